Context: an optimization exercise on an open-source flow, tuned for small area, a short achievable clock period and few clock cycles. The choices shown serve that exercise and are no tape-out recipe. Only simulation tests tie the RTL to the original design; equivalence was not proved. Runs are listed by start time; runs that overlapped did not see each other's results, and the first one shown may already differ from the original design. Not every run is shown, and edits may drop behaviour that the tests do not exercise. Power figures rest on the tool's default switching activity, not on a simulated workload.

## flow/run.sh

```bash
#!/bin/bash
# synth_recipe.tcl (not shown) runs the flow's synth.tcl, then flattens the netlist and writes it again
# the make line also repeats each setting of config.mk as NAME=value (left out here)
make -C /OpenROAD-flow-scripts/flow DESIGN_CONFIG=/design/flow/config.mk WORK_HOME=/design/flow/orfs CLKGATE_MAP_FILE= SYNTH_SCRIPT=/design/flow/synth_recipe.tcl finish
```

## flow/design.v

```verilog
module Stallctrl(
    input wire rst,
    input wire if_stall,
    input wire id_stall,
    input wire mem_stall,
    output reg [5:0] stall_out
);
    always @ (*) begin
        if (rst == 1)
            stall_out <= 6'b000000;
        else if (mem_stall == 1)
            stall_out <= 6'b011111;
        else if (id_stall == 1)
            stall_out <= 6'b000111;
        else if (if_stall == 1)
            stall_out <= 6'b000011;
        else
            stall_out <= 6'b000000;
    end
endmodule
module Pc_Reg(
    input wire clk,
    input wire rst,
    input wire [5:0] stall,
    input wire branch_enable,
    input wire [31:0] branch_addr,
    output reg [31:0] pc
);
always @(posedge clk) begin
    if(rst)
        pc <= 0;
    else if(branch_enable)
        pc <= branch_addr;
    else if(stall[0] == 0)
        pc <= pc + 4;
end
endmodule
module Register(
    input wire clk,
    input wire rst,
    input wire write_enable,
    input wire [4:0] write_addr,
    input wire [31:0] write_data,
    input wire reg1_read_enable,   
    input wire [4:0] reg1_addr,
    output reg [31:0] reg1_data,
    input wire reg2_read_enable,   
    input wire [4:0] reg2_addr,
    output reg [31:0] reg2_data
);
reg[31:0] real_register[31:0];
integer i;
always @(posedge clk) begin
    if(rst == 1) begin
        for(i = 0; i<= 31; i = i + 1)
            real_register[i] <= 0;
    end
    else begin
        if(write_enable == 1 && rst == 0 && write_addr != 32'h0) 
            real_register[write_addr] <= write_data;
    end
end
always @(*) begin
    if(reg1_read_enable == 1 && rst == 0) begin
        if(reg1_addr == 5'h0)
            reg1_data = 32'h0;
        else
            reg1_data = real_register[reg1_addr];
    end
    else
        reg1_data = 32'h0;
end
always @(*) begin
    if(reg2_read_enable == 1 && rst == 0) begin
        if(reg2_addr == 5'h0)
            reg2_data = 32'h0;
        else
            reg2_data = real_register[reg2_addr];
    end
    else
        reg2_data = 32'h0;
end
endmodule
module IF(
    input wire rst,
    input wire [31:0] pc_in,
    input wire [31:0] mem_ctrl_inst_in,
    input wire mem_ctrl_busy_if_in,
    input wire mem_ctrl_busy_mem_in,
    input wire mem_ctrl_inst_done_in,
    input wire branch_enable,
    output reg mem_ctrl_enable_out,
    output reg [31:0] mem_ctrl_addr_out,
    output reg stall_from_if,
    output reg [31:0] pc_out,
    output reg [31:0] inst_out
);
always @(*) begin
    if(rst == 1) begin
        stall_from_if <= 0;
        pc_out <= 0;
        inst_out <= 0;
        mem_ctrl_enable_out <= 0;
        mem_ctrl_addr_out <= 0;
    end
    else if(branch_enable) begin
        stall_from_if <= 0;
        pc_out <= 0;
        inst_out <= 0;
        mem_ctrl_enable_out <= 0;
        mem_ctrl_addr_out <= 0;
    end
    else if(mem_ctrl_inst_done_in) begin
        stall_from_if <= 0;
        pc_out <= pc_in;
        inst_out <= mem_ctrl_inst_in;
        mem_ctrl_enable_out <= 0;
        mem_ctrl_addr_out <= 0;
    end
    else if(mem_ctrl_busy_mem_in) begin
        stall_from_if <= 0;
        pc_out <= 0;
        inst_out <= 0;
        mem_ctrl_enable_out <= 0;
        mem_ctrl_addr_out <= 0;
    end
    else if(mem_ctrl_busy_if_in == 1 && mem_ctrl_busy_mem_in == 0) begin
        stall_from_if <= 1;
        pc_out <= pc_in;
        inst_out <= 0;
        mem_ctrl_enable_out <= 1;
        mem_ctrl_addr_out <= pc_in;
    end
    else begin
        stall_from_if <= 1;
        pc_out <= pc_in;
        inst_out <= 0;
        mem_ctrl_enable_out <= 1;
        mem_ctrl_addr_out <= pc_in;
    end
end
endmodule
module IFID(
    input wire clk, 
    input wire rst,
    input wire [5:0] stall,
    input wire [31:0] if_pc,
    input wire [31:0] if_inst,
    output reg [31:0] id_pc,
    output reg [31:0] id_inst,
    input wire branch_enable
);
always @(posedge clk) begin
    if (rst == 1) begin
        id_pc <= 0;
        id_inst <= 0;
    end
    else if(stall[1] == 1 && stall[2] == 0) begin
        id_pc <= 0;
        id_inst <= 0;
    end  
    else if(branch_enable) begin
        id_pc <= 0;
        id_inst <= 0;
    end
    else if(stall[1] == 0) begin
        id_pc <= if_pc;
        id_inst <= if_inst;
    end
end
endmodule
module ID(
    input wire rst,
    input wire [31:0] pc_in,
    input wire [31:0] inst,
    input wire [31:0] reg1_data,
    input wire [31:0] reg2_data,
    output reg [31:0] pc_out,
    output reg [4:0] reg1_addr,
    output reg reg1_read_enable,
    output reg [4:0] reg2_addr,
    output reg reg2_read_enable,
    output reg [31:0] rs1_num,
    output reg [31:0] rs2_num,
    output reg [31:0] imm,
    output reg [4:0] rd,
    output reg rd_enable,
    output reg [5:0] aluop,
    output reg [2:0] alusel
    );
    wire[6:0] opcode = inst[6:0];
    wire[2:0] func3 = inst[14:12];
    wire[4:0] rs1 = inst[19:15];
    wire[4:0] rs2 = inst[24:20];
    wire[6:0] func7 = inst[31:25];
always @ (*) begin
    if (rst == 1) begin
        reg1_addr = 0;
        reg2_addr = 0;
    end
    else begin
        reg1_addr = inst[19:15];
        reg2_addr = inst[24:20];
    end
end
always @(*) begin
    imm = 0;
    rd_enable = 0;
    reg1_read_enable = 0;
    reg2_read_enable = 0;
    rd = 0; 
    aluop = 0;
    alusel = 0;
    case(opcode)
        7'b0110111: begin
            rd_enable = 1;
            rd = inst[11:7];
            imm = {inst[31:12], 12'h0};
            aluop = 6'd1;
        end
        7'b0010111: begin
            rd_enable = 1;
            rd = inst[11:7];
            imm = {inst[31:12], 12'h0};
            aluop = 6'd2;
        end
        7'b1101111: begin
            rd_enable = 1;
            rd = inst[11:7];
            imm = {{12{inst[31]}}, inst[19:12], inst[20], inst[30:25], inst[24:21], 1'b0};
            aluop = 6'd3;
        end
        7'b1100111: begin
            rd_enable = 1;
            rd = inst[11:7];
            reg1_read_enable = 1;
            imm = {{21{inst[31]}}, inst[30:20]};
            aluop = 6'd4;
        end
        7'b1100011: begin
            reg1_read_enable = 1;
            reg2_read_enable = 1;
            imm = {{20{inst[31]}}, inst[7], inst[30:25], inst[11:8], 1'b0};
            case(func3)
                3'b000: begin
                    aluop = 6'd5;
                end
                3'b001: begin
                    aluop = 6'd6;
                end
                3'b100: begin
                    aluop = 6'd7;
                end
                3'b101: begin
                    aluop = 6'd8;
                end
                3'b110: begin
                    aluop = 6'd9;
                end
                3'b111: begin
                    aluop = 6'd10;
                end
            endcase
        end
        7'b0000011: begin
            rd_enable = 1;
            rd = inst[11:7];
            reg1_read_enable = 1;
            imm = {{21{inst[31]}}, inst[30:20]};
            case(func3)
                3'b000: begin
                    aluop = 6'd11;
                end
                3'b001: begin
                    aluop = 6'd12;
                end
                3'b010: begin
                    aluop = 6'd13;
                end
                3'b100: begin
                    aluop = 6'd14;
                end
                3'b101: begin
                    aluop = 6'd15;
                end
            endcase
        end
        7'b0100011: begin
            reg1_read_enable = 1;
            reg2_read_enable = 1;
            imm = {{21{inst[31]}}, inst[30:25], inst[11:8], inst[7]};
            case(func3)
                3'b000: begin
                    aluop = 6'd16;
                end
                3'b001: begin
                    aluop = 6'd17;
                end
                3'b010: begin
                    aluop = 6'd18;
                end
            endcase
        end
        7'b0010011: begin
            rd_enable = 1;
            rd = inst[11:7];
            reg1_read_enable = 1;
            imm = {{21{inst[31]}}, inst[30:20]};
            case(func3)
                3'b000: begin
                    aluop = 6'd19;
                end
                3'b010: begin
                    aluop = 6'd20;
                end
                3'b011: begin
                    aluop = 6'd21;
                end
                3'b100: begin
                    aluop = 6'd22;
                end
                3'b110: begin
                    aluop = 6'd23;
                end
                3'b111: begin
                    aluop = 6'd24;
                end
                3'b001: begin
                    aluop = 6'd25;
                end
                3'b101: begin
                    imm = {27'b0, inst[24:20]};
                    if(func7 == 7'b0000000)
                        aluop = 6'd26;
                    else
                        aluop = 6'd27;
                end
            endcase
        end
        7'b0110011: begin
            rd_enable = 1;
            rd = inst[11:7];
            reg1_read_enable = 1;
            reg2_read_enable = 1;
            if(func3 == 3'b000 && func7 == 7'b0000000) begin
                aluop = 6'd28;
            end
            else if(func3 == 3'b000 && func7 == 7'b0100000) begin
                aluop = 6'd29;
            end
            else if(func3 == 3'b001 && func7 == 7'b0000000) begin
                aluop = 6'd30;
            end
            else if(func3 == 3'b010 && func7 == 7'b0000000) begin
                aluop = 6'd31;
            end
            else if(func3 == 3'b011 && func7 == 7'b0000000) begin
                aluop = 6'd32;
            end
            else if(func3 == 3'b100 && func7 == 7'b0000000) begin
                aluop = 6'd33;
            end
            else if(func3 == 3'b101 && func7 == 7'b0000000) begin
                aluop = 6'd34;
            end
            else if(func3 == 3'b101 && func7 == 7'b0100000) begin
                aluop = 6'd35;
            end
            else if(func3 == 3'b110 && func7 == 7'b0000000) begin
                aluop = 6'd36;
            end
            else if(func3 == 3'b111 && func7 == 7'b0000000) begin
                aluop = 6'd37;
            end
        end
    endcase
end
always @ (*) begin
    if (rst == 1) begin
        rs1_num = 0;
    end
    else if (reg1_read_enable == 0) begin
        rs1_num = 0;
    end
    else begin
        rs1_num = reg1_data;
    end
end
always @ (*) begin
    if (rst == 1) begin
        rs2_num = 0;
    end
    else if (reg2_read_enable == 0) begin
        rs2_num = 0;
    end
    else begin
        rs2_num = reg2_data;
    end
end
always @(*) begin
    pc_out = pc_in;
end
endmodule
module IDEX(
    input wire clk,
    input wire rst,
    input wire [5:0] stall,
    input wire [31:0] id_rs1,
    input wire [31:0] id_rs2,
    input wire [31:0] id_imm,
    input wire [4:0] id_rd_addr,
    input wire id_rd_enable,
    input wire [5:0] id_aluop,
    input wire [2:0] id_alusel,
    input wire [31:0] id_pc,
    input wire branch_enable,
    output reg [31:0] ex_rs1,
    output reg [31:0] ex_rs2,
    output reg [31:0] ex_imm,
    output reg [4:0] ex_rd_addr,
    output reg ex_rd_enable,
    output reg [5:0] ex_aluop,
    output reg [2:0] ex_alusel,
    output reg [31:0] ex_pc
    );
always @ (posedge clk) begin
    if (rst == 1) begin
        ex_aluop <= 0;
        ex_alusel <= 0;
        ex_rs1 <= 0;
        ex_rs2 <= 0;
        ex_rd_addr <= 0;
        ex_imm <= 0;
        ex_rd_enable <= 0;
        ex_pc <= 0;
    end
    else if(stall[2] == 1 && stall[3] == 0) begin
        ex_aluop <= 0;
        ex_alusel <= 0;
        ex_rs1 <= 0;
        ex_rs2 <= 0;
        ex_rd_addr <= 0;
        ex_imm <= 0;
        ex_rd_enable <= 0;
        ex_pc <= 0;
    end
    else if(branch_enable) begin
        ex_aluop <= 0;
        ex_alusel <= 0;
        ex_rs1 <= 0;
        ex_rs2 <= 0;
        ex_rd_addr <= 0;
        ex_imm <= 0;
        ex_rd_enable <= 0;
        ex_pc <= 0;
    end
    else if(stall[2] == 0) begin
        ex_rs1 <= id_rs1;
        ex_rs2 <= id_rs2;
        ex_imm <= id_imm;
        ex_rd_addr <= id_rd_addr;
        ex_rd_enable <= id_rd_enable;
        ex_aluop <= id_aluop;
        ex_alusel <= id_alusel;
        ex_pc <= id_pc;
    end
end
endmodule
module EX(
    input wire rst,
    input wire [31:0] rs1,
    input wire [31:0] rs2,
    input wire [31:0] imm,
    input wire [4:0] rd_addr_in,
    input wire rd_enable_in,
    input wire [5:0] aluop,
    input wire [2:0] alusel,
    input wire [31:0] pc_in,
    output reg pc_change,
    output reg [31:0] new_pc_num,
    output reg [31:0] rd_num_out,
    output reg [4:0] rd_addr_out,
    output reg rd_enable_out,
    output reg [31:0] val_store_num,
    output reg [31:0] val_store_and_load_addr,
    output reg val_store_enable,
    output reg val_load_enable
    );
    reg [31:0] temp_out;
    always @(*) begin
        if (rst == 1) begin
            pc_change = 0;
            new_pc_num = 0;
            temp_out = 0;
            rd_num_out = 0;
            rd_addr_out = 0;
            rd_enable_out = 0;
            val_store_num = 0;
            val_store_and_load_addr = 0;
            val_store_enable = 0;
            val_load_enable = 0;
        end
        else begin
            pc_change = 0;
            new_pc_num = 0;
            temp_out = 0;
            rd_num_out = 0;
            rd_addr_out = rd_addr_in;
            rd_enable_out = rd_enable_in;
            val_store_num = 0;
            val_store_and_load_addr = 0;
            val_store_enable = 0;
            val_load_enable = 0;
            case (aluop)
                6'd1: begin
                    rd_num_out = imm;
                end
                6'd2: begin
                    rd_num_out = pc_in + imm;
                end
                6'd3: begin
                    rd_num_out = pc_in + 4;
                    pc_change = 1;
                    new_pc_num = pc_in + imm;
                end
                6'd4: begin
                    rd_num_out = pc_in + 4;
                    pc_change = 1;
                    new_pc_num = (rs1 + imm) & 32'hFFFFFFFE;
                end
                6'd5: begin
                    if(rs1 == rs2) begin
                        pc_change = 1;
                        new_pc_num = pc_in + imm;
                    end
                    else begin
                        pc_change = 0;
                    end
                end
                6'd6: begin
                    if(rs1 != rs2) begin
                        pc_change = 1;
                        new_pc_num = pc_in + imm;
                    end
                    else begin
                        pc_change = 0;
                    end
                end
                6'd7: begin
                    if($signed(rs1) < $signed(rs2)) begin
                        pc_change = 1;
                        new_pc_num = pc_in + imm;
                    end
                    else begin
                        pc_change = 0;
                    end
                end
                6'd8: begin
                    if($signed(rs1) >= $signed(rs2)) begin
                        pc_change = 1;
                        new_pc_num = pc_in + imm;
                    end
                    else begin
                        pc_change = 0;
                    end
                end
                6'd9: begin
                    if(rs1 < rs2) begin
                        pc_change = 1;
                        new_pc_num = pc_in + imm;
                    end
                    else begin
                        pc_change = 0;
                    end
                end
                6'd10: begin
                    if(rs1 >= rs2) begin
                        pc_change = 1;
                        new_pc_num = pc_in + imm;
                    end
                    else begin
                        pc_change = 0;
                    end
                end
                6'd11: begin
                    val_load_enable = 1;
                    val_store_and_load_addr = rs1 + imm;
                end
                6'd12: begin
                    val_load_enable = 1;
                    val_store_and_load_addr = rs1 + imm;
                end
                6'd13: begin
                    val_load_enable = 1;
                    val_store_and_load_addr = rs1 + imm;
                end
                6'd14: begin
                    val_load_enable = 1;
                    val_store_and_load_addr = rs1 + imm;
                end
                6'd15: begin
                    val_load_enable = 1;
                    val_store_and_load_addr = rs1 + imm;
                end
                6'd16: begin
                    val_store_enable = 1;
                    val_store_num = rs2;
                    val_store_and_load_addr = rs1 + imm;
                end
                6'd17: begin
                    val_store_enable = 1;
                    val_store_num = rs2;
                    val_store_and_load_addr = rs1 + imm;
                end
                6'd18: begin
                    val_store_enable = 1;
                    val_store_num = rs2;
                    val_store_and_load_addr = rs1 + imm;
                end
                6'd19: begin
                    rd_num_out = rs1 + imm;
                end
                6'd20: begin
                    rd_num_out = $signed(rs1) < $signed(imm);
                end
                6'd21: begin
                    rd_num_out = rs1 < imm;
                end
                6'd22: begin
                    rd_num_out = rs1 ^ imm;
                end
                6'd23: begin
                    rd_num_out = rs1 | imm;
                end
                6'd24: begin
                    rd_num_out = rs1 & imm;
                end
                6'd25: begin
                    rd_num_out = rs1 << imm[4:0];
                end
                6'd26: begin
                    rd_num_out = rs1 >> imm[4:0];
                end
                6'd27: begin
                    rd_num_out = $signed(rs1) >>> imm[4:0];
                end
                6'd28: begin
                    rd_num_out = rs1 + rs2;
                end
                6'd29: begin
                    rd_num_out = rs1 - rs2;
                end
                6'd30: begin
                    rd_num_out = rs1 << rs2[4:0];
                end
                6'd31: begin
                    rd_num_out = $signed(rs1) < $signed(rs2);
                end
                6'd32: begin
                    rd_num_out = rs1 < rs2;
                end
                6'd33: begin
                    rd_num_out = rs1 ^ rs2;
                end
                6'd34: begin
                    rd_num_out = rs1 >> rs2[4:0];
                end
                6'd35: begin
                    rd_num_out = $signed(rs1) >>> rs2[4:0];
                end
                6'd36 : begin
                    rd_num_out = rs1 | rs2;
                end
                6'd37: begin
                    rd_num_out = rs1 & rs2;
                end
                default: 
                    rd_num_out = 0;
            endcase
        end
    end
endmodule
module EXMEM(
    input wire clk,
    input wire rst,
    input wire [5:0] stall,
    input wire ex_rd_enable,
    input wire [31:0] ex_rd_num,
    input wire [4:0] ex_rd_addr,
    input wire [5:0] ex_aluop,
    input wire [31:0] ex_val_store_num,
    input wire [31:0] ex_val_store_and_load_addr,
    input wire ex_val_store_enable,
    input wire ex_val_load_enable,
    output reg mem_rd_enable,
    output reg [31:0] mem_rd_num,
    output reg [4:0] mem_rd_addr,
    output reg [5:0] mem_aluop,
    output reg [31:0] mem_val_store_num,
    output reg [31:0] mem_val_store_and_load_addr,
    output reg mem_val_store_enable,
    output reg mem_val_load_enable
);
always @(posedge clk) begin
    if(rst == 1) begin
        mem_rd_enable <= 0;
        mem_rd_num <= 0;
        mem_rd_addr <= 0;
        mem_aluop <= 0;
        mem_val_store_num <= 0;
        mem_val_store_and_load_addr <= 0;
        mem_val_store_enable <= 0;
        mem_val_load_enable <= 0;
    end
    else if(stall[3] == 1 && stall[4] == 0) begin
        mem_rd_enable <= 0;
        mem_rd_num <= 0;
        mem_rd_addr <= 0;
        mem_aluop <= 0;
        mem_val_store_num <= 0;
        mem_val_store_and_load_addr <= 0;
        mem_val_store_enable <= 0;
        mem_val_load_enable <= 0;
    end
    else if(stall[3] == 0) begin
        mem_rd_enable <= ex_rd_enable;
        mem_rd_num <= ex_rd_num;
        mem_rd_addr <= ex_rd_addr;
        mem_aluop <= ex_aluop;
        mem_val_store_num <= ex_val_store_num;
        mem_val_store_and_load_addr <= ex_val_store_and_load_addr;
        mem_val_store_enable <= ex_val_store_enable;
        mem_val_load_enable <= ex_val_load_enable;
    end
end
endmodule
module MEM(
    input wire rst,
    input wire rd_enable_in,
    input wire [4:0] rd_addr_in,
    input wire [31:0] rd_num_in,
    input wire [5:0] aluop,
    input wire [31:0] val_store_num,
    input wire [31:0] val_store_and_load_addr,
    input wire val_store_enable,
    input wire val_load_enable,
    input wire mem_ctrl_enable_in,
    input wire mem_ctrl_if_busy_in,
    input wire mem_ctrl_mem_busy_in,
    input wire [31:0] mem_ctrl_addr_in,
    input wire [31:0] mem_ctrl_data_in,
    output reg mem_ctrl_enable_out,
    output reg mem_ctrl_rw_status_out,
    output reg [31:0] mem_ctrl_addr_out,
    output reg [31:0] mem_ctrl_data_out,
    output reg [2:0] mem_ctrl_data_len_out,
    output reg stall_from_mem,
    output reg rd_enable_out,
    output reg [31:0] rd_data_out,
    output reg [4:0] rd_addr_out
);
always @(*) begin
    mem_ctrl_data_len_out <= 0;
    if(rst == 1) begin
        mem_ctrl_enable_out <= 0;
        mem_ctrl_rw_status_out <= 0;
        mem_ctrl_addr_out <= 0;
        mem_ctrl_data_out <= 0;
        mem_ctrl_data_len_out <= 0;
        stall_from_mem <= 0;
        rd_enable_out <= 0;
        rd_data_out <= 0;
        rd_addr_out <= 0;
    end
    else if(mem_ctrl_enable_in) begin
        mem_ctrl_enable_out <= 0;
        mem_ctrl_rw_status_out <= 0;
        mem_ctrl_addr_out <= 0;
        mem_ctrl_data_out <= 0;
        stall_from_mem <= 0;
        rd_enable_out <= 1;
        rd_addr_out <= rd_addr_in;
        if (aluop == 6'd11)
            rd_data_out <= {{24{mem_ctrl_data_in[7]}}, mem_ctrl_data_in[7:0]};
        else if (aluop == 6'd14)
            rd_data_out <= mem_ctrl_data_in[7:0];
        else if (aluop == 6'd12)
            rd_data_out <= {{16{mem_ctrl_data_in[15]}}, mem_ctrl_data_in[15:0]};
        else if (aluop == 6'd15)
            rd_data_out <= mem_ctrl_data_in[15:0];
        else if (aluop == 6'd13)
            rd_data_out <= mem_ctrl_data_in;
        else
            rd_data_out <= 0;
    end
    else if(val_load_enable) begin
        if(mem_ctrl_if_busy_in) begin
            mem_ctrl_enable_out <= 0;
            mem_ctrl_rw_status_out <= 0;
            mem_ctrl_addr_out <= 0;
            mem_ctrl_data_out <= 0;
            stall_from_mem <= 1;
            rd_enable_out <= 0;
            rd_data_out <= 0;
            rd_addr_out <= 0;
        end
        else begin
            mem_ctrl_enable_out <= 1;
            mem_ctrl_rw_status_out <= 0;
            mem_ctrl_addr_out <= val_store_and_load_addr;
            mem_ctrl_data_out <= 0;
            stall_from_mem <= 1;
            rd_enable_out <= 0;
            rd_data_out <= 0;
            rd_addr_out <= 0;
        end
    end
    else if(val_store_enable) begin
        if(mem_ctrl_if_busy_in) begin
            mem_ctrl_enable_out <= 0;
            mem_ctrl_rw_status_out <= 0;
            mem_ctrl_addr_out <= 0;
            mem_ctrl_data_out <= 0;
            stall_from_mem <= 1;
            rd_enable_out <= 0;
            rd_data_out <= 0;
            rd_addr_out <= 0;
        end
        else begin
            mem_ctrl_enable_out <= 1;
            mem_ctrl_rw_status_out <= 1;
            mem_ctrl_addr_out <= val_store_and_load_addr;
            stall_from_mem <= 1;
            rd_enable_out <= 0;
            rd_data_out <= 0;
            rd_addr_out <= 0;
            if (aluop == 6'd16)
                mem_ctrl_data_out <= val_store_num[7:0];
            else if (aluop == 6'd17)
                mem_ctrl_data_out <= val_store_num[15:0];
            else if (aluop == 6'd18)
                mem_ctrl_data_out <= val_store_num;
            else
                mem_ctrl_data_out <= 0;
            if (aluop == 6'd16)
                mem_ctrl_data_len_out <= 1;
            else if (aluop == 6'd17)
                mem_ctrl_data_len_out <= 2;
            else if (aluop == 6'd18)
                mem_ctrl_data_len_out <= 4;
            else
                mem_ctrl_data_len_out <= 0;
        end
    end
    else begin
        mem_ctrl_enable_out <= 0;
        mem_ctrl_rw_status_out <= 0;
        mem_ctrl_addr_out <= 0;
        mem_ctrl_data_out <= 0;
        stall_from_mem <= 0;
        rd_enable_out <= rd_enable_in;
        rd_data_out <= rd_num_in;
        rd_addr_out <= rd_addr_in;
    end
end
endmodule
module MEMWB(
    input wire clk,
    input wire rst,
    input wire [5:0] stall,
    input wire mem_rd_enable,
    input wire[31:0] mem_rd_num,
    input wire[4:0] mem_rd_addr,
    output reg wb_rd_enable,
    output reg [31:0] wb_rd_num,
    output reg [4:0] wb_rd_addr
);
always @(posedge clk) begin
    if (rst == 1) begin
        wb_rd_enable <= 0;
        wb_rd_addr <= 0;
        wb_rd_num <= 0;
    end
    else if(stall[4] == 1 && stall[5] == 0) begin
        wb_rd_enable <= 0;
        wb_rd_addr <= 0;
        wb_rd_num <= 0;
    end
    else if(stall[4] == 0) begin
        wb_rd_enable <= mem_rd_enable;
        wb_rd_addr <= mem_rd_addr;
        wb_rd_num <= mem_rd_num;
    end  
end
endmodule
module MEMCTRL(
    input wire clk,
    input wire rst,
    input wire if_enable_in,
    input wire [31:0] if_addr_in,
    input wire mem_enable_in,
    input wire mem_rw_status_in,
    input wire [31:0] mem_addr_in,
    input wire [31:0] mem_data_in,
    input wire [2:0] mem_data_len_in,
    input wire [7:0] ram_data_in,
    output reg ram_rw_status_out,
    output wire [31:0] ram_addr_out,
    output reg [7:0] ram_data_out,
    output reg if_busy_out,
    output reg if_enable_out,
    output reg [31:0] if_inst_out,
    output reg mem_busy_out,
    output reg mem_enable_out,
    output reg [31:0] mem_data_out
);
wire [7:0] store_data [3:0];
assign store_data[0] = mem_data_in[7:0];
assign store_data[1] = mem_data_in[15:8];
assign store_data[2] = mem_data_in[23:16];
assign store_data[3] = mem_data_in[31:24];
reg[7:0] load_data[2:0];
reg[2:0] cnt;
assign ram_addr_out = if_enable_in ? (if_addr_in + cnt) : (mem_rw_status_in ? (cnt == 0? 0 : mem_addr_in + cnt - 1) :mem_addr_in + cnt);
always @(posedge clk) begin
    if (rst == 1) begin
        cnt <= 0;
        load_data[0] <= 8'b00000000;
        load_data[1] <= 8'b00000000;
        load_data[2] <= 8'b00000000;
        ram_rw_status_out <= 0;
        ram_data_out <= 0;
        mem_enable_out <= 0;
        mem_data_out <= 0;
        if_busy_out <= 0;
        if_enable_out <= 0;
        if_inst_out <= 0;
        mem_busy_out <= 0;
        mem_enable_out <= 0;
        mem_data_out <= 0;
    end
    else begin
        if(mem_enable_in == 1) begin
            ram_rw_status_out <= 0;
            ram_data_out <= 0;
            if_busy_out <= 0;
            if_enable_out <= 0;
            if_inst_out <= 0;
            mem_busy_out <= 1;
            mem_enable_out <= 0;
            mem_data_out <= 0;
            if(mem_rw_status_in == 0) begin
                if(cnt == 0) begin
                    cnt <= cnt + 1;
                end
                if(cnt < 4) begin
                    load_data[cnt-1] <= ram_data_in;
                    cnt <= cnt + 1;
                end
                else if(cnt == 4) begin
                    cnt <= 0;
                    mem_enable_out <= 1;
                    mem_data_out <= {ram_data_in, load_data[2], load_data[1], load_data[0]};
                    mem_busy_out <= 0;
                    if_busy_out <= 0;
                end
            end
            else if(mem_rw_status_in == 1) begin
                ram_rw_status_out <= 1;
                if(cnt < mem_data_len_in) begin
                    ram_data_out <= store_data[cnt];
                    cnt <= cnt + 1;
                end
                else if(cnt == mem_data_len_in) begin
                    cnt <= 0;
                    mem_enable_out <= 1;
                    mem_busy_out <= 0;
                    if_busy_out <= 0;
                    ram_rw_status_out <= 0;
                end
            end   
        end
        else if(if_enable_in == 1) begin
            ram_rw_status_out <= 0;
            if_busy_out <= 1;
            if_enable_out <= 0;
            if_inst_out <= 0;
            mem_busy_out <= 0;
            mem_enable_out <= 0;
            mem_data_out <= 0;
            if(cnt == 0) begin
                cnt <= cnt + 1;
            end
            if(cnt < 4) begin
                load_data[cnt-1] <= ram_data_in;
                cnt <= cnt + 1;
            end
            else if(cnt == 4) begin
                cnt <= 0;
                if_enable_out <= 1;
                if_inst_out <= {ram_data_in, load_data[2], load_data[1], load_data[0]};
                if_busy_out <= 0;
                mem_busy_out <= 0;
            end
        end
        else begin
            cnt <= 0;
            if_enable_out <= 0;
            mem_enable_out <= 0;
        end
    end
end
endmodule
module cpu(
    input  wire                 clk_in,			 
    input  wire                 rst_in,			 
	input  wire					rdy_in,			 
    input  wire [ 7:0]          mem_din,		 
    output wire [ 7:0]          mem_dout,		 
    output wire [31:0]          mem_a,			 
    output wire                 mem_wr,			 
	input  wire                 io_buffer_full,  
	output wire [31:0]			dbgreg_dout		 
);
wire rst = rst_in | (~rdy_in);
wire if_stall;
wire id_stall;
wire mem_stall;
assign id_stall = 1'b0;
wire [5:0] main_stall;
Stallctrl stallctrl(
    .rst(rst_in),
    .if_stall(if_stall),
    .id_stall(id_stall),
    .mem_stall(mem_stall),
    .stall_out(main_stall)
);
wire ex_out_branch_enable;
wire [31:0] ex_out_branch_addr;
wire [31:0] pc;
Pc_Reg pc_reg(
    .clk(clk_in),
    .rst(rst),
    .pc(pc),
    .stall(main_stall),
    .branch_enable(ex_out_branch_enable),
    .branch_addr(ex_out_branch_addr)
);
wire wb_rd_enable;
wire [31:0] wb_rd_num;
wire [4:0] wb_rd_addr;
wire reg1_read_enable;   
wire [4:0] reg1_addr;
wire [31:0] reg1_data;
wire reg2_read_enable;   
wire [4:0] reg2_addr;
wire [31:0] reg2_data;
Register register(
    .clk(clk_in),
    .rst(rst),
    .write_enable(wb_rd_enable),
    .write_addr(wb_rd_addr),
    .write_data(wb_rd_num),
    .reg1_read_enable(reg1_read_enable),   
    .reg1_addr(reg1_addr),
    .reg1_data(reg1_data),
    .reg2_read_enable(reg2_read_enable),   
    .reg2_addr(reg2_addr),
    .reg2_data(reg2_data)
);
wire [31:0] if_to_ifid_pc;
wire [31:0] if_inst;
wire if_to_mem_ctrl_enable;
wire [31:0] if_to_mem_ctrl_addr;
wire mem_ctrl_to_if_busy;
wire mem_ctrl_to_if_enable;
wire [31:0] mem_ctrl_to_if_inst;
wire mem_ctrl_to_mem_busy;
wire mem_ctrl_to_mem_enable;
IF ifif(
    .rst(rst),
    .pc_in(pc),
    .mem_ctrl_inst_in(mem_ctrl_to_if_inst),
    .mem_ctrl_busy_if_in(mem_ctrl_to_if_busy),
    .mem_ctrl_busy_mem_in(mem_ctrl_to_mem_busy),
    .mem_ctrl_inst_done_in(mem_ctrl_to_if_enable),
    .branch_enable(ex_out_branch_enable),
    .mem_ctrl_enable_out(if_to_mem_ctrl_enable),
    .mem_ctrl_addr_out(if_to_mem_ctrl_addr),
    .stall_from_if(if_stall),
    .pc_out(if_to_ifid_pc),
    .inst_out(if_inst)
);
wire [31:0] ifid_to_id_pc;
wire [31:0] id_inst;
IFID ifid(
    .clk(clk_in),
    .rst(rst),
    .stall(main_stall),
    .if_pc(if_to_ifid_pc),
    .if_inst(if_inst),
    .id_pc(ifid_to_id_pc),
    .id_inst(id_inst),
    .branch_enable(ex_out_branch_enable)
);
wire [31:0] id_rs1;
wire [31:0] id_rs2;
wire [31:0] id_imm;
wire [4:0] id_rd_addr;
wire id_rd_enable;
wire [5:0] id_aluop;
wire [2:0] id_alusel;
wire [31:0] id_to_idex_pc;
ID id(
    .rst(rst),
    .pc_in(ifid_to_id_pc),
    .pc_out(id_to_idex_pc),
    .inst(id_inst),
    .reg1_read_enable(reg1_read_enable),   
    .reg1_addr(reg1_addr),
    .reg1_data(reg1_data),
    .reg2_read_enable(reg2_read_enable),   
    .reg2_addr(reg2_addr),
    .reg2_data(reg2_data),
    .rs1_num(id_rs1),
    .rs2_num(id_rs2),
    .imm(id_imm),
    .rd(id_rd_addr),
    .rd_enable(id_rd_enable),
    .aluop(id_aluop),
    .alusel(id_alusel)
);
wire [31:0] ex_rs1;
wire [31:0] ex_rs2;
wire [31:0] ex_imm;
wire [4:0] idex_to_ex_rd_addr;
wire [31:0] idex_to_ex_pc;
wire idex_to_ex_rd_enable;
wire [5:0] ex_aluop;
wire [2:0] ex_alusel;
IDEX idex(
    .clk(clk_in),
    .rst(rst),
    .stall(main_stall),
    .id_rs1(id_rs1),
    .id_rs2(id_rs2),
    .id_imm(id_imm),
    .id_rd_addr(id_rd_addr),
    .id_rd_enable(id_rd_enable),
    .id_aluop(id_aluop),
    .id_alusel(id_alusel),
    .id_pc(id_to_idex_pc),
    .ex_rs1(ex_rs1),
    .ex_rs2(ex_rs2),
    .ex_imm(ex_imm),
    .ex_rd_addr(idex_to_ex_rd_addr),
    .ex_rd_enable(idex_to_ex_rd_enable),
    .ex_aluop(ex_aluop),
    .ex_alusel(ex_alusel),
    .ex_pc(idex_to_ex_pc),
    .branch_enable(ex_out_branch_enable)
); 
wire [31:0] ex_rd_num;
wire [4:0] ex_rd_addr;
wire ex_rd_enable;
wire [31:0] ex_val_store_num;
wire [31:0] ex_val_store_and_load_addr;
wire ex_val_store_enable;
wire ex_val_load_enable;
EX ex(
    .rst(rst),
    .rs1(ex_rs1),
    .rs2(ex_rs2),
    .imm(ex_imm),
    .rd_addr_in(idex_to_ex_rd_addr),
    .rd_enable_in(idex_to_ex_rd_enable),
    .aluop(ex_aluop),
    .alusel(ex_alusel),
    .pc_in(idex_to_ex_pc),
    .pc_change(ex_out_branch_enable),
    .new_pc_num(ex_out_branch_addr),
    .rd_num_out(ex_rd_num),
    .rd_addr_out(ex_rd_addr),
    .rd_enable_out(ex_rd_enable),
    .val_store_num(ex_val_store_num),
    .val_store_and_load_addr(ex_val_store_and_load_addr),
    .val_store_enable(ex_val_store_enable),
    .val_load_enable(ex_val_load_enable)
);
wire exmem_to_mem_rd_enable;
wire [31:0] exmem_to_mem_rd_num;
wire [4:0] exmem_to_mem_rd_addr;
wire [5:0] mem_aluop;
wire [31:0] mem_val_store_num;
wire [31:0] mem_val_store_and_load_addr;
wire mem_val_store_enable;
wire mem_val_load_enable;
EXMEM exmem(
    .clk(clk_in),
    .rst(rst),
    .stall(main_stall),
    .ex_rd_enable(ex_rd_enable),
    .ex_rd_num(ex_rd_num),
    .ex_rd_addr(ex_rd_addr),
    .ex_aluop(ex_aluop),
    .ex_val_store_num(ex_val_store_num),
    .ex_val_store_and_load_addr(ex_val_store_and_load_addr),
    .ex_val_store_enable(ex_val_store_enable),
    .ex_val_load_enable(ex_val_load_enable),
    .mem_rd_enable(exmem_to_mem_rd_enable),
    .mem_rd_num(exmem_to_mem_rd_num),
    .mem_rd_addr(exmem_to_mem_rd_addr),
    .mem_aluop(mem_aluop),
    .mem_val_store_num(mem_val_store_num),
    .mem_val_store_and_load_addr(mem_val_store_and_load_addr),
    .mem_val_store_enable(mem_val_store_enable),
    .mem_val_load_enable(mem_val_load_enable)
);
wire mem_rd_enable;
wire [31:0] mem_rd_num;
wire [4:0] mem_rd_addr;
wire [31:0] mem_ctrl_to_mem_addr;
assign mem_ctrl_to_mem_addr = 32'h0;
wire [31:0] mem_ctrl_to_mem_data;
wire mem_to_mem_ctrl_enable;
wire mem_to_mem_ctrl_rw_status;
wire [31:0] mem_to_mem_ctrl_addr;
wire [31:0] mem_to_mem_ctrl_data;
wire [2:0] mem_to_mem_ctrl_data_len;
MEM mem(
    .rst(rst),
    .rd_enable_in(exmem_to_mem_rd_enable),
    .rd_addr_in(exmem_to_mem_rd_addr),
    .rd_num_in(exmem_to_mem_rd_num),
    .aluop(mem_aluop),
    .val_store_num(mem_val_store_num),
    .val_store_and_load_addr(mem_val_store_and_load_addr),
    .val_store_enable(mem_val_store_enable),
    .val_load_enable(mem_val_load_enable),
    .mem_ctrl_enable_in(mem_ctrl_to_mem_enable),
    .mem_ctrl_if_busy_in(mem_ctrl_to_if_busy),
    .mem_ctrl_mem_busy_in(mem_ctrl_to_mem_busy),
    .mem_ctrl_addr_in(mem_ctrl_to_mem_addr),
    .mem_ctrl_data_in(mem_ctrl_to_mem_data),
    .mem_ctrl_enable_out(mem_to_mem_ctrl_enable),
    .mem_ctrl_rw_status_out(mem_to_mem_ctrl_rw_status),
    .mem_ctrl_addr_out(mem_to_mem_ctrl_addr),
    .mem_ctrl_data_out(mem_to_mem_ctrl_data),
    .mem_ctrl_data_len_out(mem_to_mem_ctrl_data_len),
    .stall_from_mem(mem_stall),
    .rd_enable_out(mem_rd_enable),
    .rd_data_out(mem_rd_num),
    .rd_addr_out(mem_rd_addr)
);
MEMCTRL memctrl(
    .clk(clk_in),
    .rst(rst),
    .if_enable_in(if_to_mem_ctrl_enable),
    .if_addr_in(if_to_mem_ctrl_addr),
    .mem_enable_in(mem_to_mem_ctrl_enable),
    .mem_rw_status_in(mem_to_mem_ctrl_rw_status),
    .mem_addr_in(mem_to_mem_ctrl_addr),
    .mem_data_in(mem_to_mem_ctrl_data),
    .mem_data_len_in(mem_to_mem_ctrl_data_len),
    .ram_data_in(mem_din),
    .ram_rw_status_out(mem_wr),
    .ram_addr_out(mem_a),
    .ram_data_out(mem_dout),
    .if_busy_out(mem_ctrl_to_if_busy),
    .if_enable_out(mem_ctrl_to_if_enable),
    .if_inst_out(mem_ctrl_to_if_inst),
    .mem_busy_out(mem_ctrl_to_mem_busy),
    .mem_enable_out(mem_ctrl_to_mem_enable),
    .mem_data_out(mem_ctrl_to_mem_data)
);
MEMWB memwb(
    .clk(clk_in),
    .rst(rst),
    .stall(main_stall),
    .mem_rd_enable(mem_rd_enable),
    .mem_rd_num(mem_rd_num),
    .mem_rd_addr(mem_rd_addr),
    .wb_rd_enable(wb_rd_enable),
    .wb_rd_num(wb_rd_num),
    .wb_rd_addr(wb_rd_addr)
);
assign dbgreg_dout = 32'h0;
endmodule
```

## flow/config.mk

```make
export PLATFORM = sky130hd
export DESIGN_NAME = cpu
export DESIGN_NICKNAME = cpu
export VERILOG_FILES = /design/flow/design.v
export SDC_FILE = /design/flow/constraint.sdc
export NUM_CORES = 8
export LEC_CHECK = 0
export CAP_MARGIN = 20
export CORE_MARGIN = 2
export CORE_UTILIZATION = 40
export SLEW_MARGIN = 20
```

## flow/constraint.sdc

```tcl
create_clock -name core_clock -period 12.0 [get_ports {clk_in}]
set_input_delay 2.4000 -clock core_clock [delete_from_list [all_inputs] [get_ports {clk_in}]]
set_output_delay 2.4000 -clock core_clock [all_outputs]
set_load 0.01 [all_outputs]
```

==> results of run 1 <==
## cells in the mapped netlist (all sizes together) (14+ instances only)
library cell and count:
o21ai 386, and2 1040, a22oi 71, a222oi 27
nor2b 233, nor3 137, a32oi 62, a311oi 226
clkbuf 817, nand3 341, a221o 35, and3 102
nor2 505, o211ai 46, a211oi 295, xnor2 152
o21bai 35, o31ai 24, o221ai 30, a31oi 62
o22ai 99, mux2i 550, a22o 64, o311ai 75
or2 18, edfxtp 1048, buf 189, inv 149
a21oi 663, nand4 39, nand2b 44, dfxtp 464
mux2 25, o2111ai 14, a221oi 79, a21o 63
ha 175, a211o 15, xor2 73, or3 40
nand2 1394, nor4 34, mux4 145, or4 14
a2111oi 14
## logic make-up after synthesis
kind of cell    Yosys count  synth area share [%]
xor+xnor                225                 2.059
other cells               1              0.003919
buf+inv                1157                 4.810
flops                  1512                 42.59
mux                     720                 9.476
compound gates         2493                 17.75
simple gates           4006                 20.88
fa+ha+maj               182                 2.424
## worst min-delay path, delay by kind of cell, from the launching register on
family | cells | cell delay (ns)
flops | 1 | 0.31
simple gates | 1 | 0.05
compound gates | 1 | 0.06
## per-layer routing
metal  vias to the layer above  global-route usage [%]  wire length, um
met5                         -                       0              181
li1                      36849                       -                -
met2                      5740                   54.02           193800
met3                      1404                   8.558            47740
met4                        26                   23.13            34800
met1                     42752                   43.23           162800
## through the flow
step           hold WS, ns  power, mW  cell area [um2]  worst slack (ns)  util [%]
2_1_floorplan       0.4168      6.162            95930             3.413         -
3_3_place_gp        0.4323      6.312            99580             2.101     41.87
3_5_place_dp        0.4448      6.328            99670             2.130     41.90
4_1_cts             0.4338      11.75           105500             1.222     44.35
5_1_grt             0.4499      12.01           105500            0.8046     44.38
6_report            0.4459      11.74           105600            0.9363     44.38
## worst max path at each step
stage | start | to | slack, ns | cells past startpoint
2_1_floorplan | rdy_in | mem_a[24] | 3.41 | 19
3_3_place_gp | rst_in | mem_a[11] | 2.10 | 13
3_5_place_dp | rst_in | mem_a[11] | 2.13 | 13
4_1_cts | idex.ex_rs2[31]$_SDFFE_PP0N_ | mem_a[24] | 1.22 | 20
5_1_grt | idex.ex_rs2[31]$_SDFFE_PP0N_ | mem_a[24] | 0.80 | 20
6_report | idex.ex_rs2[31]$_SDFFE_PP0N_ | mem_a[24] | 0.94 | 20
## where the power goes
part | leakage [nW] | internal, mW | switching [mW]
sequential | 15.3 | 5.73 | 0.0892
combinational | 18.5 | 0.130 | 0.287
clock | 2.82 | 3.10 | 2.41
## layout make-up
cell class | instances | area [um2] | area share [%]
Antenna cell | 7 | 17.52 | 0.01659
Clock buffer | 222 | 4693 | 4.446
Clock inverter | 95 | 1115 | 1.056
Inverter | 151 | 571.8 | 0.5417
Multi-Input combinational cell | 7690 | 51420 | 48.71
Sequential cell | 1512 | 40790 | 38.64
Tap cell | 3167 | 3963 | 3.754
Timing Repair Buffer | 356 | 2994 | 2.836
==> results by group, run 1 <==
Timing
  – Slew Viols, Final: 0
  – Hold Fails Final Rpt: 0
  – Final Skew: 0.09146 ns
  – Final worst-path cycle share: 92.20%
  – Final setup vio count: 0
  – Tmin final: 11.06 ns
  – Slew headroom: 10.52%
  – Measured slew at the worst slew-check pin: 1.321 ns
  – RSZ-0062 raised after global routing: no
  – Fin Setup TNS: 0 ns
  – Fmax: 90.39 MHz

Synthesis
  – Synthesized instance count: 10,296
  – Share of the synthesized area in the top cell type: 32.89%
  – Post-synth EDFFs: 1,048
  – Top_reg_cell synth: edfxtp_1
  – FF+latch count, synth: 1,512
  – Post-Syn Area: 95,700 um2
  – Cell variety after synth: 110
  – Syn Area/Cell: 9.295 um2
  – Warnings, synthesis: 12
  – Most area-consuming cells after synthesis: edfxtp_1, dfxtp_1, and2_1
  – Asr flop ratio synth: 0%
  – Post-synthesis sequential area ratio: 42.59%
  – Area leader, netlist: edfxtp_1

Critical path
  – CP bufs+invs: 3
  – Register-to-Register Path Depth: 15
  – Worst path cell trace: inv_1 -> ha_1 -> and3_1 -> nand4_1 -> nor4_1 -> mux2i_1 -> o311ai_2 -> nor4_4 -> buf_4 -> nand2_1 -> fa_1 -> nor2b_1 -> o2111ai_1 -> nor2_1 -> nand3_1 -> or2_2 -> nand2b_1 -> xor2_1 -> o22ai_1 -> clkdlybuf4s50_1
  – Top delay family on crit path: simple AND/OR/NAND/NOR gates
  – Reg-to-reg endpoint: memctrl.load_data[2][6]$_SDFFCE_PN0P_
  – WP data arrival: 8.66 ns
  – CP max-delay cell: nor4_1
  – Setup crit start kind: flip-flop
  – R2r setup slk: 5.52 ns
  – Worst Setup End Kind: primary output
  – Maximum fanout along the worst path: 56
  – Worst stage delay on the critical path: 0.99 ns
  – R2R Path Start: idex.ex_rs2[31]$_SDFFE_PP0N_
  – WP data required: 9.60 ns
  – Critical path type: reg -> out

Global route
  – Vias in the first global route: 81,536
  – GRT Total Usage: 34.91%
  – Initial antenna violation count: 26
  – First-pass GRT wire length: 614,600 um
  – Largest net degree at the start of global routing: 130
  – Congestion Overflow GR: 0

Clocking
  – CTS resizes: 0
  – TritonCTS clock tree: yes
  – Num CTS Buffers: 174
  – CTS Sinks: 1,512
  – Clock-pin slew on the worst setup and hold paths: 0.06 ns
  – Deepest clock path buffer count: 3
  – Clock root buffer: clkbuf_16
  – Setup bufs post-CTS: 0
  – Clock Latency Late Sink: 0.90 ns
  – # hold bufs at CTS: 0
  – CTS H-tree depth: 4

Die
  – Core area: 237,900 um2
  – Die area: 243,200 um2
  – Io pins: 85
  – Height of the chip: 493.1 um
  – DIE WIDTH: 493.1 um
  – Starting density of the core: 40.23%
  – Row count: 179

Power and ir drop
  – PwrDens: 111.2 nW/um2
  – Leakage: 36.62 nW
  – VDD IR max: 0.0001087 V

Worst hold path
  – Hold Crit Depth: 2
  – Hold Crit Start: ifid.id_pc[5]$_SDFFE_PP0N_
  – Endpoint of the worst hold path: idex.ex_pc[5]$_SDFFE_PP0N_
  – Hold Crit Class: reg -> reg

Placed design
  – Routability Congestion: 1.066
  – Post-detail-place hpwl: 292,300 um
  – Placed Instances: 12,875
  – Port Buffers: 51

Detailed routing
  – WL per Instance: 33.28 um
  – DRT Pass-1 Iters: 19
  – # DRC: 0
  – Initial DRC Count: 12,501
  – Post-Route WL: 439,300 um
  – Post-DR vias/cell: 6.574
  – Routed Antenna Nets: 0
  – Total number of vias: 86,771

Layout
  – Max reg flops: 1,024
  – Commonest non-fill, non-tap cells in the layout: nand2_1, edfxtp_1, and2_1, a21oi_1, mux2i_1
  – # fillers: 22,654
  – Share of cells above drive strength 1: 9.435%
  – Area growth, synth to finish: 10.31%
  – Most common cell after layout, fill and taps aside: nand2_1
  – Layout Nets: 10,078
  – Non-filler cells, final: 13,200
  – Top reg by flops: register.real_register

Job
  – Number of max-cap violations: 0

Outcome
  – Outcome: complete, no violations
Testbench counts, summed over its fixed seeds: cycles 323,444.
==> run 2: changes to the inputs <==
==> flow/design.v (replaced) <==
module cpu(
    input  wire        clk_in,
    input  wire        rst_in,
    input  wire        rdy_in,
    input  wire [ 7:0] mem_din,
    output wire [ 7:0] mem_dout,
    output wire [31:0] mem_a,
    output wire        mem_wr,
    input  wire        io_buffer_full,
    output wire [31:0] dbgreg_dout
);
wire clk = clk_in;
wire rst = rst_in | ~rdy_in;
assign dbgreg_dout = 32'h0;
reg  [1:0] ph;
reg  [1:0] clrc;
wire       clr = rst | (clrc != 2'd0);
always @(posedge clk) begin
    if (rst) begin
        ph   <= 2'd0;
        clrc <= 2'd3;
    end else begin
        ph <= ph + 2'd1;
        if (clrc != 2'd0) clrc <= clrc - 2'd1;
    end
end
wire p0 = (ph == 2'd0);
wire p1 = (ph == 2'd1);
wire p2 = (ph == 2'd2);
wire p3 = (ph == 2'd3);
reg  [31:0] FB;           
reg         fbh;          
reg  [2:0]  fbi;          
reg  [15:0] FA;           
reg         rq_ok;        
reg  [1:0]  rq_b;         
reg         fa_ok;        
reg  [1:0]  fa_b;         
reg         tgtu;         
reg  [31:0] IR;           
reg         XV;           
reg         XF;           
reg  [29:0] XPC;          
reg  [17:0] MA;           
reg         MW;           
reg  [7:0]  MD;           
reg  [1:0]  mcnt;         
reg         mst;          
reg         lreq;         
reg         ldin;         
reg  [7:0]  A, B;         
reg  [7:0]  D1, D2, D3;   
reg  [7:0]  SD;           
reg         cy;           
reg         lcy;          
reg         eqa;          
reg         sflag;        
reg         sgn;          
reg  [4:0]  shreg;        
reg         lsgn;         
reg  [7:0]  Wd;           
reg         Wwe;
reg  [4:0]  Wrd;
assign mem_a    = {14'h0, MA};
assign mem_wr   = MW;
assign mem_dout = MD;
wire [4:0] opc   = IR[6:2];
wire [2:0] f3    = IR[14:12];
wire [4:0] rdi   = IR[11:7];
wire isLUI   = (opc == 5'b01101);
wire isAUIPC = (opc == 5'b00101);
wire isJAL   = (opc == 5'b11011);
wire isJALR  = (opc == 5'b11001);
wire isBR    = (opc == 5'b11000);
wire isLD    = (opc == 5'b00000);
wire isST    = (opc == 5'b01000);
wire isOPI   = (opc == 5'b00100);
wire isOP    = (opc == 5'b01100);
wire isALU   = isOP | isOPI;
wire isSLT   = isALU & (f3[2:1] == 2'b01);
wire isSR    = isALU & (f3 == 3'b101);
wire isSLL   = isALU & (f3 == 3'b001);
wire isSUB   = isOP & (f3 == 3'b000) & IR[30];
wire multi   = isLD | isSLT | isSR;
wire back    = isBR & IR[31];
wire x0 = XV & ~XF;       
wire x1 = XV &  XF;       
wire [31:0] immI = {{20{IR[31]}}, IR[31:20]};
wire [31:0] immS = {{20{IR[31]}}, IR[31:25], IR[11:7]};
wire [31:0] immU = {IR[31:12], 12'h0};
wire [29:0] immJ = {{12{IR[31]}}, IR[19:12], IR[20], IR[30:22]};          
wire [29:0] immB = {{20{IR[31]}}, IR[7], IR[30:25], IR[11:9]};           
wire [31:0] imm  = (isLUI | isAUIPC) ? immU : (isST ? immS : immI);
reg  [7:0]  immb;
always @(*) begin
    case (ph)
        2'd0: immb = imm[7:0];
        2'd1: immb = imm[15:8];
        2'd2: immb = imm[23:16];
        default: immb = imm[31:24];
    endcase
end
wire [29:0] TA = XPC + (isJAL ? immJ : immB);
reg [7:0] pcb;
always @(*) begin
    case (ph)
        2'd0: pcb = {XPC[5:0], 2'b00};
        2'd1: pcb = XPC[13:6];
        2'd2: pcb = XPC[21:14];
        default: pcb = XPC[29:22];
    endcase
end
wire [31:0] wsel;
wire [7:0]  wdat = clr ? 8'h00 : Wd;
wire [255:0] rdf;         
assign rdf[7:0] = 8'h00;
genvar g;
generate
    for (g = 1; g < 32; g = g + 1) begin : RF
        reg [7:0] b0, b1, b2, b3;
        assign wsel[g] = clr | (Wwe & (Wrd == g));
        always @(posedge clk) begin
            b0 <= b1;
            b1 <= b2;
            b2 <= wsel[g] ? wdat : b3;
            b3 <= b0;
        end
        assign rdf[g*8 +: 8] = b1;
    end
endgenerate
assign wsel[0] = 1'b0;
wire       irbusy = x0 & multi;                   
wire       rsel_fb = p3 & ~irbusy;
wire [4:0] rs1i = rsel_fb ? FB[19:15] : IR[19:15];
wire [4:0] rs2i = rsel_fb ? FB[24:20] : IR[24:20];
wire [7:0] rA = rdf[rs1i*8 +: 8];
wire [7:0] rB = rdf[rs2i*8 +: 8];
wire [7:0] Ae = isAUIPC ? pcb : (isLUI ? 8'h00 : A);
wire       useimm = isOPI | isLD | isST | isJALR | isLUI | isAUIPC;
wire [7:0] Be = useimm ? immb : B;
wire       dosub = isSUB | isBR | isSLT;
wire [7:0] Bx = dosub ? ~Be : Be;
wire       cin = p0 ? dosub : cy;
wire [8:0] sum = {1'b0, Ae} + {1'b0, Bx} + {8'h00, cin};
wire       eqn = (p0 ? 1'b1 : eqa) & (A == Be);
wire       ltu = ~sum[8];
wire       lts = (A[7] ^ Be[7]) ? A[7] : ~sum[8];
reg        taken;
always @(*) begin
    case (f3)
        3'b000: taken = eqn;
        3'b001: taken = ~eqn;
        3'b100: taken = lts;
        3'b101: taken = ~lts;
        3'b110: taken = ltu;
        default: taken = ~ltu;
    endcase
end
wire [8:0] lk = {1'b0, pcb} + (p0 ? 9'd4 : {8'h00, lcy});
wire [4:0]  sh = isOPI ? IR[24:20] : ((~XF & p0) ? B[4:0] : shreg);
wire [31:0] Wv = {A, D1, D2, D3};
wire        sr = isSR;
wire [4:0]  rot = sr ? (5'd24 + sh) : (5'd24 - sh);
wire [63:0] Wvv = {Wv, Wv} >> rot;
wire [7:0]  shraw = Wvv[7:0];
wire [5:0]  base8 = {1'b0, ph, 3'b000};
wire [6:0]  tl = {1'b0, base8} - {2'b00, sh};        
wire [6:0]  tr = {1'b0, base8} + {2'b00, sh};        
wire        fillb = IR[30] & sgn;
reg  [7:0]  shout;
integer j;
always @(*) begin
    for (j = 0; j < 8; j = j + 1) begin
        if (sr) shout[j] = ((tr + j) <= 7'd31) ? shraw[j] : fillb;
        else    shout[j] = ($signed(tl) + j >= 0) ? shraw[j] : 1'b0;
    end
end
wire [1:0] lw = f3[1:0];            
wire       ldv = (lw == 2'd2) | (ph == 2'd0) | ((lw == 2'd1) & (ph == 2'd1));
wire [7:0] ldb = ldv ? D1 : {8{lsgn & ~f3[2]}};
reg [7:0] Y;
always @(*) begin
    if (XF & isLD)            Y = ldb;
    else if (XF & isSLT)      Y = {7'h00, sflag & p0};
    else if (isSR | isSLL)    Y = shout;
    else if (isJAL | isJALR)  Y = lk[7:0];
    else if (isALU & (f3 == 3'b100)) Y = A ^ Be;
    else if (isALU & (f3 == 3'b110)) Y = A | Be;
    else if (isALU & (f3 == 3'b111)) Y = A & Be;
    else Y = sum[7:0];
end
wire writer = (x0 & (isLUI | isAUIPC | isJAL | isJALR | (isALU & ~multi))) |
              (x1 & (isLD | isSR | isSLT));
wire [1:0]  a1716 = rA[1:0] + {IR[31], IR[31]} + {1'b0, sum[8]};
wire [17:0] daddr = {a1716, sum[7:0], D1};
wire mstart = x0 & (isLD | isST) & p1;
wire mcont  = (mcnt != 2'd0);
wire mbusy  = mstart | mcont;            
wire brr   = x0 & isBR & p3;
wire red_jal  = x0 & isJAL & p0;
wire red_jalr = x0 & isJALR & p1;
wire red_bt   = brr & taken & ~(fbh & tgtu);       
wire red_bn   = brr & ~taken & tgtu;               
wire flush    = red_jal | red_jalr | red_bt | (red_bn & fbh);
wire [15:0] fa_red = red_jalr ? daddr[17:2] :
                     (red_bn ? (XPC[15:0] + 16'd2) : TA[15:0]);
wire        redir = red_jal | red_jalr | red_bt | red_bn;
wire arr     = fa_ok & ~flush;                     
wire fbh_end = fbh | (arr & (fa_b == 2'd3));       
wire xfer    = p3 & fbh & ~irbusy;                 
wire [15:0] fa_e  = redir ? fa_red : FA;
wire [2:0]  fbi_e = redir ? ((red_bn & ~fbh) ? 3'd4 : 3'd0) : fbi;
wire        want  = (fbi_e != 3'd4) | (p1 & ~irbusy);
wire        fiss  = want & ~mbusy;
wire [1:0]  fidx  = (fbi_e == 3'd4) ? 2'd0 : fbi_e[1:0];
wire        ovr   = x0 & back & ~tgtu & ~p3 & ~redir;
wire        ovr3  = ovr & fiss & (fidx == 2'd3);
always @(posedge clk) begin
    if (rst) begin
        fbh   <= 1'b0;
        fbi   <= 3'd0;
        FA    <= 16'h0;
        rq_ok <= 1'b0;
        fa_ok <= 1'b0;
        tgtu  <= 1'b0;
    end else begin
        if (arr) FB[fa_b*8 +: 8] <= mem_din;
        fa_ok <= rq_ok & ~flush;
        fa_b  <= rq_b;
        rq_ok <= fiss;
        rq_b  <= fidx;
        if (fiss) begin
            if (fidx == 2'd3) begin
                FA  <= ovr3 ? TA[15:0] : fa_e + 16'd1;
                fbi <= 3'd4;
            end else begin
                FA  <= fa_e;
                fbi <= {1'b0, fidx} + 3'd1;
            end
        end else begin
            FA  <= fa_e;
            fbi <= (xfer & (fbi_e == 3'd4) & ~redir) ? 3'd0 : fbi_e;
        end
        if (flush) fbh <= 1'b0;
        else if (xfer) fbh <= 1'b0;
        else fbh <= fbh_end;
        if (xfer | redir) tgtu <= 1'b0;
        else if (ovr3) tgtu <= 1'b1;
    end
end
wire squash = x0 & ((isBR & taken) | isJAL | isJALR);
wire [29:0] jtgt = {sum[7:0], D1, D2, D3[7:2]};
always @(posedge clk) begin
    if (rst) begin
        XV  <= 1'b0;
        XF  <= 1'b0;
        XPC <= 30'h0;
    end else if (p3) begin
        if (irbusy) begin
            XF <= 1'b1;
        end else if (fbh) begin
            IR <= FB;
            XV <= ~squash;
            XF <= 1'b0;
        end else begin
            XV <= 1'b0;
            XF <= 1'b0;
        end
        if (x0) begin
            if (isJAL | (isBR & taken)) XPC <= TA;
            else if (isJALR)            XPC <= jtgt;
            else                        XPC <= XPC + 30'd1;
        end
    end
end
always @(posedge clk) begin
    A  <= rA;
    B  <= rB;
    SD <= B;
    D2 <= D1;
    D3 <= D2;
    if (ldin)                D1 <= mem_din;
    else if (isSR | isSLL)   D1 <= A;
    else                     D1 <= sum[7:0];
    cy  <= sum[8];
    lcy <= lk[8];
    eqa <= eqn;
    if (x0 & p3) begin
        sflag <= isSLT & (f3[0] ? ltu : lts);
        sgn   <= A[7];
    end
    if (x0 & p0) shreg <= B[4:0];
    if (x1 & (ph == {1'b0, lw[0]})) lsgn <= D1[7];
    Wd  <= Y;
    Wrd <= rdi;
end
always @(posedge clk) begin
    if (rst) Wwe <= 1'b0;
    else     Wwe <= writer & (rdi != 5'd0);
end
always @(posedge clk) begin
    if (rst) begin
        MA   <= 18'h0;
        MW   <= 1'b0;
        mcnt <= 2'd0;
        mst  <= 1'b0;
        lreq <= 1'b0;
        ldin <= 1'b0;
    end else begin
        lreq <= 1'b0;
        ldin <= lreq;
        MW   <= 1'b0;
        if (mstart) begin
            MA   <= daddr;
            mcnt <= (lw == 2'd2) ? 2'd3 : {1'b0, lw[0]};
            mst  <= isST;
            MW   <= isST;
            lreq <= isLD;
        end else if (mcont) begin
            MA   <= MA + 18'd1;
            mcnt <= mcnt - 2'd1;
            MW   <= mst;
            lreq <= ~mst;
        end else if (fiss) begin
            MA <= {fa_e, fidx};
        end
    end
end
always @(posedge clk) MD <= SD;
endmodule
==> results by group, run 2 <==
Die
  – Die area: 116,500 um2 (-52%)
  – Height of the chip: 341.3 um (-31%)
  – Starting density of the core: 40.41% (+0.17 points)
  – Core area: 112,700 um2 (-53%)
  – Io pins: 85 (unchanged)
  – DIE WIDTH: 341.3 um (-31%)
  – Row count: 123 (-31%)

Synthesis
  – Top-count cell post-synth: dfxtp_1
  – Syn Area/Cell: 9.716 um2 (+4.5%)
  – Synthesized instance count: 4,685 (-54%)
  – Share of the synthesized area in the top cell type: 50.49% (+18 points)
  – Top cells by count, synth: dfxtp_1, nand2_1, nor2_1, mux2i_1, clkbuf_1
  – Asr flop ratio synth: 0% (unchanged)
  – Top_reg_cell synth: dfxtp_1
  – Post-Syn Area: 45,520 um2 (-52%)
  – Post-synth EDFFs: 72 (-93%)
  – Post-synthesis sequential area ratio: 55.24% (+13 points)
  – Area leader, netlist: dfxtp_1
  – Warnings, synthesis: 1 (-11)
  – Most area-consuming cells after synthesis: dfxtp_1, mux2i_1, nand2_1
  – Cell variety after synth: 95 (-14%)
  – FF+latch count, synth: 1,220 (-19%)

Clocking
  – Clock-pin slew on the worst setup and hold paths: 0.06 ns (about the same)
  – Deepest clock path buffer count: 3 (unchanged)
  – CTS H-tree depth: 3 (-1)
  – TritonCTS clock tree: yes
  – CTS Sinks: 1,220 (-19%)
  – Clock Latency Late Sink: 0.74 ns (-0.16 ns)
  – Num CTS Buffers: 115 (-34%)
  – Setup bufs post-CTS: 0 (unchanged)
  – Clock root buffer: clkbuf_16
  – # hold bufs at CTS: 0 (unchanged)
  – CTS resizes: 0 (unchanged)

Power and ir drop
  – VDD IR max: 0.0001425 V (+31%)
  – Leakage: 19.30 nW (-47%)
  – PwrDens: 158.6 nW/um2 (+43%)
  – Switching Fraction: 22.32% (-1.4 points)
  – Internal power: 6.293 mW (-30%)
  – Sequential Power Share: 50.9% (+1.4 points)
  – Logic pwr share: 3.2% (-0.4 points)
  – Clock Power Share: 45.9% (-1.0 points)
  – Switching power: 1.809 mW (-35%)

Timing
  – Fmax: 114.0 MHz (+26%)
  – Slew Viols, Final: 0 (unchanged)
  – Measured slew at the worst slew-check pin: 1.102 ns (-0.2189 ns)
  – Final setup vio count: 0 (unchanged)
  – Fin Setup TNS: 0 ns (unchanged)
  – RSZ-0062 raised after global routing: no
  – Tmin final: 8.770 ns (-2.294 ns)
  – Final Skew: 0.06985 ns (-0.02162 ns)
  – PnR worst setup slack: 3.230 ns (+2.294 ns)
  – Hold Fails Final Rpt: 0 (unchanged)
  – Final worst-path cycle share: 73.08% (-19 points)
  – Slew headroom: 25.82% (+15 points)

Global route
  – Congestion Overflow GR: 0 (unchanged)
  – Vias in the first global route: 31,738 (-61%)
  – Largest net degree at the start of global routing: 134 (+3.1%)
  – First-pass GRT wire length: 207,100 um (-66%)
  – Initial antenna violation count: 4 (-85%)
  – GRT Total Usage: 23.24% (-12 points)

Layout
  – Final core utilization: 45.35% (+0.97 points)
  – Area growth, synth to finish: 12.25%
  – Share of cells above drive strength 1: 7.433% (-2.0 points)
  – Commonest non-fill, non-tap cells in the layout: dfxtp_1, nand2_1, nor2_1, mux2i_1, nand3_1
  – # fillers: 10,743 (-53%)
  – Area occupied by multi-input gates: 18,810 um2 (-63%)
  – Most common cell after layout, fill and taps aside: dfxtp_1
  – Reg area: 25,150 um2 (-38%)
  – Layout Nets: 4,718 (-53%)
  – ANT cells: 0 (-7)

Critical path
  – Worst Setup End Kind: flip-flop
  – WP data required: 12.58 ns (+2.98 ns)
  – Critical path type: reg -> reg
  – Setup crit start kind: flip-flop
  – Maximum fanout along the worst path: 22 (-61%)
  – WP data arrival: 9.35 ns (+0.69 ns)

Placed design
  – Dpl ws: 3.616 ns (+1.486 ns)
  – Port Buffers: 37 (-27%)
  – Routability Congestion: 0.9629 (-9.7%)
  – Post-detail-place hpwl: 89,140 um (-70%)

Detailed routing
  – Post-DR vias/cell: 5.513 (-16%)
  – Initial DRC Count: 3,242 (-74%)
  – # DRC: 0 (unchanged)
  – Total number of vias: 34,231 (-61%)
  – WL per Instance: 22.26 um (-33%)
  – DRT Pass-1 Iters: 8 (-11)
  – Routed Antenna Nets: 0 (unchanged)
  – Post-Route WL: 138,200 um (-69%)

Outcome
  – Outcome: complete, no violations

Worst hold path
  – Hold Crit Class: reg -> reg

Job
  – Number of max-cap violations: 0 (unchanged)
[run 2: cell types whose count changed after synthesis, moves of 150 or more]
| cell | previous run | this run |
|---|---|---|
| and2_1 | 1038 | 18 |
| mux2i_1 | 548 | 311 |
| nor2b_1 | 233 | 23 |
| a21oi_1 | 661 | 197 |
| nand2_1 | 1391 | 719 |
| a211oi_1 | 293 | 49 |
| nand3_1 | 341 | 191 |
| dfxtp_1 | 464 | 1148 |
| edfxtp_1 | 1048 | 72 |
| clkbuf_1 | 816 | 243 |
| o21ai_0 | 366 | 161 |
[run 2: final timing paths]
path | start | end | slack [ns] | depth (start not counted)
max reg2reg | IR[4]$_DFFE_PP_ | tgtu$_SDFFE_PP0P_ | 3.23 | 24
min | RF[1].b2[7]$_DFF_P_ | RF[1].b1[7]$_DFF_P_ | 0.28 | 0
min reg2reg | RF[1].b2[7]$_DFF_P_ | RF[1].b1[7]$_DFF_P_ | 0.28 | 0
max | IR[4]$_DFFE_PP_ | tgtu$_SDFFE_PP0P_ | 3.23 | 24
[run 2: routing by layer]
| metal | routed length, um | GRT usage [%] |
|---|---|---|
| met1 | 60970 | 31.97 |
| met2 | 62090 | 36.95 |
| met3 | 9302 | 2.956 |
| met4 | 5862 | 9.462 |
| met5 | 0 | 0 |
[run 2: power by group through the flow]
stage | clock, mW | combinational (mW) | sequential (mW)
after CTS | 3.78 | 0.250 | 4.13
after global routing | 3.94 | 0.273 | 4.13
final | 3.72 | 0.255 | 4.13
after floorplan | 0 | 0.181 | 4.20
after global placement | 0 | 0.247 | 4.22
after detailed placement | 0 | 0.248 | 4.22
[run 2: cell type report]
type	instances	share of cell area (%)
Sequential cell	1220	49.22
Multi-Input combinational cell	3066	36.82
Clock buffer	159	6.529
Tap cell	1500	3.673
Timing Repair Buffer	109	1.832
Clock inverter	54	1.178
Inverter	101	0.7420
[run 2: kinds of logic (layout without fill, tap and decap cells)]
kind of cell | count (synthesis) | in the layout | synth area share (%)
DFF | 1220 | 1220 | 55.24
and+or+nand+nor | 1671 | 1671 | 15.97
muxes | 347 | 347 | 8.076
AOI/OAI and AO/OA | 796 | 796 | 11.77
other | 1 | 46 | 0.008238
buffers and inverters | 444 | 423 | 4.123
adders and majority gates | 93 | 93 | 2.639
xor gates and xnor gates | 113 | 113 | 2.174
[run 2: stage by stage]
stage	cells	total power, mW	hold WS (ns)	area (um2)
4_1_cts	6209	8.157	0.2886	51090
3_5_place_dp	5996	4.466	0.3121	47150
2_1_floorplan	4730	4.377	0.3096	45690
5_1_grt	6209	8.342	0.3016	51090
3_3_place_gp	5996	4.465	0.3095	47150
6_report	6209	8.102	0.2782	51090
[run 2: critical path: stages (launching register included)]
cell       delay (ns)
edfxtp_1         0.62
nor4_1           0.98
nand2_1          0.32
mux2_2           0.35
a222oi_1         0.23
o32ai_1          0.14
mux2_2           0.34
xnor2_1          0.16
fa_1             0.45
inv_1            0.08
fa_1             0.20
nor2b_1          0.06
o31a_1           0.28
o22ai_1          0.53
o32a_1           0.42
o21a_1           0.62
o211a_2          0.55
nand2_1          0.17
ha_1             0.24
and2_1           0.15
o21ai_1          0.10
nand3_1          0.71
nor2_1           0.61
nor2_1           0.08
a2111oi_0        0.26
Testbench counts for the RTL of run 2, summed over its fixed seeds: cycles 227,636.
==> run 3: changes to the inputs <==
==> flow/design.v (replaced) <==
module cpu(
    input  wire        clk_in,
    input  wire        rst_in,
    input  wire        rdy_in,
    input  wire [ 7:0] mem_din,
    output wire [ 7:0] mem_dout,
    output wire [31:0] mem_a,
    output wire        mem_wr,
    input  wire        io_buffer_full,
    output wire [31:0] dbgreg_dout
);
wire clk = clk_in;
wire rst_n = rst_in | ~rdy_in;    
reg  rst;
always @(posedge clk) rst <= rst_n;
assign dbgreg_dout = 32'h0;
reg  [1:0] ph;
reg  [2:0] clrc;                  
wire       clr = (clrc != 3'd0);
always @(posedge clk) begin
    if (rst) begin
        ph   <= 2'd0;
        clrc <= 3'd4;
    end else begin
        ph <= ph + 2'd1;
        if (clr) clrc <= clrc - 3'd1;
    end
end
wire p0 = (ph == 2'd0);
wire p1 = (ph == 2'd1);
wire p2 = (ph == 2'd2);
wire p3 = (ph == 2'd3);
reg  [31:0] FB;           
reg         fbh;          
reg  [2:0]  fbi;          
reg  [15:0] FA;           
reg         rq_ok;        
reg  [1:0]  rq_b;         
reg         fa_ok;        
reg  [1:0]  fa_b;         
reg         tgtu;         
reg         rbt;          
reg         rbn;          
reg         rbf;          
reg  [31:0] IR;           
reg         XV;           
reg         XF;           
reg  [29:0] XPC;          
reg dLUI, dAUIPC, dJAL, dJALR, dBR, dLD, dST, dSLT, dSR, dSLL, dSHF;
reg dXOR, dOR, dAND, dUseImm, dSub, dMulti, dBack, dWr1, dWr2, dSRA;
reg dShOP, dBeq, dBltu, dBinv;    
reg [31:1] OH1, OH2;      
reg [4:0] rotr;           
reg [4:0] thr;            
reg  [17:0] MA;           
reg         MW;           
reg  [7:0]  MD;           
reg  [1:0]  mcnt;         
reg         mst;          
reg         lreq;         
reg         ldin;         
reg  [7:0]  A, B;         
reg  [7:0]  IMB;          
reg  [7:0]  PCB;          
reg  [7:0]  D1, D2, D3;   
reg  [7:0]  SD;           
reg         cy;           
reg         lcy;          
reg         eqa;          
reg         sflag;        
reg         sgn;          
reg         lsgn;         
reg  [7:0]  Wd;           
reg         Wwe;
reg  [4:0]  Wrd;
assign mem_a    = {14'h0, MA};
assign mem_wr   = MW;
assign mem_dout = MD;
wire x0 = XV & ~XF;       
wire x1 = XV &  XF;       
wire [2:0] f3  = IR[14:12];
wire [4:0] rdi = IR[11:7];
wire [31:0] wsel;
wire [7:0]  wdat = clr ? 8'h00 : Wd;
wire [255:0] rdf;         
assign rdf[7:0] = 8'h00;
genvar g;
generate
    for (g = 1; g < 32; g = g + 1) begin : RF
        reg [7:0] b0, b1, b2, b3;
        assign wsel[g] = clr | (Wwe & (Wrd == g));
        always @(posedge clk) begin
            b0 <= b1;
            b1 <= b2;
            b2 <= wsel[g] ? wdat : b3;
            b3 <= b0;
        end
        assign rdf[g*8 +: 8] = b1;
    end
endgenerate
assign wsel[0] = 1'b0;
wire       irbusy  = x0 & dMulti;                 
wire       rsel_fb = p3 & ~irbusy;
reg  [7:0] rA, rB;
integer k;
always @(*) begin
    rA = 8'h00;
    rB = 8'h00;
    for (k = 1; k < 32; k = k + 1) begin
        rA = rA | ({8{OH1[k]}} & rdf[k*8 +: 8]);
        rB = rB | ({8{OH2[k]}} & rdf[k*8 +: 8]);
    end
end
wire [4:0] fo = FB[6:2];
wire [2:0] ff3 = FB[14:12];
wire fLUI   = (fo == 5'b01101);
wire fAUIPC = (fo == 5'b00101);
wire fJAL   = (fo == 5'b11011);
wire fJALR  = (fo == 5'b11001);
wire fBR    = (fo == 5'b11000);
wire fLD    = (fo == 5'b00000);
wire fST    = (fo == 5'b01000);
wire fOPI   = (fo == 5'b00100);
wire fOP    = (fo == 5'b01100);
wire fALU   = fOP | fOPI;
wire fSLT   = fALU & (ff3[2:1] == 2'b01);
wire fSR    = fALU & (ff3 == 3'b101);
wire fSLL   = fALU & (ff3 == 3'b001);
wire fShOP  = fOP & (ff3[1:0] == 2'b01);          
wire fMulti = fLD | fSLT | fSR | fShOP;
wire frdnz  = (FB[11:7] != 5'd0);
function [7:0] immbyte;
    input [31:0] ins;
    input [1:0]  p;
    reg   [4:0]  o;
    reg   [31:0] im;
    begin
        o = ins[6:2];
        if (o == 5'b01101 || o == 5'b00101) im = {ins[31:12], 12'h0};
        else if (o == 5'b01000)             im = {{20{ins[31]}}, ins[31:25], ins[11:7]};
        else                                im = {{20{ins[31]}}, ins[31:20]};
        case (p)
            2'd0: immbyte = im[7:0];
            2'd1: immbyte = im[15:8];
            2'd2: immbyte = im[23:16];
            default: immbyte = im[31:24];
        endcase
    end
endfunction
wire [7:0] Ae = dAUIPC ? PCB : (dLUI ? 8'h00 : A);
wire [7:0] Be = dUseImm ? IMB : B;
wire [7:0] Bx = dSub ? ~Be : Be;
wire       cin = p0 ? dSub : cy;
wire [8:0] sum = {1'b0, Ae} + {1'b0, Bx} + {8'h00, cin};
wire       eqb = (A == B);
wire       eqn = (p0 ? 1'b1 : eqa) & eqb;
wire       ltu = ~sum[8];
wire       lts = (A[7] ^ Be[7]) ? A[7] : ~sum[8];
wire       bltu = (A < B) | (eqb & ~cy);
wire       blts = (A[7] ^ B[7]) ? A[7] : bltu;
wire       taken = dBinv ^ (dBeq ? eqn : (dBltu ? bltu : blts));
wire [8:0] lk = {1'b0, PCB} + (p0 ? 9'd4 : {8'h00, lcy});
reg [7:0] wlo, whi;
always @(*) begin
    case (rotr[4:3])
        2'd0: begin wlo = D3; whi = D2; end
        2'd1: begin wlo = D2; whi = D1; end
        2'd2: begin wlo = D1; whi = A;  end
        default: begin wlo = A; whi = D3; end
    endcase
end
wire [15:0] wpair = {whi, wlo} >> rotr[2:0];
wire        fillb = dSRA & sgn;
reg  [7:0]  shout;
integer j;
always @(*) begin
    for (j = 0; j < 8; j = j + 1) begin
        if (dSR) shout[j] = ({ph, j[2:0]} <= thr) ? wpair[j] : fillb;
        else     shout[j] = ({ph, j[2:0]} >= thr) ? wpair[j] : 1'b0;
    end
end
wire [1:0] lw = f3[1:0];            
wire       ldv = (lw == 2'd2) | p0 | ((lw == 2'd1) & p1);
wire [7:0] ldb = ldv ? D1 : {8{lsgn & ~f3[2]}};
reg [7:0] Y;
always @(*) begin
    if (XF & dLD)             Y = ldb;
    else if (XF & dSLT)       Y = {7'h00, sflag & p0};
    else if (dSHF)            Y = shout;
    else if (dJAL | dJALR)    Y = lk[7:0];
    else if (dXOR)            Y = A ^ Be;
    else if (dOR)             Y = A | Be;
    else if (dAND)            Y = A & Be;
    else                      Y = sum[7:0];
end
wire writer = (x0 & dWr1) | (x1 & dWr2);
wire [1:0]  a1716 = rA[1:0] + {IR[31], IR[31]} + {1'b0, sum[8]};
wire [17:0] daddr = {a1716, sum[7:0], D1};
wire [29:0] immJ = {{12{IR[31]}}, IR[19:12], IR[20], IR[30:22]};        
wire [29:0] immB = {{20{IR[31]}}, IR[7], IR[30:25], IR[11:9]};          
wire [29:0] TA   = XPC + (dJAL ? immJ : immB);
wire [29:0] XPC1 = XPC + 30'd1;
wire [29:0] jtgt = {sum[7:0], D1, D2, D3[7:2]};
wire mstart = x0 & (dLD | dST) & p1;
wire mcont  = (mcnt != 2'd0);
wire mbusy  = mstart | mcont | red_jalr;           
wire red_jal  = x0 & dJAL & p0;
wire red_jalr = x0 & dJALR & p1;                   
wire red_b    = (rbt | rbn) & ~red_jal;            
wire redir    = red_jal | red_b;
wire flush    = red_jal | red_jalr | rbt | (rbn & rbf);
wire [15:0] fa_red = red_jal ? TA[15:0] : (rbt ? XPC[15:0] : XPC1[15:0]);
wire arr     = fa_ok & ~flush;                     
wire fbh_end = fbh | (arr & (fa_b == 2'd3));       
wire xfer    = p3 & fbh & ~irbusy;                 
wire [15:0] fa_e  = redir ? fa_red : FA;
wire [2:0]  fbi_e = redir ? ((red_b & rbn & ~rbf) ? 3'd4 : 3'd0) : fbi;
wire        want  = (fbi_e != 3'd4) | (p1 & ~irbusy);
wire        fiss  = want & ~mbusy;
wire [1:0]  fidx  = (fbi_e == 3'd4) ? 2'd0 : fbi_e[1:0];
wire        ovr   = x0 & dBack & ~tgtu & ~p3;
wire        ovr3  = ovr & fiss & (fidx == 2'd3);
always @(posedge clk) begin
    if (rst) begin
        fbh   <= 1'b0;
        fbi   <= 3'd0;
        FA    <= 16'h0;
        rq_ok <= 1'b0;
        fa_ok <= 1'b0;
        tgtu  <= 1'b0;
    end else begin
        fa_ok <= rq_ok & ~flush;
        fa_b  <= rq_b;
        rq_ok <= fiss | red_jalr;
        rq_b  <= red_jalr ? 2'd0 : fidx;
        if (red_jalr) begin
            FA  <= daddr[17:2];
            fbi <= 3'd1;
        end else if (fiss) begin
            if (fidx == 2'd3) begin
                FA  <= ovr3 ? TA[15:0] : FA + 16'd1;
                fbi <= 3'd4;
            end else begin
                FA  <= fa_e;
                fbi <= {1'b0, fidx} + 3'd1;
            end
        end else begin
            FA  <= fa_e;
            fbi <= (xfer & (fbi_e == 3'd4) & ~redir) ? 3'd0 : fbi_e;
        end
        if (flush) fbh <= 1'b0;
        else if (xfer) fbh <= 1'b0;
        else fbh <= fbh_end;
        if (xfer | redir | red_jalr) tgtu <= 1'b0;
        else if (ovr3) tgtu <= 1'b1;
    end
end
always @(posedge clk) if (arr) FB[fa_b*8 +: 8] <= mem_din;
wire brt    = x0 & dBR & taken;
wire squash = brt | (x0 & (dJAL | dJALR));
wire [29:0] xpc_n = (dJAL | (dBR & taken)) ? TA : (dJALR ? jtgt : XPC1);
always @(posedge clk) begin
    if (rst) begin
        XV  <= 1'b0;
        XF  <= 1'b0;
        XPC <= 30'h0;
        rbt <= 1'b0;
        rbn <= 1'b0;
        rbf <= 1'b0;
    end else begin
        rbt <= p3 & brt & ~(fbh & tgtu);
        rbn <= p3 & x0 & dBR & ~taken & tgtu;
        rbf <= fbh;
        if (p3) begin
            if (irbusy) begin
                XF <= 1'b1;
            end else begin
                XV <= fbh & ~squash;
                XF <= 1'b0;
            end
            if (x0) XPC <= xpc_n;
        end
    end
end
always @(posedge clk) begin
    if (p3 & ~irbusy & fbh) begin
        IR      <= FB;
        dLUI    <= fLUI;
        dAUIPC  <= fAUIPC;
        dJAL    <= fJAL;
        dJALR   <= fJALR;
        dBR     <= fBR;
        dLD     <= fLD;
        dST     <= fST;
        dSLT    <= fSLT;
        dSR     <= fSR;
        dSLL    <= fSLL;
        dSHF    <= fSR | fSLL;
        dSRA    <= FB[30];
        dXOR    <= fALU & (ff3 == 3'b100);
        dOR     <= fALU & (ff3 == 3'b110);
        dAND    <= fALU & (ff3 == 3'b111);
        dUseImm <= fOPI | fLD | fST | fJALR | fLUI | fAUIPC;
        dSub    <= (fOP & (ff3 == 3'b000) & FB[30]) | fBR | fSLT;
        dMulti  <= fMulti;
        dBack   <= fBR & FB[31];
        dWr1    <= frdnz & (fLUI | fAUIPC | fJAL | fJALR | (fALU & ~fMulti));
        dWr2    <= frdnz & fMulti;
        dShOP   <= fShOP;
        dBeq    <= (ff3[2:1] == 2'b00);
        dBltu   <= ff3[1];
        dBinv   <= ff3[0];
    end
end
wire [4:0] shs  = (p3 & ~irbusy) ? FB[24:20] : B[4:0];
wire       shsr = (p3 & ~irbusy) ? fSR : dSR;
always @(posedge clk) begin
    if ((p3 & ~irbusy & fbh) | (x0 & p0 & dShOP)) begin
        rotr <= shsr ? (5'd24 + shs) : (5'd24 - shs);
        thr  <= shsr ? (5'd31 - shs) : shs;
    end
end
wire fb24 = (arr & (fa_b == 2'd3)) ? mem_din[0] : FB[24];
reg [4:0] ri1, ri2;
always @(*) begin
    if (p2 & ~irbusy) begin
        ri1 = FB[19:15];
        ri2 = {fb24, FB[23:20]};
    end else if (p3 & xfer) begin
        ri1 = FB[19:15];
        ri2 = FB[24:20];
    end else begin
        ri1 = IR[19:15];
        ri2 = IR[24:20];
    end
end
always @(posedge clk) begin
    for (k = 1; k < 32; k = k + 1) begin
        OH1[k] <= (ri1 == k);
        OH2[k] <= (ri2 == k);
    end
end
always @(posedge clk) begin
    A   <= rA;
    B   <= rB;
    IMB <= rsel_fb ? immbyte(FB, 2'd0) : immbyte(IR, ph + 2'd1);
    PCB <= p3 ? {(x0 ? XPC1[5:0] : XPC[5:0]), 2'b00} :
           p0 ? XPC[13:6] : p1 ? XPC[21:14] : XPC[29:22];
    SD  <= B;
    D2  <= D1;
    D3  <= D2;
    if (ldin)       D1 <= mem_din;
    else if (dSHF)  D1 <= A;
    else            D1 <= sum[7:0];
    cy  <= sum[8];
    lcy <= lk[8];
    eqa <= eqn;
    if (x0 & p3) begin
        sflag <= dSLT & (f3[0] ? ltu : lts);
        sgn   <= A[7];
    end
    if (x1 & (ph == {1'b0, lw[0]})) lsgn <= D1[7];
    Wd  <= Y;
    Wrd <= rdi;
end
always @(posedge clk) begin
    if (rst) Wwe <= 1'b0;
    else     Wwe <= writer;
end
always @(posedge clk) begin
    if (rst) begin
        MA   <= 18'h0;
        MW   <= 1'b0;
        mcnt <= 2'd0;
        mst  <= 1'b0;
        lreq <= 1'b0;
        ldin <= 1'b0;
    end else begin
        lreq <= 1'b0;
        ldin <= lreq;
        MW   <= 1'b0;
        if (mstart) begin
            MA   <= daddr;
            mcnt <= (lw == 2'd2) ? 2'd3 : {1'b0, lw[0]};
            mst  <= dST;
            MW   <= dST & ~rst_n;
            lreq <= dLD;
        end else if (red_jalr) begin
            MA   <= {daddr[17:2], 2'b00};
        end else if (mcont) begin
            MA   <= MA + 18'd1;
            mcnt <= mcnt - 2'd1;
            MW   <= mst & ~rst_n;
            lreq <= ~mst;
        end else if (fiss) begin
            MA <= {fa_e, fidx};
        end
    end
end
always @(posedge clk) MD <= SD;
endmodule
==> results by group, run 3 <==
Global route
  – GRT Total Usage: 25.71% (+2.5 points)
  – Largest net degree at the start of global routing: 140 (+4.5%)
  – Initial antenna violation count: 9 (+5)
  – First-pass GRT wire length: 219,500 um (+6.0%)
  – Vias in the first global route: 30,779 (-3.0%)
  – Congestion Overflow GR: 0 (unchanged)

Synthesis
  – Area leader, netlist: dfxtp_1
  – Cell variety after synth: 87 (-8.4%)
  – Top-count cell post-synth: dfxtp_1
  – Post-synthesis sequential area ratio: 59.89% (+4.7 points)
  – Top cells by count, synth: dfxtp_1, nor2_1, mux2i_1, nand2_1, clkbuf_1
  – Most area-consuming cells after synthesis: dfxtp_1, mux2i_1, edfxtp_1
  – Synthesized instance count: 4,280 (-8.6%)
  – Share of the synthesized area in the top cell type: 53.50% (+3.0 points)
  – Post-synth EDFFs: 98 (+36%)
  – FF+latch count, synth: 1,329 (+8.9%)
  – Syn Area/Cell: 10.76 um2 (+11%)
  – Warnings, synthesis: 1 (unchanged)
  – Asr flop ratio synth: 0% (unchanged)
  – Post-Syn Area: 46,060 um2 (+1.2%)
  – Top_reg_cell synth: dfxtp_1

Timing
  – Slew headroom: 20.04% (-5.8 points)
  – Tmin final: 4.661 ns (-4.108 ns)
  – RSZ-0062 raised after global routing: no
  – Final Skew: 0.03231 ns (-0.03753 ns)
  – Measured slew at the worst slew-check pin: 1.198 ns (+0.09562 ns)
  – Fin Setup TNS: 0 ns (unchanged)
  – Slew Viols, Final: 0 (unchanged)
  – Hold Fails Final Rpt: 0 (unchanged)
  – Hold slack: 0.3080 ns (+0.02980 ns)
  – Fmax: 214.5 MHz (+88%)
  – Final worst-path cycle share: 38.85% (-34 points)
  – PnR worst setup slack: 7.339 ns (+4.108 ns)
  – Final setup vio count: 0 (unchanged)

Power and ir drop
  – VDD IR max: 0.0001375 V (-3.5%)
  – Leakage: 20.27 nW (+5.1%)
  – PwrDens: 169.4 nW/um2 (+6.8%)
  – Total power: 8.827 mW (+9.0%)

Clocking
  – Clock root buffer: clkbuf_16
  – TritonCTS clock tree: yes
  – Num CTS Buffers: 134 (+17%)
  – CTS H-tree depth: 4 (+1)
  – Clock-pin slew on the worst setup and hold paths: 0.06 ns (about the same)
  – Clock Latency Late Sink: 0.76 ns (+0.02 ns)
  – Deepest clock path buffer count: 3 (unchanged)
  – # hold bufs at CTS: 0 (unchanged)
  – Setup bufs post-CTS: 0 (unchanged)
  – CTS resizes: 0 (unchanged)
  – CTS Sinks: 1,329 (+8.9%)

Detailed routing
  – Post-Route WL: 154,400 um (+12%)
  – # DRC: 0 (unchanged)
  – Initial DRC Count: 4,223 (+30%)
  – Post-DR vias/cell: 5.686 (+3.1%)
  – Total number of vias: 33,414 (-2.4%)
  – DRT Pass-1 Iters: 7 (-1)
  – Routed Antenna Nets: 0 (unchanged)
  – WL per Instance: 26.27 um (+18%)

Layout
  – Share of cells above drive strength 1: 7.731% (+0.30 points)
  – Area growth, synth to finish: 13.13%
  – Most common cell after layout, fill and taps aside: dfxtp_1
  – Design Area, Final: 52,110 um2 (+2.0%)
  – Layout Nets: 4,355 (-7.7%)
  – # fillers: 10,523 (-2.0%)
  – Area occupied by multi-input gates: 16,980 um2 (-9.7%)
  – Commonest non-fill, non-tap cells in the layout: dfxtp_1, nor2_1, mux2i_1, nand2_1
  – Reg area: 27,600 um2 (+9.7%)

Critical path
  – WP data arrival: 5.28 ns (-4.07 ns)
  – WP data required: 12.62 ns (+0.04 ns)
  – Worst Setup End Kind: flip-flop
  – Worst path cell trace: inv_1 -> ha_1 -> buf_4 -> mux2i_1 -> fa_1 -> inv_1 -> fa_1 -> a21o_1 -> a21oi_1 -> nor2b_1 -> nor2_1 -> o21bai_1 -> a21oi_1 -> fa_1 -> xnor2_1 -> xnor2_1 -> a21oi_1 -> o21ai_0 -> o21ai_0
  – Maximum fanout along the worst path: 34 (+55%)
  – CP max-delay cell: xnor2_1
  – Top delay family on crit path: compound AO/OA/AOI/OAI gates
  – CP bufs+invs: 3 (+2)
  – Worst stage delay on the critical path: 0.51 ns (-0.47 ns)
  – Critical path type: reg -> reg
  – Setup crit start kind: flip-flop

Worst hold path
  – Hold Crit Class: reg -> reg

Placed design
  – Port Buffers: 37 (unchanged)
  – Post-detail-place hpwl: 108,900 um (+22%)
  – Cell Area, Placed: 47,580 um2 (+0.92%)
  – Routability Congestion: 1.061 (+10%)
  – Dpl ws: 7.440 ns (+3.823 ns)

Outcome
  – Outcome: complete, no violations

Die
  – Height of the chip: 343.3 um (+0.59%)
  – Io pins: 85 (unchanged)
  – Starting density of the core: 40.28% (-0.13 points)
  – DIE WIDTH: 343.3 um (+0.59%)
  – Core area: 114,300 um2 (+1.5%)
  – Row count: 124 (+0.81%)
  – Die area: 117,900 um2 (+1.2%)

Job
  – Number of max-cap violations: 0 (unchanged)
run 3: through the flow:
step / instances / utilization (%)
5_1_grt: 5872 / 45.56
6_report: 5877 / 45.57
2_1_floorplan: 4325 / -
3_5_place_dp: 5629 / 41.61
4_1_cts: 5870 / 45.54
3_3_place_gp: 5629 / 41.61
run 3: cells by family after synthesis:
group                    count (synthesis)  synth area share [%]
adder cells (fa/ha/maj)                 89                 2.483
XOR/XNOR                               116                 2.206
multiplexers                           333                 7.704
buffers and inverters                  393                 3.656
AO/OA/AOI/OAI                          838                 12.40
flip-flops                            1329                 59.89
other                                    1              0.008142
AND/OR/NAND/NOR                       1181                 11.65
run 3: cell type report:
type                    instances  share of cell area, %
flip-flops and latches       1329                  52.96
multi-input cells            2603                  32.59
clock inverters                54                  1.263
well taps                    1512                  3.631
diodes                          6                0.02881
inverters                     101                 0.7276
clock buffers                 187                  7.360
repair buffers                 85                  1.441
run 3: final timing paths:
path | start | to | slack, ns | depth (start not counted)
max | ph[0]$_SDFF_PP0_ | MA[17]$_SDFFE_PP0P_ | 7.34 | 19
min | RF[15].b2[7]$_DFF_P_ | RF[15].b1[7]$_DFF_P_ | 0.31 | 0
max reg2reg | ph[0]$_SDFF_PP0_ | MA[17]$_SDFFE_PP0P_ | 7.34 | 19
min reg2reg | RF[15].b2[7]$_DFF_P_ | RF[15].b1[7]$_DFF_P_ | 0.31 | 0
run 3: metal layers:
layer,share of wire (%),routed length [um],global-route usage [%]
met1,43,66760,35.42
met2,42,64320,37.37
met3,9.7,14920,6.537
met4,5.4,8339,12.70
met5,0.019,30,0.3205
run 3: power breakdown:
group | internal [mW] | switching, mW | total (mW)
sequential | 4.47 | 0.0189 | 4.49
combinational | 0.0344 | 0.0946 | 0.129
clock | 2.43 | 1.78 | 4.21
Testbench counts for the RTL of run 3, summed over its fixed seeds: cycles 227,676.
==> run 4: changes to the inputs <==
--- a/flow/design.v
+++ b/flow/design.v
@@ -27,8 +27,10 @@
     end
 end
-wire p0 = (ph == 2'd0);
-wire p1 = (ph == 2'd1);
-wire p2 = (ph == 2'd2);
-wire p3 = (ph == 2'd3);
+reg  [3:0] P;                     
+always @(posedge clk) P <= rst ? 4'b0001 : {P[2:0], P[3]};
+wire p0 = P[0];
+wire p1 = P[1];
+wire p2 = P[2];
+wire p3 = P[3];
 reg  [31:0] FB;           
 reg         fbh;          
@@ -40,4 +42,5 @@
 reg  [1:0]  fa_b;         
 reg         tgtu;         
+reg         tpend;        
 reg         rbt;          
 reg         rbn;          
@@ -199,5 +202,6 @@
 wire [29:0] immJ = {{12{IR[31]}}, IR[19:12], IR[20], IR[30:22]};        
 wire [29:0] immB = {{20{IR[31]}}, IR[7], IR[30:25], IR[11:9]};          
-wire [29:0] TA   = XPC + (dJAL ? immJ : immB);
+reg  [29:0] TAR;          
+always @(posedge clk) TAR <= XPC + (dJAL ? immJ : immB);
 wire [29:0] XPC1 = XPC + 30'd1;
 wire [29:0] jtgt = {sum[7:0], D1, D2, D3[7:2]};
@@ -205,20 +209,20 @@
 wire mcont  = (mcnt != 2'd0);
 wire mbusy  = mstart | mcont | red_jalr;           
-wire red_jal  = x0 & dJAL & p0;
+wire red_jal  = x0 & dJAL & p1;
 wire red_jalr = x0 & dJALR & p1;                   
-wire red_b    = (rbt | rbn) & ~red_jal;            
+wire red_b    = rbt | rbn;                         
 wire redir    = red_jal | red_b;
 wire flush    = red_jal | red_jalr | rbt | (rbn & rbf);
-wire [15:0] fa_red = red_jal ? TA[15:0] : (rbt ? XPC[15:0] : XPC1[15:0]);
+wire [15:0] fa_red = red_jal ? TAR[15:0] : (rbt ? XPC[15:0] : XPC1[15:0]);
 wire arr     = fa_ok & ~flush;                     
 wire fbh_end = fbh | (arr & (fa_b == 2'd3));       
 wire xfer    = p3 & fbh & ~irbusy;                 
-wire [15:0] fa_e  = redir ? fa_red : FA;
+wire [15:0] fa_e  = redir ? fa_red : (usetgt ? TAR[15:0] : FA);
 wire [2:0]  fbi_e = redir ? ((red_b & rbn & ~rbf) ? 3'd4 : 3'd0) : fbi;
+wire        usetgt = tpend & p1 & ~redir;
 wire        want  = (fbi_e != 3'd4) | (p1 & ~irbusy);
 wire        fiss  = want & ~mbusy;
 wire [1:0]  fidx  = (fbi_e == 3'd4) ? 2'd0 : fbi_e[1:0];
-wire        ovr   = x0 & dBack & ~tgtu & ~p3;
-wire        ovr3  = ovr & fiss & (fidx == 2'd3);
+wire        ovr3  = x0 & dBack & ~tgtu & ~tpend & ~p3 & fiss & (fidx == 2'd3);
 always @(posedge clk) begin
     if (rst) begin
@@ -229,4 +233,5 @@
         fa_ok <= 1'b0;
         tgtu  <= 1'b0;
+        tpend <= 1'b0;
     end else begin
         fa_ok <= rq_ok & ~flush;
@@ -239,5 +244,5 @@
         end else if (fiss) begin
             if (fidx == 2'd3) begin
-                FA  <= ovr3 ? TA[15:0] : FA + 16'd1;
+                FA  <= FA + 16'd1;
                 fbi <= 3'd4;
             end else begin
@@ -253,5 +258,7 @@
         else fbh <= fbh_end;
         if (xfer | redir | red_jalr) tgtu <= 1'b0;
-        else if (ovr3) tgtu <= 1'b1;
+        else if (usetgt & fiss) tgtu <= 1'b1;
+        if (xfer | redir | red_jalr | p3 | (usetgt & fiss) | p1) tpend <= 1'b0;
+        else if (ovr3) tpend <= 1'b1;
     end
 end
@@ -259,5 +266,5 @@
 wire brt    = x0 & dBR & taken;
 wire squash = brt | (x0 & (dJAL | dJALR));
-wire [29:0] xpc_n = (dJAL | (dBR & taken)) ? TA : (dJALR ? jtgt : XPC1);
+wire [29:0] xpc_n = (dJAL | (dBR & taken)) ? TAR : (dJALR ? jtgt : XPC1);
 always @(posedge clk) begin
     if (rst) begin
==> flow/flow/run.sh (new file) <==
#!/bin/bash
# Standard ORFS layout (standard.sh, unchanged synthesis), with two
# placement/repair choices of our own:
#  - ports are buffered with buf_4 instead of the default delay buffer;
#  - repair_timing aims for 8 ns of setup slack at the design's clock, so that
#    the resizer keeps improving paths well beyond the required period.
set -euo pipefail
export SETUP_SLACK_MARGIN=8
export BUFFER_PORTS_ARGS="-buffer_cell sky130_fd_sc_hd__buf_4"
bash standard.sh > run_standard.log 2>&1
==> flow/standard.sh (new file) <==
#!/bin/bash
# synth_recipe.tcl (not shown) runs the flow's synth.tcl, then flattens the netlist and writes it again
# the make line also repeats each setting of config.mk as NAME=value (left out here)
make -C /OpenROAD-flow-scripts/flow DESIGN_CONFIG=/design/flow/config.mk WORK_HOME=/design/flow/orfs CLKGATE_MAP_FILE= SYNTH_SCRIPT=/design/flow/synth_recipe.tcl "${@:-finish}"
removed: flow/run.sh
==> results by group, run 4 <==
Timing
  – Final setup vio count: 0 (unchanged)
  – Slew headroom: 20.11% (+0.064 points)
  – Tmin final: 3.903 ns (-0.7585 ns)
  – RSZ-0062 raised after global routing: yes
  – Final Skew: 0.05040 ns (+0.01809 ns)
  – Measured slew at the worst slew-check pin: 1.190 ns (-0.008222 ns)
  – Final worst-path cycle share: 32.52% (-6.3 points)
  – Fin Setup TNS: 0 ns (unchanged)
  – Slew Viols, Final: 0 (unchanged)
  – Fmax: 256.2 MHz (+19%)
  – Hold Fails Final Rpt: 0 (unchanged)

Synthesis
  – Post-synthesis sequential area ratio: 61.26% (+1.4 points)
  – Asr flop ratio synth: 0% (unchanged)
  – Area leader, netlist: dfxtp_1
  – Simple-gate share of the synthesized area: 10.54% (-1.1 points)
  – Largest family of logic cells by synthesized area: compound AO/OA/AOI/OAI gates
  – Syn Area/Cell: 11.00 um2 (+2.3%)
  – Most area-consuming cells after synthesis: dfxtp_1, mux2i_1, edfxtp_1
  – Top-count cell post-synth: dfxtp_1
  – FF+latch count, synth: 1,364 (+2.6%)
  – Warnings, synthesis: 1 (unchanged)
  – Post-synth EDFFs: 98 (unchanged)
  – Mux cell area share after synthesis: 8.078% (+0.37 points)
  – Top_reg_cell synth: dfxtp_1
  – Share of the synthesized area in the top cell type: 54.89% (+1.4 points)
  – Post-synthesis xor/xnor area fraction: 2.580% (+0.37 points)
  – Post-Synth Adder-Cell Area: 2.450% (-0.033 points)
  – Cell variety after synth: 77 (-11%)
  – Top cells by count, synth: dfxtp_1, nor2_1, mux2i_1, nand2_1, clkbuf_1
  – Post-Syn Area: 46,170 um2 (+0.25%)
  – Synth Area in Compound Gates: 11.49% (-0.91 points)
  – Synthesized instance count: 4,196 (-2.0%)

Die
  – Starting density of the core: 40.38% (+0.10 points)
  – Height of the chip: 343.8 um (+0.12%)
  – Row count: 124 (unchanged)
  – Die area: 118,200 um2 (+0.25%)
  – DIE WIDTH: 343.8 um (+0.12%)
  – Core area: 114,300 um2 (unchanged)
  – Io pins: 85 (unchanged)

Global route
  – Largest net degree at the start of global routing: 74 (-47%)
  – GRT Total Usage: 26.79% (+1.1 points)
  – First-pass GRT wire length: 225,000 um (+2.5%)
  – Congestion Overflow GR: 0 (unchanged)
  – Initial antenna violation count: 6 (-3)
  – Vias in the first global route: 30,163 (-2.0%)

Clocking
  – Clock Latency Late Sink: 0.77 ns (about the same)
  – Num CTS Buffers: 139 (+3.7%)
  – TritonCTS clock tree: yes
  – # hold bufs at CTS: 0 (unchanged)
  – Deepest clock path buffer count: 3 (unchanged)
  – CTS H-tree depth: 4 (unchanged)
  – Clock-pin slew on the worst setup and hold paths: 0.06 ns (about the same)
  – Clock root buffer: clkbuf_16
  – CTS Sinks: 1,364 (+2.6%)

Critical path
  – Worst Setup End Kind: flip-flop
  – Setup crit start kind: flip-flop
  – Maximum fanout along the worst path: 7 (-79%)
  – R2R Path Start: dUseImm$_DFFE_PP_
  – Worst setup path start: dUseImm$_DFFE_PP_
  – WP data arrival: 4.56 ns (-0.72 ns)
  – CP max-delay cell: xnor2_1
  – Top delay family on crit path: XOR/XNOR gates
  – Worst path cell trace: buf_4 -> mux2i_1 -> xnor2_1 -> ha_1 -> nor2b_1 -> o21ai_0 -> a21oi_1 -> nor3_1 -> xnor2_1 -> nand2b_1 -> a221oi_1 -> a211oi_1 -> o31ai_1
  – WP data required: 12.66 ns (+0.04 ns)
  – Worst stage delay on the critical path: 0.93 ns (+0.42 ns)
  – Most used cell, CP: xnor2_1
  – Critical path type: reg -> reg
  – CP bufs+invs: 1 (-2)

Placed design
  – Post-detail-place hpwl: 114,400 um (+5.0%)
  – Routability Congestion: 1.014 (-4.3%)
  – Port Buffers: 37 (unchanged)

Worst hold path
  – Hold Crit Start: RF[30].b2[0]$_DFF_P_
  – Hold Crit Class: reg -> reg

Layout
  – Area growth, synth to finish: 14.06%
  – Final core utilization: 46.06% (+0.49 points)
  – Layout Nets: 4,312 (-0.99%)
  – Commonest non-fill, non-tap cells in the layout: dfxtp_1, nor2_1, mux2i_1, nand2_1, a22oi_1
  – # fillers: 10,478 (-0.43%)
  – Share of cells above drive strength 1: 9.560% (+1.8 points)
  – Most common cell after layout, fill and taps aside: dfxtp_1

Job
  – Number of max-cap violations: 0 (unchanged)

Power and ir drop
  – VDD IR max: 0.0001342 V (-2.4%)
  – Leakage: 20.72 nW (+2.2%)
  – PwrDens: 174.2 nW/um2 (+2.9%)

Detailed routing
  – Post-DR vias/cell: 5.594 (-1.6%)
  – Post-Route WL: 160,400 um (+3.9%)
  – DRT Pass-1 Iters: 7 (unchanged)
  – Total number of vias: 32,648 (-2.3%)
  – WL per Instance: 27.48 um (+4.6%)
  – Routed Antenna Nets: 0 (unchanged)
  – # DRC: 0 (unchanged)
  – Initial DRC Count: 4,024 (-4.7%)

Outcome
  – Outcome: complete, no violations
run 4: layout make-up:
| class | count | area [um2] | area share, % |
|---|---|---|---|
| diodes | 4 | 10.01 | 0.01901 |
| repair buffers | 110 | 829.5 | 1.575 |
| inverters | 103 | 386.6 | 0.7341 |
| multi-input cells | 2494 | 16480 | 31.29 |
| well taps | 1512 | 1892 | 3.592 |
| flip-flops and latches | 1364 | 28300 | 53.74 |
| clock inverters | 47 | 695.7 | 1.321 |
| clock buffers | 202 | 4069 | 7.726 |
run 4: metrics by stage:
| step | hold WS (ns) | instance area [um2] | setup slack, ns | instances | power (mW) |
|---|---|---|---|---|---|
| 3_5_place_dp | 0.3121 | 47740 | 7.264 | 5571 | 4.865 |
| 4_1_cts | 0.2981 | 52580 | 8.013 | 5828 | 9.238 |
| 3_3_place_gp | 0.3096 | 47730 | 7.254 | 5570 | 4.864 |
| 5_1_grt | 0.3053 | 52650 | 7.964 | 5832 | 9.434 |
| 2_1_floorplan | 0.3096 | 46340 | 8.205 | 4241 | 4.806 |
| 6_report | 0.2967 | 52660 | 8.097 | 5836 | 9.176 |
run 4: report_power, final:
group | total (mW) | internal, mW | switching, mW | leakage, nW
registers | 4.62 | 4.59 | 0.0310 | 11.1
logic | 0.146 | 0.0416 | 0.104 | 7.25
clock network | 4.41 | 2.53 | 1.87 | 2.33
run 4: worst paths after layout:
path	endpoint	slack (ns)	cells past startpoint
hold / removal	RF[30].b1[0]$_DFF_P_	0.30	0
hold reg to reg	RF[30].b1[0]$_DFF_P_	0.30	0
setup / recovery	Wd[5]$_DFF_P_	8.10	13
setup reg to reg	Wd[5]$_DFF_P_	8.10	13
run 4: repair_timing:
| action | CTS | global route |
|---|---|---|
| buffers inserted | 8 | 4 |
| gates resized for setup | 4 | 10 |
| endpoints found under the setup margin | 6 | 8 |
| pin swaps | 2 | 8 |
| endpoints found under the hold margin | 0 | 0 |
run 4: metal layers:
layer,global-route usage (%),wire length (um),vias up
met5,0,12,-
met4,11.75,7346,2
met3,6.327,14550,339
met2,37.07,64320,1526
met1,39.37,74140,16099
li1,-,-,14682
run 4: worst reg2reg max path, delay by kind of cell (launching register included):
family / cells / cell delay (ns)
simple gates: 3 / 0.36
flops: 1 / 0.38
fa+ha+maj: 1 / 0.29
xor+xnor: 2 / 1.10
buf+inv: 1 / 0.21
compound gates: 5 / 1.09
mux: 1 / 0.39
run 4: cell families after synthesis:
family / after synthesis
mux: 351
flops: 1364
xor+xnor: 136
simple gates: 1090
compound gates: 783
buf+inv: 383
fa+ha+maj: 88
other cells: 1
Testbench counts for the RTL of run 4, summed over its fixed seeds: cycles 227,676.
==> run 5: changes to the inputs <==
--- a/flow/design.v
+++ b/flow/design.v
@@ -53,5 +53,5 @@
 reg dXOR, dOR, dAND, dUseImm, dSub, dMulti, dBack, dWr1, dWr2, dSRA;
 reg dShOP, dBeq, dBltu, dBinv;    
-reg [31:1] OH1, OH2;      
+reg [4:0] RI1, RI2;
 reg [4:0] rotr;           
 reg [4:0] thr;            
@@ -111,6 +111,6 @@
     rB = 8'h00;
     for (k = 1; k < 32; k = k + 1) begin
-        rA = rA | ({8{OH1[k]}} & rdf[k*8 +: 8]);
-        rB = rB | ({8{OH2[k]}} & rdf[k*8 +: 8]);
+        rA = rA | ({8{RI1 == k}} & rdf[k*8 +: 8]);
+        rB = rB | ({8{RI2 == k}} & rdf[k*8 +: 8]);
     end
 end
@@ -202,6 +202,5 @@
 wire [29:0] immJ = {{12{IR[31]}}, IR[19:12], IR[20], IR[30:22]};        
 wire [29:0] immB = {{20{IR[31]}}, IR[7], IR[30:25], IR[11:9]};          
-reg  [29:0] TAR;          
-always @(posedge clk) TAR <= XPC + (dJAL ? immJ : immB);
+wire [29:0] TAR = XPC + (dJAL ? immJ : immB);    
 wire [29:0] XPC1 = XPC + 30'd1;
 wire [29:0] jtgt = {sum[7:0], D1, D2, D3[7:2]};
@@ -343,8 +342,5 @@
 end
 always @(posedge clk) begin
-    for (k = 1; k < 32; k = k + 1) begin
-        OH1[k] <= (ri1 == k);
-        OH2[k] <= (ri2 == k);
-    end
+    RI1 <= ri1; RI2 <= ri2;
 end
 always @(posedge clk) begin
==> flow/flow/run.sh (replaced) <==
#!/bin/bash
# Standard ORFS layout (standard.sh, unchanged synthesis), with choices
# of our own for how the layout is made:
#  - ports are buffered with buf_4 instead of the default delay buffer;
#  - repair_timing aims for 8.3 ns of setup slack at the design's clock, so that
#    the resizer keeps improving paths well beyond the required period;
#  - clock tree: larger sink clusters, clkbuf_16 only.
set -euo pipefail
export SETUP_SLACK_MARGIN=8.3
export BUFFER_PORTS_ARGS="-buffer_cell sky130_fd_sc_hd__buf_4"
export CTS_CLUSTER_SIZE=30
export CTS_CLUSTER_DIAMETER=80
export CTS_BUF_LIST=sky130_fd_sc_hd__clkbuf_16
bash standard.sh > run_standard.log 2>&1
==> results by group, run 5 <==
Detailed routing
  – Post-Route WL: 153,900 um (-4.0%)
  – DRT Pass-1 Iters: 8 (+1)
  – Total number of vias: 32,182 (-1.4%)
  – Post-DR vias/cell: 5.645 (+0.91%)
  – WL per Instance: 26.99 um (-1.8%)
  – Routed Antenna Nets: 0 (unchanged)
  – # DRC: 0 (unchanged)
  – Initial DRC Count: 3,647 (-9.4%)

Critical path
  – WP data arrival: 1.26 ns (-3.30 ns)
  – CP max-delay cell: dfxtp_4
  – Maximum fanout along the worst path: 6 (-1)
  – Worst path cell trace: buf_4
  – Critical path type: reg -> out
  – Top delay family on crit path: flip-flops
  – Setup crit start kind: flip-flop
  – Worst stage delay on the critical path: 0.41 ns (-0.52 ns)
  – CP bufs+invs: 1 (unchanged)
  – WP data required: 9.60 ns (-3.06 ns)
  – Worst Setup End Kind: primary output

Timing
  – Hold Fails Final Rpt: 0 (unchanged)
  – Slew headroom: 10.91% (-9.2 points)
  – Fmax: 273.3 MHz (+6.7%)
  – Slew Viols, Final: 0 (unchanged)
  – Measured slew at the worst slew-check pin: 1.331 ns (+0.1416 ns)
  – Final Skew: 0.06073 ns (+0.01033 ns)
  – Final setup vio count: 0 (unchanged)
  – PnR worst setup slack: 8.342 ns (+0.2445 ns)
  – RSZ-0062 raised after global routing: yes
  – Tmin final: 3.658 ns (-0.2445 ns)
  – Final worst-path cycle share: 30.49% (-2.0 points)
  – Fin Setup TNS: 0 ns (unchanged)
  – Hold slack: 0.3074 ns (+0.01065 ns)

Power and ir drop
  – PwrDens: 140.8 nW/um2 (-19%)
  – Total power: 6.957 mW (-24%)
  – Leakage: 19.02 nW (-8.2%)
  – VDD IR max: 0.0001286 V (-4.2%)

Global route
  – Vias in the first global route: 29,803 (-1.2%)
  – Initial antenna violation count: 13 (+7)
  – Largest net degree at the start of global routing: 76 (+2.7%)
  – Congestion Overflow GR: 0 (unchanged)
  – First-pass GRT wire length: 218,200 um (-3.0%)
  – GRT Total Usage: 26.01% (-0.79 points)

Placed design
  – Post-detail-place hpwl: 111,500 um (-2.6%)
  – Port Buffers: 37 (unchanged)
  – Routability Congestion: 1.061 (+4.6%)
  – Dpl ws: 7.224 ns (-0.03955 ns)

Clocking
  – Clock Latency Late Sink: 0.73 ns (-0.04 ns)
  – TritonCTS clock tree: yes
  – Clock-pin slew on the worst setup and hold paths: 0.10 ns (+0.04 ns)
  – CTS H-tree depth: 2 (-2)
  – Deepest clock path buffer count: 3 (unchanged)
  – Clock root buffer: clkbuf_16
  – Num CTS Buffers: 59 (-58%)
  – CTS Sinks: 1,282 (-6.0%)

Layout
  – Most common cell after layout, fill and taps aside: dfxtp_1
  – Area occupied by multi-input gates: 17,230 um2 (+4.5%)
  – Layout Nets: 4,276 (-0.83%)
  – # fillers: 10,548 (+0.67%)
  – Area growth, synth to finish: 9.910%
  – Reg area: 26,710 um2 (-5.6%)
  – Share of cells above drive strength 1: 9.586% (+0.026 points)
  – Commonest non-fill, non-tap cells in the layout: dfxtp_1, nor2_1, mux2i_1, nand2_1, buf_4

Synthesis
  – Syn Area/Cell: 10.85 um2 (-1.4%)
  – Asr flop ratio synth: 0% (unchanged)
  – Top-count cell post-synth: dfxtp_1
  – FF+latch count, synth: 1,282 (-6.0%)
  – Synthesized instance count: 4,141 (-1.3%)
  – Post-Syn Area: 44,950 um2 (-2.7%)
  – Area leader, netlist: dfxtp_1
  – Cell variety after synth: 93 (+21%)
  – Share of the synthesized area in the top cell type: 52.73% (-2.2 points)
  – Most area-consuming cells after synthesis: dfxtp_1, mux2i_1, edfxtp_1
  – Top_reg_cell synth: dfxtp_1
  – Top cells by count, synth: dfxtp_1, nor2_1, mux2i_1, nand2_1, o21ai_0
  – Post-synth EDFFs: 98 (unchanged)
  – Warnings, synthesis: 1 (unchanged)
  – Post-synthesis sequential area ratio: 59.28% (-2.0 points)

Die
  – Height of the chip: 339.2 um (-1.3%)
  – Io pins: 85 (unchanged)
  – DIE WIDTH: 339.2 um (-1.3%)
  – Core area: 111,100 um2 (-2.8%)
  – Starting density of the core: 40.45% (+0.066 points)
  – Row count: 122 (-1.6%)
  – Die area: 115,100 um2 (-2.6%)

Outcome
  – Outcome: complete, no violations

Worst hold path
  – Hold Crit Class: reg -> reg

Job
  – Number of max-cap violations: 0 (unchanged)
run 5: cell types whose count changed after synthesis, sizes merged, moves of 28 or more:
cell	previous run	this run
nand2	245	294
nor2	479	507
clkbuf	203	145
dfxtp	1266	1184
nand3	107	72
a22oi	171	111
run 5: worst reg2reg max path: stages (launching register included):
cell     delay (ns)
dfxtp_1        0.52
nand2_1        0.33
nor2_1         0.76
a22oi_1        0.23
nand4_1        0.16
nor2_1         0.08
nand2_1        0.21
inv_1          0.14
fa_2           0.39
xor2_2         0.17
xnor2_2        0.33
o21ai_0        0.14
o21ai_1        0.13
run 5: layout make-up:
cell class,instances,share of cell area [%]
Clock inverter,29,0.8940
Clock buffer,60,3.039
Inverter,105,0.7978
Sequential cell,1282,54.06
Timing Repair Buffer,161,2.520
Multi-Input combinational cell,2567,34.87
Antenna cell,9,0.04559
Tap cell,1488,3.769
run 5: worst paths after layout:
path                        from                   to  slack [ns]  cells past startpoint
min          RF[3].b0[1]$_DFF_P_  RF[3].b3[1]$_DFF_P_        0.31                      0
max           MA[1]$_SDFFE_PP0P_             mem_a[1]        8.34                      1
min reg2reg  RF[3].b0[1]$_DFF_P_  RF[3].b3[1]$_DFF_P_        0.31                      0
max reg2reg       RI1[1]$_DFF_P_  MA[17]$_SDFFE_PP0P_        8.35                     12
run 5: routing by layer:
layer / wire length (um) / global-route usage, % / up-vias
li1: - / - / 14577
met1: 68760 / 37.03 / 15745
met2: 64410 / 38.46 / 1524
met3: 13880 / 5.780 / 328
met4: 6784 / 9.799 / 8
met5: 57 / 0 / -
run 5: stage by stage:
| stage | instance area, um2 | util (%) | instances |
|---|---|---|---|
| after floorplan | 45120 | - | 4186 |
| after CTS | 49010 | 44.10 | 5669 |
| after detailed placement | 46880 | 42.18 | 5572 |
| after global placement | 46850 | 42.16 | 5571 |
| final | 49400 | 44.46 | 5701 |
| after global routing | 49380 | 44.44 | 5692 |
run 5: repair_timing:
| item | 4_1_cts | 5_1_grt |
|---|---|---|
| resized for setup | 42 | 43 |
| pin swaps | 7 | 15 |
| endpoints found under the setup margin | 47 | 33 |
| setup buffers | 8 | 21 |
| hold buffers | 0 | 0 |
run 5: power breakdown:
group	switching, mW	leakage, nW	internal (mW)	total [mW]
clock network	1.45	0.953	1.01	2.46
logic	0.108	7.59	0.0464	0.155
registers	0.0264	10.5	4.31	4.34
total	1.58	19.0	5.37	6.96
run 5: kinds of logic (layout without fill, tap and decap cells):
family          after synthesis  in the layout  share of synthesized area (%)
compound gates              787            787                          12.14
xor+xnor                    127            127                          2.475
fa+ha+maj                    88             88                          2.516
buf+inv                     337            355                          3.388
flops                      1282           1282                          59.28
mux                         358            358                          8.593
other cells                   1             55                       0.008343
simple gates               1161           1161                          11.60
Testbench counts for the RTL of run 5, summed over its fixed seeds: cycles 227,676.
==> run 6: changes to the inputs <==
--- a/flow/design.v
+++ b/flow/design.v
@@ -44,4 +44,10 @@
 reg         tpend;        
 reg         rbt;          
+reg         BV;
+reg  [5:0]  BTAG;
+reg  [15:0] BTGT;
+reg         s_hit;        
+reg         fbp;          
+reg         irp;          
 reg         rbn;          
 reg         rbf;          
@@ -208,5 +214,6 @@
 wire mcont  = (mcnt != 2'd0);
 wire mbusy  = mstart | mcont | red_jalr;           
-wire red_jal  = x0 & dJAL & p1;
+wire tmatch   = (BTGT == TAR[15:0]);
+wire red_jal  = x0 & dJAL & p1 & ~(irp & tmatch);
 wire red_jalr = x0 & dJALR & p1;                   
 wire red_b    = rbt | rbn;                         
@@ -223,5 +230,5 @@
 wire        fiss  = want & ~mbusy;
 wire [1:0]  fidx  = (fbi_e == 3'd4) ? 2'd0 : fbi_e[1:0];
-wire        ovr3  = x0 & dBack & ~tgtu & ~tpend & ~p3 & fiss & (fidx == 2'd3);
+wire        ovr3  = x0 & dBack & ~irp & ~tgtu & ~tpend & ~p3 & fiss & (fidx == 2'd3);
 always @(posedge clk) begin
     if (rst) begin
@@ -233,5 +240,11 @@
         tgtu  <= 1'b0;
         tpend <= 1'b0;
+        s_hit <= 1'b0;
+        fbp   <= 1'b0;
     end else begin
+        if (flush | red_jalr) s_hit <= 1'b0;
+        else if (fiss & (fidx == 2'd0)) s_hit <= BV & (BTAG == fa_e[5:0]);
+        if (flush | red_jalr | xfer | redir | (usetgt & fiss)) fbp <= 1'b0;
+        else if (fiss & (fidx == 2'd3)) fbp <= s_hit;
         fa_ok <= rq_ok & ~flush;
         fa_b  <= rq_b;
@@ -243,5 +256,5 @@
         end else if (fiss) begin
             if (fidx == 2'd3) begin
-                FA  <= FA + 16'd1;
+                FA  <= s_hit ? BTGT : FA + 16'd1;
                 fbi <= 3'd4;
             end else begin
@@ -264,5 +277,7 @@
 always @(posedge clk) if (arr) FB[fa_b*8 +: 8] <= mem_din;
 wire brt    = x0 & dBR & taken;
-wire squash = brt | (x0 & (dJAL | dJALR));
+wire pok    = irp & tmatch & (dJAL | (dBR & taken));       
+wire squash = x0 & (irp ? ~pok : ((dBR & taken) | dJAL | dJALR));
+wire btb_ins   = x0 & p3 & (dJAL | (dBR & taken & dBack)) & ~pok & ~fbp;
 wire [29:0] xpc_n = (dJAL | (dBR & taken)) ? TAR : (dJALR ? jtgt : XPC1);
 always @(posedge clk) begin
@@ -274,7 +289,15 @@
         rbn <= 1'b0;
         rbf <= 1'b0;
+        BV  <= 1'b0;
     end else begin
-        rbt <= p3 & brt & ~(fbh & tgtu);
-        rbn <= p3 & x0 & dBR & ~taken & tgtu;
+        rbt <= p3 & x0 & (irp ? (~pok & ~dJAL & ~dJALR) : (dBR & taken & ~(fbh & tgtu)));
+        rbn <= p3 & x0 & dBR & ~taken & tgtu & ~irp;
+        if (btb_ins) begin
+            BV   <= 1'b1;
+            BTAG <= XPC[5:0];
+            BTGT <= TAR[15:0];
+        end else if (p3 & x0 & irp & ~pok) begin
+            BV   <= 1'b0;
+        end
         rbf <= fbh;
         if (p3) begin
@@ -290,6 +313,8 @@
 end
 always @(posedge clk) begin
+    if (rbn) irp <= 1'b0;                       
     if (p3 & ~irbusy & fbh) begin
         IR      <= FB;
+        irp     <= fbp & ~rbn;
         dLUI    <= fLUI;
         dAUIPC  <= fAUIPC;
@@ -348,5 +373,5 @@
     B   <= rB;
     IMB <= rsel_fb ? immbyte(FB, 2'd0) : immbyte(IR, ph + 2'd1);
-    PCB <= p3 ? {(x0 ? XPC1[5:0] : XPC[5:0]), 2'b00} :
+    PCB <= p3 ? {(x0 ? (irp ? TAR[5:0] : XPC1[5:0]) : XPC[5:0]), 2'b00} :
            p0 ? XPC[13:6] : p1 ? XPC[21:14] : XPC[29:22];
     SD  <= B;
==> results by group, run 6 <==
Die
  – Die area: 117,600 um2 (+2.2%)
  – DIE WIDTH: 342.9 um (+1.1%)
  – Starting density of the core: 40.24% (-0.21 points)
  – Core area: 114,200 um2 (+2.8%)
  – Height of the chip: 342.9 um (+1.1%)
  – Row count: 124 (+1.6%)
  – Io pins: 85 (unchanged)

Detailed routing
  – Max Used Layer: met5
  – # DRC: 0 (unchanged)
  – Post-Route WL: 159,600 um (+3.7%)
  – Routed Antenna Nets: 0 (unchanged)
  – Initial DRC Count: 4,226 (+16%)
  – DRT Pass-1 Iters: 6 (-2)
  – WL per Instance: 27.37 um (+1.4%)
  – Met2 WL: 64,780 um (+0.56%)
  – Total number of vias: 33,582 (+4.4%)
  – WL met3: 15,940 um (+15%)
  – Post-Route M1 WL: 70,690 um (+2.8%)
  – Post-DR vias/cell: 5.761 (+2.1%)

Clocking
  – # hold bufs at CTS: 0 (unchanged)
  – TritonCTS clock tree: yes
  – Num CTS Buffers: 60 (+1.7%)
  – Clock Latency Late Sink: 0.74 ns (about the same)
  – Clock root buffer: clkbuf_16
  – CTS H-tree depth: 2 (unchanged)
  – CTS Sinks: 1,308 (+2.0%)
  – Clock-pin slew on the worst setup and hold paths: 0.11 ns (about the same)
  – Deepest clock path buffer count: 3 (unchanged)

Power and ir drop
  – PwrDens: 139.0 nW/um2 (-1.3%)
  – Leakage: 19.68 nW (+3.5%)
  – VDD IR max: 0.0001183 V (-8.0%)

Timing
  – Fmax: 177.8 MHz (-35%)
  – Tmin final: 5.626 ns (+1.967 ns)
  – Measured slew at the worst slew-check pin: 1.260 ns (-0.07162 ns)
  – Final Skew: 0.08074 ns (+0.02001 ns)
  – Fin Setup TNS: 0 ns (unchanged)
  – Final setup vio count: 0 (unchanged)
  – Hold slack: 0.3049 ns (-0.002537 ns)
  – Slew headroom: 15.55% (+4.6 points)
  – Hold Fails Final Rpt: 0 (unchanged)
  – Final worst-path cycle share: 46.88% (+16 points)
  – Slew Viols, Final: 0 (unchanged)
  – RSZ-0062 raised after global routing: yes

Global route
  – GRT Total Usage: 26.32% (+0.32 points)
  – Congestion Overflow GR: 0 (unchanged)
  – Vias in the first global route: 30,322 (+1.7%)
  – Initial antenna violation count: 5 (-8)
  – First-pass GRT wire length: 223,700 um (+2.5%)
  – Largest net degree at the start of global routing: 82 (+7.9%)

Critical path
  – Setup crit start kind: flip-flop
  – Top delay family on crit path: simple AND/OR/NAND/NOR gates
  – Maximum fanout along the worst path: 8 (+2)
  – CP bufs+invs: 5 (+4)
  – CP max-delay cell: or4b_4
  – WP data arrival: 6.27 ns (+5.01 ns)
  – Critical path type: reg -> reg
  – Worst stage delay on the critical path: 0.56 ns (+0.15 ns)
  – Worst Setup End Kind: flip-flop
  – WP data required: 12.65 ns (+3.05 ns)

Synthesis
  – Post-Syn Area: 45,950 um2 (+2.2%)
  – Area leader, netlist: dfxtp_1
  – Top-count cell post-synth: dfxtp_1
  – Synthesized instance count: 4,228 (+2.1%)
  – Post-synth EDFFs: 121 (+23%)
  – Top cells by count, synth: dfxtp_1, nor2_1, mux2i_1, nand2_1, a21oi_1
  – Asr flop ratio synth: 0% (unchanged)
  – Most area-consuming cells after synthesis: dfxtp_1, edfxtp_1, mux2i_1
  – Syn Area/Cell: 10.87 um2 (+0.12%)
  – Cell variety after synth: 91 (-2.2%)
  – Top_reg_cell synth: dfxtp_1
  – FF+latch count, synth: 1,308 (+2.0%)
  – Warnings, synthesis: 1 (unchanged)
  – Share of the synthesized area in the top cell type: 51.72% (-1.0 points)
  – Post-synthesis sequential area ratio: 59.63% (+0.35 points)

Worst hold path
  – Hold Crit Class: reg -> reg

Placed design
  – Routability Congestion: 1.028 (-3.2%)
  – Port Buffers: 37 (unchanged)
  – Post-detail-place hpwl: 113,200 um (+1.5%)

Layout
  – Commonest non-fill, non-tap cells in the layout: dfxtp_1, nor2_1, mux2i_1, nand2_1, a21oi_1
  – # fillers: 10,703 (+1.5%)
  – Layout Nets: 4,383 (+2.5%)
  – Area occupied by multi-input gates: 17,750 um2 (+3.0%)
  – Final core utilization: 44.74% (+0.29 points)
  – Most common cell after layout, fill and taps aside: dfxtp_1
  – Reg area: 27,460 um2 (+2.8%)
  – Area growth, synth to finish: 11.21%
  – Share of cells above drive strength 1: 11.30% (+1.7 points)

Job
  – Number of max-cap violations: 0 (unchanged)

Outcome
  – Outcome: complete, no violations
==> run 6: cell count changes in the layout (fill, tap and decap cells not counted), sizes merged, moves of 7 or more <==
cell | before | now
a211oi | 37 | 57
a21o | 26 | 12
a21oi | 151 | 189
and2 | 15 | 8
buf | 161 | 188
edfxtp | 98 | 121
mux2i | 306 | 285
nand2 | 294 | 270
nand3 | 72 | 96
o211ai | 19 | 30
o22ai | 11 | 28
or2 | 7 | 14
xnor2 | 87 | 74
xor2 | 40 | 52
==> run 6: cells by family after synthesis <==
| kind of cell | after synthesis | share of synthesized area [%] |
|---|---|---|
| xor+xnor | 131 | 2.672 |
| other cells | 1 | 0.008162 |
| mux | 335 | 7.802 |
| fa+ha+maj | 88 | 2.462 |
| flops | 1308 | 59.63 |
| simple gates | 1155 | 11.32 |
| compound gates | 857 | 12.78 |
| buf+inv | 353 | 3.328 |
==> run 6: path summary, 6_finish.rpt <==
path / start / end / slack, ns / cells past startpoint
max: dJAL$_DFFE_PP_ / tpend$_SDFFE_PP0P_ / 6.37 / 25
min reg2reg: RF[1].b0[7]$_DFF_P_ / RF[1].b3[7]$_DFF_P_ / 0.30 / 0
min: RF[1].b0[7]$_DFF_P_ / RF[1].b3[7]$_DFF_P_ / 0.30 / 0
max reg2reg: dJAL$_DFFE_PP_ / tpend$_SDFFE_PP0P_ / 6.37 / 25
==> run 6: area by class of cell <==
class | count | share of cell area, %
clock buffer | 61 | 2.988
tap | 1512 | 3.703
inverter | 108 | 0.7934
sequential | 1308 | 53.74
multi-input combinational | 2616 | 34.74
timing repair buffer | 189 | 3.049
antenna | 6 | 0.02939
clock inverter | 29 | 0.9599
==> run 6: timing repair <==
action                                  in CTS  in global routing
buffers inserted                            39                 27
pin swaps                                   52                 47
endpoints found under the setup margin     137                133
resized for setup                           97                 63
hold endpoints to repair                     0                  0
gates cloned                                 6                  0
==> run 6: worst register-to-register path, cell delays in order (launching register included) <==
cell and delay [ns]:
edfxtp_1 0.51, buf_6 0.18, mux2_4 0.34, fa_2 0.37, a21o_1 0.18, a32o_2 0.30
buf_4 0.15, nor3b_2 0.15, or4b_4 0.56, xnor2_2 0.18, nand4_2 0.16, nor4_4 0.27
nor2_4 0.12, nor3_4 0.26, nand2_2 0.12, ha_4 0.19, a21boi_4 0.14, nand3_2 0.08
inv_2 0.05, a32oi_2 0.17, inv_2 0.08, a211oi_4 0.19, buf_6 0.17, and2_4 0.24
a31oi_2 0.11, nor4b_1 0.27
==> run 6: power by group <==
part	switching [mW]	total, mW	leakage [nW]	internal [mW]
combinational	0.112	0.159	7.98	0.0471
clock	1.49	2.51	0.977	1.02
sequential	0.0255	4.44	10.7	4.41
total	1.63	7.10	19.7	5.47
==> run 6: metrics by stage <==
step	instance area [um2]	power (mW)	setup slack (ns)	instances
floorplan	46210	4.624	6.334	4273
global placement	47920	4.682	4.967	5661
detailed placement	47920	4.683	4.885	5661
CTS	50650	7.134	6.424	5796
global route	51080	7.309	6.213	5823
finish	51090	7.104	6.374	5829
==> run 6: routing by layer <==
| layer | track usage, % | vias to the layer above |
|---|---|---|
| met5 | 0.6410 | - |
| li1 | - | 14993 |
| met4 | 11.28 | 2 |
| met3 | 6.632 | 372 |
| met1 | 37.88 | 16470 |
| met2 | 37.17 | 1745 |
Testbench counts for the RTL of run 6, summed over its fixed seeds: cycles 213,280.
==> run 7: changes to the inputs <==
--- a/flow/design.v
+++ b/flow/design.v
@@ -56,5 +56,5 @@
 reg         XF;           
 reg  [29:0] XPC;          
-reg dLUI, dAUIPC, dJAL, dJALR, dBR, dLD, dST, dSLT, dSR, dSLL, dSHF;
+reg dLUI, dAUIPC, dJAL, dJALR, dBR, dLD, dST, dSLT, dSR, dSLL, dSHF, dSR1;
 reg dXOR, dOR, dAND, dUseImm, dSub, dMulti, dBack, dWr1, dWr2, dSRA;
 reg dShOP, dBeq, dBltu, dBinv;    
@@ -137,5 +137,6 @@
 wire fSLL   = fALU & (ff3 == 3'b001);
 wire fShOP  = fOP & (ff3[1:0] == 2'b01);          
-wire fMulti = fLD | fSLT | fSR | fShOP;
+wire fSR1   = fSR & fOPI & (FB[24:23] == 2'b00);    
+wire fMulti = fLD | fSLT | (fSR & ~fSR1) | fShOP;
 wire frdnz  = (FB[11:7] != 5'd0);
 function [7:0] immbyte;
@@ -176,9 +177,9 @@
         2'd1: begin wlo = D2; whi = D1; end
         2'd2: begin wlo = D1; whi = A;  end
-        default: begin wlo = A; whi = D3; end
+        default: begin wlo = A; whi = dSR1 ? rA : D3; end
     endcase
 end
 wire [15:0] wpair = {whi, wlo} >> rotr[2:0];
-wire        fillb = dSRA & sgn;
+wire        fillb = dSRA & (dSR1 ? A[7] : sgn);
 reg  [7:0]  shout;
 integer j;
@@ -214,5 +215,6 @@
 wire mcont  = (mcnt != 2'd0);
 wire mbusy  = mstart | mcont | red_jalr;           
-wire tmatch   = (BTGT == TAR[15:0]);
+reg  tmatch;              
+always @(posedge clk) if (p0) tmatch <= (BTGT == TAR[15:0]);
 wire red_jal  = x0 & dJAL & p1 & ~(irp & tmatch);
 wire red_jalr = x0 & dJALR & p1;                   
@@ -272,5 +274,4 @@
         else if (usetgt & fiss) tgtu <= 1'b1;
         if (xfer | redir | red_jalr | p3 | (usetgt & fiss) | p1) tpend <= 1'b0;
-        else if (ovr3) tpend <= 1'b1;
     end
 end
@@ -326,4 +327,5 @@
         dSLT    <= fSLT;
         dSR     <= fSR;
+        dSR1    <= fSR1;
         dSLL    <= fSLL;
         dSHF    <= fSR | fSLL;
==> results by group, run 7 <==
Critical path
  – CP bufs+invs: 0 (-5)
  – Register-to-Register Path Depth: 9 (-64%)
  – Setup crit start kind: flip-flop
  – Worst stage delay on the critical path: 0.89 ns (+0.33 ns)
  – R2R Path Start: RI1[3]$_DFF_P_
  – R2r setup slk: 8.29 ns (+1.92 ns)
  – WP data required: 12.67 ns (+0.02 ns)
  – Worst setup path start: RI1[3]$_DFF_P_
  – Worst path cell trace: nand3_1 -> nor2_1 -> a2111oi_0 -> nand4_1 -> or3_1 -> o21ai_1 -> o2bb2ai_1 -> a2111o_1 -> a31oi_1
  – Top delay family on crit path: simple AND/OR/NAND/NOR gates
  – Worst Setup End Kind: flip-flop
  – WP data arrival: 4.38 ns (-1.89 ns)
  – CP max-delay cell: nor2_1
  – Maximum fanout along the worst path: 18 (+10)
  – Critical path type: reg -> reg
  – Reg-to-reg endpoint: Wd[6]$_DFF_P_

Synthesis
  – Post-Syn Area: 46,620 um2 (+1.5%)
  – Top_reg_cell synth: dfxtp_1
  – Asr flop ratio synth: 0% (unchanged)
  – Top-count cell post-synth: dfxtp_1
  – Share of the synthesized area in the top cell type: 50.80% (-0.92 points)
  – Syn Area/Cell: 10.68 um2 (-1.7%)
  – Post-synthesis sequential area ratio: 58.72% (-0.90 points)
  – Synthesized instance count: 4,366 (+3.3%)
  – Warnings, synthesis: 1 (unchanged)
  – Area leader, netlist: dfxtp_1
  – Top cells by count, synth: dfxtp_1, nor2_1, mux2i_1, nand2_1, o21ai_0
  – Cell variety after synth: 93 (+2.2%)
  – Post-synth EDFFs: 123 (+1.7%)
  – FF+latch count, synth: 1,306 (-0.15%)
  – Most area-consuming cells after synthesis: dfxtp_1, edfxtp_1, mux2i_1

Die
  – Die area: 119,300 um2 (+1.4%)
  – Starting density of the core: 40.23% (about the same)
  – Height of the chip: 345.4 um (+0.72%)
  – Core area: 115,900 um2 (+1.5%)
  – DIE WIDTH: 345.4 um (+0.72%)
  – Io pins: 85 (unchanged)
  – Row count: 125 (+0.81%)

Timing
  – Slew Viols, Final: 0 (unchanged)
  – Final setup vio count: 0 (unchanged)
  – Final worst-path cycle share: 30.91% (-16 points)
  – Final Skew: 0.06486 ns (-0.01588 ns)
  – Slew headroom: 15.05% (-0.50 points)
  – Fmax: 269.6 MHz (+52%)
  – Fin Setup TNS: 0 ns (unchanged)
  – Tmin final: 3.709 ns (-1.917 ns)
  – RSZ-0062 raised after global routing: yes
  – PnR worst setup slack: 8.291 ns (+1.917 ns)
  – Hold Fails Final Rpt: 0 (unchanged)
  – Measured slew at the worst slew-check pin: 1.270 ns (+0.009645 ns)

Power and ir drop
  – Logic pwr share: 2.1% (about the same)
  – Internal power: 5.456 mW (-0.35%)
  – PwrDens: 138.4 nW/um2 (-0.49%)
  – Total power: 7.076 mW (-0.39%)
  – Switching power: 1.620 mW (-0.54%)
  – VDD IR max: 0.0001313 V (+11%)
  – Switching Fraction: 22.90% (-0.034 points)
  – Sequential Power Share: 62.6% (+0.2 points)
  – Leakage: 19.88 nW (+1.0%)
  – Clock Power Share: 35.3% (about the same)

Outcome
  – Outcome: complete, no violations

Placed design
  – Routability Congestion: 1.022 (-0.57%)
  – Port Buffers: 37 (unchanged)
  – Placed Instances: 5,785 (+2.2%)
  – Dpl ws: 7.395 ns (+2.510 ns)
  – Post-detail-place hpwl: 116,600 um (+3.0%)

Worst hold path
  – Hold Crit Class: reg -> reg
  – Hold Crit Start: RF[3].b2[0]$_DFF_P_
  – Endpoint of the worst hold path: RF[3].b1[0]$_DFF_P_
  – Hold Crit Depth: 0 (unchanged)

Detailed routing
  – # DRC: 0 (unchanged)
  – Total number of vias: 33,635 (+0.16%)
  – Post-DR vias/cell: 5.684 (-1.3%)
  – Post-Route WL: 161,500 um (+1.2%)
  – Initial DRC Count: 3,501 (-17%)
  – Routed Antenna Nets: 0 (unchanged)
  – DRT Pass-1 Iters: 7 (+1)
  – WL per Instance: 27.29 um (-0.30%)

Layout
  – Area growth, synth to finish: 9.713%
  – Share of cells above drive strength 1: 9.747% (-1.5 points)
  – Layout Nets: 4,460 (+1.8%)
  – Most common cell after layout, fill and taps aside: dfxtp_1
  – Non-filler cells, final: 5,917 (+1.5%)
  – Commonest non-fill, non-tap cells in the layout: dfxtp_1, nor2_1, mux2i_1, nand2_1, o21ai_0

Clocking
  – CTS Sinks: 1,306 (-0.15%)
  – Clock-pin slew on the worst setup and hold paths: 0.11 ns (about the same)
  – Clock Latency Late Sink: 0.74 ns (about the same)
  – Clock root buffer: clkbuf_16
  – TritonCTS clock tree: yes
  – Num CTS Buffers: 60 (unchanged)
  – CTS H-tree depth: 2 (unchanged)
  – Deepest clock path buffer count: 3 (unchanged)

Global route
  – GRT Total Usage: 26.27% (-0.052 points)
  – Largest net degree at the start of global routing: 80 (-2.4%)
  – Congestion Overflow GR: 0 (unchanged)
  – Vias in the first global route: 30,810 (+1.6%)
  – First-pass GRT wire length: 229,300 um (+2.5%)
  – Initial antenna violation count: 6 (+1)

Job
  – Number of max-cap violations: 0 (unchanged)
-- run 7: cell types whose count changed after synthesis, sizes merged, moves of 25 or more --
| cell | change |
|---|---|
| nand2 | +26 |
| a22oi | -37 |
| mux2i | +38 |
| and3 | +48 |
| nand3 | +25 |
| a21oi | -30 |
| o21ai | +33 |
-- run 7: worst register-to-register path: cells and delay by family (launching register included) --
family,cells,cell delay (ns)
simple gates,4,1.84
compound gates,5,1.24
flops,1,0.58
-- run 7: through the flow --
step                hold WS (ns)  util, %  cell area, um2
detailed placement        0.3121    41.79           48430
global route              0.3176    44.13           51140
CTS                       0.3093    43.78           50740
finish                    0.3043    44.13           51150
global placement          0.3095    41.78           48420
floorplan                 0.3096        -           46790
-- run 7: what timing repair did --
item                                    in CTS  in global routing
buffers inserted                            14                 22
cloned                                       0                  0
pin swaps                                    5                 19
hold buffers                                 0                  0
gates resized for setup                     63                 49
endpoints found under the setup margin      59                 43
-- run 7: cell families (layout without fill, tap and decap cells) --
kind of cell    Yosys count  count (layout)  share of synthesized area (%)
buf+inv                 393             373                          3.749
xor+xnor                133             133                          2.499
other cells               1              48                       0.008044
flops                  1306            1306                          58.72
fa+ha+maj                89              89                          2.453
compound gates          796             796                          11.59
simple gates           1283            1283                          12.76
mux                     365             365                          8.215
-- run 7: worst max path at each step --
stage	to	slack (ns)	cells past startpoint
final	Wd[6]$_DFF_P_	8.29	9
after global routing	MA[17]$_SDFFE_PP0P_	8.10	19
after CTS	MA[17]$_SDFFE_PP0P_	8.22	19
after detailed placement	MA[17]$_SDFFE_PP0P_	7.40	17
after global placement	MA[17]$_SDFFE_PP0P_	7.41	17
after floorplan	MA[16]$_SDFFE_PP0P_	8.33	16
-- run 7: area by class of cell --
type                            count  area [um2]
Timing Repair Buffer              159        1242
Multi-Input combinational cell   2712       18120
Clock inverter                     34       498.0
Inverter                          120       450.4
Clock buffer                       60        1501
Antenna cell                        2       5.005
Fill cell                       10930       64750
Tap cell                         1524        1907
Sequential cell                  1306       27430
-- run 7: power groups by stage --
stage                     sequential (mW)  combinational (mW)  clock (mW)
after detailed placement             4.53               0.139           0
after global placement               4.53               0.139           0
after floorplan                      4.51               0.103           0
after CTS                            4.43               0.141        2.56
final                                4.43               0.147        2.50
after global routing                 4.43               0.158        2.69
-- run 7: per-layer routing --
| metal | wire (um) | global-route usage, % | vias up |
|---|---|---|---|
| met4 | 8868 | 12.22 | 2 |
| met1 | 70950 | 36.83 | 16553 |
| met2 | 70090 | 39.95 | 1450 |
| li1 | - | - | 15273 |
| met5 | 12 | 0 | - |
| met3 | 11560 | 3.803 | 357 |
Testbench counts for the RTL of run 7, summed over its fixed seeds: cycles 209,556.
==> run 8: changes to the inputs <==
--- a/flow/design.v
+++ b/flow/design.v
@@ -41,6 +41,4 @@
 reg         fa_ok;        
 reg  [1:0]  fa_b;         
-reg         tgtu;         
-reg         tpend;        
 reg         rbt;          
 reg         BV;
@@ -50,6 +48,4 @@
 reg         fbp;          
 reg         irp;          
-reg         rbn;          
-reg         rbf;          
 reg  [31:0] IR;           
 reg         XV;           
@@ -219,18 +215,16 @@
 wire red_jal  = x0 & dJAL & p1 & ~(irp & tmatch);
 wire red_jalr = x0 & dJALR & p1;                   
-wire red_b    = rbt | rbn;                         
+wire red_b    = rbt;                               
 wire redir    = red_jal | red_b;
-wire flush    = red_jal | red_jalr | rbt | (rbn & rbf);
-wire [15:0] fa_red = red_jal ? TAR[15:0] : (rbt ? XPC[15:0] : XPC1[15:0]);
+wire flush    = red_jal | red_jalr | rbt;
+wire [15:0] fa_red = red_jal ? TAR[15:0] : XPC[15:0];
 wire arr     = fa_ok & ~flush;                     
 wire fbh_end = fbh | (arr & (fa_b == 2'd3));       
 wire xfer    = p3 & fbh & ~irbusy;                 
-wire [15:0] fa_e  = redir ? fa_red : (usetgt ? TAR[15:0] : FA);
-wire [2:0]  fbi_e = redir ? ((red_b & rbn & ~rbf) ? 3'd4 : 3'd0) : fbi;
-wire        usetgt = tpend & p1 & ~redir;
+wire [15:0] fa_e  = redir ? fa_red : FA;
+wire [2:0]  fbi_e = redir ? 3'd0 : fbi;
 wire        want  = (fbi_e != 3'd4) | (p1 & ~irbusy);
 wire        fiss  = want & ~mbusy;
 wire [1:0]  fidx  = (fbi_e == 3'd4) ? 2'd0 : fbi_e[1:0];
-wire        ovr3  = x0 & dBack & ~irp & ~tgtu & ~tpend & ~p3 & fiss & (fidx == 2'd3);
 always @(posedge clk) begin
     if (rst) begin
@@ -240,6 +234,4 @@
         rq_ok <= 1'b0;
         fa_ok <= 1'b0;
-        tgtu  <= 1'b0;
-        tpend <= 1'b0;
         s_hit <= 1'b0;
         fbp   <= 1'b0;
@@ -247,5 +239,5 @@
         if (flush | red_jalr) s_hit <= 1'b0;
         else if (fiss & (fidx == 2'd0)) s_hit <= BV & (BTAG == fa_e[5:0]);
-        if (flush | red_jalr | xfer | redir | (usetgt & fiss)) fbp <= 1'b0;
+        if (flush | red_jalr | xfer | redir) fbp <= 1'b0;
         else if (fiss & (fidx == 2'd3)) fbp <= s_hit;
         fa_ok <= rq_ok & ~flush;
@@ -271,7 +263,4 @@
         else if (xfer) fbh <= 1'b0;
         else fbh <= fbh_end;
-        if (xfer | redir | red_jalr) tgtu <= 1'b0;
-        else if (usetgt & fiss) tgtu <= 1'b1;
-        if (xfer | redir | red_jalr | p3 | (usetgt & fiss) | p1) tpend <= 1'b0;
     end
 end
@@ -280,4 +269,5 @@
 wire pok    = irp & tmatch & (dJAL | (dBR & taken));       
 wire squash = x0 & (irp ? ~pok : ((dBR & taken) | dJAL | dJALR));
+wire skip1  = dBR & taken & ~irp & ~fbp & fbh & (immB == 30'd2);
 wire btb_ins   = x0 & p3 & (dJAL | (dBR & taken & dBack)) & ~pok & ~fbp;
 wire [29:0] xpc_n = (dJAL | (dBR & taken)) ? TAR : (dJALR ? jtgt : XPC1);
@@ -288,10 +278,7 @@
         XPC <= 30'h0;
         rbt <= 1'b0;
-        rbn <= 1'b0;
-        rbf <= 1'b0;
         BV  <= 1'b0;
     end else begin
-        rbt <= p3 & x0 & (irp ? (~pok & ~dJAL & ~dJALR) : (dBR & taken & ~(fbh & tgtu)));
-        rbn <= p3 & x0 & dBR & ~taken & tgtu & ~irp;
+        rbt <= p3 & x0 & (irp ? (~pok & ~dJAL & ~dJALR) : (dBR & taken & ~skip1));
         if (btb_ins) begin
             BV   <= 1'b1;
@@ -301,5 +288,4 @@
             BV   <= 1'b0;
         end
-        rbf <= fbh;
         if (p3) begin
             if (irbusy) begin
@@ -314,8 +300,7 @@
 end
 always @(posedge clk) begin
-    if (rbn) irp <= 1'b0;                       
     if (p3 & ~irbusy & fbh) begin
         IR      <= FB;
-        irp     <= fbp & ~rbn;
+        irp     <= fbp;
         dLUI    <= fLUI;
         dAUIPC  <= fAUIPC;
--- a/flow/flow/run.sh
+++ b/flow/flow/run.sh
@@ -5,7 +5,9 @@
 #  - repair_timing aims for 8.3 ns of setup slack at the design's clock, so that
 #    the resizer keeps improving paths well beyond the required period;
-#  - clock tree: larger sink clusters, clkbuf_16 only.
+#  - clock tree: larger sink clusters, clkbuf_16 only;
+#  - ABC maps for area (the resizer then fixes the timing).
 set -euo pipefail
 export SETUP_SLACK_MARGIN=8.3
+export ABC_AREA=1
 export BUFFER_PORTS_ARGS="-buffer_cell sky130_fd_sc_hd__buf_4"
 export CTS_CLUSTER_SIZE=30
==> results by group, run 8 <==
Power and ir drop
  – Clock Power Share: 32.6% (-2.7 points)
  – Switching power: 1.727 mW (+6.6%)
  – Leakage: 20.08 nW (+0.99%)
  – Internal power: 5.556 mW (+1.8%)
  – Logic pwr share: 4.0% (+1.9 points)
  – VDD IR max: 0.0001156 V (-12%)
  – PwrDens: 145.9 nW/um2 (+5.4%)
  – Sequential Power Share: 63.4% (+0.8 points)
  – Switching Fraction: 23.72% (+0.82 points)

Critical path
  – WP data required: 12.61 ns (-0.06 ns)
  – Maximum fanout along the worst path: 5 (-13)
  – Setup crit start kind: flip-flop
  – R2R Path Start: B[0]$_DFF_P_
  – WP data arrival: 4.35 ns (-0.03 ns)
  – Reg-to-reg endpoint: MA[17]$_SDFFE_PP0P_
  – Critical path type: reg -> reg
  – Worst Setup End Kind: flip-flop
  – R2r setup slk: 8.27 ns (-0.03 ns)
  – Register-to-Register Path Depth: 20 (+11)

Placed design
  – Routability Congestion: 1.032 (+1.0%)
  – Port Buffers: 37 (unchanged)
  – Post-detail-place hpwl: 112,600 um (-3.4%)

Synthesis
  – Most area-consuming cells after synthesis: dfxtp_1, nand2_1, edfxtp_1
  – Largest family of logic cells by synthesized area: simple AND/OR/NAND/NOR gates
  – Post-synthesis xor/xnor area fraction: 2.041% (-0.46 points)
  – Simple-gate share of the synthesized area: 16.03% (+3.3 points)
  – Mux cell area share after synthesis: 0.1090% (-8.1 points)
  – Asr flop ratio synth: 0% (unchanged)
  – Area leader, netlist: dfxtp_1
  – Post-synth EDFFs: 123 (unchanged)
  – Post-Syn Area: 45,910 um2 (-1.5%)
  – Top_reg_cell synth: dfxtp_1
  – Share of the synthesized area in the top cell type: 51.58% (+0.78 points)
  – Post-Synth Adder-Cell Area: 2.491% (+0.038 points)
  – Synthesized instance count: 5,026 (+15%)
  – Top-count cell post-synth: dfxtp_1
  – Post-synthesis sequential area ratio: 59.63% (+0.91 points)
  – FF+latch count, synth: 1,306 (unchanged)
  – Syn Area/Cell: 9.135 um2 (-14%)
  – Synth Area in Compound Gates: 13.36% (+1.8 points)
  – Warnings, synthesis: 1 (unchanged)
  – Cell variety after synth: 68 (-27%)
  – Top cells by count, synth: dfxtp_1, nand2_1, o21ai_0, inv_1, nor2_1

Timing
  – Fin Setup TNS: 0 ns (unchanged)
  – RSZ-0062 raised after global routing: yes
  – Final worst-path cycle share: 31.12% (+0.21 points)
  – Measured slew at the worst slew-check pin: 1.059 ns (-0.2106 ns)
  – Hold slack: 0.3093 ns (+0.005042 ns)
  – Hold Fails Final Rpt: 0 (unchanged)
  – Final setup vio count: 0 (unchanged)
  – Final Skew: 0.06261 ns (-0.002246 ns)
  – Tmin final: 3.734 ns (+0.02580 ns)
  – Slew Viols, Final: 0 (unchanged)
  – Slew headroom: 29.16% (+14 points)
  – Fmax: 267.8 MHz (-0.69%)

Clocking
  – CTS H-tree depth: 2 (unchanged)
  – CTS Sinks: 1,306 (unchanged)
  – TritonCTS clock tree: yes
  – # hold bufs at CTS: 0 (unchanged)
  – Deepest clock path buffer count: 3 (unchanged)
  – Num CTS Buffers: 57 (-5.0%)
  – Clock root buffer: clkbuf_16
  – Clock-pin slew on the worst setup and hold paths: 0.10 ns (about the same)
  – Clock Latency Late Sink: 0.73 ns (about the same)

Worst hold path
  – Hold Crit Depth: 0 (unchanged)
  – Hold Crit Start: RF[28].b2[4]$_DFF_P_
  – Hold Crit Class: reg -> reg
  – Endpoint of the worst hold path: RF[28].b1[4]$_DFF_P_

Global route
  – Largest net degree at the start of global routing: 58 (-28%)
  – Initial antenna violation count: 4 (-2)
  – Congestion Overflow GR: 0 (unchanged)
  – GRT Total Usage: 25.20% (-1.1 points)
  – Vias in the first global route: 31,961 (+3.7%)
  – First-pass GRT wire length: 218,300 um (-4.8%)

Detailed routing
  – DRT Pass-1 Iters: 6 (-1)
  – Routed Antenna Nets: 0 (unchanged)
  – Initial DRC Count: 4,530 (+29%)
  – Total number of vias: 35,522 (+5.6%)
  – # DRC: 0 (unchanged)
  – Post-Route WL: 152,200 um (-5.8%)
  – WL per Instance: 23.17 um (-15%)
  – Post-DR vias/cell: 5.408 (-4.9%)

Die
  – Io pins: 85 (unchanged)
  – Row count: 124 (-0.80%)
  – Starting density of the core: 40.26% (about the same)
  – Core area: 114,000 um2 (-1.6%)
  – Die area: 117,500 um2 (-1.5%)
  – DIE WIDTH: 342.8 um (-0.75%)
  – Height of the chip: 342.8 um (-0.75%)

Layout
  – Share of cells above drive strength 1: 6.448% (-3.3 points)
  – Area occupied by multi-input gates: 16,010 um2 (-12%)
  – Reg area: 27,400 um2 (about the same)
  – Most common cell after layout, fill and taps aside: dfxtp_1
  – # fillers: 11,227 (+2.7%)
  – Commonest non-fill, non-tap cells in the layout: dfxtp_1, nand2_1, o21ai_0, inv_1, nor2_1
  – Area growth, synth to finish: 8.740%
  – Layout Nets: 5,133 (+15%)

Job
  – Number of max-cap violations: 0 (unchanged)

Outcome
  – Outcome: complete, no violations
## run 8: cell count changes in the layout (fill, tap and decap cells not counted), sizes merged, moves of 35 or more
cell / delta
mux2i: -318
a22oi: -68
a21oi: +45
buf: -47
xnor2: -56
a211oi: -38
nor2: -190
o21ai: +379
nand2b: -35
and3: -73
nand2: +751
a22o: -40
inv: +359
nand3: +120
## run 8: cells by family after synthesis
logic type | count (synthesis)
flip-flops | 1306
XOR/XNOR | 107
multiplexers | 5
other | 1
adder cells (fa/ha/maj) | 89
AO/OA/AOI/OAI | 1062
buffers and inverters | 712
AND/OR/NAND/NOR | 1744
## run 8: routing by layer
metal	global-route usage, %	share of wire, %	up-vias
li1	-	-	16589
met1	37.20	46	16997
met2	36.90	42	1624
met3	4.133	8.3	308
met4	9.147	4.2	4
met5	0	0.017	-
## run 8: critical path: stages, from the launching register on
cell	delay, ns
dfxtp_1	0.59
o21ai_2	0.15
xor2_2	0.20
fa_2	0.34
inv_2	0.10
fa_2	0.22
a21oi_2	0.06
o21bai_1	0.18
a21oi_1	0.10
o21bai_1	0.18
nand2_1	0.09
inv_2	0.08
nor2_4	0.04
nor2_4	0.12
nor2_4	0.06
fa_2	0.37
xnor2_2	0.24
xor2_2	0.10
buf_6	0.14
o211ai_1	0.17
a21oi_1	0.08
## run 8: layout make-up
class                           instances  share of cell area (%)
Sequential cell                      1306                   54.89
Multi-Input combinational cell       3053                   32.07
Tap cell                             1512                   3.789
Inverter                              497                   3.784
Clock buffer                           58                   2.907
Timing Repair Buffer                  113                   1.784
Clock inverter                         25                  0.7293
Timing Repair inverter                  4                 0.04511
Antenna cell                            1                0.005013
## run 8: worst max path at each step
| stage | startpoint | end | slack, ns | depth (start not counted) |
|---|---|---|---|---|
| final | B[0]$_DFF_P_ | MA[17]$_SDFFE_PP0P_ | 8.27 | 20 |
| after global routing | dUseImm$_DFFE_PP_ | MA[17]$_SDFFE_PP0P_ | 8.07 | 21 |
| after CTS | RI1[2]$_DFF_P_ | MA[17]$_SDFFE_PP0P_ | 8.28 | 15 |
| after detailed placement | dJAL$_DFFE_PP_ | MA[5]$_SDFFE_PP0P_ | 7.28 | 13 |
| after global placement | dJAL$_DFFE_PP_ | MA[13]$_SDFFE_PP0P_ | 7.30 | 13 |
| after floorplan | dUseImm$_DFFE_PP_ | MA[17]$_SDFFE_PP0P_ | 8.53 | 21 |
## run 8: power by group through the flow
stage | clock network [mW] | registers, mW | logic [mW]
2_1_floorplan | 0 | 4.67 | 0.178
3_3_place_gp | 0 | 4.71 | 0.273
3_5_place_dp | 0 | 4.72 | 0.276
4_1_cts | 2.42 | 4.62 | 0.281
5_1_grt | 2.57 | 4.63 | 0.315
6_report | 2.37 | 4.62 | 0.290
## run 8: what timing repair did
item                       4_1_cts  5_1_grt
setup endpoints to repair       98       81
pin swaps                        6       21
gates cloned                     1        3
resized for setup               50       40
buffers inserted                14       20
## run 8: metrics by stage
stage	std cells	instance area, um2	utilization (%)	total power, mW	setup WS (ns)
5_1_grt	6568	49920	43.78	7.520	8.072
6_report	6569	49920	43.78	7.283	8.266
3_5_place_dp	6446	47550	41.70	4.995	7.275
2_1_floorplan	5071	46080	-	4.849	8.526
4_1_cts	6544	49610	43.50	7.319	8.278
3_3_place_gp	6444	47530	41.68	4.987	7.304
Testbench counts for the RTL of run 8, summed over its fixed seeds: cycles 208,292.
==> run 9: changes to the inputs <==
--- a/flow/design.v
+++ b/flow/design.v
@@ -144,4 +144,6 @@
         o = ins[6:2];
         if (o == 5'b01101 || o == 5'b00101) im = {ins[31:12], 12'h0};
+        else if (o == 5'b11011)             im = {{12{ins[31]}}, ins[19:12], ins[20], ins[30:21], 1'b0};
+        else if (o == 5'b11000)             im = {{20{ins[31]}}, ins[7], ins[30:25], ins[11:8], 1'b0};
         else if (o == 5'b01000)             im = {{20{ins[31]}}, ins[31:25], ins[11:7]};
         else                                im = {{20{ins[31]}}, ins[31:20]};
@@ -203,7 +205,10 @@
 wire [1:0]  a1716 = rA[1:0] + {IR[31], IR[31]} + {1'b0, sum[8]};
 wire [17:0] daddr = {a1716, sum[7:0], D1};
-wire [29:0] immJ = {{12{IR[31]}}, IR[19:12], IR[20], IR[30:22]};        
-wire [29:0] immB = {{20{IR[31]}}, IR[7], IR[30:25], IR[11:9]};          
-wire [29:0] TAR = XPC + (dJAL ? immJ : immB);    
+reg        pcy;
+wire [8:0] padd = {1'b0, PCB} + {1'b0, IMB} + {8'h00, ~p0 & pcy};
+always @(posedge clk) pcy <= padd[8];
+wire [1:0]  t1716 = XPC[15:14] + (dJAL ? IR[17:16] : {IR[31], IR[31]}) + {1'b0, padd[8]};
+wire [15:0] tgt16 = {t1716, padd[7:0], D1[7:2]};
+wire [29:0] TAR = {padd[7:0], D1, D2, D3[7:2]};
 wire [29:0] XPC1 = XPC + 30'd1;
 wire [29:0] jtgt = {sum[7:0], D1, D2, D3[7:2]};
@@ -211,12 +216,13 @@
 wire mcont  = (mcnt != 2'd0);
 wire mbusy  = mstart | mcont | red_jalr;           
+wire tmatchc = (BTGT == tgt16);
 reg  tmatch;              
-always @(posedge clk) if (p0) tmatch <= (BTGT == TAR[15:0]);
-wire red_jal  = x0 & dJAL & p1 & ~(irp & tmatch);
+always @(posedge clk) if (p1) tmatch <= tmatchc;
+wire red_jal  = x0 & dJAL & p1 & ~(irp & tmatchc);
 wire red_jalr = x0 & dJALR & p1;                   
 wire red_b    = rbt;                               
 wire redir    = red_jal | red_b;
 wire flush    = red_jal | red_jalr | rbt;
-wire [15:0] fa_red = red_jal ? TAR[15:0] : XPC[15:0];
+wire [15:0] fa_red = red_jal ? tgt16 : XPC[15:0];
 wire arr     = fa_ok & ~flush;                     
 wire fbh_end = fbh | (arr & (fa_b == 2'd3));       
@@ -269,5 +275,5 @@
 wire pok    = irp & tmatch & (dJAL | (dBR & taken));       
 wire squash = x0 & (irp ? ~pok : ((dBR & taken) | dJAL | dJALR));
-wire skip1  = dBR & taken & ~irp & ~fbp & fbh & (immB == 30'd2);
+wire skip1  = dBR & taken & ~irp & ~fbp & fbh & (IR[31:25] == 7'd0) & (IR[11:7] == 5'b01000);
 wire btb_ins   = x0 & p3 & (dJAL | (dBR & taken & dBack)) & ~pok & ~fbp;
 wire [29:0] xpc_n = (dJAL | (dBR & taken)) ? TAR : (dJALR ? jtgt : XPC1);
@@ -367,4 +373,5 @@
     if (ldin)       D1 <= mem_din;
     else if (dSHF)  D1 <= A;
+    else if (dBR | dJAL) D1 <= padd[7:0];
     else            D1 <= sum[7:0];
     cy  <= sum[8];
==> results by group, run 9 <==
Outcome
  – Outcome: complete, no violations

Detailed routing
  – DRT Pass-1 Iters: 6 (unchanged)
  – WL per Instance: 23.50 um (+1.4%)
  – # DRC: 0 (unchanged)
  – Total number of vias: 34,190 (-3.7%)
  – Routed Antenna Nets: 0 (unchanged)
  – Post-Route WL: 150,300 um (-1.3%)
  – Post-DR vias/cell: 5.347 (-1.1%)
  – Initial DRC Count: 3,899 (-14%)

Timing
  – RSZ-0062 raised after global routing: yes
  – Slew headroom: 24.01% (-5.2 points)
  – Final worst-path cycle share: 37.37% (+6.2 points)
  – Fmax: 223.0 MHz (-17%)
  – Measured slew at the worst slew-check pin: 1.136 ns (+0.07699 ns)
  – Final Skew: 0.05379 ns (-0.008822 ns)
  – Tmin final: 4.484 ns (+0.7499 ns)
  – Slew Viols, Final: 0 (unchanged)
  – Hold Fails Final Rpt: 0 (unchanged)
  – Final setup vio count: 0 (unchanged)
  – Fin Setup TNS: 0 ns (unchanged)

Critical path
  – Top delay family on crit path: simple AND/OR/NAND/NOR gates
  – CP bufs+invs: 8 (+5)
  – Setup crit start kind: flip-flop
  – Register-to-Register Path Depth: 35 (+75%)
  – R2R Path Start: P[0]$_SDFF_PP1_
  – Reg-to-reg endpoint: FA[9]$_SDFF_PP0_
  – Most used cell, CP: nand2_2
  – Maximum fanout along the worst path: 8 (+3)
  – Worst stage delay on the critical path: 0.38 ns (-0.21 ns)
  – Critical path type: reg -> reg
  – WP data required: 12.67 ns (+0.06 ns)
  – CP max-delay cell: dfxtp_4
  – R2r setup slk: 7.52 ns (-0.75 ns)
  – WP data arrival: 5.16 ns (+0.81 ns)
  – Worst Setup End Kind: flip-flop

Synthesis
  – Warnings, synthesis: 1 (unchanged)
  – Cell variety after synth: 65 (-4.4%)
  – Share of the synthesized area in the top cell type: 53.06% (+1.5 points)
  – Most area-consuming cells after synthesis: dfxtp_1, nand2_1, edfxtp_1
  – Area leader, netlist: dfxtp_1
  – Synthesized instance count: 4,836 (-3.8%)
  – Post-synthesis sequential area ratio: 61.32% (+1.7 points)
  – Post-synth EDFFs: 123 (unchanged)
  – Top cells by count, synth: dfxtp_1, nand2_1, inv_1, o21ai_0, nor2_1
  – Top_reg_cell synth: dfxtp_1
  – Asr flop ratio synth: 0% (unchanged)
  – Top-count cell post-synth: dfxtp_1
  – FF+latch count, synth: 1,307 (+0.077%)
  – Post-Syn Area: 44,670 um2 (-2.7%)
  – Syn Area/Cell: 9.238 um2 (+1.1%)

Clocking
  – Clock-pin slew on the worst setup and hold paths: 0.12 ns (+0.02 ns)
  – Num CTS Buffers: 58 (+1.8%)
  – Clock root buffer: clkbuf_16
  – CTS Sinks: 1,307 (+0.077%)
  – Clock Latency Late Sink: 0.72 ns (about the same)
  – Deepest clock path buffer count: 3 (unchanged)
  – TritonCTS clock tree: yes
  – CTS H-tree depth: 2 (unchanged)
  – # hold bufs at CTS: 0 (unchanged)

Die
  – Die area: 114,400 um2 (-2.7%)
  – Height of the chip: 338.2 um (-1.3%)
  – DIE WIDTH: 338.2 um (-1.3%)
  – Row count: 122 (-1.6%)
  – Io pins: 85 (unchanged)
  – Core area: 110,700 um2 (-3.0%)
  – Starting density of the core: 40.37% (+0.11 points)

Layout
  – Area growth, synth to finish: 10.54%
  – Share of cells above drive strength 1: 7.465% (+1.0 points)
  – Final core utilization: 44.62% (+0.85 points)
  – Commonest non-fill, non-tap cells in the layout: dfxtp_1, nand2_1, inv_1, o21ai_0, nor2_1
  – Most common cell after layout, fill and taps aside: dfxtp_1
  – Non-filler cells, final: 6,394 (-2.7%)
  – Layout Nets: 4,960 (-3.4%)

Global route
  – Vias in the first global route: 31,006 (-3.0%)
  – First-pass GRT wire length: 215,800 um (-1.1%)
  – Initial antenna violation count: 13 (+9)
  – Grt met3 use: 3.560% (-0.57 points)
  – Top Usage Layer GRT: met2
  – GRT Total Usage: 25.38% (+0.18 points)
  – Largest net degree at the start of global routing: 57 (-1.7%)
  – M2 GR Usage: 37.75% (+0.84 points)
  – Met1 Usage GRT: 37.44% (+0.24 points)
  – Congestion Overflow GR: 0 (unchanged)

Power and ir drop
  – Logic pwr share: 5.0% (+1.0 points)
  – Switching Fraction: 24.46% (+0.74 points)
  – Switching power: 1.813 mW (+5.0%)
  – Clock Power Share: 32.4% (-0.2 points)
  – Internal power: 5.600 mW (+0.79%)
  – Sequential Power Share: 62.6% (-0.8 points)
  – PwrDens: 150.1 nW/um2 (+2.9%)
  – Leakage: 19.50 nW (-2.9%)
  – VDD IR max: 0.0001435 V (+24%)

Placed design
  – Routability Congestion: 1.033 (about the same)
  – Port Buffers: 37 (unchanged)
  – Placed Instances: 6,246 (-3.1%)
  – Post-detail-place hpwl: 110,100 um (-2.2%)

Worst hold path
  – Hold Crit Start: RF[26].b2[2]$_DFF_P_
  – Hold Crit Class: reg -> reg
  – Endpoint of the worst hold path: RF[26].b1[2]$_DFF_P_
  – Hold Crit Depth: 0 (unchanged)

Job
  – Number of max-cap violations: 0 (unchanged)
run 9: cell types whose count changed in the layout (fill, tap and decap cells not counted), sizes merged, moves of 16 or more:
cell   delta
inv      +63
nand3    -63
o22ai    +53
o21ai    -43
nand4    -40
nand2    -30
ha       -22
xor2     -22
a31oi    -16
run 9: cell type report:
type                            instances  area, um2
Antenna cell                            3      7.507
Sequential cell                      1307      27440
Timing Repair Buffer                  117       1107
Fill cell                           10727      61280
Clock inverter                         25      364.1
Tap cell                             1488       1862
Multi-Input combinational cell       2839      14960
Clock buffer                           59       1476
Inverter                              550       2103
Timing Repair inverter                  6      65.06
run 9: metal layers:
layer  vias up  share of wire [%]
met1     16480                 45
li1      15893                  -
met5         -             0.0087
met4         2                4.0
met3       267                8.0
met2      1548                 43
run 9: power groups by stage:
| stage | sequential, mW | combinational, mW | clock (mW) |
|---|---|---|---|
| floorplan | 4.69 | 0.213 | 0 |
| global placement | 4.73 | 0.335 | 0 |
| detailed placement | 4.74 | 0.338 | 0 |
| CTS | 4.64 | 0.355 | 2.45 |
| global route | 4.65 | 0.398 | 2.60 |
| finish | 4.64 | 0.372 | 2.40 |
run 9: repair_timing:
item                       CTS  global route
cloned                      12             0
setup buffers               33            16
gates resized for setup    119            61
pin swaps                   19            23
setup endpoints to repair  126           114
run 9: worst max-delay path by stage:
stage / startpoint / end / slack (ns) / depth (start not counted)
2_1_floorplan: P[0]$_SDFF_PP1_ / RI2[4]$_DFF_P_ / 7.63 / 28
3_3_place_gp: P[0]$_SDFF_PP1_ / FA[13]$_SDFF_PP0_ / 6.36 / 34
3_5_place_dp: P[0]$_SDFF_PP1_ / FA[13]$_SDFF_PP0_ / 6.32 / 34
4_1_cts: P[0]$_SDFF_PP1_ / FA[13]$_SDFF_PP0_ / 7.58 / 35
5_1_grt: P[0]$_SDFF_PP1_ / s_hit$_SDFFE_PP0P_ / 7.30 / 36
6_report: P[0]$_SDFF_PP1_ / FA[9]$_SDFF_PP0_ / 7.52 / 35
run 9: stage by stage:
stage          worst slack, ns  total power, mW  cell area, um2  hold WS, ns
2_1_floorplan            7.634            4.903           44900       0.3096
3_3_place_gp             6.364            5.068           46330       0.3096
3_5_place_dp             6.318            5.076           46330       0.3121
4_1_cts                  7.583            7.445           49000       0.3156
5_1_grt                  7.300            7.648           49380       0.3124
6_report                 7.516            7.413           49380       0.3123
run 9: kinds of logic after synthesis:
group                      count (synthesis)  synth area share, %
xor gates and xnor gates                  77                1.510
buffers and inverters                    738                6.730
AOI/OAI and AO/OA                       1040                13.44
adders and majority gates                 69                2.033
DFF                                     1307                61.32
other                                      1             0.008394
muxes                                      6               0.1344
and+or+nand+nor                         1598                14.82
Testbench counts for the RTL of run 9, summed over its fixed seeds: cycles 208,292.
==> run 10: changes to the inputs <==
--- a/flow/design.v
+++ b/flow/design.v
@@ -210,14 +210,11 @@
 wire [1:0]  t1716 = XPC[15:14] + (dJAL ? IR[17:16] : {IR[31], IR[31]}) + {1'b0, padd[8]};
 wire [15:0] tgt16 = {t1716, padd[7:0], D1[7:2]};
-wire [29:0] TAR = {padd[7:0], D1, D2, D3[7:2]};
+wire [29:0] TAR = {(dJALR ? sum[7:0] : padd[7:0]), D1, D2, D3[7:2]};    
 wire [29:0] XPC1 = XPC + 30'd1;
-wire [29:0] jtgt = {sum[7:0], D1, D2, D3[7:2]};
 wire mstart = x0 & (dLD | dST) & p1;
 wire mcont  = (mcnt != 2'd0);
 wire mbusy  = mstart | mcont | red_jalr;           
-wire tmatchc = (BTGT == tgt16);
-reg  tmatch;              
-always @(posedge clk) if (p1) tmatch <= tmatchc;
-wire red_jal  = x0 & dJAL & p1 & ~(irp & tmatchc);
+wire tmatch  = (BTGT == TAR[15:0]);     
+wire red_jal  = x0 & dJAL & p1 & ~irp;            
 wire red_jalr = x0 & dJALR & p1;                   
 wire red_b    = rbt;                               
@@ -277,5 +274,5 @@
 wire skip1  = dBR & taken & ~irp & ~fbp & fbh & (IR[31:25] == 7'd0) & (IR[11:7] == 5'b01000);
 wire btb_ins   = x0 & p3 & (dJAL | (dBR & taken & dBack)) & ~pok & ~fbp;
-wire [29:0] xpc_n = (dJAL | (dBR & taken)) ? TAR : (dJALR ? jtgt : XPC1);
+wire [29:0] xpc_n = (dJAL | dJALR | (dBR & taken)) ? TAR : XPC1;
 always @(posedge clk) begin
     if (rst) begin
@@ -286,5 +283,5 @@
         BV  <= 1'b0;
     end else begin
-        rbt <= p3 & x0 & (irp ? (~pok & ~dJAL & ~dJALR) : (dBR & taken & ~skip1));
+        rbt <= p3 & x0 & (irp ? (~pok & ~dJALR) : (dBR & taken & ~skip1));
         if (btb_ins) begin
             BV   <= 1'b1;
==> results by group, run 10 <==
Die
  – Height of the chip: 337.3 um (-0.26%)
  – Io pins: 85 (unchanged)
  – Row count: 122 (unchanged)
  – Die area: 113,800 um2 (-0.51%)
  – DIE WIDTH: 337.3 um (-0.26%)
  – Core area: 110,400 um2 (-0.28%)
  – Starting density of the core: 40.27% (-0.098 points)

Detailed routing
  – WL per Instance: 23.57 um (+0.29%)
  – Routed Antenna Nets: 0 (unchanged)
  – Total number of vias: 33,378 (-2.4%)
  – Initial DRC Count: 3,679 (-5.6%)
  – DRT Pass-1 Iters: 6 (unchanged)
  – Post-DR vias/cell: 5.297 (-0.93%)
  – Post-Route WL: 148,500 um (-1.2%)
  – # DRC: 0 (unchanged)

Synthesis
  – Area leader, netlist: dfxtp_1
  – Post-Syn Area: 44,440 um2 (-0.52%)
  – Share of the synthesized area in the top cell type: 53.33% (+0.28 points)
  – Top cells by count, synth: dfxtp_1, nand2_1, o21ai_0, inv_1, nor2_1
  – FF+latch count, synth: 1,306 (-0.077%)
  – Post-synth EDFFs: 122 (-0.81%)
  – Warnings, synthesis: 1 (unchanged)
  – Syn Area/Cell: 9.294 um2 (+0.61%)
  – Top-count cell post-synth: dfxtp_1
  – Synthesized instance count: 4,782 (-1.1%)
  – Cell variety after synth: 63 (-3.1%)
  – Post-synthesis sequential area ratio: 61.58% (+0.25 points)
  – Top_reg_cell synth: dfxtp_1
  – Most area-consuming cells after synthesis: dfxtp_1, nand2_1, edfxtp_1
  – Asr flop ratio synth: 0% (unchanged)

Critical path
  – R2R Path Start: dUseImm$_DFFE_PP_
  – WP data required: 12.61 ns (-0.06 ns)
  – Register-to-Register Path Depth: 23 (-34%)
  – Setup crit start kind: flip-flop
  – Worst Setup End Kind: flip-flop
  – Worst setup path start: dUseImm$_DFFE_PP_
  – Maximum fanout along the worst path: 5 (-3)
  – WP data arrival: 4.34 ns (-0.82 ns)
  – Critical path type: reg -> reg

Power and ir drop
  – Leakage: 19.39 nW (-0.56%)
  – Total power: 7.446 mW (+0.45%)
  – PwrDens: 153.7 nW/um2 (+2.4%)
  – VDD IR max: 0.0001236 V (-14%)

Job
  – Number of max-cap violations: 0 (unchanged)

Layout
  – Share of cells above drive strength 1: 6.173% (-1.3 points)
  – Area growth, synth to finish: 8.989%
  – Commonest non-fill, non-tap cells in the layout: dfxtp_1, nand2_1, o21ai_0, inv_1, nor2_1
  – Design Area, Final: 48,440 um2 (-1.9%)
  – Most common cell after layout, fill and taps aside: dfxtp_1
  – Layout Nets: 4,862 (-2.0%)

Worst hold path
  – Hold Crit Start: RF[2].b0[5]$_DFF_P_
  – Hold Crit Depth: 0 (unchanged)
  – Hold Crit Class: reg -> reg

Placed design
  – Cell Area, Placed: 46,080 um2 (-0.55%)
  – Port Buffers: 37 (unchanged)
  – Post-detail-place hpwl: 110,700 um (+0.52%)
  – Routability Congestion: 1.034 (+0.12%)

Clocking
  – Clock root buffer: clkbuf_16
  – Clock-pin slew on the worst setup and hold paths: 0.11 ns (about the same)
  – # hold bufs at CTS: 0 (unchanged)
  – CTS H-tree depth: 2 (unchanged)
  – CTS Sinks: 1,306 (-0.077%)
  – Clock Latency Late Sink: 0.73 ns (about the same)
  – TritonCTS clock tree: yes
  – Num CTS Buffers: 59 (+1.7%)
  – Deepest clock path buffer count: 3 (unchanged)

Timing
  – Final setup vio count: 0 (unchanged)
  – Hold Fails Final Rpt: 0 (unchanged)
  – RSZ-0062 raised after global routing: yes
  – Measured slew at the worst slew-check pin: 1.267 ns (+0.1309 ns)
  – Tmin final: 3.734 ns (-0.7502 ns)
  – Fin Setup TNS: 0 ns (unchanged)
  – Slew Viols, Final: 0 (unchanged)
  – Fmax: 267.8 MHz (+20%)
  – Final worst-path cycle share: 31.12% (-6.3 points)
  – Final Skew: 0.07220 ns (+0.01841 ns)
  – Slew headroom: 14.94% (-9.1 points)

Global route
  – Largest net degree at the start of global routing: 61 (+7.0%)
  – First-pass GRT wire length: 213,900 um (-0.90%)
  – Initial antenna violation count: 7 (-6)
  – Vias in the first global route: 31,070 (+0.21%)
  – Congestion Overflow GR: 0 (unchanged)
  – GRT Total Usage: 25.81% (+0.43 points)

Outcome
  – Outcome: complete, no violations
-- run 10: path summary, 6_finish.rpt --
check | end | slack, ns
worst max register to register | MA[17]$_SDFFE_PP0P_ | 8.27
worst max-delay path | MA[17]$_SDFFE_PP0P_ | 8.27
worst min-delay path | RF[2].b3[5]$_DFF_P_ | 0.30
worst min register to register | RF[2].b3[5]$_DFF_P_ | 0.30
-- run 10: metrics by stage --
| step | hold WS [ns] | cells | util (%) | worst slack [ns] |
|---|---|---|---|---|
| floorplan | 0.3096 | 4827 | - | 8.403 |
| global placement | 0.3095 | 6186 | 41.75 | 7.426 |
| detailed placement | 0.3121 | 6186 | 41.75 | 7.320 |
| CTS | 0.2966 | 6294 | 43.75 | 8.167 |
| global route | 0.3141 | 6299 | 43.88 | 8.017 |
| finish | 0.3037 | 6301 | 43.89 | 8.266 |
-- run 10: cells by family (layout without fill, tap and decap cells) --
logic type,count (synthesis),after routing,synth area share (%)
AO/OA/AOI/OAI,990,990,12.89
XOR/XNOR,86,86,1.695
adder cells (fa/ha/maj),69,69,2.044
buffers and inverters,646,630,5.912
flip-flops,1306,1306,61.58
multiplexers,2,2,0.04505
other,1,48,0.008438
AND/OR/NAND/NOR,1682,1682,15.83
-- run 10: where the power goes --
part	internal, mW	leakage (nW)	switching (mW)
clock network	0.997	0.953	1.46
registers	4.56	10.7	0.101
logic	0.0821	7.71	0.248
total	5.64	19.4	1.81
-- run 10: layer usage --
metal,vias up,wire (um),global-route usage [%]
met1,15941,64430,35.00
met3,313,9798,3.235
met2,1357,66300,40.81
met5,-,22,0
li1,15763,-,-
met4,4,7956,12.48
-- run 10: layout make-up --
cell class / count / area, um2
fill: 10839 / 61930
timing repair buffer: 92 / 713.2
tap: 1488 / 1862
clock inverter: 31 / 439.2
inverter: 447 / 1685
clock buffer: 60 / 1501
antenna: 2 / 5.005
multi-input combinational: 2875 / 14830
sequential: 1306 / 27400
-- run 10: repair_timing --
action                                  4_1_cts  5_1_grt
pin swaps                                     7        8
cloned                                        0        0
endpoints found under the setup margin       66       46
buffers inserted                             17        5
gates resized for setup                      52       24
-- run 10: critical path, cell delays in order (launching register included) --
cell and delay (ns):
edfxtp_1 0.52, nand2_2 0.14, o21ai_4 0.08, xor2_2 0.16, fa_2 0.36, inv_2 0.09, fa_2 0.21, nand3_1 0.10
nand3_2 0.09, a21oi_1 0.07, o21ai_1 0.16, inv_1 0.07, nor2_2 0.13, nor2_1 0.05, nor2_1 0.12, nor2_2 0.09
fa_2 0.36, xnor2_2 0.16, xor2_2 0.17, buf_4 0.17, nand2_1 0.09, nand3_1 0.09, o211ai_1 0.10, inv_1 0.05
Testbench counts for the RTL of run 10, summed over its fixed seeds: cycles 208,292.
==> run 11: changes to the inputs <==
--- a/flow/design.v
+++ b/flow/design.v
@@ -43,5 +43,5 @@
 reg         rbt;          
 reg         BV;
-reg  [5:0]  BTAG;
+reg  [3:0]  BTAG;
 reg  [15:0] BTGT;
 reg         s_hit;        
@@ -52,7 +52,7 @@
 reg         XF;           
 reg  [29:0] XPC;          
-reg dLUI, dAUIPC, dJAL, dJALR, dBR, dLD, dST, dSLT, dSR, dSLL, dSHF, dSR1;
+reg dLUI, dAUIPC, dJAL, dJALR, dBR, dLD, dST, dSLT, dSR, dSLL, dSR1;
 reg dXOR, dOR, dAND, dUseImm, dSub, dMulti, dBack, dWr1, dWr2, dSRA;
-reg dShOP, dBeq, dBltu, dBinv;    
+reg dShOP;                
 reg [4:0] RI1, RI2;
 reg [4:0] rotr;           
@@ -82,4 +82,5 @@
 assign mem_wr   = MW;
 assign mem_dout = MD;
+wire dSHF = dSR | dSLL;
 wire x0 = XV & ~XF;       
 wire x1 = XV &  XF;       
@@ -139,13 +140,12 @@
     input [31:0] ins;
     input [1:0]  p;
-    reg   [4:0]  o;
+    input        u, jj, bb, ss;
     reg   [31:0] im;
     begin
-        o = ins[6:2];
-        if (o == 5'b01101 || o == 5'b00101) im = {ins[31:12], 12'h0};
-        else if (o == 5'b11011)             im = {{12{ins[31]}}, ins[19:12], ins[20], ins[30:21], 1'b0};
-        else if (o == 5'b11000)             im = {{20{ins[31]}}, ins[7], ins[30:25], ins[11:8], 1'b0};
-        else if (o == 5'b01000)             im = {{20{ins[31]}}, ins[31:25], ins[11:7]};
-        else                                im = {{20{ins[31]}}, ins[31:20]};
+        if (u)       im = {ins[31:12], 12'h0};
+        else if (jj) im = {{12{ins[31]}}, ins[19:12], ins[20], ins[30:21], 1'b0};
+        else if (bb) im = {{20{ins[31]}}, ins[7], ins[30:25], ins[11:8], 1'b0};
+        else if (ss) im = {{20{ins[31]}}, ins[31:25], ins[11:7]};
+        else         im = {{20{ins[31]}}, ins[31:20]};
         case (p)
             2'd0: immbyte = im[7:0];
@@ -167,5 +167,5 @@
 wire       bltu = (A < B) | (eqb & ~cy);
 wire       blts = (A[7] ^ B[7]) ? A[7] : bltu;
-wire       taken = dBinv ^ (dBeq ? eqn : (dBltu ? bltu : blts));
+wire       taken = f3[0] ^ (~f3[2] ? eqn : (f3[1] ? bltu : blts));
 wire [8:0] lk = {1'b0, PCB} + (p0 ? 9'd4 : {8'h00, lcy});
 reg [7:0] wlo, whi;
@@ -241,5 +241,5 @@
     end else begin
         if (flush | red_jalr) s_hit <= 1'b0;
-        else if (fiss & (fidx == 2'd0)) s_hit <= BV & (BTAG == fa_e[5:0]);
+        else if (fiss & (fidx == 2'd0)) s_hit <= BV & (BTAG == fa_e[3:0]);
         if (flush | red_jalr | xfer | redir) fbp <= 1'b0;
         else if (fiss & (fidx == 2'd3)) fbp <= s_hit;
@@ -286,5 +286,5 @@
         if (btb_ins) begin
             BV   <= 1'b1;
-            BTAG <= XPC[5:0];
+            BTAG <= XPC[3:0];
             BTGT <= TAR[15:0];
         end else if (p3 & x0 & irp & ~pok) begin
@@ -317,5 +317,4 @@
         dSR1    <= fSR1;
         dSLL    <= fSLL;
-        dSHF    <= fSR | fSLL;
         dSRA    <= FB[30];
         dXOR    <= fALU & (ff3 == 3'b100);
@@ -329,7 +328,4 @@
         dWr2    <= frdnz & fMulti;
         dShOP   <= fShOP;
-        dBeq    <= (ff3[2:1] == 2'b00);
-        dBltu   <= ff3[1];
-        dBinv   <= ff3[0];
     end
 end
@@ -362,5 +358,6 @@
     A   <= rA;
     B   <= rB;
-    IMB <= rsel_fb ? immbyte(FB, 2'd0) : immbyte(IR, ph + 2'd1);
+    IMB <= rsel_fb ? immbyte(FB, 2'd0, fLUI | fAUIPC, fJAL, fBR, fST)
+                   : immbyte(IR, ph + 2'd1, dLUI | dAUIPC, dJAL, dBR, dST);
     PCB <= p3 ? {(x0 ? (irp ? TAR[5:0] : XPC1[5:0]) : XPC[5:0]), 2'b00} :
            p0 ? XPC[13:6] : p1 ? XPC[21:14] : XPC[29:22];
==> results by group, run 11 <==
Die
  – Io pins: 85 (unchanged)
  – Starting density of the core: 40.21% (-0.059 points)
  – Row count: 122 (unchanged)
  – Height of the chip: 337.1 um (about the same)
  – DIE WIDTH: 337.1 um (about the same)
  – Die area: 113,600 um2 (-0.15%)
  – Core area: 110,400 um2 (unchanged)

Critical path
  – Top delay family on crit path: flip-flops
  – Register-to-Register Path Depth: 16 (-30%)
  – Critical path type: reg -> out
  – Crit path to: mem_a[6]
  – Worst setup path start: MA[6]$_SDFFE_PP0P_
  – CP bufs+invs: 1 (-3)
  – R2r setup slk: 8.34 ns (+0.07 ns)
  – WP data arrival: 1.27 ns (-3.07 ns)
  – Maximum fanout along the worst path: 7 (+2)
  – WP data required: 9.60 ns (-3.01 ns)
  – Worst path cell trace: buf_4
  – Worst stage delay on the critical path: 0.39 ns (-0.13 ns)
  – Reg-to-reg endpoint: MA[17]$_SDFFE_PP0P_
  – R2R Path Start: RI1[2]$_DFF_P_
  – Worst path depth: 1 (-96%)
  – Setup crit start kind: flip-flop
  – Worst Setup End Kind: primary output
  – CP max-delay cell: dfxtp_4

Detailed routing
  – Post-Route WL: 152,100 um (+2.4%)
  – WL per Instance: 24.07 um (+2.1%)
  – Initial DRC Count: 4,119 (+12%)
  – Routed Antenna Nets: 0 (unchanged)
  – Total number of vias: 34,101 (+2.2%)
  – DRT Pass-1 Iters: 6 (unchanged)
  – # DRC: 0 (unchanged)
  – Post-DR vias/cell: 5.395 (+1.8%)

Global route
  – Largest net degree at the start of global routing: 69 (+13%)
  – Vias in the first global route: 30,008 (-3.4%)
  – Congestion Overflow GR: 0 (unchanged)
  – GRT Total Usage: 26.18% (+0.37 points)
  – Initial antenna violation count: 15 (+8)
  – First-pass GRT wire length: 215,200 um (+0.63%)

Layout
  – # fillers: 10,827 (-0.11%)
  – Area growth, synth to finish: 9.158%
  – Layout Nets: 4,883 (+0.43%)
  – Commonest non-fill, non-tap cells in the layout: dfxtp_1, nand2_1, o21ai_0, inv_1, nand3_1
  – Final core utilization: 43.89% (about the same)
  – Most common cell after layout, fill and taps aside: dfxtp_1
  – Share of cells above drive strength 1: 6.504% (+0.33 points)

Clocking
  – Clock-pin slew on the worst setup and hold paths: 0.11 ns (about the same)
  – Clock Latency Late Sink: 0.75 ns (+0.02 ns)
  – Deepest clock path buffer count: 3 (unchanged)
  – TritonCTS clock tree: yes
  – CTS H-tree depth: 2 (unchanged)
  – CTS Sinks: 1,298 (-0.61%)
  – Clock root buffer: clkbuf_16
  – Num CTS Buffers: 58 (-1.7%)

Outcome
  – Outcome: complete, no violations

Placed design
  – Routability Congestion: 1.014 (-1.9%)
  – Port Buffers: 37 (unchanged)
  – Post-detail-place hpwl: 112,600 um (+1.8%)

Power and ir drop
  – Leakage: 19.62 nW (+1.2%)
  – PwrDens: 153.5 nW/um2 (-0.12%)
  – Total power: 7.438 mW (-0.11%)
  – VDD IR max: 0.0001278 V (+3.4%)

Synthesis
  – Cell variety after synth: 59 (-6.3%)
  – Top cells by count, synth: dfxtp_1, nand2_1, o21ai_0, inv_1, nor2_1
  – Post-Syn Area: 44,380 um2 (-0.15%)
  – Asr flop ratio synth: 0% (unchanged)
  – Area leader, netlist: dfxtp_1
  – Top_reg_cell synth: dfxtp_1
  – Post-synthesis sequential area ratio: 61.13% (-0.45 points)
  – Syn Area/Cell: 9.220 um2 (-0.79%)
  – Share of the synthesized area in the top cell type: 53.41% (+0.078 points)
  – Synthesized instance count: 4,813 (+0.65%)
  – Top-count cell post-synth: dfxtp_1
  – Most area-consuming cells after synthesis: dfxtp_1, nand2_1, edfxtp_1
  – Warnings, synthesis: 1 (unchanged)
  – FF+latch count, synth: 1,298 (-0.61%)
  – Post-synth EDFFs: 114 (-6.6%)

Timing
  – Final worst-path cycle share: 30.57% (-0.55 points)
  – Fin Setup TNS: 0 ns (unchanged)
  – Hold Fails Final Rpt: 0 (unchanged)
  – RSZ-0062 raised after global routing: yes
  – Fmax: 272.6 MHz (+1.8%)
  – Final setup vio count: 0 (unchanged)
  – Slew Viols, Final: 0 (unchanged)
  – Final Skew: 0.1059 ns (+0.03367 ns)
  – Measured slew at the worst slew-check pin: 1.175 ns (-0.09228 ns)
  – Tmin final: 3.668 ns (-0.06588 ns)
  – Slew headroom: 20.84% (+5.9 points)

Worst hold path
  – Hold Crit Class: reg -> reg

Job
  – Number of max-cap violations: 0 (unchanged)
-- run 11: cell types whose count changed in the layout (fill, tap and decap cells not counted), moves of 14 or more --
cell,before,now
nand3_1,211,265
nand2_1,1013,1060
inv_1,427,385
o21ai_0,495,457
nand4_1,60,85
o211ai_1,48,30
nor2_1,276,260
o22ai_1,70,54
nor3_1,30,44
-- run 11: layout make-up --
class	instances	area, um2	area share (%)
multi-input cells	2934	15140	31.26
well taps	1488	1862	3.843
repair buffers	103	792.0	1.635
flip-flops and latches	1298	27170	56.09
repair inverters	3	20.02	0.04133
clock inverters	28	442.9	0.9144
clock buffers	58	1451	2.996
inverters	404	1546	3.192
diodes	5	12.51	0.02583
-- run 11: repair_timing --
| item | 4_1_cts | 5_1_grt |
|---|---|---|
| gates resized for setup | 69 | 42 |
| gates cloned | 0 | 3 |
| setup buffers | 8 | 17 |
| pin swaps | 3 | 14 |
| setup endpoints to repair | 74 | 63 |
| hold buffers | 0 | 0 |
-- run 11: worst min-delay path by stage --
stage                      endpoint                  from  depth (start not counted)  slack, ns
3_3_place_gp    RF[6].b1[2]$_DFF_P_   RF[6].b2[2]$_DFF_P_                          0       0.31
5_1_grt        RF[27].b1[6]$_DFF_P_  RF[27].b2[6]$_DFF_P_                          0       0.31
6_report       RF[26].b1[7]$_DFF_P_  RF[26].b2[7]$_DFF_P_                          0       0.29
4_1_cts        RF[13].b1[2]$_DFF_P_  RF[13].b2[2]$_DFF_P_                          0       0.29
2_1_floorplan         MD[0]$_DFF_P_         SD[0]$_DFF_P_                          0       0.31
3_5_place_dp   RF[11].b1[0]$_DFF_P_  RF[11].b2[0]$_DFF_P_                          0       0.31
-- run 11: per-layer routing --
metal / global-route usage, % / share of wire (%) / vias up
li1: - / - / 15884
met1: 39.56 / 47 / 16389
met2: 36.87 / 41 / 1545
met3: 5.309 / 9.0 / 271
met4: 8.596 / 3.4 / 12
met5: 0 / 0.047 / -
-- run 11: stage by stage --
stage	cells	setup WS (ns)	hold WS, ns	instance area (um2)
floorplan	4858	8.377	0.3096	44550
global placement	6202	7.058	0.3095	45990
detailed placement	6202	7.055	0.3121	45990
CTS	6296	8.281	0.2939	48140
global route	6316	8.206	0.3104	48430
finish	6321	8.332	0.2919	48440
-- run 11: kinds of logic after synthesis --
| kind of cell | count (synthesis) | synth area share (%) |
|---|---|---|
| mux | 6 | 0.1353 |
| buf+inv | 626 | 5.755 |
| compound gates | 928 | 12.24 |
| other cells | 1 | 0.008450 |
| fa+ha+maj | 69 | 2.047 |
| flops | 1298 | 61.13 |
| xor+xnor | 76 | 1.500 |
| simple gates | 1809 | 17.19 |
-- run 11: report_power, final --
group / leakage (nW) / switching, mW / internal, mW
sequential: 10.7 / 0.125 / 4.55
clock: 0.920 / 1.44 / 0.966
combinational: 8.00 / 0.263 / 0.0914
Testbench counts for the RTL of run 11, summed over its fixed seeds: cycles 208,380.
==> run 12: changes to the inputs <==
--- a/flow/flow/run.sh
+++ b/flow/flow/run.sh
@@ -3,10 +3,10 @@
 # of our own for how the layout is made:
 #  - ports are buffered with buf_4 instead of the default delay buffer;
-#  - repair_timing aims for 8.3 ns of setup slack at the design's clock, so that
+#  - repair_timing aims for 8.5 ns of setup slack at the design's clock, so that
 #    the resizer keeps improving paths well beyond the required period;
 #  - clock tree: larger sink clusters, clkbuf_16 only;
 #  - ABC maps for area (the resizer then fixes the timing).
 set -euo pipefail
-export SETUP_SLACK_MARGIN=8.3
+export SETUP_SLACK_MARGIN=8.5
 export ABC_AREA=1
 export BUFFER_PORTS_ARGS="-buffer_cell sky130_fd_sc_hd__buf_4"
==> results by group, run 12 <==
Placed design
  – Dpl ws: 6.937 ns (-0.1184 ns)
  – Port Buffers: 37 (unchanged)
  – Routability Congestion: 1.030 (+1.6%)
  – Cell Area, Placed: 45,960 um2 (about the same)
  – Post-detail-place hpwl: 113,000 um (+0.33%)

Detailed routing
  – DRT Pass-1 Iters: 6 (unchanged)
  – Post-Route WL: 153,000 um (+0.58%)
  – Post-DR vias/cell: 5.372 (-0.42%)
  – Routed Antenna Nets: 0 (unchanged)
  – # DRC: 0 (unchanged)
  – Total number of vias: 34,169 (+0.20%)
  – WL per Instance: 24.06 um (about the same)
  – Initial DRC Count: 4,295 (+4.3%)

Die
  – Height of the chip: 337.1 um (unchanged)
  – Row count: 122 (unchanged)
  – Core area: 110,400 um2 (unchanged)
  – Die area: 113,600 um2 (unchanged)
  – Starting density of the core: 40.21% (unchanged)
  – Io pins: 85 (unchanged)
  – DIE WIDTH: 337.1 um (unchanged)

Synthesis
  – Post-synthesis sequential area ratio: 61.13% (unchanged)
  – Syn Area/Cell: 9.220 um2 (unchanged)
  – Area leader, netlist: dfxtp_1
  – Post-synth EDFFs: 114 (unchanged)
  – Top cells by count, synth: dfxtp_1, nand2_1, o21ai_0, inv_1, nor2_1
  – Asr flop ratio synth: 0% (unchanged)
  – Most area-consuming cells after synthesis: dfxtp_1, nand2_1, edfxtp_1
  – Warnings, synthesis: 1 (unchanged)
  – Top_reg_cell synth: dfxtp_1
  – Cell variety after synth: 59 (unchanged)
  – Share of the synthesized area in the top cell type: 53.41% (unchanged)
  – FF+latch count, synth: 1,298 (unchanged)
  – Top-count cell post-synth: dfxtp_1
  – Post-Syn Area: 44,380 um2 (unchanged)
  – Synthesized instance count: 4,813 (unchanged)

Layout
  – Most common cell after layout, fill and taps aside: dfxtp_1
  – # fillers: 10,770 (-0.53%)
  – Design Area, Final: 49,070 um2 (+1.3%)
  – Share of cells above drive strength 1: 7.887% (+1.4 points)
  – Commonest non-fill, non-tap cells in the layout: dfxtp_1, nand2_1, o21ai_0, inv_1, nand3_1
  – Area growth, synth to finish: 10.58%
  – Layout Nets: 4,922 (+0.80%)

Power and ir drop
  – Leakage: 19.94 nW (+1.6%)
  – PwrDens: 152.3 nW/um2 (-0.84%)
  – VDD IR max: 0.0001243 V (-2.7%)

Critical path
  – Worst Setup End Kind: primary output
  – Worst path cell trace: buf_6
  – WP data required: 9.60 ns (about the same)
  – CP bufs+invs: 1 (unchanged)
  – Top delay family on crit path: flip-flops
  – Worst stage delay on the critical path: 0.37 ns (-0.02 ns)
  – Setup crit start kind: flip-flop
  – WP data arrival: 1.19 ns (-0.08 ns)
  – Critical path type: reg -> out
  – CP max-delay cell: dfxtp_4
  – Maximum fanout along the worst path: 2 (-5)

Timing
  – Slew headroom: 25.45% (+4.6 points)
  – Fmax: 278.2 MHz (+2.0%)
  – Measured slew at the worst slew-check pin: 1.104 ns (-0.07073 ns)
  – RSZ-0062 raised after global routing: yes
  – Fin Setup TNS: 0 ns (unchanged)
  – Tmin final: 3.595 ns (-0.07338 ns)
  – Final Skew: 0.04816 ns (-0.05771 ns)
  – Slew Viols, Final: 0 (unchanged)
  – Hold Fails Final Rpt: 0 (unchanged)
  – Final worst-path cycle share: 29.96% (-0.61 points)
  – Final setup vio count: 0 (unchanged)
  – PnR worst setup slack: 8.405 ns (+0.07338 ns)

Global route
  – Vias in the first global route: 30,825 (+2.7%)
  – GRT Total Usage: 26.46% (+0.28 points)
  – Congestion Overflow GR: 0 (unchanged)
  – Largest net degree at the start of global routing: 62 (-10%)
  – Initial antenna violation count: 9 (-6)
  – First-pass GRT wire length: 217,900 um (+1.2%)

Clocking
  – Clock root buffer: clkbuf_16
  – CTS Sinks: 1,298 (unchanged)
  – Clock-pin slew on the worst setup and hold paths: 0.10 ns (about the same)
  – Deepest clock path buffer count: 3 (unchanged)
  – CTS H-tree depth: 2 (unchanged)
  – Clock Latency Late Sink: 0.73 ns (-0.02 ns)
  – TritonCTS clock tree: yes
  – Num CTS Buffers: 59 (+1.7%)

Job
  – Number of max-cap violations: 0 (unchanged)

Outcome
  – Outcome: complete, no violations

Worst hold path
  – Hold Crit Class: reg -> reg
[run 12: cell counts after synthesis]
Identical to the previous run, type by type.
[run 12: stage by stage]
| step | power, mW | util, % | hold WS (ns) | instances |
|---|---|---|---|---|
| 5_1_grt | 7.714 | 44.46 | 0.3096 | 6357 |
| 3_5_place_dp | 5.107 | 41.65 | 0.3121 | 6199 |
| 2_1_floorplan | 4.915 | - | 0.3096 | 4858 |
| 3_3_place_gp | 5.099 | 41.65 | 0.3097 | 6199 |
| 6_report | 7.471 | 44.46 | 0.3061 | 6360 |
| 4_1_cts | 7.504 | 44.03 | 0.2985 | 6327 |
[run 12: cell type report]
class                   instances  area [um2]  share of cell area (%)
repair buffers                141        1282                   2.613
clock inverters                30       445.4                  0.9077
well taps                    1488        1862                   3.794
inverters                     404        1550                   3.159
multi-input cells            2934       15230                   31.03
clock buffers                  59        1476                   3.009
diodes                          3       7.507                 0.01530
repair inverters                3       20.02                 0.04080
flip-flops and latches       1298       27200                   55.43
[run 12: worst reg2reg max path, stage by stage (launching register included)]
cell and delay, ns:
dfxtp_4 0.37, inv_4 0.09, nand2_1 0.08, fa_2 0.34
inv_2 0.08, fa_2 0.20, nand3_1 0.07, nand2_1 0.10
a21oi_1 0.08, o21bai_1 0.19, a21oi_1 0.11, o21bai_2 0.25
fa_2 0.26, inv_1 0.05, or2_2 0.30, nand3_2 0.08
o21ai_1 0.08, a31oi_2 0.32, nand2_1 0.09, nand3_1 0.10
nand3_2 0.06, o211ai_1 0.08, inv_1 0.05
[run 12: routing by layer]
layer  up-vias  share of wire, %  track usage [%]
li1      15961                 -                -
met1     16419                45            38.29
met2      1527                43            40.00
met3       258               8.2            4.158
met4         4               3.7            9.081
met5         -             0.016                0
[run 12: repair_timing]
item / CTS / global route
hold buffers: 0 / 0
setup buffers: 35 / 29
setup endpoints to repair: 120 / 95
gates cloned: 4 / 0
resized for setup: 129 / 58
pin swaps: 13 / 20
[run 12: path summary, 6_finish.rpt]
check,start,end,slack (ns),cells past startpoint
setup reg to reg,P[0]$_SDFF_PP1_,MA[17]$_SDFFE_PP0P_,8.45,22
hold reg to reg,RF[24].b2[7]$_DFF_P_,RF[24].b1[7]$_DFF_P_,0.31,0
hold / removal,RF[24].b2[7]$_DFF_P_,RF[24].b1[7]$_DFF_P_,0.31,0
setup / recovery,MA[6]$_SDFFE_PP0P_,mem_a[6],8.41,1
[run 12: cells by family (layout without fill, tap and decap cells)]
family,count (synthesis),count (layout),synth area share [%]
simple gates,1809,1809,17.19
flops,1298,1298,61.13
compound gates,928,928,12.24
buf+inv,626,637,5.755
xor+xnor,76,76,1.500
fa+ha+maj,69,69,2.047
mux,6,6,0.1353
other cells,1,49,0.008450
[run 12: where the power goes]
| group | internal [mW] | total (mW) | switching [mW] |
|---|---|---|---|
| sequential | 4.55 | 4.67 | 0.125 |
| combinational | 0.0949 | 0.360 | 0.265 |
| clock | 0.969 | 2.44 | 1.47 |
==> run 13: changes to the inputs <==
--- a/flow/design.v
+++ b/flow/design.v
@@ -15,15 +15,9 @@
 always @(posedge clk) rst <= rst_n;
 assign dbgreg_dout = 32'h0;
-reg  [1:0] ph;
 reg  [2:0] clrc;                  
 wire       clr = (clrc != 3'd0);
 always @(posedge clk) begin
-    if (rst) begin
-        ph   <= 2'd0;
-        clrc <= 3'd4;
-    end else begin
-        ph <= ph + 2'd1;
-        if (clr) clrc <= clrc - 3'd1;
-    end
+    if (rst) clrc <= 3'd4;
+    else if (clr) clrc <= clrc - 3'd1;
 end
 reg  [3:0] P;                     
@@ -33,4 +27,5 @@
 wire p2 = P[2];
 wire p3 = P[3];
+wire [1:0] ph = {P[2] | P[3], P[1] | P[3]};
 reg  [31:0] FB;           
 reg         fbh;          
@@ -53,9 +48,8 @@
 reg  [29:0] XPC;          
 reg dLUI, dAUIPC, dJAL, dJALR, dBR, dLD, dST, dSLT, dSR, dSLL, dSR1;
-reg dXOR, dOR, dAND, dUseImm, dSub, dMulti, dBack, dWr1, dWr2, dSRA;
+reg dALU, dUseImm, dSub, dMulti, dBack, dWr1, dWr2, dSRA;
 reg dShOP;                
 reg [4:0] RI1, RI2;
 reg [4:0] rotr;           
-reg [4:0] thr;            
 reg  [17:0] MA;           
 reg         MW;           
@@ -69,7 +63,5 @@
 reg  [7:0]  PCB;          
 reg  [7:0]  D1, D2, D3;   
-reg  [7:0]  SD;           
 reg         cy;           
-reg         lcy;          
 reg         eqa;          
 reg         sflag;        
@@ -87,4 +79,8 @@
 wire [2:0] f3  = IR[14:12];
 wire [4:0] rdi = IR[11:7];
+wire dXOR = dALU & (f3 == 3'b100);
+wire dOR  = dALU & (f3 == 3'b110);
+wire dAND = dALU & (f3 == 3'b111);
+wire [4:0] thr = (dSR ? 5'd23 : 5'd24) - rotr;
 wire [31:0] wsel;
 wire [7:0]  wdat = clr ? 8'h00 : Wd;
@@ -156,6 +152,7 @@
     end
 endfunction
-wire [7:0] Ae = dAUIPC ? PCB : (dLUI ? 8'h00 : A);
-wire [7:0] Be = dUseImm ? IMB : B;
+wire [7:0] c4 = {5'b00000, p0, 2'b00};             
+wire [7:0] Ae = (dAUIPC | dJAL) ? PCB : (dLUI ? 8'h00 : A);
+wire [7:0] Be = dUseImm ? IMB : (dJAL ? c4 : B);    
 wire [7:0] Bx = dSub ? ~Be : Be;
 wire       cin = p0 ? dSub : cy;
@@ -168,5 +165,7 @@
 wire       blts = (A[7] ^ B[7]) ? A[7] : bltu;
 wire       taken = f3[0] ^ (~f3[2] ? eqn : (f3[1] ? bltu : blts));
-wire [8:0] lk = {1'b0, PCB} + (p0 ? 9'd4 : {8'h00, lcy});
+reg        pcy;
+wire [8:0] padd = {1'b0, PCB} + {1'b0, (dJALR ? c4 : IMB)} + {8'h00, ~p0 & pcy};
+always @(posedge clk) pcy <= padd[8];
 reg [7:0] wlo, whi;
 always @(*) begin
@@ -196,5 +195,5 @@
     else if (XF & dSLT)       Y = {7'h00, sflag & p0};
     else if (dSHF)            Y = shout;
-    else if (dJAL | dJALR)    Y = lk[7:0];
+    else if (dJALR)           Y = padd[7:0];
     else if (dXOR)            Y = A ^ Be;
     else if (dOR)             Y = A | Be;
@@ -205,7 +204,4 @@
 wire [1:0]  a1716 = rA[1:0] + {IR[31], IR[31]} + {1'b0, sum[8]};
 wire [17:0] daddr = {a1716, sum[7:0], D1};
-reg        pcy;
-wire [8:0] padd = {1'b0, PCB} + {1'b0, IMB} + {8'h00, ~p0 & pcy};
-always @(posedge clk) pcy <= padd[8];
 wire [1:0]  t1716 = XPC[15:14] + (dJAL ? IR[17:16] : {IR[31], IR[31]}) + {1'b0, padd[8]};
 wire [15:0] tgt16 = {t1716, padd[7:0], D1[7:2]};
@@ -318,7 +314,5 @@
         dSLL    <= fSLL;
         dSRA    <= FB[30];
-        dXOR    <= fALU & (ff3 == 3'b100);
-        dOR     <= fALU & (ff3 == 3'b110);
-        dAND    <= fALU & (ff3 == 3'b111);
+        dALU    <= fALU;
         dUseImm <= fOPI | fLD | fST | fJALR | fLUI | fAUIPC;
         dSub    <= (fOP & (ff3 == 3'b000) & FB[30]) | fBR | fSLT;
@@ -335,5 +329,4 @@
     if ((p3 & ~irbusy & fbh) | (x0 & p0 & dShOP)) begin
         rotr <= shsr ? (5'd24 + shs) : (5'd24 - shs);
-        thr  <= shsr ? (5'd31 - shs) : shs;
     end
 end
@@ -362,6 +355,5 @@
     PCB <= p3 ? {(x0 ? (irp ? TAR[5:0] : XPC1[5:0]) : XPC[5:0]), 2'b00} :
            p0 ? XPC[13:6] : p1 ? XPC[21:14] : XPC[29:22];
-    SD  <= B;
-    D2  <= D1;
+    D2  <= dST ? B : D1;                 
     D3  <= D2;
     if (ldin)       D1 <= mem_din;
@@ -370,5 +362,4 @@
     else            D1 <= sum[7:0];
     cy  <= sum[8];
-    lcy <= lk[8];
     eqa <= eqn;
     if (x0 & p3) begin
@@ -414,4 +405,4 @@
     end
 end
-always @(posedge clk) MD <= SD;
+always @(posedge clk) MD <= D2;         
 endmodule
==> results by group, run 13 <==
Synthesis
  – Post-synth EDFFs: 107 (-6.1%)
  – Asr flop ratio synth: 0% (unchanged)
  – Share of the synthesized area in the top cell type: 53.18% (-0.23 points)
  – Synthesized instance count: 4,808 (-0.10%)
  – Mux cell area share after synthesis: 0.06847% (-0.067 points)
  – Post-synthesis xor/xnor area fraction: 1.318% (-0.18 points)
  – Area leader, netlist: dfxtp_1
  – Largest family of logic cells by synthesized area: simple AND/OR/NAND/NOR gates
  – Most area-consuming cells after synthesis: dfxtp_1, nand2_1, edfxtp_1
  – Top cells by count, synth: dfxtp_1, nand2_1, o21ai_0, inv_1, nor2_1
  – Synth Area in Compound Gates: 12.81% (+0.57 points)
  – Top_reg_cell synth: dfxtp_1
  – Post-Syn Area: 43,860 um2 (-1.2%)
  – Cell variety after synth: 62 (+5.1%)
  – Top-count cell post-synth: dfxtp_1
  – Post-Synth Adder-Cell Area: 2.031% (-0.016 points)
  – Warnings, synthesis: 1 (unchanged)
  – Post-synthesis sequential area ratio: 60.50% (-0.62 points)
  – FF+latch count, synth: 1,272 (-2.0%)
  – Simple-gate share of the synthesized area: 17.22% (+0.035 points)
  – Syn Area/Cell: 9.122 um2 (-1.1%)

Clocking
  – CTS Sinks: 1,272 (-2.0%)
  – Clock root buffer: clkbuf_16
  – TritonCTS clock tree: yes
  – CTS H-tree depth: 2 (unchanged)
  – Clock Latency Late Sink: 0.74 ns (about the same)
  – Deepest clock path buffer count: 3 (unchanged)
  – # hold bufs at CTS: 0 (unchanged)
  – Num CTS Buffers: 57 (-3.4%)
  – Clock-pin slew on the worst setup and hold paths: 0.11 ns (about the same)

Detailed routing
  – Post-DR vias/cell: 5.407 (+0.65%)
  – Total number of vias: 33,958 (-0.62%)
  – # DRC: 0 (unchanged)
  – Routed Antenna Nets: 0 (unchanged)
  – Initial DRC Count: 3,515 (-18%)
  – DRT Pass-1 Iters: 9 (+3)
  – WL per Instance: 24.15 um (+0.38%)
  – Post-Route WL: 151,700 um (-0.89%)

Outcome
  – Outcome: complete, no violations

Worst hold path
  – Hold Crit Class: reg -> reg

Layout
  – Layout Nets: 4,919 (-0.061%)
  – Most common cell after layout, fill and taps aside: dfxtp_1
  – # fillers: 10,663 (-0.99%)
  – Commonest non-fill, non-tap cells in the layout: dfxtp_1, nand2_1, o21ai_0, inv_1, nor2_1
  – ANT cells: 0 (-3)
  – Non-filler cells, final: 6,280 (-1.3%)
  – Area growth, synth to finish: 10.43%
  – Share of cells above drive strength 1: 8.549% (+0.66 points)
  – Final core utilization: 44.49% (about the same)

Critical path
  – Worst Setup End Kind: flip-flop
  – WP data required: 12.63 ns (+3.03 ns)
  – WP data arrival: 4.33 ns (+3.14 ns)
  – Setup crit start kind: flip-flop
  – Maximum fanout along the worst path: 2 (unchanged)
  – Critical path type: reg -> reg

Timing
  – Measured slew at the worst slew-check pin: 1.122 ns (+0.01781 ns)
  – Tmin final: 3.699 ns (+0.1044 ns)
  – Slew headroom: 24.25% (-1.2 points)
  – Slew Viols, Final: 0 (unchanged)
  – RSZ-0062 raised after global routing: yes
  – Final Skew: 0.08053 ns (+0.03237 ns)
  – Hold Fails Final Rpt: 0 (unchanged)
  – PnR worst setup slack: 8.301 ns (-0.1044 ns)
  – Final worst-path cycle share: 30.83% (+0.87 points)
  – Final setup vio count: 0 (unchanged)
  – Fmax: 270.3 MHz (-2.8%)
  – Fin Setup TNS: 0 ns (unchanged)

Placed design
  – Port Buffers: 37 (unchanged)
  – Routability Congestion: 1.047 (+1.6%)
  – Dpl ws: 7.149 ns (+0.2129 ns)
  – Placed Instances: 6,114 (-1.4%)
  – Post-detail-place hpwl: 110,000 um (-2.6%)

Global route
  – Congestion Overflow GR: 0 (unchanged)
  – GRT Total Usage: 26.34% (-0.12 points)
  – First-pass GRT wire length: 216,600 um (-0.60%)
  – Largest net degree at the start of global routing: 62 (unchanged)
  – Vias in the first global route: 31,173 (+1.1%)
  – Initial antenna violation count: 11 (+2)

Power and ir drop
  – PwrDens: 149.0 nW/um2 (-2.1%)
  – VDD IR max: 0.0001383 V (+11%)
  – Leakage: 19.69 nW (-1.2%)
  – Total power: 7.218 mW (-3.4%)

Die
  – Core area: 108,900 um2 (-1.4%)
  – Die area: 112,300 um2 (-1.2%)
  – Starting density of the core: 40.29% (+0.081 points)
  – Row count: 121 (-0.82%)
  – Io pins: 85 (unchanged)
  – DIE WIDTH: 335.1 um (-0.58%)
  – Height of the chip: 335.1 um (-0.58%)

Job
  – Number of max-cap violations: 0 (unchanged)
## run 13: cell types whose count changed in the layout (fill, tap and decap cells not counted), moves of 8 or more
cell	before	now
nand3_1	264	229
nor2_1	257	284
a21oi_1	186	208
nand2_1	1054	1032
dfxtp_1	1147	1131
o21ai_0	456	471
buf_4	101	115
nand2_2	12	26
xor2_1	65	53
nand3b_1	13	4
o211ai_1	30	38
## run 13: layer usage
| metal | track usage (%) | wire length [um] |
|---|---|---|
| met1 | 34.80 | 63860 |
| met4 | 15.42 | 10320 |
| met3 | 3.765 | 10370 |
| met5 | 0 | 69 |
| met2 | 41.19 | 67030 |
## run 13: cell families after synthesis
kind of cell             count (synthesis)
other                                    1
AO/OA/AOI/OAI                          969
AND/OR/NAND/NOR                       1791
adder cells (fa/ha/maj)                 67
flip-flops                            1272
multiplexers                             3
XOR/XNOR                                66
buffers and inverters                  639
## run 13: power breakdown
part	switching (mW)	internal, mW	total [mW]	leakage, nW
clock network	1.43	0.965	2.40	0.916
registers	0.0995	4.43	4.53	10.5
logic	0.217	0.0766	0.294	8.31
total	1.75	5.47	7.22	19.7
## run 13: layout make-up
cell class / instances / area (um2) / area share [%]
clock inverter: 27 / 427.9 / 0.8835
clock buffer: 58 / 1451 / 2.997
multi-input combinational: 2944 / 15210 / 31.41
sequential: 1272 / 26610 / 54.95
timing repair buffer: 151 / 1341 / 2.769
tap: 1414 / 1769 / 3.653
timing repair inverter: 1 / 5.005 / 0.01033
inverter: 413 / 1610 / 3.325
## run 13: critical path: stages, from the launching register on
cell,delay (ns)
edfxtp_1,0.45
buf_12,0.17
clkinv_8,0.04
nand2_4,0.04
fa_2,0.40
fa_2,0.38
o21ai_2,0.22
a21oi_2,0.08
o21a_1,0.21
nor2_1,0.11
o21ai_1,0.07
nand2_1,0.13
fa_2,0.22
inv_2,0.04
or2_4,0.22
nand3_2,0.07
o22ai_2,0.11
a31oi_2,0.22
a21oi_1,0.10
o21ai_1,0.12
nand3_2,0.08
o211ai_1,0.09
inv_1,0.05
## run 13: path summary, 6_finish.rpt
kind	from	endpoint	slack [ns]	cells after the start
max reg2reg	dJALR$_DFFE_PP_	MA[17]$_SDFFE_PP0P_	8.30	22
min reg2reg	RF[23].b0[0]$_DFF_P_	RF[23].b3[0]$_DFF_P_	0.31	0
min	RF[23].b0[0]$_DFF_P_	RF[23].b3[0]$_DFF_P_	0.31	0
max	dJALR$_DFFE_PP_	MA[17]$_SDFFE_PP0P_	8.30	22
## run 13: through the flow
step / hold WS, ns / instance area, um2
global route: 0.3127 / 48430
global placement: 0.3095 / 45290
CTS: 0.3065 / 47950
finish: 0.3067 / 48430
floorplan: 0.3096 / 44030
detailed placement: 0.3121 / 45300
## run 13: repair_timing
item                                   CTS  global route
cloned                                   2             2
setup endpoints to repair              104           115
pin swaps                               27            38
gates resized for setup                116            79
endpoints found under the hold margin    0             0
setup buffers                           54            22
Testbench counts for the RTL of run 13, summed over its fixed seeds: cycles 208,380.

[static timing again, ports no longer ideal]
Ports are ideal in the flow. The routed layouts listed here were re-timed in OpenROAD.
Step 1 (the two cells are an assumption about what drives the block):
set clk [get_ports {clk_in}]
set_driving_cell -lib_cell sky130_fd_sc_hd__clkbuf_16 $clk
set_driving_cell -lib_cell sky130_fd_sc_hd__buf_2 [delete_from_list [all_inputs] $clk]
Step 2 adds t to the input delays and takes it off the output delays; t is the mean of the earliest and latest rising clock arrival at the registers after step 1. Input paths then give back, and output paths get back, about the clock's delay inside the block.
a / b / c = no drivers / after step 1 / after step 2; a / b = the first two.
run | shift t [ns] | setup slack, ns | slew at the worst register clock pin (ns)
run 1 | 0.943 | 0.936 / 0.846 / 1.788 | 0.07 / 0.07
run 2 | 0.777 | 3.230 / 3.230 / 3.230 | 0.07 / 0.07
run 3 | 0.823 | 7.339 / 7.339 / 7.339 | 0.07 / 0.07
run 4 | 0.813 | 8.097 / 8.097 / 8.097 | 0.07 / 0.07
run 5 | 0.778 | 8.342 / 8.265 / 8.352 | 0.11 / 0.11
run 6 | 0.772 | 6.374 / 6.374 / 6.374 | 0.12 / 0.12
run 7 | 0.791 | 8.291 / 8.241 / 8.291 | 0.12 / 0.12
run 8 | 0.776 | 8.266 / 8.259 / 8.266 | 0.12 / 0.12
run 9 | 0.766 | 7.516 / 7.516 / 7.516 | 0.12 / 0.12
run 10 | 0.768 | 8.266 / 8.266 / 8.266 | 0.12 / 0.12
run 11 | 0.778 | 8.332 / 8.253 / 8.337 | 0.12 / 0.12
run 12 | 0.774 | 8.405 / 8.335 / 8.453 | 0.12 / 0.12
run 13 | 0.766 | 8.301 / 8.276 / 8.301 | 0.12 / 0.12
After both steps setup and hold are still met in every run listed.
